What follows belongs to an exercise in optimizing a design on an open flow for small area; a production flow would make more cautious choices.
In this exercise RTL edits were held to simulation tests only and were not proved equivalent to the original.
Runs are listed by start time; runs that overlapped did not see each other's results, and the first one shown may already differ from the original design.
Not every run is shown, and edits may drop behaviour that the tests do not exercise.
The clock port is modelled as an ideal driver; clocking choices that lean on that would not hold on a real chip.
Power is estimated from default activity; no workload was simulated.

[flow/run.sh]
#!/bin/bash
# synth_recipe.tcl (not shown) runs the flow's synth.tcl, then flattens the netlist and writes it again
# the make line also repeats each setting of config.mk as NAME=value (left out here)
make -C /OpenROAD-flow-scripts/flow DESIGN_CONFIG=/design/flow/config.mk WORK_HOME=/design/flow/orfs CLKGATE_MAP_FILE= SYNTH_SCRIPT=/design/flow/synth_recipe.tcl finish
[flow/config.mk]
export PLATFORM = sky130hd
export DESIGN_NAME = drsstc_sfp_transceiver_top
export DESIGN_NICKNAME = drsstc_sfp_transceiver_top
export VERILOG_FILES = /design/flow/design.v
export SDC_FILE = /design/flow/constraint.sdc
export NUM_CORES = 4
export LEC_CHECK = 0
export CAP_MARGIN = 20
export CORE_MARGIN = 2
export CORE_UTILIZATION = 40
export SLEW_MARGIN = 20
[flow/constraint.sdc]
create_clock -name core_clock -period 25.0 [get_ports {CLK_40M}]
set_input_delay 5.0000 -clock core_clock [delete_from_list [all_inputs] [get_ports {CLK_40M}]]
set_output_delay 5.0000 -clock core_clock [all_outputs]
set_load 0.01 [all_outputs]
[flow/design.v]
module reset_gen (
    input   wire    i_clk,
    input   wire    i_res_n,
    output  wire    o_res_n
);
    reg r_ff1;
    reg r_ff2;
    always @(posedge i_clk or negedge i_res_n) begin
        if (~i_res_n) begin
            r_ff1 <= 1'b0;
            r_ff2 <= 1'b0;
        end else begin
            r_ff1 <= 1'b1;
            r_ff2 <= r_ff1;
        end
    end
    assign o_res_n = r_ff2;
endmodule
module boot_seq (
    input   wire            i_clk,
    input   wire            i_res_n,
    input   wire    [1:0]   i_rx_led,
    input   wire    [1:0]   i_tx_led,
    output  wire    [1:0]   o_rx_led,
    output  wire    [1:0]   o_tx_led
);
    reg     [15:0]  r_cnt;
    reg     [ 1:0]  r_boot_st;
    wire            w_cnt_max = (r_cnt == 16'd39999);
    always @(posedge i_clk or negedge i_res_n) begin
        if (~i_res_n) begin
            r_cnt <= 16'd0;
            r_boot_st <= 2'd0;
        end else begin
            if (w_cnt_max) begin
                r_cnt <= 16'd0;
                if (r_boot_st != 2'b11) begin
                    r_boot_st <= r_boot_st + 2'd1;
                end
            end else begin
                r_cnt <= r_cnt + 16'd1;
            end
        end
    end
    assign o_rx_led = (r_boot_st == 2'd0) ? 2'b11 :
                      (r_boot_st == 2'd1) ? 2'b00 :
                      i_rx_led;
    assign o_tx_led = (r_boot_st == 2'd0) ? 2'b11 :
                      (r_boot_st == 2'd1) ? 2'b00 :
                      i_tx_led;
endmodule
module encode_8b10b (datain, dispin, dataout, dispout) ;
  input [8:0]   datain ;
  input 	dispin ;   
  output [9:0]	dataout ;
  output	dispout ;
  wire ai = datain[0] ;
  wire bi = datain[1] ;
  wire ci = datain[2] ;
  wire di = datain[3] ;
  wire ei = datain[4] ;
  wire fi = datain[5] ;
  wire gi = datain[6] ;
  wire hi = datain[7] ;
  wire ki = datain[8] ;
  wire aeqb = (ai & bi) | (!ai & !bi) ;
  wire ceqd = (ci & di) | (!ci & !di) ;
  wire l22 = (ai & bi & !ci & !di) |
	     (ci & di & !ai & !bi) |
	     ( !aeqb & !ceqd) ;
  wire l40 = ai & bi & ci & di ;
  wire l04 = !ai & !bi & !ci & !di ;
  wire l13 = ( !aeqb & !ci & !di) |
	     ( !ceqd & !ai & !bi) ;
  wire l31 = ( !aeqb & ci & di) |
	     ( !ceqd & ai & bi) ;
  wire ao = ai ;
  wire bo = (bi & !l40) | l04 ;
  wire co = l04 | ci | (ei & di & !ci & !bi & !ai) ;
  wire dout = di & ! (ai & bi & ci) ;
  wire eo = (ei | l13) & ! (ei & di & !ci & !bi & !ai) ;
  wire io = (l22 & !ei) |
	    (ei & !di & !ci & !(ai&bi)) |   
	    (ei & l40) |
	    (ki & ei & di & ci & !bi & !ai) |  
	    (ei & !di & ci & !bi & !ai) ;
  wire pd1s6 = (ei & di & !ci & !bi & !ai) | (!ei & !l22 & !l31) ;
  wire nd1s6 = ki | (ei & !l22 & !l13) | (!ei & !di & ci & bi & ai) ;
  wire ndos6 = pd1s6 ;
  wire pdos6 = ki | (ei & !l22 & !l13) ;
  wire alt7 = fi & gi & hi & (ki | 
			      (dispin ? (!ei & di & l31) : (ei & !di & l13))) ;
  wire fo = fi & ! alt7 ;
  wire go = gi | (!fi & !gi & !hi) ;
  wire ho = hi ;
  wire jo = (!hi & (gi ^ fi)) | alt7 ;
  wire nd1s4 = fi & gi ;
  wire pd1s4 = (!fi & !gi) | (ki & ((fi & !gi) | (!fi & gi))) ;
  wire ndos4 = (!fi & !gi) ;
  wire pdos4 = fi & gi & hi ;
  wire illegalk = ki & 
		  (ai | bi | !ci | !di | !ei) &  
		  (!fi | !gi | !hi | !ei | !l31) ;  
  wire compls6 = (pd1s6 & !dispin) | (nd1s6 & dispin) ;
  wire disp6 = dispin ^ (ndos6 | pdos6) ;
  wire compls4 = (pd1s4 & !disp6) | (nd1s4 & disp6) ;
  assign dispout = disp6 ^ (ndos4 | pdos4) ;
  assign dataout = {(ao ^ compls6), (bo ^ compls6),
		    (co ^ compls6), (dout ^ compls6),
		    (eo ^ compls6), (io ^ compls6),
		    (fo ^ compls4), (go ^ compls4),
		    (ho ^ compls4), (jo ^ compls4)};
endmodule
module serial_tx_master (
    input   wire            i_clk,       
    input   wire            i_res_n,
    input   wire            i_sfp_tx_flt,
    input   wire            i_IsPro,
    input   wire            i_IsMaster,
    input   wire            i_RawPls,
    input   wire    [2:0]   i_Option,
    output  wire            o_SerialData,
    output  wire            o_drv_en,
    output  wire            o_sfp_tx_dis_n,
    output  wire    [1:0]   o_tx_led
);
    reg             r_IsPro;
    reg             r_IsMaster;
    reg             r_RawPls;
    reg     [2:0]   r_Option;
    always @(posedge i_clk or negedge i_res_n) begin
        if (~i_res_n) begin
            r_IsPro <= 1'b0;
            r_IsMaster <= 1'b0;
            r_RawPls <= 1'b0;
            r_Option <= 3'd0;
        end else begin
            r_IsPro <= i_IsPro;
            r_IsMaster <= i_IsMaster;
            r_RawPls <= i_RawPls;
            r_Option <= i_Option;
        end
    end
    wire            w_p1 = r_IsPro ^ r_IsMaster ^ r_RawPls ^ 1'b1;
    wire            w_p2 = ^r_Option[2:0] ^ 1'b1;
    wire    [7:0]   w_mosi_8b = {r_IsPro, r_IsMaster, r_RawPls, w_p1, r_Option[2:0], w_p2};
    reg     [5:0]   r_sample_prsc_cnt;
    wire            w_sample_prsc_en = (r_sample_prsc_cnt == 6'd39); 
    always @(posedge i_clk or negedge i_res_n) begin
        if (~i_res_n) begin
            r_sample_prsc_cnt <= 6'd0;
        end else if (w_sample_prsc_en) begin
            r_sample_prsc_cnt <= 6'd0;
        end else begin
            r_sample_prsc_cnt <= r_sample_prsc_cnt + 6'd1;
        end
    end
    reg     [7:0]   r_mosi_8b;
    always @(posedge i_clk or negedge i_res_n) begin
        if (~i_res_n) begin
            r_mosi_8b <= 8'd0;
        end else if (w_sample_prsc_en) begin
            r_mosi_8b <= w_mosi_8b;
        end
    end
    reg     [7:0]   r_k28_5_cnt;
    wire            w_k28_5_en = (r_k28_5_cnt == 8'd0);
    always @(posedge i_clk or negedge i_res_n) begin
        if (~i_res_n) begin
            r_k28_5_cnt <= 8'd0;
        end else if (w_sample_prsc_en) begin
            r_k28_5_cnt <= r_k28_5_cnt + 8'd1;
        end
    end
    reg             r_dispin;
    wire            w_dispout;
    always @(posedge i_clk or negedge i_res_n) begin
        if (~i_res_n) begin
            r_dispin <= 1'b0;
        end else begin
            if (w_sample_prsc_en) begin
                r_dispin <= w_dispout;
            end
        end
    end
    wire    [9:0]   w_data_10b;
    encode_8b10b encode_8b10b_inst (
        .datain ( {w_k28_5_en, w_k28_5_en ? 8'hbc : r_mosi_8b[7:0]} ),
        .dispin ( r_dispin ),
        .dataout ( w_data_10b ),
        .dispout ( w_dispout )
    );
    reg     [1:0]   r_ser_prsc;
    wire            w_ser_en = (r_ser_prsc == 2'd0);
    always @(posedge i_clk or negedge i_res_n) begin
        if (~i_res_n) begin
            r_ser_prsc <= 2'd0;
        end else begin
            r_ser_prsc <= r_ser_prsc + 2'd1;
        end
    end
    reg             r_sample_prsc_en_ff;
    always @(posedge i_clk or negedge i_res_n) begin
        if (~i_res_n) begin
            r_sample_prsc_en_ff <= 1'b0;
        end else begin
            r_sample_prsc_en_ff <= w_sample_prsc_en;
        end
    end
    reg     [9:0]   r_tx_shiftreg;
    always @(posedge i_clk or negedge i_res_n) begin
        if (~i_res_n) begin
            r_tx_shiftreg <= 10'd0;
        end else if (w_ser_en) begin
            if (r_sample_prsc_en_ff) begin
                r_tx_shiftreg <= w_data_10b;
            end else begin
                r_tx_shiftreg <= {r_tx_shiftreg[8:0], 1'b0};
            end
        end
    end
    reg             r_serialData;
    always @(posedge i_clk or negedge i_res_n) begin
        if (~i_res_n) begin
            r_serialData <= 1'b0;
        end else begin
            r_serialData <= r_tx_shiftreg[9] & ~i_sfp_tx_flt;
        end
    end
    assign o_SerialData = r_serialData;
    assign o_tx_led[0] = i_sfp_tx_flt;   
    assign o_tx_led[1] = ~i_sfp_tx_flt;  
    assign o_drv_en = ~i_sfp_tx_flt;
    assign o_sfp_tx_dis_n = i_sfp_tx_flt;
endmodule
module cdr (
    input   wire            i_clk,
    input   wire            i_res_n,
    input   wire            i_SerialData,
    output  reg             o_RecoveryData,
    output  reg             o_DataEn
);
    reg     [2:0]   r_syncFF;
    always @(posedge i_clk or negedge i_res_n) begin
        if (~i_res_n) begin
            r_syncFF <= 3'd0;
        end else begin
            r_syncFF <= {r_syncFF[1:0], i_SerialData};
        end
    end
    wire            w_ts = r_syncFF[2] ^ r_syncFF[1];
    reg     [1:0]   r_rcvState;
    always @(posedge i_clk or negedge i_res_n) begin
        if (~i_res_n) begin
            r_rcvState <= 2'd0;
            o_RecoveryData <= 1'b0;
            o_DataEn <= 1'b0;
        end else begin
            if (w_ts) begin
                r_rcvState <= 2'd0;
            end else begin
                r_rcvState <= r_rcvState + 2'd1;
            end
            if (r_rcvState == 2'd1) begin    
                o_RecoveryData <= r_syncFF[2];
                o_DataEn <= 1'b1;
            end else begin
                o_DataEn <= 1'b0;
            end
        end
    end
endmodule
module decode_8b10b (datain, dispin, dataout, dispout, code_err, disp_err) ;
  input [9:0]   datain ;
  input		dispin ;
  output [8:0]	dataout ;
  output	dispout ;
  output	code_err ;
  output	disp_err ;
  wire ai = datain[9] ;
  wire bi = datain[8] ;
  wire ci = datain[7] ;
  wire di = datain[6] ;
  wire ei = datain[5] ;
  wire ii = datain[4] ;
  wire fi = datain[3] ;
  wire gi = datain[2] ;
  wire hi = datain[1] ;
  wire ji = datain[0] ;
  wire aeqb = (ai & bi) | (!ai & !bi) ;
  wire ceqd = (ci & di) | (!ci & !di) ;
  wire p22 = (ai & bi & !ci & !di) |
	     (ci & di & !ai & !bi) |
	     ( !aeqb & !ceqd) ;
  wire p13 = ( !aeqb & !ci & !di) |
	     ( !ceqd & !ai & !bi) ;
  wire p31 = ( !aeqb & ci & di) |
	     ( !ceqd & ai & bi) ;
  wire p40 = ai & bi & ci & di ;
  wire p04 = !ai & !bi & !ci & !di ;
  wire disp6a = p31 | (p22 & dispin) ;  
   wire disp6a2 = p31 & dispin ;   
   wire disp6a0 = p13 & ! dispin ;  
  wire disp6b = (((ei & ii & ! disp6a0) | (disp6a & (ei | ii)) | disp6a2 |
		  (ei & ii & di)) & (ei | ii | di)) ;
  wire p22bceeqi = p22 & bi & ci & (ei == ii) ;
  wire p22bncneeqi = p22 & !bi & !ci & (ei == ii) ;
  wire p13in = p13 & !ii ;
  wire p31i = p31 & ii ;
  wire p13dei = p13 & di & ei & ii ;
  wire p22aceeqi = p22 & ai & ci & (ei == ii) ;
  wire p22ancneeqi = p22 & !ai & !ci & (ei == ii) ;
  wire p13en = p13 & !ei ;
  wire anbnenin = !ai & !bi & !ei & !ii ;
  wire abei = ai & bi & ei & ii ;
  wire cdei = ci & di & ei & ii ;
  wire cndnenin = !ci & !di & !ei & !ii ;
  wire p22enin = p22 & !ei & !ii ;
  wire p22ei = p22 & ei & ii ;
  wire p31dnenin = p31 & !di & !ei & !ii ;
  wire p31e = p31 & ei ;
  wire compa = p22bncneeqi | p31i | p13dei | p22ancneeqi | 
		p13en | abei | cndnenin ;
  wire compb = p22bceeqi | p31i | p13dei | p22aceeqi | 
		p13en | abei | cndnenin ;
  wire compc = p22bceeqi | p31i | p13dei | p22ancneeqi | 
		p13en | anbnenin | cndnenin ;
  wire compd = p22bncneeqi | p31i | p13dei | p22aceeqi |
		p13en | abei | cndnenin ;
  wire compe = p22bncneeqi | p13in | p13dei | p22ancneeqi | 
		p13en | anbnenin | cndnenin ;
  wire ao = ai ^ compa ;
  wire bo = bi ^ compb ;
  wire co = ci ^ compc ;
  wire dout = di ^ compd ;
  wire eo = ei ^ compe ;
  wire feqg = (fi & gi) | (!fi & !gi) ;
  wire heqj = (hi & ji) | (!hi & !ji) ;
  wire fghj22 = (fi & gi & !hi & !ji) |
		(!fi & !gi & hi & ji) |
		( !feqg & !heqj) ;
  wire fghjp13 = ( !feqg & !hi & !ji) |
		 ( !heqj & !fi & !gi) ;
  wire fghjp31 = ( (!feqg) & hi & ji) |
		 ( !heqj & fi & gi) ;
  wire dispout = (fghjp31 | (disp6b & fghj22) | (hi & ji)) & (hi | ji) ;
  wire ko = ( (ci & di & ei & ii) | ( !ci & !di & !ei & !ii) |
		(p13 & !ei & ii & gi & hi & ji) |
		(p31 & ei & !ii & !gi & !hi & !ji)) ;
  wire alt7 =   (fi & !gi & !hi &  
		 ((dispin & ci & di & !ei & !ii) | ko |
		  (dispin & !ci & di & !ei & !ii))) |
		(!fi & gi & hi &  
		 (( !dispin & !ci & !di & ei & ii) | ko |
		  ( !dispin & ci & !di & ei & ii))) ;
  wire k28 = (ci & di & ei & ii) | ! (ci | di | ei | ii) ;
  wire k28p = ! (ci | di | ei | ii) ;
  wire fo = (ji & !fi & (hi | !gi | k28p)) |
	    (fi & !ji & (!hi | gi | !k28p)) |
	    (k28p & gi & hi) |
	    (!k28p & !gi & !hi) ;
  wire go = (ji & !fi & (hi | !gi | !k28p)) |
	    (fi & !ji & (!hi | gi |k28p)) |
	    (!k28p & gi & hi) |
	    (k28p & !gi & !hi) ;
  wire ho = ((ji ^ hi) & ! ((!fi & gi & !hi & ji & !k28p) | (!fi & gi & hi & !ji & k28p) | 
			    (fi & !gi & !hi & ji & !k28p) | (fi & !gi & hi & !ji & k28p))) |
	    (!fi & gi & hi & ji) | (fi & !gi & !hi & !ji) ;
  wire disp6p = (p31 & (ei | ii)) | (p22 & ei & ii) ;
  wire disp6n = (p13 & ! (ei & ii)) | (p22 & !ei & !ii) ;
  wire disp4p = fghjp31 ;
  wire disp4n = fghjp13 ;
  assign code_err = p40 | p04 | (fi & gi & hi & ji) | (!fi & !gi & !hi & !ji) |
		    (p13 & !ei & !ii) | (p31 & ei & ii) | 
		    (ei & ii & fi & gi & hi) | (!ei & !ii & !fi & !gi & !hi) | 
		    (ei & !ii & gi & hi & ji) | (!ei & ii & !gi & !hi & !ji) |
		    (!p31 & ei & !ii & !gi & !hi & !ji) |
		    (!p13 & !ei & ii & gi & hi & ji) |
		    (((ei & ii & !gi & !hi & !ji) | 
		      (!ei & !ii & gi & hi & ji)) &
		     ! ((ci & di & ei) | (!ci & !di & !ei))) |
		    (disp6p & disp4p) | (disp6n & disp4n) |
		    (ai & bi & ci & !ei & !ii & ((!fi & !gi) | fghjp13)) |
		    (!ai & !bi & !ci & ei & ii & ((fi & gi) | fghjp31)) |
		    (fi & gi & !hi & !ji & disp6p) |
		    (!fi & !gi & hi & ji & disp6n) |
		    (ci & di & ei & ii & !fi & !gi & !hi) |
		    (!ci & !di & !ei & !ii & fi & gi & hi) ;
  assign dataout = {ko, ho, go, fo, eo, dout, co, bo, ao} ;
   assign disp_err = ((dispin & disp6p) | (disp6n & !dispin) |
		      (dispin & !disp6n & fi & gi) |
		      (dispin & ai & bi & ci) |
		      (dispin & !disp6n & disp4p) |
		      (!dispin & !disp6p & !fi & !gi) |
		      (!dispin & !ai & !bi & !ci) |
		      (!dispin & !disp6p & disp4n) |
		      (disp6p & disp4p) | (disp6n & disp4n)) ;
endmodule
module serial_rx (
    input   wire            i_clk,       
    input   wire            i_res_n,
    input   wire            i_SerialData,
    output  wire            o_rcv_en_n,
    output  reg             o_IsPro,
    output  reg             o_IsMaster,
    output  reg             o_RawPls,
    output  reg     [2:0]   o_Option,
    output  wire    [1:0]   o_rx_led
);
    assign o_rcv_en_n = 1'b0;    
    wire            w_sync1bData;
    wire            w_sync1bEn;
    cdr cdr_inst (
        .i_clk ( i_clk ),
        .i_res_n ( i_res_n ),
        .i_SerialData ( i_SerialData ),
        .o_RecoveryData ( w_sync1bData ),
        .o_DataEn ( w_sync1bEn )
    );
    reg     [9:0]   r_10bShift;
    always @(posedge i_clk or negedge i_res_n) begin
        if (~i_res_n) begin
            r_10bShift <= 10'd0;
        end else if (w_sync1bEn) begin
            r_10bShift <= {r_10bShift[8:0], w_sync1bData};
        end
    end
    wire            w_k28_5_det = (r_10bShift == 10'b0011111010) | 
                                  (r_10bShift == 10'b1100000101);
    reg     [3:0]   r_sym_bitCnt;
    wire            r_sym_capture = (r_sym_bitCnt == 4'd9);
    reg     [9:0]   r_sym_data;
    always @(posedge i_clk or negedge i_res_n) begin
        if (~i_res_n) begin
            r_sym_bitCnt <= 4'd0;
            r_sym_data <= 10'd0;
        end else if (w_sync1bEn) begin
            if (w_k28_5_det || r_sym_capture) begin
                r_sym_bitCnt <= 4'd0;
            end else begin
                r_sym_bitCnt <= r_sym_bitCnt + 4'd1;
            end
            if (r_sym_capture) begin
                r_sym_data <= r_10bShift;
            end
        end
    end
    reg             r_sym_locked;
    reg     [15:0]  r_k28_5_cnt;
    always @(posedge i_clk or negedge i_res_n) begin
        if (~i_res_n) begin
            r_sym_locked <= 1'b0;
            r_k28_5_cnt <= 16'hFFFF;
        end else if (w_sync1bEn) begin
            if (w_k28_5_det) begin
                r_k28_5_cnt <= 16'd0;
                if (r_k28_5_cnt == 16'h9ff) begin
                    r_sym_locked <= 1'b1;
                end else begin
                    r_sym_locked <= 1'b0;
                end
            end else begin
                if (r_k28_5_cnt != 16'hFFFF) begin
                    r_k28_5_cnt <= r_k28_5_cnt + 16'd1;
                end
            end
            if (r_k28_5_cnt > 16'h9ff) begin
                r_sym_locked <= 1'b0;
            end
        end
    end
    wire            w_disp;
    reg             r_disp;
    wire            w_code_err;
    reg             r_code_err;
    wire            w_disp_err;
    reg             r_disp_err;
    always @(posedge i_clk or negedge i_res_n) begin
        if (~i_res_n) begin
            r_disp <= 1'b0;
            r_code_err <= 1'b1;
            r_disp_err <= 1'b1;
        end else begin
            if (r_sym_capture) begin
                r_disp <= w_disp;
                r_code_err <= w_code_err;
                r_disp_err <= w_disp_err;
            end
        end
    end
    wire    [7:0]   w_8b_data;
    decode_8b10b decode_8b10b (
        .datain ( r_sym_data[9:0] ),
        .dispin ( r_disp ),
        .dataout ( w_8b_data[7:0] ),
        .dispout ( w_disp ),
        .code_err ( w_code_err ),
        .disp_err ( w_disp_err )
    );
    reg             r_sym_capture_FF;
    reg             r_k28_5_det_FF;
    wire            w_out_trig = (~r_sym_capture & r_sym_capture_FF);
    always @(posedge i_clk or negedge i_res_n) begin
        if (~i_res_n) begin
            r_sym_capture_FF <= 1'b0;
            r_k28_5_det_FF <= 1'b0;
        end else begin
            r_sym_capture_FF <= r_sym_capture;
            r_k28_5_det_FF <= w_k28_5_det;
        end
    end
    wire            w_p1_ok = ^w_8b_data[7:4];
    wire            w_p2_ok = ^w_8b_data[3:0];
    always @(posedge i_clk or negedge i_res_n) begin
        if (~i_res_n) begin
            o_IsPro <= 1'b0;
            o_IsMaster <= 1'b0;
            o_RawPls <= 1'b0;
            o_Option <= 3'd0;
        end else if (w_out_trig) begin
            if (r_k28_5_det_FF) begin
            end else begin
                if (w_p1_ok & w_p2_ok & r_sym_locked) begin
                    o_IsPro <= w_8b_data[7];
                    o_IsMaster <= w_8b_data[6];
                    o_RawPls <= w_8b_data[5];
                    o_Option <= w_8b_data[3:1];
                end else begin
                    o_RawPls <= 1'b0;
                end
            end
        end
    end
    assign o_rx_led[0] = ~r_sym_locked;  
    assign o_rx_led[1] = o_RawPls;       
endmodule
module drsstc_sfp_transceiver_top (
    input           CLK_40M,
    input           RST_N,
    input   [7:0]   IN,
    output  [7:0]   OUT,
    input   [2:0]   LV_IN,
    output  [2:0]   LV_OUT,
    input   [7:0]   DIP_SW1,
    input   [7:0]   DIP_SW2,
    output  [1:0]   LED_TX,
    output  [1:0]   LED_RX,
    input           SFP_LOSS_SIG,    
    output          SFP_RATE_SEL,    
    output          SFP_TX_DIS_N,    
    input           SFP_TX_FLT,      
    input           LVDS_DAT_OUT,    
    output          LVDS_DAT_IN,     
    output          LVDS_DRV_EN,     
    output          LVDS_RCV_EN_N,   
    output          TP1,
    output          TP2
    );
    wire            w_IsMaster = ~DIP_SW1[0];
    wire    [2:0]   w_option = ~DIP_SW1[3:1];
    wire            w_clk = CLK_40M;
    wire    [1:0]   w_tx_led;
    wire    [1:0]   w_rx_led;
    wire            w_rst_n;
    reset_gen reset_gen_inst (
        .i_clk ( w_clk ),
        .i_res_n ( RST_N ),
        .o_res_n ( w_rst_n )
    );
    boot_seq boot_seq_inst (
        .i_clk ( w_clk ),
        .i_res_n ( w_rst_n ),
        .i_rx_led ( w_rx_led[1:0] ),
        .i_tx_led ( w_tx_led[1:0] ),
        .o_rx_led ( LED_RX[1:0] ),
        .o_tx_led ( LED_TX[1:0] )
    );
    serial_tx_master serial_tx_master_inst (
        .i_clk ( w_clk ),
        .i_res_n ( w_rst_n ),
        .i_sfp_tx_flt ( SFP_TX_FLT ),
        .i_IsPro ( 1'b0 ),
        .i_IsMaster ( w_IsMaster ),
        .i_RawPls ( IN[0] ),             
        .i_Option ( {2'd0, IN[1]} ),     
        .o_SerialData ( LVDS_DAT_IN ),
        .o_drv_en ( LVDS_DRV_EN ),
        .o_sfp_tx_dis_n ( SFP_TX_DIS_N ),
        .o_tx_led ( w_tx_led[1:0] )
    );
    wire    [2:0]   w_rx_option;
    serial_rx serial_rx_inst (
        .i_clk ( w_clk ),
        .i_res_n ( w_rst_n ),
        .i_SerialData ( LVDS_DAT_OUT ),
        .o_rcv_en_n ( LVDS_RCV_EN_N ),
        .o_IsPro (  ),
        .o_IsMaster (  ),
        .o_RawPls ( OUT[0] ),
        .o_Option ( w_rx_option[2:0] ),
        .o_rx_led ( w_rx_led[1:0] )
    );
    assign OUT[1] = w_rx_option[0];   
    assign OUT[7:2] = 6'd0;
    assign LV_OUT[2:0] = 3'd0;
    assign TP1 = 1'b0;
    assign TP2 = 1'b0;
    assign SFP_RATE_SEL = 1'b0;
endmodule
==> results.txt, run 1 <==
Status: finished clean
Pwr per Cell Area: 78.44 mW/mm2
Most frequent cells in the layout: dfrtp_1 (92), nor2_1 (57), nand2_1 (40), mux2_2 (32), nand3_1 (27)
DRT Pass-1 Iters: 6
Final std cells w/o fill: 774
Number of synthesis warnings: 6
Critical Path End Type: output port
Largest net degree at the start of global routing: 62
CTS Sinks: 109
CP Launch Type: primary input
Synth Flop Type: dfrtp_1
Maximum VDD drop: 38.23 uV
Die H: 125.6 um
Clk_skew: 0.007430 ns
Yosys reg bits: 109
Root Buffer: clkbuf_16
Gpl congestion: 0.7895
Resize count post-CTS: 0
Switching share of power: 0.3227
Crit share post-route: 0.4495
Internal power: 0.3396 mW
FP Rows: 44
Initial core utilization: 0.4084
Clock share of power: 0.261
Number of buffers added for setup after CTS: 0
Routed WL per cell: 13.33 um
Worst Path Required: 20.00 ns
Max Cap Violations: 0
Final TNS setup: 0 ns
CTS clk-pin slew, worst paths: 0.07 ns
Post-synthesis cell type count: 70
Post-cts hold buffer count: 0
Worst skew pair latency: 0.35 ns
# DRC: 0
DP HPWL: 7292 um
Leakage: 2.775 nW
Area delta synth->final: 8.083%
Flop pwr share: 0.480
H-tree Lvls: 3
Post-synth EDFFs: 0
Port Buffers: 15
Layout net count: 635
Critical path class: primary input to output port
Maximum clock frequency: 89.00 MHz
RSZ-0062 raised after global routing: false
Critical path peak fanout: 5
CP arrival: 6.24 ns
Vias in the first global route: 4000
Routed vias: 4120
Avg Cell Area, Syn: 10.07 um2
Hold WC Path Type: flop to asynchronous set/reset pin
N_diodes: 0
Design Area, Final: 0.006391 mm2
Normalized max-slew margin: 0.4363
Commonest non-fill, non-tap cell in the layout: dfrtp_1
DR vias/cell: 5.323
Post-route minimum period: 11.24 ns
CTS tree: done
Total GRT Usage: 0.1386
# setup viols final: 0
First-pass GRT wire length: 18250 um
Total die area: 0.01577 mm2
Max Transition Viols Final: 0
CTS Buf Count: 9
Initial antenna violation count: 0
Placed Area: 0.006120 mm2
Comb pwr share: 0.259
DRT iter0 DRCs: 238
Clock buffer depth: 2
Layout cells sized above 1: 0.1407
Antenna Nets Post-Route: 0
Switch Pwr: 0.1618 mW
Die Wd: 125.6 um
Synth Cell Area: 0.005913 mm2
Placed cells: 758
Fin. Hold Viols: 0
Core Box Area: 0.01448 mm2
Part of the Yosys area used for sequential elements: 0.4647
Worst Tran Pin Value: 0.8378 ns
I/O pin cnt: 54
Mapped Cells: 587
Final wirelength: 10320 um
Ys async rst share: 1.000
GR Overflow Total: 0
==> worst max-delay path: stages <==
cell and delay (ns):
clkdlybuf4s50_1 0.54, nand2_1 0.07, o21ai_0 0.07, clkdlybuf4s50_1 0.56
==> stage by stage <==
stage          hold slack (ns)  setup slack [ns]  utilization  power (mW)
6_report                0.3372             13.76       0.4414      0.5013
5_1_grt                 0.3530             13.66       0.4414      0.5379
4_1_cts                 0.3517             13.75       0.4414      0.5080
3_3_place_gp            0.3355             13.75       0.4227      0.3669
2_1_floorplan           0.3312             14.78            -      0.3482
3_5_place_dp            0.3355             13.75       0.4227      0.3738
==> area by class of cell <==
cell class / instances / area, um2
clock buffer: 12 / 246.5
clock inverter: 4 / 25.02
fill: 1356 / 8088
inverter: 22 / 82.58
multi-input combinational: 426 / 2890
sequential: 109 / 2751
tap: 184 / 230.2
timing repair buffer: 17 / 165.2
==> power groups by stage <==
stage | Clock, mW | Sequential [mW] | Combinational [mW]
2_1_floorplan | 0 | 0.226 | 0.122
4_1_cts | 0.137 | 0.241 | 0.130
3_3_place_gp | 0 | 0.242 | 0.125
5_1_grt | 0.144 | 0.246 | 0.147
6_report | 0.131 | 0.241 | 0.130
3_5_place_dp | 0 | 0.244 | 0.130
==> layer usage <==
metal	wire length, um	vias to the layer above	global-route usage
li1	-	2037	-
met5	0	-	0
met3	365	20	0.04065
met4	199	0	0.04706
met2	4900	60	0.2280
met1	4856	2003	0.1749
==> cell families after synthesis <==
kind of cell,synth area share
other,0.001270
xor gates and xnor gates,0.07088
DFF,0.4647
and+or+nand+nor,0.1892
muxes,0.07131
adders and majority gates,0.03809
buffers and inverters,0.05417
AOI/OAI and AO/OA,0.1105
==> cell usage after synthesis, types with 3 or more instances <==
cell,number,area (um2)
dfstp_2,16,420.4
clkbuf_1,16,60.06
o21ai_0,23,115.1
nand3_1,27,135.1
nor3_1,7,35.03
or3_1,4,25.02
buf_4,18,135.1
xor2_1,23,201.4
a21o_1,3,22.52
inv_1,22,82.58
a31oi_1,6,37.54
mux2_2,32,360.4
nor3b_1,3,22.52
buf_2,3,15.01
nand2b_1,4,25.02
dfrtp_1,93,2327
nand2_1,40,150.1
ha_1,18,225.2
nor2_1,57,214.0
and2_1,6,37.54
xnor2_1,23,201.4
and3_1,10,62.56
buf_1,3,11.26
a22o_1,4,35.03
or2_2,7,43.79
o31ai_1,3,22.52
nor4_1,6,37.54
o211ai_1,8,60.06
nor2b_1,8,50.05
and4_1,5,43.79
mux2i_1,5,50.05
a21oi_1,24,120.1
nand4_1,14,87.58
==> registers in the layout, indices dropped and copies added, names as in the netlist, 2 cells and up <==
signal / count
serial_tx_master_inst.r_ser_prsc: 2
serial_rx_inst.cdr_inst.r_rcvState: 2
serial_rx_inst.r_sym_data: 10
serial_tx_master_inst.r_mosi_8b: 5
serial_tx_master_inst.r_k28_5_cnt: 8
serial_rx_inst.cdr_inst.r_syncFF: 3
serial_tx_master_inst.r_sample_prsc_cnt: 6
serial_rx_inst.r_k28_5_cnt: 16
serial_rx_inst.r_sym_bitCnt: 4
boot_seq_inst.r_boot_st: 2
serial_tx_master_inst.r_tx_shiftreg: 10
serial_rx_inst.r_10bShift: 10
boot_seq_inst.r_cnt: 16
==> final timing paths <==
check                      slack (ns)                                             start                                                 end  depth (start not counted)
setup / recovery                13.76                                        SFP_TX_FLT                                           LED_TX[0]                          4
hold / removal                   0.34                    reset_gen_inst.r_ff2$_DFF_PN0_          serial_rx_inst.r_sym_bitCnt[2]$_DFFE_PN0P_                          0
setup reg to reg                21.15  serial_tx_master_inst.r_k28_5_cnt[4]$_DFFE_PN0P_  serial_tx_master_inst.r_tx_shiftreg[2]$_DFFE_PN0N_                         12
hold reg to reg                  0.34                    reset_gen_inst.r_ff2$_DFF_PN0_          serial_rx_inst.r_sym_bitCnt[2]$_DFFE_PN0P_                          0
max in group asynchronous       20.06                                             RST_N                      reset_gen_inst.r_ff2$_DFF_PN0_                          1
min in group core_clock          0.35                    reset_gen_inst.r_ff1$_DFF_PN0_                      reset_gen_inst.r_ff2$_DFF_PN0_                          0
==> run 2: changes to the inputs <==
==> flow/design.v (replaced) <==
module reset_gen (
    input   wire    i_clk,
    input   wire    i_res_n,
    output  wire    o_res_n
);
    reg r_ff1;
    reg r_ff2;
    always @(posedge i_clk or negedge i_res_n) begin
        if (~i_res_n) begin
            r_ff1 <= 1'b0;
            r_ff2 <= 1'b0;
        end else begin
            r_ff1 <= 1'b1;
            r_ff2 <= r_ff1;
        end
    end
    assign o_res_n = r_ff2;
endmodule
module encode_8b10b (datain, dispin, dataout, dispout) ;
  input [8:0]   datain ;
  input 	dispin ;   
  output [9:0]	dataout ;
  output	dispout ;
  wire ai = datain[0] ;
  wire bi = datain[1] ;
  wire ci = datain[2] ;
  wire di = datain[3] ;
  wire ei = datain[4] ;
  wire fi = datain[5] ;
  wire gi = datain[6] ;
  wire hi = datain[7] ;
  wire ki = datain[8] ;
  wire aeqb = (ai & bi) | (!ai & !bi) ;
  wire ceqd = (ci & di) | (!ci & !di) ;
  wire l22 = (ai & bi & !ci & !di) |
	     (ci & di & !ai & !bi) |
	     ( !aeqb & !ceqd) ;
  wire l40 = ai & bi & ci & di ;
  wire l04 = !ai & !bi & !ci & !di ;
  wire l13 = ( !aeqb & !ci & !di) |
	     ( !ceqd & !ai & !bi) ;
  wire l31 = ( !aeqb & ci & di) |
	     ( !ceqd & ai & bi) ;
  wire ao = ai ;
  wire bo = (bi & !l40) | l04 ;
  wire co = l04 | ci | (ei & di & !ci & !bi & !ai) ;
  wire dout = di & ! (ai & bi & ci) ;
  wire eo = (ei | l13) & ! (ei & di & !ci & !bi & !ai) ;
  wire io = (l22 & !ei) |
	    (ei & !di & !ci & !(ai&bi)) |   
	    (ei & l40) |
	    (ki & ei & di & ci & !bi & !ai) |  
	    (ei & !di & ci & !bi & !ai) ;
  wire pd1s6 = (ei & di & !ci & !bi & !ai) | (!ei & !l22 & !l31) ;
  wire nd1s6 = ki | (ei & !l22 & !l13) | (!ei & !di & ci & bi & ai) ;
  wire ndos6 = pd1s6 ;
  wire pdos6 = ki | (ei & !l22 & !l13) ;
  wire alt7 = fi & gi & hi & (ki | 
			      (dispin ? (!ei & di & l31) : (ei & !di & l13))) ;
  wire fo = fi & ! alt7 ;
  wire go = gi | (!fi & !gi & !hi) ;
  wire ho = hi ;
  wire jo = (!hi & (gi ^ fi)) | alt7 ;
  wire nd1s4 = fi & gi ;
  wire pd1s4 = (!fi & !gi) | (ki & ((fi & !gi) | (!fi & gi))) ;
  wire ndos4 = (!fi & !gi) ;
  wire pdos4 = fi & gi & hi ;
  wire illegalk = ki & 
		  (ai | bi | !ci | !di | !ei) &  
		  (!fi | !gi | !hi | !ei | !l31) ;  
  wire compls6 = (pd1s6 & !dispin) | (nd1s6 & dispin) ;
  wire disp6 = dispin ^ (ndos6 | pdos6) ;
  wire compls4 = (pd1s4 & !disp6) | (nd1s4 & disp6) ;
  assign dispout = disp6 ^ (ndos4 | pdos4) ;
  assign dataout = {(ao ^ compls6), (bo ^ compls6),
		    (co ^ compls6), (dout ^ compls6),
		    (eo ^ compls6), (io ^ compls6),
		    (fo ^ compls4), (go ^ compls4),
		    (ho ^ compls4), (jo ^ compls4)};
endmodule
module decode_8b10b (datain, dispin, dataout, dispout, code_err, disp_err) ;
  input [9:0]   datain ;
  input		dispin ;
  output [8:0]	dataout ;
  output	dispout ;
  output	code_err ;
  output	disp_err ;
  wire ai = datain[9] ;
  wire bi = datain[8] ;
  wire ci = datain[7] ;
  wire di = datain[6] ;
  wire ei = datain[5] ;
  wire ii = datain[4] ;
  wire fi = datain[3] ;
  wire gi = datain[2] ;
  wire hi = datain[1] ;
  wire ji = datain[0] ;
  wire aeqb = (ai & bi) | (!ai & !bi) ;
  wire ceqd = (ci & di) | (!ci & !di) ;
  wire p22 = (ai & bi & !ci & !di) |
	     (ci & di & !ai & !bi) |
	     ( !aeqb & !ceqd) ;
  wire p13 = ( !aeqb & !ci & !di) |
	     ( !ceqd & !ai & !bi) ;
  wire p31 = ( !aeqb & ci & di) |
	     ( !ceqd & ai & bi) ;
  wire p40 = ai & bi & ci & di ;
  wire p04 = !ai & !bi & !ci & !di ;
  wire disp6a = p31 | (p22 & dispin) ;  
   wire disp6a2 = p31 & dispin ;   
   wire disp6a0 = p13 & ! dispin ;  
  wire disp6b = (((ei & ii & ! disp6a0) | (disp6a & (ei | ii)) | disp6a2 |
		  (ei & ii & di)) & (ei | ii | di)) ;
  wire p22bceeqi = p22 & bi & ci & (ei == ii) ;
  wire p22bncneeqi = p22 & !bi & !ci & (ei == ii) ;
  wire p13in = p13 & !ii ;
  wire p31i = p31 & ii ;
  wire p13dei = p13 & di & ei & ii ;
  wire p22aceeqi = p22 & ai & ci & (ei == ii) ;
  wire p22ancneeqi = p22 & !ai & !ci & (ei == ii) ;
  wire p13en = p13 & !ei ;
  wire anbnenin = !ai & !bi & !ei & !ii ;
  wire abei = ai & bi & ei & ii ;
  wire cdei = ci & di & ei & ii ;
  wire cndnenin = !ci & !di & !ei & !ii ;
  wire p22enin = p22 & !ei & !ii ;
  wire p22ei = p22 & ei & ii ;
  wire p31dnenin = p31 & !di & !ei & !ii ;
  wire p31e = p31 & ei ;
  wire compa = p22bncneeqi | p31i | p13dei | p22ancneeqi | 
		p13en | abei | cndnenin ;
  wire compb = p22bceeqi | p31i | p13dei | p22aceeqi | 
		p13en | abei | cndnenin ;
  wire compc = p22bceeqi | p31i | p13dei | p22ancneeqi | 
		p13en | anbnenin | cndnenin ;
  wire compd = p22bncneeqi | p31i | p13dei | p22aceeqi |
		p13en | abei | cndnenin ;
  wire compe = p22bncneeqi | p13in | p13dei | p22ancneeqi | 
		p13en | anbnenin | cndnenin ;
  wire ao = ai ^ compa ;
  wire bo = bi ^ compb ;
  wire co = ci ^ compc ;
  wire dout = di ^ compd ;
  wire eo = ei ^ compe ;
  wire feqg = (fi & gi) | (!fi & !gi) ;
  wire heqj = (hi & ji) | (!hi & !ji) ;
  wire fghj22 = (fi & gi & !hi & !ji) |
		(!fi & !gi & hi & ji) |
		( !feqg & !heqj) ;
  wire fghjp13 = ( !feqg & !hi & !ji) |
		 ( !heqj & !fi & !gi) ;
  wire fghjp31 = ( (!feqg) & hi & ji) |
		 ( !heqj & fi & gi) ;
  wire dispout = (fghjp31 | (disp6b & fghj22) | (hi & ji)) & (hi | ji) ;
  wire ko = ( (ci & di & ei & ii) | ( !ci & !di & !ei & !ii) |
		(p13 & !ei & ii & gi & hi & ji) |
		(p31 & ei & !ii & !gi & !hi & !ji)) ;
  wire alt7 =   (fi & !gi & !hi &  
		 ((dispin & ci & di & !ei & !ii) | ko |
		  (dispin & !ci & di & !ei & !ii))) |
		(!fi & gi & hi &  
		 (( !dispin & !ci & !di & ei & ii) | ko |
		  ( !dispin & ci & !di & ei & ii))) ;
  wire k28 = (ci & di & ei & ii) | ! (ci | di | ei | ii) ;
  wire k28p = ! (ci | di | ei | ii) ;
  wire fo = (ji & !fi & (hi | !gi | k28p)) |
	    (fi & !ji & (!hi | gi | !k28p)) |
	    (k28p & gi & hi) |
	    (!k28p & !gi & !hi) ;
  wire go = (ji & !fi & (hi | !gi | !k28p)) |
	    (fi & !ji & (!hi | gi |k28p)) |
	    (!k28p & gi & hi) |
	    (k28p & !gi & !hi) ;
  wire ho = ((ji ^ hi) & ! ((!fi & gi & !hi & ji & !k28p) | (!fi & gi & hi & !ji & k28p) | 
			    (fi & !gi & !hi & ji & !k28p) | (fi & !gi & hi & !ji & k28p))) |
	    (!fi & gi & hi & ji) | (fi & !gi & !hi & !ji) ;
  wire disp6p = (p31 & (ei | ii)) | (p22 & ei & ii) ;
  wire disp6n = (p13 & ! (ei & ii)) | (p22 & !ei & !ii) ;
  wire disp4p = fghjp31 ;
  wire disp4n = fghjp13 ;
  assign code_err = p40 | p04 | (fi & gi & hi & ji) | (!fi & !gi & !hi & !ji) |
		    (p13 & !ei & !ii) | (p31 & ei & ii) | 
		    (ei & ii & fi & gi & hi) | (!ei & !ii & !fi & !gi & !hi) | 
		    (ei & !ii & gi & hi & ji) | (!ei & ii & !gi & !hi & !ji) |
		    (!p31 & ei & !ii & !gi & !hi & !ji) |
		    (!p13 & !ei & ii & gi & hi & ji) |
		    (((ei & ii & !gi & !hi & !ji) | 
		      (!ei & !ii & gi & hi & ji)) &
		     ! ((ci & di & ei) | (!ci & !di & !ei))) |
		    (disp6p & disp4p) | (disp6n & disp4n) |
		    (ai & bi & ci & !ei & !ii & ((!fi & !gi) | fghjp13)) |
		    (!ai & !bi & !ci & ei & ii & ((fi & gi) | fghjp31)) |
		    (fi & gi & !hi & !ji & disp6p) |
		    (!fi & !gi & hi & ji & disp6n) |
		    (ci & di & ei & ii & !fi & !gi & !hi) |
		    (!ci & !di & !ei & !ii & fi & gi & hi) ;
  assign dataout = {ko, ho, go, fo, eo, dout, co, bo, ao} ;
   assign disp_err = ((dispin & disp6p) | (disp6n & !dispin) |
		      (dispin & !disp6n & fi & gi) |
		      (dispin & ai & bi & ci) |
		      (dispin & !disp6n & disp4p) |
		      (!dispin & !disp6p & !fi & !gi) |
		      (!dispin & !ai & !bi & !ci) |
		      (!dispin & !disp6p & disp4n) |
		      (disp6p & disp4p) | (disp6n & disp4n)) ;
endmodule
module drsstc_sfp_transceiver_top (
    input           CLK_40M,
    input           RST_N,
    input   [7:0]   IN,
    output  [7:0]   OUT,
    input   [2:0]   LV_IN,
    output  [2:0]   LV_OUT,
    input   [7:0]   DIP_SW1,
    input   [7:0]   DIP_SW2,
    output  [1:0]   LED_TX,
    output  [1:0]   LED_RX,
    input           SFP_LOSS_SIG,
    output          SFP_RATE_SEL,
    output          SFP_TX_DIS_N,
    input           SFP_TX_FLT,
    input           LVDS_DAT_OUT,
    output          LVDS_DAT_IN,
    output          LVDS_DRV_EN,
    output          LVDS_RCV_EN_N,
    output          TP1,
    output          TP2
    );
    wire            w_clk = CLK_40M;
    wire            w_rst_n;
    reset_gen reset_gen_inst (
        .i_clk ( w_clk ),
        .i_res_n ( RST_N ),
        .o_res_n ( w_rst_n )
    );
    reg     [1:0]   r_ser;
    reg     [3:0]   r_bit;
    reg     [7:0]   r_frm;
    reg     [2:0]   r_hi;
    reg             r_boot1;     
    reg             r_boot2;     
    wire            w_bit9  = (r_bit == 4'd9);
    wire            w_smp   = w_bit9 & (r_ser == 2'd1);    
    wire            w_frm   = w_bit9 & (r_ser == 2'd2);    
    wire            w_last  = (r_bit == 4'd8) & (r_ser == 2'd3);
    wire            w_k28   = (r_frm == 8'd0);
    wire            w_first = w_k28 & (r_hi == 3'd0) & ~r_boot1;
    always @(posedge w_clk or negedge w_rst_n) begin
        if (~w_rst_n) begin
            r_ser <= 2'd3;
            r_bit <= 4'd9;
            r_frm <= 8'd0;
            r_hi <= 3'd0;
            r_boot1 <= 1'b0;
            r_boot2 <= 1'b0;
        end else begin
            r_ser <= r_ser + 2'd1;
            if (r_ser == 2'd3) begin
                r_bit <= w_bit9 ? 4'd0 : r_bit + 4'd1;
            end
            if (w_frm) begin
                r_frm <= r_frm + 8'd1;
                if (r_frm == 8'hff) begin
                    r_hi <= r_hi + 3'd1;
                end
                if (r_hi == 3'd3 && r_frm == 8'd231) begin
                    r_boot1 <= 1'b1;
                end
                if (r_hi == 3'd7 && r_frm == 8'd207) begin
                    r_boot2 <= 1'b1;
                end
            end
        end
    end
    reg             r_M, r_R, r_O;
    always @(posedge w_clk) begin
        if (w_smp) begin
            r_M <= ~DIP_SW1[0];
            r_R <= IN[0];
            r_O <= IN[1];
        end
    end
    wire            w_p1 = ~(r_M ^ r_R);
    wire            w_p2 = ~r_O;
    wire    [7:0]   w_mosi_8b = {1'b0, r_M, r_R, w_p1, 2'b00, r_O, w_p2};
    reg             r_disp;
    wire    [9:0]   w_sym;
    wire            w_dispout;
    encode_8b10b encode_8b10b_inst (
        .datain ( {w_k28, w_k28 ? 8'hbc : w_mosi_8b} ),
        .dispin ( r_disp ),
        .dataout ( w_sym ),
        .dispout ( w_dispout )
    );
    reg             r_lastbit;
    always @(posedge w_clk) begin
        if (w_last) begin
            r_lastbit <= w_sym[0] & ~w_first;
        end
    end
    always @(posedge w_clk or negedge w_rst_n) begin
        if (~w_rst_n) begin
            r_disp <= 1'b0;
        end else if (w_last) begin
            r_disp <= w_dispout;
        end
    end
    wire            w_txbit = ~w_first & (w_bit9 ? r_lastbit : w_sym[4'd9 - r_bit]);
    reg             r_serialData;
    always @(posedge w_clk or negedge w_rst_n) begin
        if (~w_rst_n) begin
            r_serialData <= 1'b0;
        end else begin
            r_serialData <= w_txbit & ~SFP_TX_FLT;
        end
    end
    reg     [2:0]   r_syncFF;
    reg     [1:0]   r_rcvState;
    reg             r_DataEn;
    wire            w_ts = r_syncFF[2] ^ r_syncFF[1];
    always @(posedge w_clk or negedge w_rst_n) begin
        if (~w_rst_n) begin
            r_syncFF <= 3'd0;
            r_rcvState <= 2'd0;
            r_DataEn <= 1'b0;
        end else begin
            r_syncFF <= {r_syncFF[1:0], LVDS_DAT_OUT};
            r_rcvState <= w_ts ? 2'd0 : r_rcvState + 2'd1;
            r_DataEn <= (r_rcvState == 2'd1);
        end
    end
    wire            w_rxbit = r_syncFF[2] ^ ~r_rcvState[1];
    reg     [9:0]   r_shift;
    reg             r_shift10;
    always @(posedge w_clk or negedge w_rst_n) begin
        if (~w_rst_n) begin
            r_shift <= 10'd0;
        end else if (r_DataEn) begin
            r_shift <= {r_shift[8:0], w_rxbit};
        end
    end
    always @(posedge w_clk) begin
        if (r_DataEn) begin
            r_shift10 <= r_shift[9];
        end
    end
    wire            w_k28_det = (r_shift == 10'b0011111010) |
                                (r_shift == 10'b1100000101);
    reg     [3:0]   r_bitCnt;
    wire            w_capture = (r_bitCnt == 4'd9);
    reg     [7:0]   r_gap;       
    reg             r_sat;       
    reg             r_locked;
    wire            w_gap_end = (r_gap == 8'hff) & w_capture;
    always @(posedge w_clk or negedge w_rst_n) begin
        if (~w_rst_n) begin
            r_bitCnt <= 4'd0;
            r_sat <= 1'b1;
            r_locked <= 1'b0;
        end else if (r_DataEn) begin
            if (w_k28_det || w_capture) begin
                r_bitCnt <= 4'd0;
            end else begin
                r_bitCnt <= r_bitCnt + 4'd1;
            end
            if (w_k28_det) begin
                r_sat <= 1'b0;
            end else if (w_gap_end) begin
                r_sat <= 1'b1;
            end
            if (r_sat) begin
                r_locked <= 1'b0;
            end else if (w_k28_det) begin
                r_locked <= w_gap_end;
            end
        end
    end
    always @(posedge w_clk) begin
        if (r_DataEn) begin
            if (w_k28_det) begin
                r_gap <= 8'd0;
            end else if (w_capture) begin
                r_gap <= r_gap + 8'd1;
            end
        end
    end
    reg             r_capture_FF;
    reg             r_k28_5_det_FF;
    always @(posedge w_clk) begin
        r_capture_FF <= w_capture;
        r_k28_5_det_FF <= w_k28_det;
    end
    wire            w_out_trig = r_capture_FF & ~w_capture & ~r_k28_5_det_FF;
    wire    [8:0]   w_8b_data;
    decode_8b10b decode_8b10b_inst (
        .datain ( {r_shift10, r_shift[9:1]} ),
        .dispin ( 1'b0 ),
        .dataout ( w_8b_data ),
        .dispout ( ),
        .code_err ( ),
        .disp_err ( )
    );
    wire            w_ok = (^w_8b_data[7:4]) & (^w_8b_data[3:0]) & r_locked;
    reg             r_RawPls;
    reg             r_Option;
    always @(posedge w_clk or negedge w_rst_n) begin
        if (~w_rst_n) begin
            r_RawPls <= 1'b0;
            r_Option <= 1'b0;
        end else if (w_out_trig) begin
            r_RawPls <= w_ok & w_8b_data[5];
            if (w_ok) begin
                r_Option <= w_8b_data[1];
            end
        end
    end
    wire    [1:0]   w_rx_led = {r_RawPls, ~r_locked};
    wire    [1:0]   w_tx_led = {~SFP_TX_FLT, SFP_TX_FLT};
    assign LED_RX = ~r_boot1 ? 2'b11 : ~r_boot2 ? 2'b00 : w_rx_led;
    assign LED_TX = ~r_boot1 ? 2'b11 : ~r_boot2 ? 2'b00 : w_tx_led;
    assign OUT[0] = r_RawPls;
    assign OUT[1] = r_Option;
    assign OUT[7:2] = 6'd0;
    assign LV_OUT[2:0] = 3'd0;
    assign TP1 = 1'b0;
    assign TP2 = 1'b0;
    assign SFP_RATE_SEL = 1'b0;
    assign SFP_TX_DIS_N = SFP_TX_FLT;
    assign LVDS_DRV_EN = ~SFP_TX_FLT;
    assign LVDS_RCV_EN_N = 1'b0;
    assign LVDS_DAT_IN = r_serialData;
endmodule
==> run 2 against run 1 <==
  * Critical path type unchanged
  * Sequential cell count down 47
  * Largest cell class unchanged
  * Register-to-register slack better by 0.43 ns
  * Clock skew up 0.0087 ns
  * Maximum frequency down 1.2%
  * Still clean
==> results.txt, run 2 <==
# setup viols final: 0
Resize count post-CTS: 0
Part of the Yosys area used for sequential elements: 0.4050
R2R Path Start: r_shift[8]$_DFFE_PN0P_
Routed vias: 2966
Critical path class: primary input to output port
Vias in the first global route: 2761
Die H: 103.8 um
Post-synthesis cell type count: 65
Number of buffers added for setup after CTS: 0
Synth Flop Type: dfrtp_1
Maximum clock frequency: 87.97 MHz
DRT Pass-1 Iters: 4
Port Buffers: 15
Post-route minimum period: 11.37 ns
Initial antenna violation count: 0
Normalized max-slew margin: 0.5035
CP arrival: 6.37 ns
Area delta synth->final: 9.080%
Core Box Area: 0.009729 mm2
Layout net count: 486
Status: finished clean
Placed cells: 551
Ys async rst share: 0.7581
FP Rows: 36
CP Launch Type: primary input
Top cell type's share of synthesized area: 0.2639
Max Transition Viols Final: 0
Hold WC Path Type: flop to asynchronous set/reset pin
Commonest non-fill, non-tap cell in the layout: dfrtp_1
Crit share post-route: 0.4547
Most frequent cells in the layout: dfrtp_1 (41), inv_1 (32), nor2_1 (29), nand2_1 (29), o21ai_0 (28)
Final std cells w/o fill: 567
Mapped Cells: 421
R2R Setup Slk: 21.58 ns
RSZ-0062 raised after global routing: false
Yosys reg bits: 62
Most common cell in the netlist: dfrtp_1
I/O pin cnt: 54
Max Cap Violations: 0
Final TNS setup: 0 ns
Commonest cells post-synth: dfrtp_1 (42), inv_1 (32), nand2_1 (29), nor2_1 (29), o21ai_0 (28)
Worst skew pair latency: 0.35 ns
DR vias/cell: 5.231
DRT iter0 DRCs: 98
CTS Buf Count: 9
Synth Cell Area: 0.003983 mm2
Antenna Nets Post-Route: 0
H-tree Lvls: 3
Pwr per Cell Area: 87.36 mW/mm2
CTS Sinks: 62
Most flops, register: r_shift
Total GRT Usage: 0.1449
DP Worst Slack: 13.61 ns
N_diodes: 0
Die Wd: 103.8 um
Clk_skew: 0.01614 ns
Leakage: 1.805 nW
First-pass GRT wire length: 12910 um
Critical path peak fanout: 3
R2r endpoint: r_Option$_DFFE_PN0P_
Root Buffer: clkbuf_8
CTS clk-pin slew, worst paths: 0.08 ns
Total die area: 0.01077 mm2
Max FFs per register: 10
CTS tree: done
Clock buffer depth: 2
R2r worst-path depth: 10
Gpl congestion: 0.8661
DP HPWL: 5386 um
Post-cts hold buffer count: 0
Routed WL per cell: 13.38 um
GR Overflow Total: 0
Final wirelength: 7585 um
Maximum VDD drop: 40.81 uV
Avg Cell Area, Syn: 9.460 um2
Largest regs: r_shift (10), r_frm (8), r_gap (8)
Post-route setup slack: 13.63 ns
Worst Path Required: 20.00 ns
Synth area leaders: dfrtp_1 (26%), edfxtp_1 (9.8%), ha_1 (7.9%), xnor2_1 (4.2%), o21ai_0 (3.5%)
Initial core utilization: 0.4093
Number of synthesis warnings: 2
Post-synth EDFFs: 13
Critical Path End Type: output port
# DRC: 0
Layout cells sized above 1: 0.09677
Yosys top cell by area: dfrtp_1
Largest net degree at the start of global routing: 46
Worst Tran Pin Value: 0.7432 ns
Fin. Hold Viols: 0
Worst hold slack: 0.3371 ns
run 2: cell count changes in the layout (fill, tap and decap cells not counted), sizes merged, moves of 11 or more:
cell,previous run,this run
nor2,57,29
edfxtp,0,13
dfrtp,93,42
mux2,33,8
dfstp,16,5
run 2: area by class of cell:
cell class                      count  area (um2)
Timing Repair Buffer               17       165.2
Fill cell                         976        5385
Clock buffer                       12       135.1
Inverter                           32       120.1
Tap cell                          133       166.4
Sequential cell                    62        1617
Multi-Input combinational cell    307        2093
Clock inverter                      4       47.55
run 2: power breakdown:
group / internal [mW] / switching, mW
Combinational: 0.0664 / 0.0747
Sequential: 0.119 / 0.0348
Clock: 0.0458 / 0.0390
run 2: how the worst max path moves through the flow:
stage                     from   endpoint  slack, ns
floorplan           SFP_TX_FLT  LED_TX[0]      14.64
global placement    SFP_TX_FLT  LED_TX[0]      13.61
detailed placement  SFP_TX_FLT  LED_TX[0]      13.61
CTS                 SFP_TX_FLT  LED_TX[0]      13.61
global route        SFP_TX_FLT  LED_TX[0]      13.57
finish              SFP_TX_FLT  LED_TX[0]      13.63
run 2: metal layers:
layer | GRT usage | wire [um]
met1 | 0.1856 | 3639
met2 | 0.2431 | 3518
met3 | 0.03839 | 285
met4 | 0.03861 | 143
met5 | 0 | 0
run 2: worst max-delay path: stages:
cell,delay (ns)
clkdlybuf4s50_1,0.56
inv_1,0.09
o21ai_0,0.16
clkdlybuf4s50_1,0.55
run 2: cells by family (layout without fill, tap and decap cells):
logic type	after synthesis	count (layout)	share of synthesized area
fa+ha+maj	25	25	0.07854
simple gates	139	139	0.1888
other cells	2	14	0.001886
buf+inv	64	65	0.08074
flops	62	62	0.4050
xor+xnor	32	32	0.07037
mux	12	12	0.03267
compound gates	85	85	0.1420
run 2: stage by stage:
stage	area (um2)	utilization	power, mW
after CTS	4342	0.4462	0.3812
after global placement	4159	0.4275	0.2912
after floorplan	4028	-	0.2719
after global routing	4344	0.4465	0.4052
after detailed placement	4159	0.4275	0.2953
final	4344	0.4465	0.3795
==> run 3: changes to the inputs <==
--- a/flow/design.v
+++ b/flow/design.v
@@ -256,18 +256,11 @@
         end else begin
             r_ser <= r_ser + 2'd1;
-            if (r_ser == 2'd3) begin
-                r_bit <= w_bit9 ? 4'd0 : r_bit + 4'd1;
+            r_bit <= (w_bit9 & (r_ser == 2'd3)) ? 4'd0 : r_bit + {3'd0, (r_ser == 2'd3)};
+            {r_hi, r_frm} <= {r_hi, r_frm} + {10'd0, w_frm};
+            if (w_frm && r_hi == 3'd3 && r_frm == 8'd231) begin
+                r_boot1 <= 1'b1;
             end
-            if (w_frm) begin
-                r_frm <= r_frm + 8'd1;
-                if (r_frm == 8'hff) begin
-                    r_hi <= r_hi + 3'd1;
-                end
-                if (r_hi == 3'd3 && r_frm == 8'd231) begin
-                    r_boot1 <= 1'b1;
-                end
-                if (r_hi == 3'd7 && r_frm == 8'd207) begin
-                    r_boot2 <= 1'b1;
-                end
+            if (w_frm && r_hi == 3'd7 && r_frm == 8'd207) begin
+                r_boot2 <= 1'b1;
             end
         end
@@ -356,12 +349,13 @@
         if (~w_rst_n) begin
             r_bitCnt <= 4'd0;
+        end else begin
+            r_bitCnt <= (r_DataEn & (w_k28_det | w_capture)) ? 4'd0 : r_bitCnt + {3'd0, r_DataEn};
+        end
+    end
+    always @(posedge w_clk or negedge w_rst_n) begin
+        if (~w_rst_n) begin
             r_sat <= 1'b1;
             r_locked <= 1'b0;
         end else if (r_DataEn) begin
-            if (w_k28_det || w_capture) begin
-                r_bitCnt <= 4'd0;
-            end else begin
-                r_bitCnt <= r_bitCnt + 4'd1;
-            end
             if (w_k28_det) begin
                 r_sat <= 1'b0;
@@ -377,11 +371,5 @@
     end
     always @(posedge w_clk) begin
-        if (r_DataEn) begin
-            if (w_k28_det) begin
-                r_gap <= 8'd0;
-            end else if (w_capture) begin
-                r_gap <= r_gap + 8'd1;
-            end
-        end
+        r_gap <= (r_DataEn & w_k28_det) ? 8'd0 : r_gap + {7'd0, r_DataEn & w_capture};
     end
     reg             r_capture_FF;
==> run 3 against run 2 <==
  * Non-clock buffer count decreased by 2
  * Largest power group unchanged
  * Sequential cell count unchanged
  * Final area shrank 8.1%
  * Sequential power decreased by 4%
  * Critical path type unchanged
  * Routed wire length fell by 13%
  * Clock power about the same
  * Via count shrank 12%
  * Still clean on timing, DRC and antenna
  * Register-to-register slack got worse by 0.22 ns
  * Global-route usage barely moved
  * Utilization shrank 0.61 points
==> results.txt, run 3 <==
CTS tree: done
Largest net degree at the start of global routing: 46
Die H: 99.95 um
Part of the Yosys area used for sequential elements: 0.4162
Most frequent cells in the layout: dfrtp_1 (41), nor2_1 (29), nand2_1 (27), inv_1 (21), o21ai_0 (21)
Commonest cells post-synth: dfrtp_1 (42), nor2_1 (29), nand2_1 (27)
Final wirelength: 6577 um
R2r worst-path depth: 10
Maximum VDD drop: 36.61 uV
Port Buffers: 15
H-tree Lvls: 3
Largest regs: r_shift (10), r_frm (8), r_gap (8)
Top cell type's share of synthesized area: 0.2854
Critical Path End Type: output port
Final TNS setup: 0 ns
I/O pin cnt: 54
Normalized max-slew margin: 0.5734
RSZ-0062 raised after global routing: false
Core Box Area: 0.009065 mm2
WP depth: 4
DRT iter0 DRCs: 91
Critical path class: primary input to output port
Fin. Hold Viols: 0
Total die area: 0.009989 mm2
Routed vias: 2618
Pwr per Cell Area: 92.08 mW/mm2
Yosys top cell by area: dfrtp_1
Critical path peak fanout: 4
Total GRT Usage: 0.1444
Synth Cell Area: 0.003682 mm2
Number of synthesis warnings: 2
Gpl congestion: 0.8309
Critical path's top delay family: buffers and inverters
Synth Flop Type: dfrtp_1
DRT Pass-1 Iters: 6
Post-route setup slack: 13.61 ns
GR Overflow Total: 0
Number of buffers added for setup after CTS: 0
Post-synth EDFFs: 5
Layout cells sized above 1: 0.1005
Initial antenna violation count: 0
# DRC: 0
CP arrival: 6.39 ns
Worst Path Required: 20.00 ns
Hold WC Path Type: flop to asynchronous set/reset pin
# setup viols final: 0
Maximum clock frequency: 87.77 MHz
DR vias/cell: 5.246
Avg Cell Area, Syn: 9.741 um2
Leakage: 1.682 nW
Most common cell in the netlist: dfrtp_1
Worst Tran Pin Value: 0.6340 ns
Post-synthesis cell type count: 66
Root Buffer: clkbuf_8
Max Cap Violations: 0
Crit share post-route: 0.4557
Vias in the first global route: 2424
CP Launch Type: primary input
First-pass GRT wire length: 11700 um
Worst skew pair latency: 0.34 ns
Bufs and invs on worst path: 3
Ys async rst share: 0.7581
Commonest non-fill, non-tap cell in the layout: dfrtp_1
N_diodes: 0
Post-route minimum period: 11.39 ns
Resize count post-CTS: 0
Most used cell, CP: clkdlybuf4s50_1
DP HPWL: 4690 um
Clk_skew: 0.007129 ns
Status: finished clean
CP peak stage delay: 0.59 ns
Initial core utilization: 0.4062
CP cell instances: clkdlybuf4s50_1 > inv_1 > o21ai_0 > clkdlybuf4s50_1
Synth area leaders: dfrtp_1 (29%), ha_1 (6.8%), dfxtp_1 (5.4%), xnor2_1 (4.5%), edfxtp_1 (4.1%)
Antenna Nets Post-Route: 0
Yosys reg bits: 62
Routed WL per cell: 13.18 um
Most flops, register: r_shift
Max FFs per register: 10
CTS Sinks: 62
Die Wd: 99.95 um
Clock buffer depth: 2
Max Transition Viols Final: 0
Mapped Cells: 378
FP Rows: 35
Crit-path slowest cell: clkdlybuf4s50_1
CTS Buf Count: 9
Post-cts hold buffer count: 0
Layout net count: 435
CTS clk-pin slew, worst paths: 0.07 ns
Area delta synth->final: 8.427%
DP Worst Slack: 13.58 ns
run 3: cell types whose count changed in the layout (fill, tap and decap cells not counted), moves of 4 or more:
cell	delta
edfxtp_1	-8
ha_1	-5
o21ai_0	-7
dfxtp_1	+8
inv_1	-11
nand3_1	-5
nor4_1	+6
or3b_2	-4
run 3: final timing paths:
check / start / endpoint / slack [ns]
max: SFP_TX_FLT / LED_TX[0] / 13.61
min: reset_gen_inst.r_ff2$_DFF_PN0_ / r_syncFF[0]$_DFF_PN0_ / 0.34
max reg2reg: r_shift[8]$_DFFE_PN0P_ / r_Option$_DFFE_PN0P_ / 21.36
min reg2reg: reset_gen_inst.r_ff2$_DFF_PN0_ / r_syncFF[0]$_DFF_PN0_ / 0.34
max in group asynchronous: RST_N / reset_gen_inst.r_ff2$_DFF_PN0_ / 20.05
min in group core_clock: r_syncFF[0]$_DFF_PN0_ / r_syncFF[1]$_DFF_PN0_ / 0.35
run 3: metrics by stage:
stage | power [mW] | cell area [um2] | cells | hold slack (ns) | util
2_1_floorplan | 0.2661 | 3727 | 390 | 0.3312 | -
3_3_place_gp | 0.2807 | 3801 | 483 | 0.3355 | 0.4193
3_5_place_dp | 0.2836 | 3801 | 483 | 0.3389 | 0.4193
4_1_cts | 0.3701 | 3990 | 499 | 0.3555 | 0.4402
5_1_grt | 0.3970 | 3993 | 499 | 0.3618 | 0.4404
6_report | 0.3676 | 3993 | 499 | 0.3369 | 0.4404
run 3: cell type report:
| cell class | count | area, um2 |
|---|---|---|
| clock buffers | 10 | 127.6 |
| clock inverters | 6 | 61.31 |
| flip-flops and latches | 62 | 1536 |
| multi-input cells | 274 | 1899 |
| inverters | 21 | 78.83 |
| repair buffers | 15 | 150.1 |
| well taps | 111 | 138.9 |
| fillers | 879 | 5072 |
run 3: layer usage:
metal  routed length [um]  GRT usage
met5                    0          0
met4                   89    0.04742
met3                  190    0.02994
met2                 2836     0.2110
met1                 3461     0.2141
run 3: worst register-to-register path, cell delays in order, from the launching register on:
cell and delay, ns:
dfrtp_1 0.60, inv_1 0.24, ha_1 0.36, and2_2 0.23, o311a_1 0.42, a2111oi_4 0.49
mux2i_1 0.23, o211ai_1 0.14, o211ai_1 0.23, nor3b_1 0.23, mux2_1 0.34
run 3: power by group:
group	leakage, nW	internal (mW)	total (mW)	switching [mW]
sequential	0.709	0.116	0.148	0.0316
combinational	0.881	0.0674	0.135	0.0679
clock	0.0926	0.0457	0.0848	0.0390
run 3: cell families after synthesis:
family	after synthesis	share of synthesized area
AND/OR/NAND/NOR	127	0.1859
XOR/XNOR	33	0.07849
adder cells (fa/ha/maj)	20	0.06796
other	2	0.002039
AO/OA/AOI/OAI	71	0.1424
buffers and inverters	54	0.08019
multiplexers	9	0.02684
flip-flops	62	0.4162
==> run 4: changes to the inputs <==
==> flow/design.v (replaced) <==
module reset_gen (
    input   wire    i_clk,
    input   wire    i_res_n,
    output  wire    o_res_n
);
    reg r_ff1;
    reg r_ff2;
    always @(posedge i_clk or negedge i_res_n) begin
        if (~i_res_n) begin
            r_ff1 <= 1'b0;
            r_ff2 <= 1'b0;
        end else begin
            r_ff1 <= 1'b1;
            r_ff2 <= r_ff1;
        end
    end
    assign o_res_n = r_ff2;
endmodule
module rx_decode(s, fo, bo, ok);
  input [9:0] s;
  wire [9:0] s;
  output fo;
  wire fo;
  output bo;
  wire bo;
  output ok;
  wire ok;
  wire _000_;
  wire _001_;
  wire _002_;
  wire _003_;
  wire _004_;
  wire _005_;
  wire _006_;
  wire _007_;
  wire _008_;
  wire _009_;
  wire _010_;
  wire _011_;
  wire _012_;
  wire _013_;
  wire _014_;
  wire _015_;
  wire _016_;
  wire _017_;
  wire _018_;
  wire _019_;
  wire _020_;
  wire _021_;
  wire _022_;
  wire _023_;
  wire _024_;
  wire _025_;
  wire _026_;
  wire _027_;
  wire _028_;
  wire _029_;
  wire _030_;
  wire _031_;
  wire _032_;
  wire _033_;
  wire _034_;
  wire _035_;
  wire _036_;
  wire _037_;
  wire _038_;
  wire _039_;
  wire _040_;
  wire _041_;
  wire _042_;
  wire _043_;
  wire _044_;
  wire _045_;
  wire _046_;
  wire _047_;
  wire _048_;
  wire _049_;
  wire _050_;
  wire _051_;
  wire _052_;
  wire _053_;
  wire _054_;
  wire _055_;
  wire _056_;
  wire _057_;
  wire _058_;
  wire _059_;
  wire _060_;
  wire _061_;
  wire _062_;
  wire _063_;
  wire _064_;
  wire _065_;
  wire _066_;
  wire _067_;
  wire _068_;
  wire _069_;
  wire _070_;
  wire _071_;
  wire _072_;
  wire _073_;
  wire _074_;
  wire _075_;
  wire _076_;
  wire _077_;
  wire _078_;
  wire _079_;
  wire _080_;
  wire _081_;
  wire _082_;
  wire _083_;
  wire _084_;
  wire _085_;
  wire _086_;
  wire _087_;
  wire _088_;
  wire _089_;
  wire _090_;
  wire _091_;
  wire _092_;
  wire _093_;
  wire _094_;
  wire _095_;
  wire _096_;
  wire _097_;
  wire _098_;
  wire _099_;
  wire _100_;
  wire _101_;
  wire _102_;
  wire _103_;
  wire _104_;
  wire _105_;
  wire _106_;
  wire _107_;
  wire _108_;
  wire _109_;
  wire _110_;
  wire _111_;
  assign _041_ = 4'h4 >> { _026_, s[8] };
  assign _042_ = 4'h1 >> { _041_, _027_ };
  assign _043_ = 4'h1 >> { _042_, s[4] };
  assign _044_ = 4'h1 >> { s[6], s[7] };
  assign _045_ = 4'h8 >> { s[6], s[7] };
  assign _046_ = 4'h1 >> { _045_, _044_ };
  assign _047_ = 4'h1 >> { _046_, _034_ };
  assign _048_ = 4'h8 >> { _047_, _033_ };
  assign _049_ = 4'h1 >> { _048_, _043_ };
  assign _050_ = 4'h4 >> { _049_, _040_ };
  assign _051_ = 4'h4 >> { _050_, _032_ };
  assign _052_ = 4'h4 >> { _049_, _032_ };
  assign _053_ = 4'h1 >> { _048_, _032_ };
  assign _054_ = 4'h4 >> { _053_, _043_ };
  assign _055_ = 4'h4 >> { _016_, _040_ };
  assign _056_ = 4'h1 >> { s[4], s[7] };
  assign _057_ = 4'h8 >> { _056_, _026_ };
  assign _058_ = 4'h1 >> s[5:4];
  assign _059_ = 4'h8 >> { _058_, _044_ };
  assign _060_ = 4'h8 >> { _018_, s[1] };
  assign _061_ = 4'h8 >> { _060_, s[2] };
  assign _062_ = 4'h1 >> { _018_, s[1] };
  assign _063_ = 4'h4 >> { _062_, s[2] };
  assign _064_ = 4'h1 >> { _063_, _061_ };
  assign _065_ = 4'h1 >> { _062_, s[2] };
  assign _066_ = 4'h2 >> { _060_, s[2] };
  assign _067_ = 4'h1 >> { _066_, _065_ };
  assign _068_ = 4'h4 >> { s[3], s[0] };
  assign _069_ = 4'h4 >> { _068_, _060_ };
  assign _070_ = 4'h2 >> { s[3], s[0] };
  assign _071_ = 4'h4 >> { _070_, _062_ };
  assign _072_ = 4'h1 >> { _071_, _069_ };
  assign _073_ = 4'h4 >> { _072_, _019_ };
  assign _074_ = 4'h8 >> s[9:8];
  assign _075_ = 4'h1 >> s[9:8];
  assign _076_ = 4'h2 >> { _075_, s[6] };
  assign _077_ = 4'h1 >> { _076_, _074_ };
  assign _078_ = 4'h1 >> { _074_, s[6] };
  assign _079_ = 4'h1 >> { _078_, _075_ };
  assign _080_ = 4'h4 >> { _020_, s[5] };
  assign _081_ = 4'h4 >> { s[4], s[6] };
  assign _082_ = 4'h2 >> { _081_, s[5] };
  assign _083_ = 4'h4 >> { _082_, _020_ };
  assign _084_ = 4'h1 >> { _083_, _080_ };
  assign _085_ = 4'h8 >> { _020_, s[5] };
  assign _086_ = 4'h1 >> { _082_, _020_ };
  assign _087_ = 4'h1 >> { _086_, _085_ };
  assign _088_ = 4'h8 >> { _073_, s[0] };
  assign _089_ = 4'h2 >> { _073_, s[1] };
  assign _090_ = 4'h1 >> { _089_, _088_ };
  assign _091_ = 4'h1 >> { _073_, s[1] };
  assign _092_ = 4'h4 >> { _073_, s[0] };
  assign _093_ = 4'h1 >> { _092_, _091_ };
  assign _094_ = 4'h1 >> { _022_, s[2] };
  assign _095_ = 4'h8 >> { _022_, s[2] };
  assign _096_ = 4'h1 >> { _095_, _094_ };
  assign _097_ = 4'h1 >> { _096_, _021_ };
  assign _098_ = 4'h1 >> { _075_, _074_ };
  assign _099_ = 4'h4 >> { _098_, _046_ };
  assign _100_ = 4'h1 >> { _098_, _047_ };
  assign _101_ = 4'h4 >> { _045_, s[5] };
  assign _102_ = 4'h8 >> { _101_, _036_ };
  assign _103_ = 4'h8 >> { _058_, _045_ };
  assign _104_ = 4'h4 >> { _103_, s[9] };
  assign _105_ = 4'h4 >> { _045_, s[9] };
  assign _106_ = 4'h8 >> { _105_, _058_ };
  assign _107_ = 4'h1 >> { _023_, _100_ };
  assign _108_ = 4'h4 >> { _107_, _099_ };
  assign _109_ = 4'h1 >> { _023_, _099_ };
  assign _110_ = 4'h4 >> { _109_, _100_ };
  assign _111_ = 4'h8 >> { _096_, _021_ };
  assign _000_ = 4'h1 >> { _111_, _024_ };
  assign _001_ = 4'h4 >> { _000_, _097_ };
  assign _002_ = 4'h2 >> { _021_, s[2] };
  assign _003_ = 4'h4 >> { _021_, s[2] };
  assign _004_ = 4'h1 >> { _003_, _002_ };
  assign _005_ = 4'h8 >> { _021_, s[2] };
  assign _006_ = 4'h1 >> { _021_, s[2] };
  assign _007_ = 4'h1 >> { _006_, _005_ };
  assign _008_ = 4'h4 >> { _025_, _022_ };
  assign _009_ = 4'h2 >> { _025_, _022_ };
  assign _010_ = 4'h1 >> { _009_, _008_ };
  assign _011_ = 4'h1 >> { _010_, _024_ };
  assign _012_ = 4'h1 >> { _025_, _022_ };
  assign _013_ = 4'h8 >> { _025_, _022_ };
  assign _014_ = 4'h1 >> { _013_, _024_ };
  assign _015_ = 4'h4 >> { _014_, _012_ };
  assign _016_ = 4'he >> { _052_, _054_ };
  assign _017_ = 4'he >> { _051_, _055_ };
  assign _018_ = 4'he >> { _057_, _059_ };
  assign _019_ = 4'hb >> { _064_, _067_ };
  assign _020_ = 4'hb >> { _077_, _079_ };
  assign _021_ = 4'hb >> { _084_, _087_ };
  assign _022_ = 4'hb >> { _090_, _093_ };
  assign _023_ = 8'hfe >> { _102_, _104_, _106_ };
  assign _024_ = 4'he >> { _108_, _110_ };
  assign _025_ = 4'hb >> { _004_, _007_ };
  assign ok = 8'hfe >> { _001_, _011_, _015_ };
  assign bo = 2'h1 >> _017_;
  assign fo = 2'h1 >> _073_;
  assign _026_ = 4'h1 >> { s[5], s[6] };
  assign _027_ = 4'h2 >> { _026_, s[8] };
  assign _028_ = 4'h4 >> s[5:4];
  assign _029_ = 4'h2 >> { _028_, s[6] };
  assign _030_ = 4'h1 >> { _029_, _027_ };
  assign _031_ = 4'h1 >> { s[9], s[7] };
  assign _032_ = 4'h4 >> { _031_, _030_ };
  assign _033_ = 4'h8 >> { s[4], s[9] };
  assign _034_ = 4'h8 >> { _033_, s[5] };
  assign _035_ = 4'h4 >> { _034_, s[8] };
  assign _036_ = 4'h1 >> { s[4], s[9] };
  assign _037_ = 4'h2 >> { _033_, _026_ };
  assign _038_ = 4'h4 >> { _037_, _036_ };
  assign _039_ = 4'h1 >> { _038_, _035_ };
  assign _040_ = 4'h2 >> { _039_, s[7] };
endmodule
module drsstc_sfp_transceiver_top (
    input           CLK_40M,
    input           RST_N,
    input   [7:0]   IN,
    output  [7:0]   OUT,
    input   [2:0]   LV_IN,
    output  [2:0]   LV_OUT,
    input   [7:0]   DIP_SW1,
    input   [7:0]   DIP_SW2,
    output  [1:0]   LED_TX,
    output  [1:0]   LED_RX,
    input           SFP_LOSS_SIG,
    output          SFP_RATE_SEL,
    output          SFP_TX_DIS_N,
    input           SFP_TX_FLT,
    input           LVDS_DAT_OUT,
    output          LVDS_DAT_IN,
    output          LVDS_DRV_EN,
    output          LVDS_RCV_EN_N,
    output          TP1,
    output          TP2
    );
    wire            w_clk = CLK_40M;
    wire            w_rst_n;
    reset_gen reset_gen_inst (
        .i_clk ( w_clk ),
        .i_res_n ( RST_N ),
        .o_res_n ( w_rst_n )
    );
    reg     [1:0]   r_ser;
    reg     [3:0]   r_bit;
    reg     [10:0]  r_frm;
    reg             r_boot2;     
    wire            w_boot1 = r_boot2 | r_frm[10] |
                              ((&r_frm[9:5]) & (r_frm[4] | r_frm[3]));   
    wire            w_bit0  = (r_bit == 4'd0);
    wire            w_smp   = w_bit0 & (r_ser == 2'd2);    
    wire            w_frm   = w_bit0 & (r_ser == 2'd3);    
    wire            w_bit9  = r_bit[3] & r_bit[0];           
    wire            w_last  = w_bit9 & (r_ser == 2'd0);
    wire            w_k28   = (r_frm[7:0] == 8'd0);
    wire            w_first = (r_frm == 11'd0) & ~r_boot2;
    always @(posedge w_clk or negedge w_rst_n) begin
        if (~w_rst_n) begin
            r_ser <= 2'd0;
            r_bit <= 4'd0;
            r_frm <= 11'd0;
            r_boot2 <= 1'b0;
        end else begin
            r_ser <= r_ser + 2'd1;
            r_bit <= w_last ? 4'd0 : r_bit + {3'd0, (r_ser == 2'd0)};
            r_frm <= r_frm + {10'd0, w_frm};
            if (w_frm && (&r_frm[10:6]) && (&r_frm[3:0])) begin
                r_boot2 <= 1'b1;
            end
        end
    end
    reg             r_X, r_P, r_Q;
    always @(posedge w_clk) begin
        if (w_smp) begin
            r_X <= ~DIP_SW1[0] ^ IN[0];
            r_P <= ~DIP_SW1[0] ^ IN[0] ^ IN[1];
            r_Q <= ~DIP_SW1[0];
        end
    end
    reg             r_disp;      
    reg             r_lastbit;   
    wire            w_K = w_k28;
    wire            w_a = ~w_K & ~r_P;
    wire            w_b = ~w_K & r_P;
    wire            w_c = w_K | r_X;                 
    wire            w_e = w_K | ~r_X;
    wire            w_f = w_K | ~(r_X & r_Q);
    wire            w_g = ~w_K & r_Q;
    wire            w_h = w_K | ~(r_X | r_Q);
    wire            w_j = ~w_K & (r_X | ~r_Q);
    wire            w_m6 = r_disp & (w_K | r_X);
    wire            w_m4 = r_disp & (w_K | ~r_X);
    wire            w_dispout = ~r_disp ^ (~r_X & r_Q & ~w_K);
    always @(posedge w_clk) begin
        if (w_last) begin
            r_lastbit <= (w_j ^ w_m4) & ~w_first;
        end
    end
    always @(posedge w_clk or negedge w_rst_n) begin
        if (~w_rst_n) begin
            r_disp <= 1'b0;
        end else if (w_last) begin
            r_disp <= w_dispout;
        end
    end
    reg             w_symbit;
    always @(*) begin
        case (r_bit)
            4'd1: w_symbit = w_a ^ w_m6;
            4'd2: w_symbit = w_b ^ w_m6;
            4'd3: w_symbit = w_c ^ w_m6;
            4'd4: w_symbit = w_c ^ w_m6;
            4'd5: w_symbit = w_e ^ w_m6;
            4'd6: w_symbit = ~w_m6;
            4'd7: w_symbit = w_f ^ w_m4;
            4'd8: w_symbit = w_g ^ w_m4;
            4'd9: w_symbit = w_h ^ w_m4;
            default: w_symbit = r_lastbit;
        endcase
    end
    wire            w_txbit = ~w_first & w_symbit;
    reg             r_serialData;
    always @(posedge w_clk or negedge w_rst_n) begin
        if (~w_rst_n) begin
            r_serialData <= 1'b0;
        end else begin
            r_serialData <= w_txbit & ~SFP_TX_FLT;
        end
    end
    reg     [2:0]   r_syncFF;
    reg     [1:0]   r_rcvState;
    reg             r_DataEn;
    wire            w_ts = r_syncFF[2] ^ r_syncFF[1];
    always @(posedge w_clk or negedge w_rst_n) begin
        if (~w_rst_n) begin
            r_syncFF <= 3'd0;
            r_rcvState <= 2'd0;
            r_DataEn <= 1'b0;
        end else begin
            r_syncFF <= {r_syncFF[1:0], LVDS_DAT_OUT};
            r_rcvState <= w_ts ? 2'd0 : r_rcvState + 2'd1;
            r_DataEn <= (r_rcvState == 2'd1);
        end
    end
    wire            w_rxbit = r_syncFF[2] ^ ~r_rcvState[1];
    reg     [9:0]   r_shift;
    reg             r_shift10;
    always @(posedge w_clk or negedge w_rst_n) begin
        if (~w_rst_n) begin
            r_shift[0] <= 1'b0;
            r_shift[1] <= 1'b0;
            r_shift[3] <= 1'b0;
            r_shift[5] <= 1'b0;
        end else if (r_DataEn) begin
            r_shift[0] <= w_rxbit;
            r_shift[1] <= r_shift[0];
            r_shift[3] <= r_shift[2];
            r_shift[5] <= r_shift[4];
        end
    end
    always @(posedge w_clk) begin
        if (r_DataEn) begin
            r_shift[2] <= r_shift[1];
            r_shift[4] <= r_shift[3];
            r_shift[9:6] <= r_shift[8:5];
            r_shift10 <= r_shift[9];
        end
    end
    wire            w_k28_det = (r_shift == 10'b0011111010) |
                                (r_shift == 10'b1100000101);
    reg     [3:0]   r_bitCnt;
    wire            w_capture = r_bitCnt[3] & r_bitCnt[0];    
    reg     [7:0]   r_gap;       
    reg             r_gapok;     
    reg             r_locked;
    wire            w_gap_end = (r_gap == 8'hff) & w_capture;
    always @(posedge w_clk or negedge w_rst_n) begin
        if (~w_rst_n) begin
            r_bitCnt <= 4'd0;
        end else begin
            r_bitCnt <= (r_DataEn & (w_k28_det | w_capture)) ? 4'd0 : r_bitCnt + {3'd0, r_DataEn};
        end
    end
    always @(posedge w_clk or negedge w_rst_n) begin
        if (~w_rst_n) begin
            r_gapok <= 1'b0;
            r_locked <= 1'b0;
        end else if (r_DataEn) begin
            if (w_k28_det) begin
                r_gapok <= 1'b1;
            end else if (w_gap_end) begin
                r_gapok <= 1'b0;
            end
            if (~r_gapok) begin
                r_locked <= 1'b0;
            end else if (w_k28_det) begin
                r_locked <= w_gap_end;
            end
        end
    end
    always @(posedge w_clk) begin
        r_gap <= (r_DataEn & w_k28_det) ? 8'd0 : r_gap + {7'd0, r_DataEn & w_capture};
    end
    reg             r_capture_FF;
    reg             r_k28_5_det_FF;
    always @(posedge w_clk) begin
        r_capture_FF <= w_capture;
        r_k28_5_det_FF <= w_k28_det;
    end
    wire            w_out_trig = r_capture_FF & ~w_capture & ~r_k28_5_det_FF;
    wire            w_dec_f, w_dec_b, w_dec_ok;
    rx_decode rx_decode_inst (
        .s ( {r_shift10, r_shift[9:1]} ),
        .fo ( w_dec_f ),
        .bo ( w_dec_b ),
        .ok ( w_dec_ok )
    );
    wire            w_ok = w_dec_ok & r_locked;
    reg             r_RawPls;
    reg             r_Option;
    always @(posedge w_clk or negedge w_rst_n) begin
        if (~w_rst_n) begin
            r_RawPls <= 1'b0;
            r_Option <= 1'b0;
        end else if (w_out_trig) begin
            r_RawPls <= w_ok & w_dec_f;
            if (w_ok) begin
                r_Option <= w_dec_b;
            end
        end
    end
    wire    [1:0]   w_rx_led = {r_RawPls, ~r_locked};
    wire    [1:0]   w_tx_led = {~SFP_TX_FLT, SFP_TX_FLT};
    assign LED_RX = ~w_boot1 ? 2'b11 : ~r_boot2 ? 2'b00 : w_rx_led;
    assign LED_TX = ~w_boot1 ? 2'b11 : ~r_boot2 ? 2'b00 : w_tx_led;
    assign OUT[0] = r_RawPls;
    assign OUT[1] = r_Option;
    assign OUT[7:2] = 6'd0;
    assign LV_OUT[2:0] = 3'd0;
    assign TP1 = 1'b0;
    assign TP2 = 1'b0;
    assign SFP_RATE_SEL = 1'b0;
    assign SFP_TX_DIS_N = SFP_TX_FLT;
    assign LVDS_DRV_EN = ~SFP_TX_FLT;
    assign LVDS_RCV_EN_N = 1'b0;
    assign LVDS_DAT_IN = r_serialData;
endmodule
==> flow/flow/run.sh (new file) <==
#!/bin/bash
set -euo pipefail
bash standard.sh \
  "CTS_ARGS=-sink_clustering_enable -repair_clock_nets -sink_clustering_size 30 -sink_clustering_max_diameter 1000 -dont_use_dummy_load -buf_list sky130_fd_sc_hd__clkbuf_4 -root_buf sky130_fd_sc_hd__clkbuf_4" \
  "BUFFER_PORTS_ARGS=-buffer_cell sky130_fd_sc_hd__buf_1" \
  SKIP_REPAIR_TIE_FANOUT=1 \
  finish > flow_make.log 2>&1
==> flow/standard.sh (new file) <==
#!/bin/bash
# synth_recipe.tcl (not shown) runs the flow's synth.tcl, then flattens the netlist and writes it again
# the make line also repeats each setting of config.mk as NAME=value (left out here)
make -C /OpenROAD-flow-scripts/flow DESIGN_CONFIG=/design/flow/config.mk WORK_HOME=/design/flow/orfs CLKGATE_MAP_FILE= SYNTH_SCRIPT=/design/flow/synth_recipe.tcl "${@:-finish}"
removed: flow/run.sh
==> run 4 against run 3 <==
  * Highest routed layer unchanged
  * Clock power down 45%
  * Routed wire length down 22%
  * Count of clock-buffer cells in the layout down 1
  * Synthesized cell count down 15%
  * Die area down 12%
  * Synthesized area down 12%
  * Global-route usage down 1.7 points
  * Sequential share of layout area up 7.6 points
  * Final area down 17%
==> results.txt, run 4 <==
Worst Tran Pin Value: 0.5476 ns
Maximum VDD drop: 29.87 uV
Critical path class: primary input to output port
Hold WC Path Type: flop to asynchronous set/reset pin
# DRC: 0
Post-synth EDFFs: 11
Crit share post-route: 0.4196
Commonest non-fill, non-tap cell in the layout: dfrtp_1
Routed vias: 2153
Critical Path End Type: output port
Layout net count: 371
Max Transition Viols Final: 0
Total GRT Usage: 0.1276
Initial antenna violation count: 0
Maximum clock frequency: 95.32 MHz
DRT Pass-1 Iters: 4
Routed WL per cell: 12.15 um
CP peak stage delay: 0.17 ns
DRT iter0 DRCs: 81
Fin. Hold Viols: 0
Clock buffer depth: 2
Worst skew pair latency: 0.40 ns
Most frequent cells in the layout: dfrtp_1 (40), nor2_1 (31), nand2_1 (24), ha_1 (18)
DP HPWL: 3674 um
Clk_skew: 0.03623 ns
# setup viols final: 0
FP Rows: 32
CTS tree: done
Gpl congestion: 0.7813
Largest regs: r_frm (11), r_shift (10), r_gap (8)
Placed cells: 412
Synth area leaders: dfrtp_1 (31%), edfxtp_1 (10%), ha_1 (7.0%), dfxtp_1 (6.2%), xnor2_1 (4.3%)
Yosys top cell by area: dfrtp_1
Leakage: 1.395 nW
CP Launch Type: primary input
Max Cap Violations: 0
Post-route minimum period: 10.49 ns
Most flops, register: r_frm
R2r worst-path depth: 12
Top cell type's share of synthesized area: 0.3098
Setup crit end: LED_TX[0]
Post-cts hold buffer count: 0
Commonest cells post-synth: dfrtp_1 (40), nor2_1 (31), nand2_1 (24)
Status: finished clean
Antenna Nets Post-Route: 0
Most common cell in the netlist: dfrtp_1
N_diodes: 0
DR vias/cell: 5.114
Max FFs per register: 11
R2r endpoint: r_Option$_DFFE_PN0P_
CTS Sinks: 61
Layout cells sized above 1: 0.07210
Die Wd: 93.87 um
Normalized max-slew margin: 0.6342
R2R Path Start: r_shift[9]$_DFFE_PP_
Synth Flop Type: dfrtp_1
Most used cell, CP: buf_1
Largest net degree at the start of global routing: 39
Ys async rst share: 0.6557
RSZ-0062 raised after global routing: false
Avg Cell Area, Syn: 10.03 um2
Area delta synth->final: 2.788%
I/O pin cnt: 54
Yosys reg bits: 61
Worst Path Required: 20.00 ns
Synth Cell Area: 0.003231 mm2
Final std cells w/o fill: 421
Core Box Area: 0.007767 mm2
Number of synthesis warnings: 2
Die H: 93.87 um
Filler instances: 774
Part of the Yosys area used for sequential elements: 0.4741
CP arrival: 5.49 ns
Pwr per Cell Area: 68.39 mW/mm2
CP cell instances: buf_1 > inv_1 > o21ai_0 > buf_1
Root Buffer: clkbuf_4
Vias in the first global route: 1950
Final TNS setup: 0 ns
Initial core utilization: 0.4159
Critical path peak fanout: 3
GR Overflow Total: 0
Number of buffers added for setup after CTS: 0
Final wirelength: 5114 um
Mapped Cells: 322
H-tree Lvls: 3
First-pass GRT wire length: 8728 um
CTS Buf Count: 9
R2R Setup Slk: 22.12 ns
Setup crit start: SFP_TX_FLT
Port Buffers: 15
Resize count post-CTS: 0
CTS clk-pin slew, worst paths: 0.12 ns
Crit-path slowest cell: buf_1
Total die area: 0.008812 mm2
Post-synthesis cell type count: 50
run 4: worst max-delay path, delay by kind of cell:
| kind | cells | cell delay [ns] |
|---|---|---|
| compound gates | 1 | 0.15 |
| buf+inv | 3 | 0.34 |
run 4: per-stage QoR:
stage | hold WS, ns | utilization | worst slack [ns] | power, mW | instance area, um2
2_1_floorplan | 0.3312 | - | 14.65 | 0.1751 | 3231
3_3_place_gp | 0.3046 | 0.4188 | 14.52 | 0.1809 | 3253
6_report | 0.2613 | 0.4275 | 14.51 | 0.2271 | 3321
5_1_grt | 0.3302 | 0.4275 | 14.47 | 0.2424 | 3321
3_5_place_dp | 0.3136 | 0.4188 | 14.50 | 0.1836 | 3253
4_1_cts | 0.2865 | 0.4275 | 14.50 | 0.2306 | 3321
run 4: metal layers:
layer	track usage	vias up	share of wire
li1	-	1087	-
met3	0.04334	8	0.030
met2	0.1881	33	0.45
met5	0	-	0
met1	0.1710	1025	0.50
met4	0.05435	0	0.015
run 4: worst min path at each step:
stage                                         startpoint                    end  slack [ns]  depth (start not counted)
after floorplan                    r_syncFF[0]$_DFF_PN0_  r_syncFF[1]$_DFF_PN0_        0.33                          0
after global placement    reset_gen_inst.r_ff2$_DFF_PN0_  r_syncFF[0]$_DFF_PN0_        0.30                          1
after detailed placement  reset_gen_inst.r_ff2$_DFF_PN0_  r_syncFF[1]$_DFF_PN0_        0.31                          1
after CTS                 reset_gen_inst.r_ff2$_DFF_PN0_    r_boot2$_DFFE_PN0P_        0.29                          1
after global routing      reset_gen_inst.r_ff2$_DFF_PN0_    r_boot2$_DFFE_PN0P_        0.33                          1
final                     reset_gen_inst.r_ff2$_DFF_PN0_     r_frm[8]$_DFF_PN0_        0.26                          1
run 4: area by class of cell:
cell class / count / area [um2] / share of cell area
clock buffers: 9 / 67.56 / 0.02035
multi-input cells: 220 / 1481 / 0.4461
repair buffers: 16 / 63.81 / 0.01922
well taps: 102 / 127.6 / 0.03843
flip-flops and latches: 61 / 1531 / 0.4612
inverters: 13 / 48.80 / 0.01469
run 4: cell families (layout without fill, tap and decap cells):
group	count (synthesis)	count (layout)	share of synthesized area
AND/OR/NAND/NOR	122	122	0.1909
flip-flops	61	61	0.4741
AO/OA/AOI/OAI	42	42	0.08870
buffers and inverters	41	38	0.06739
XOR/XNOR	26	26	0.07049
adder cells (fa/ha/maj)	18	18	0.06971
multiplexers	10	10	0.03641
other	2	2	0.002325
run 4: report_power, final:
| group | internal, mW | switching [mW] |
|---|---|---|
| sequential | 0.115 | 0.0170 |
| combinational | 0.0268 | 0.0217 |
| clock | 0.0167 | 0.0296 |
| total | 0.159 | 0.0683 |
==> run 5: changes to the inputs <==
--- a/flow/design.v
+++ b/flow/design.v
@@ -17,4 +17,125 @@
     assign o_res_n = r_ff2;
 endmodule
+module tx_bit(v, K, X, A, B, d, J, first, txbit);
+  input [3:0] v;
+  wire [3:0] v;
+  input K;
+  wire K;
+  input X;
+  wire X;
+  input A;
+  wire A;
+  input B;
+  wire B;
+  input d;
+  wire d;
+  input J;
+  wire J;
+  input first;
+  wire first;
+  output txbit;
+  wire txbit;
+  wire _000_;
+  wire _001_;
+  wire _002_;
+  wire _003_;
+  wire _004_;
+  wire _005_;
+  wire _006_;
+  wire _007_;
+  wire _008_;
+  wire _009_;
+  wire _010_;
+  wire _011_;
+  wire _012_;
+  wire _013_;
+  wire _014_;
+  wire _015_;
+  wire _016_;
+  wire _017_;
+  wire _018_;
+  wire _019_;
+  wire _020_;
+  wire _021_;
+  wire _022_;
+  wire _023_;
+  wire _024_;
+  wire _025_;
+  wire _026_;
+  wire _027_;
+  wire _028_;
+  wire _029_;
+  wire _030_;
+  wire _031_;
+  wire _032_;
+  wire _033_;
+  wire _034_;
+  wire _035_;
+  wire _036_;
+  wire _037_;
+  wire _038_;
+  wire _039_;
+  wire _040_;
+  wire _041_;
+  wire _042_;
+  wire _043_;
+  wire _044_;
+  wire _045_;
+  wire _046_;
+  wire _047_;
+  wire _048_;
+  wire _049_;
+  assign _000_ = 4'h1 >> { A, v[3] };
+  assign _001_ = 4'h2 >> { B, v[3] };
+  assign _002_ = 4'h1 >> { _001_, _000_ };
+  assign _003_ = 4'h1 >> { _002_, v[2] };
+  assign _004_ = 4'h2 >> { d, X };
+  assign _005_ = 4'h2 >> { X, v[1] };
+  assign _006_ = 4'h2 >> { _005_, v[2] };
+  assign _007_ = 4'h4 >> { _006_, _004_ };
+  assign _008_ = 4'h1 >> { _007_, _003_ };
+  assign _009_ = 4'h1 >> { v[3], v[1] };
+  assign _010_ = 4'h4 >> { _009_, _008_ };
+  assign _011_ = 4'h1 >> { _006_, _004_ };
+  assign _012_ = 4'h8 >> { B, v[2] };
+  assign _013_ = 4'h2 >> { _012_, v[1] };
+  assign _014_ = 4'h4 >> { _013_, _011_ };
+  assign _015_ = 4'h2 >> { d, v[2] };
+  assign _016_ = 4'h1 >> { _015_, _001_ };
+  assign _017_ = 4'h1 >> { _016_, X };
+  assign _018_ = 4'h2 >> { _017_, v[0] };
+  assign _019_ = 4'h4 >> { _018_, _014_ };
+  assign _020_ = 4'h4 >> { _019_, _010_ };
+  assign _021_ = 4'h1 >> { _008_, v[0] };
+  assign _022_ = 4'h1 >> { _021_, K };
+  assign _023_ = 4'h4 >> { _022_, _020_ };
+  assign _024_ = 4'h1 >> v[2:1];
+  assign _025_ = 4'h1 >> { v[3], v[0] };
+  assign _026_ = 4'h2 >> { _025_, _024_ };
+  assign _027_ = 4'h1 >> { _024_, v[3] };
+  assign _028_ = 4'h1 >> { _027_, _026_ };
+  assign _029_ = 4'h2 >> { _024_, v[3] };
+  assign _030_ = 4'h1 >> { v[2], v[0] };
+  assign _031_ = 4'h8 >> { _030_, _009_ };
+  assign _032_ = 4'h1 >> { _031_, _029_ };
+  assign _033_ = 4'h2 >> { _009_, v[0] };
+  assign _034_ = 4'h1 >> { _033_, v[2] };
+  assign _035_ = 4'h4 >> { _009_, v[2] };
+  assign _036_ = 4'h1 >> { _035_, _030_ };
+  assign _037_ = 4'h1 >> { _048_, d };
+  assign _038_ = 4'h8 >> { _048_, d };
+  assign _039_ = 4'h2 >> { _038_, K };
+  assign _040_ = 4'h4 >> { _039_, _037_ };
+  assign _041_ = 4'h2 >> { _037_, K };
+  assign _042_ = 4'h4 >> { _041_, _038_ };
+  assign _043_ = 4'h2 >> { _049_, _047_ };
+  assign _044_ = 4'h4 >> { _043_, _023_ };
+  assign _045_ = 4'h1 >> { _047_, J };
+  assign _046_ = 4'h1 >> { _045_, first };
+  assign txbit = 4'h4 >> { _046_, _044_ };
+  assign _047_ = 4'hb >> { _028_, _032_ };
+  assign _048_ = 4'hb >> { _034_, _036_ };
+  assign _049_ = 4'he >> { _040_, _042_ };
+endmodule
 module rx_decode(s, fo, bo, ok);
   input [9:0] s;
@@ -311,29 +432,22 @@
         end
     end
-    reg             r_X, r_P, r_Q;
+    reg             r_disp;      
+    reg             r_lastbit;   
+    reg             r_X, r_A, r_B;
+    wire            w_Xin = ~DIP_SW1[0] ^ IN[0];
     always @(posedge w_clk) begin
         if (w_smp) begin
-            r_X <= ~DIP_SW1[0] ^ IN[0];
-            r_P <= ~DIP_SW1[0] ^ IN[0] ^ IN[1];
-            r_Q <= ~DIP_SW1[0];
+            r_X <= w_Xin;
+            r_A <= w_Xin ^ IN[1] ^ (r_disp & w_Xin);
+            r_B <= ~DIP_SW1[0] ^ (r_disp & ~w_Xin);
         end
     end
-    reg             r_disp;      
-    reg             r_lastbit;   
     wire            w_K = w_k28;
-    wire            w_a = ~w_K & ~r_P;
-    wire            w_b = ~w_K & r_P;
-    wire            w_c = w_K | r_X;                 
-    wire            w_e = w_K | ~r_X;
-    wire            w_f = w_K | ~(r_X & r_Q);
-    wire            w_g = ~w_K & r_Q;
-    wire            w_h = w_K | ~(r_X | r_Q);
-    wire            w_j = ~w_K & (r_X | ~r_Q);
-    wire            w_m6 = r_disp & (w_K | r_X);
-    wire            w_m4 = r_disp & (w_K | ~r_X);
-    wire            w_dispout = ~r_disp ^ (~r_X & r_Q & ~w_K);
+    wire            w_nd = ~r_disp;
+    wire            w_dispout = w_nd ^ (~r_X & (r_B ^ r_disp) & ~w_K);
+    wire            w_j = w_K ? r_disp : (r_X | ~r_B);
     always @(posedge w_clk) begin
         if (w_last) begin
-            r_lastbit <= (w_j ^ w_m4) & ~w_first;
+            r_lastbit <= w_j & ~w_first;
         end
     end
@@ -345,20 +459,16 @@
         end
     end
-    reg             w_symbit;
-    always @(*) begin
-        case (r_bit)
-            4'd1: w_symbit = w_a ^ w_m6;
-            4'd2: w_symbit = w_b ^ w_m6;
-            4'd3: w_symbit = w_c ^ w_m6;
-            4'd4: w_symbit = w_c ^ w_m6;
-            4'd5: w_symbit = w_e ^ w_m6;
-            4'd6: w_symbit = ~w_m6;
-            4'd7: w_symbit = w_f ^ w_m4;
-            4'd8: w_symbit = w_g ^ w_m4;
-            4'd9: w_symbit = w_h ^ w_m4;
-            default: w_symbit = r_lastbit;
-        endcase
-    end
-    wire            w_txbit = ~w_first & w_symbit;
+    wire            w_txbit;
+    tx_bit tx_bit_inst (
+        .v ( r_bit ),
+        .K ( w_K ),
+        .X ( r_X ),
+        .A ( r_A ),
+        .B ( r_B ),
+        .d ( r_disp ),
+        .J ( r_lastbit ),
+        .first ( w_first ),
+        .txbit ( w_txbit )
+    );
     reg             r_serialData;
     always @(posedge w_clk or negedge w_rst_n) begin
@@ -377,11 +487,12 @@
             r_syncFF <= 3'd0;
             r_rcvState <= 2'd0;
-            r_DataEn <= 1'b0;
         end else begin
             r_syncFF <= {r_syncFF[1:0], LVDS_DAT_OUT};
             r_rcvState <= w_ts ? 2'd0 : r_rcvState + 2'd1;
-            r_DataEn <= (r_rcvState == 2'd1);
         end
     end
+    always @(posedge w_clk) begin
+        r_DataEn <= (r_rcvState == 2'd1);
+    end
     wire            w_rxbit = r_syncFF[2] ^ ~r_rcvState[1];
     reg     [9:0]   r_shift;
==> flow/flow/run.sh (replaced) <==
#!/bin/bash
set -euo pipefail
bash standard.sh \
  "PRE_CTS_TCL=$PWD/flow/clock_tree.tcl" \
  "CTS_ARGS=-repair_clock_nets -dont_use_dummy_load" \
  "BUFFER_PORTS_ARGS=-buffer_cell sky130_fd_sc_hd__buf_1" \
  SKIP_REPAIR_TIE_FANOUT=1 \
  finish > flow_make.log 2>&1
==> flow/flow/clock_tree.tcl (new file) <==
# Pre-CTS hook: drive the flip-flop clock pins from a few clock buffers fed
# straight from the clock port, one buffer per group of nearby flip-flops
# (k-means on the placed positions, buffer at the group's centre). All
# clock pins then see the same two-stage path: port -> buffer -> pin.
set ngroups [expr {[info exists ::env(CLK_GROUPS)] ? $::env(CLK_GROUPS) : 4}]
set bufcell [expr {[info exists ::env(CLK_BUF)] ? $::env(CLK_BUF) : "sky130_fd_sc_hd__clkbuf_8"}]
set clk_net [get_nets CLK_40M]
set pins {}
set xs {}
set ys {}
foreach pin [get_pins -of_objects $clk_net] {
  if {[get_property $pin direction] ne "input"} { continue }
  set inst [[sta::sta_to_db_pin $pin] getInst]
  set bb [$inst getBBox]
  lappend pins $pin
  lappend xs [expr {([$bb xMin] + [$bb xMax]) / 2.0}]
  lappend ys [expr {([$bb yMin] + [$bb yMax]) / 2.0}]
}
set n [llength $pins]
# initial centres: spread along x
set idx [lsort -real -indices $xs]
set cx {}
set cy {}
for {set g 0} {$g < $ngroups} {incr g} {
  set k [lindex $idx [expr {int(($g + 0.5) * $n / $ngroups)}]]
  lappend cx [lindex $xs $k]
  lappend cy [lindex $ys $k]
}
for {set it 0} {$it < 50} {incr it} {
  set asg {}
  for {set i 0} {$i < $n} {incr i} {
    set best 0
    set bd 1e30
    for {set g 0} {$g < $ngroups} {incr g} {
      set d [expr {abs([lindex $xs $i] - [lindex $cx $g]) + abs([lindex $ys $i] - [lindex $cy $g])}]
      if {$d < $bd} { set bd $d; set best $g }
    }
    lappend asg $best
  }
  for {set g 0} {$g < $ngroups} {incr g} {
    set sx 0.0; set sy 0.0; set c 0
    for {set i 0} {$i < $n} {incr i} {
      if {[lindex $asg $i] == $g} { set sx [expr {$sx + [lindex $xs $i]}]; set sy [expr {$sy + [lindex $ys $i]}]; incr c }
    }
    if {$c > 0} { lset cx $g [expr {$sx / $c}]; lset cy $g [expr {$sy / $c}] }
  }
}
set dbu [[ord::get_db_block] getDbUnitsPerMicron]
for {set g 0} {$g < $ngroups} {incr g} {
  set grp {}
  for {set i 0} {$i < $n} {incr i} {
    if {[lindex $asg $i] == $g} { lappend grp [lindex $pins $i] }
  }
  if {[llength $grp] == 0} { continue }
  puts "clock group $g: [llength $grp] pins at [expr {[lindex $cx $g] / $dbu}] [expr {[lindex $cy $g] / $dbu}]"
  insert_buffer -buffer_cell $bufcell -net $clk_net -load_pins $grp \
    -location [list [expr {[lindex $cx $g] / $dbu}] [expr {[lindex $cy $g] / $dbu}]] \
    -buffer_name clkbuf_leaf_$g -net_name clknet_leaf_$g
}
--- a/flow/config.mk
+++ b/flow/config.mk
@@ -8,4 +8,4 @@
 export CAP_MARGIN = 20
 export CORE_MARGIN = 2
-export CORE_UTILIZATION = 40
+export CORE_UTILIZATION = 65
 export SLEW_MARGIN = 20
==> run 5 against run 4 <==
  * Total power down 3.6%
  * Maximum frequency about the same
  * Still clean
  * Combinational power about the same
==> results.txt, run 5 <==
Crit share post-route: 0.4196
Max Cap Violations: 0
N_diodes: 0
Fin. Hold Viols: 0
Number of synthesis warnings: 2
Worst skew pair latency: 0.16 ns
Gpl congestion: 0.8043
Most used cell, CP: buf_1
Avg Cell Area, Syn: 10.56 um2
R2R Setup Slk: 22.15 ns
Antenna Nets Post-Route: 0
Core Box Area: 0.004692 mm2
Ys async rst share: 0.6393
Clk_skew: 0.01855 ns
Maximum clock frequency: 95.34 MHz
Status: finished clean
CTS clk-pin slew, worst paths: 0.09 ns
Critical path class: primary input to output port
First-pass GRT wire length: 7797 um
Routed vias: 1904
Port Buffers: 15
Post-synth EDFFs: 11
Synth Flop Type: dfrtp_1
CP Launch Type: primary input
Initial core utilization: 0.6707
Worst Path Required: 20.00 ns
Leakage: 1.342 nW
DP HPWL: 3332 um
CP cell instances: buf_1 > inv_1 > o21ai_0 > buf_1
Die H: 73.58 um
FP Rows: 25
# setup viols final: 0
RSZ-0062 raised after global routing: false
Largest net degree at the start of global routing: 33
Vias in the first global route: 1750
Post-route minimum period: 10.49 ns
Total power: 0.2188 mW
Post-synthesis cell type count: 53
Total die area: 0.005414 mm2
Max FFs per register: 11
DRT iter0 DRCs: 63
Resize count post-CTS: 0
Critical path peak fanout: 4
DR vias/cell: 5.487
CP peak stage delay: 0.17 ns
Yosys reg bits: 61
CP arrival: 5.49 ns
Yosys top cell by area: dfrtp_1
Most frequent cells in the layout: dfrtp_1 (39), nor2_1 (25), ha_1 (18), nand2_1 (17), buf_1 (15)
I/O pin cnt: 54
Routed WL per cell: 13.01 um
Maximum VDD drop: 51.15 uV
Largest regs: r_frm (11), r_shift (10), r_gap (8)
Commonest non-fill, non-tap cell in the layout: dfrtp_1
Worst Tran Pin Value: 0.5707 ns
Normalized max-slew margin: 0.6190
Initial antenna violation count: 0
Area delta synth->final: 0.3976%
Mapped Cells: 298
GR Overflow Total: 0
Final TNS setup: 0 ns
Hold WC Path Type: flop to asynchronous set/reset pin
Crit-path slowest cell: buf_1
# DRC: 0
Synth Cell Area: 0.003147 mm2
Synth area leaders: dfrtp_1 (31%), edfxtp_1 (10%), ha_1 (7.2%), dfxtp_1 (7.0%), buf_4 (4.1%)
Number of buffers added for setup after CTS: 0
Max Transition Viols Final: 0
Critical Path End Type: output port
Final wirelength: 4513 um
Die Wd: 73.58 um
Total GRT Usage: 0.1742
Most common cell in the netlist: dfrtp_1
DRT Pass-1 Iters: 4
Layout cells sized above 1: 0.07850
Commonest cells post-synth: dfrtp_1 (39), nor2_1 (25), ha_1 (18)
Layout net count: 345
Post-cts hold buffer count: 0
Part of the Yosys area used for sequential elements: 0.4851
Pwr per Cell Area: 69.26 mW/mm2
Top cell type's share of synthesized area: 0.3101
Most flops, register: r_frm
-- run 5: cell types whose count changed after synthesis, sizes merged, moves of 3 or more --
cell and change:
and2 +3, nor4 -3, clkbuf -4, nand2 -7
nor2 -4, nand3 -6, o21ai -4
-- run 5: per-stage QoR --
| step | area [um2] | hold slack [ns] | worst slack (ns) | std cells | util |
|---|---|---|---|---|---|
| final | 3159 | 0.09464 | 14.51 | 347 | 0.6733 |
| after global routing | 3159 | 0.1226 | 14.43 | 347 | 0.6733 |
| after CTS | 3159 | 0.09251 | 14.50 | 347 | 0.6733 |
| after detailed placement | 3104 | 0.08985 | 14.50 | 343 | 0.6616 |
| after global placement | 3104 | 0.09104 | 14.50 | 343 | 0.6616 |
| after floorplan | 3147 | 0.3312 | 14.66 | 298 | - |
-- run 5: final cells by class, clock buffers not listed --
cell class                 count  area [um2]
fill                         395        1533
sequential                    61        1526
multi-input combinational    199        1398
tap                           54       67.56
timing repair buffer          16       63.81
inverter                      13       48.80
-- run 5: final timing paths --
path,start,to,cells past startpoint
setup / recovery,SFP_TX_FLT,LED_TX[0],4
hold / removal,reset_gen_inst.r_ff2$_DFF_PN0_,r_ser[1]$_DFF_PN0_,0
setup reg to reg,r_shift[7]$_DFFE_PP_,r_Option$_DFFE_PN0P_,11
hold reg to reg,reset_gen_inst.r_ff2$_DFF_PN0_,r_ser[1]$_DFF_PN0_,0
max in group asynchronous,RST_N,reset_gen_inst.r_ff1$_DFF_PN0_,1
min in group core_clock,r_syncFF[0]$_DFF_PN0_,r_syncFF[1]$_DFF_PN0_,0
-- run 5: worst max-delay path: cells and delay by family --
family | cells | cell delay (ns)
AO/OA/AOI/OAI | 1 | 0.13
buffers and inverters | 3 | 0.36
-- run 5: layer usage --
layer | vias to the layer above | track usage | routed length [um]
met4 | 0 | 0.02424 | 76
met2 | 30 | 0.2738 | 1935
met5 | - | 0 | 0
met3 | 9 | 0.01646 | 173
met1 | 867 | 0.2707 | 2327
li1 | 998 | - | -
-- run 5: logic make-up after synthesis --
| family | count (synthesis) | synth area share |
|---|---|---|
| AO/OA/AOI/OAI | 41 | 0.09304 |
| buffers and inverters | 38 | 0.07077 |
| XOR/XNOR | 24 | 0.06680 |
| multiplexers | 11 | 0.04095 |
| other | 2 | 0.002387 |
| adder cells (fa/ha/maj) | 18 | 0.07157 |
| AND/OR/NAND/NOR | 103 | 0.1694 |
| flip-flops | 61 | 0.4851 |
-- run 5: where the power goes --
group / leakage, nW / internal (mW) / switching (mW)
combinational: 0.618 / 0.0272 / 0.0215
sequential: 0.695 / 0.115 / 0.0175
clock: 0.0288 / 0.0148 / 0.0226
==> run 6: changes to the inputs <==
--- a/flow/flow/run.sh
+++ b/flow/flow/run.sh
@@ -2,4 +2,5 @@
 set -euo pipefail
 bash standard.sh \
+  "POST_FLOORPLAN_TCL=$PWD/flow/downsize.tcl" \
   "PRE_CTS_TCL=$PWD/flow/clock_tree.tcl" \
   "CTS_ARGS=-repair_clock_nets -dont_use_dummy_load" \
==> flow/flow/downsize.tcl (new file) <==
# Post-floorplan hook: synthesis sizes some gates up for drive strength;
# put every combinational gate back to the smallest-area cell of its kind
# (same function and pins, only the _N drive suffix differs). The standard
# repair_design after placement then sizes up only what slew or
# capacitance limits need.
set dont_use {}
if {[info exists ::env(DONT_USE_CELLS)]} { set dont_use $::env(DONT_USE_CELLS) }
set db [ord::get_db]
set masters {}
foreach lib [$db getLibs] {
  foreach m [$lib getMasters] { lappend masters $m }
}
set nswap 0
foreach inst [[ord::get_db_block] getInsts] {
  set m [$inst getMaster]
  if {[$m getType] ne "CORE"} { continue }
  set name [$m getName]
  if {![regexp {^(sky130_fd_sc_hd__[a-z0-9]+)_([0-9]+)$} $name -> base drive]} { continue }
  if {[regexp {__(df|edf|sdf|dl|conb|tap|fill|decap|diode|clk)} $name]} { continue }
  set best $name
  set barea [expr {[$m getWidth] * [$m getHeight]}]
  foreach m2 $masters {
    set n2 [$m2 getName]
    if {![regexp "^${base}_\[0-9\]+\$" $n2]} { continue }
    if {[lsearch -exact $dont_use $n2] >= 0} { continue }
    if {[llength [get_lib_cells -quiet */$n2]] == 0} { continue }
    set a2 [expr {[$m2 getWidth] * [$m2 getHeight]}]
    if {$a2 < $barea} { set best $n2; set barea $a2 }
  }
  if {$best ne $name} {
    replace_cell [$inst getName] $best
    incr nswap
  }
}
puts "downsize: $nswap gates set to their smallest size"
==> run 6 against run 5 <==
  * Combinational power decreased by 13%
  * Die area unchanged
  * Maximum frequency decreased by 0.11%
  * Final cell count stayed put
  * Critical path depth is the same
  * Utilization is 0.88 points lower
  * Critical endpoint unchanged
  * Largest power group unchanged
  * Via count grew 1.4%
  * Hold slack worse by 0.033 ns
  * Routed wire length decreased by 0.91%
==> results.txt, run 6 <==
Status: finished clean
Critical Path End Type: output port
Worst skew pair latency: 0.16 ns
Initial core utilization: 0.6707
Switching share of power: 0.2741
Total GRT Usage: 0.1730
DRT Pass-1 Iters: 5
CTS clk-pin slew, worst paths: 0.11 ns
Yosys reg bits: 61
Final TNS setup: 0 ns
Hold WC Path Type: flop to asynchronous set/reset pin
Total die area: 0.005414 mm2
Resize count post-CTS: 0
Flop pwr share: 0.623
Switch Pwr: 0.05780 mW
Post-route minimum period: 10.50 ns
R2r worst-path depth: 11
Layout cells sized above 1: 0.05119
Area delta synth->final: -0.9145%
Comb pwr share: 0.202
Worst Path Required: 20.00 ns
Internal power: 0.1531 mW
N_diodes: 0
Routed vias: 1930
R2R Setup Slk: 21.95 ns
Final wirelength: 4472 um
Synth Flop Type: dfrtp_1
Most common cell in the netlist: dfrtp_1
Placed cells: 343
Die Wd: 73.58 um
Die H: 73.58 um
Fin. Hold Viols: 0
DR vias/cell: 5.562
Commonest non-fill, non-tap cell in the layout: dfrtp_1
Clock share of power: 0.175
Routed WL per cell: 12.89 um
Crit share post-route: 0.4200
CP Launch Type: primary input
Maximum clock frequency: 95.24 MHz
Post-cts hold buffer count: 0
Post-synthesis cell type count: 53
DP Worst Slack: 14.50 ns
Max Cap Violations: 0
Max Transition Viols Final: 0
DRT iter0 DRCs: 113
Most flops, register: r_frm
DP HPWL: 3386 um
Commonest cells post-synth: dfrtp_1 (39), nor2_1 (25), ha_1 (18)
Mapped Cells: 298
Fin util: 0.6645
Gpl congestion: 0.7999
Clk_skew: 0.02807 ns
Yosys top cell by area: dfrtp_1
Port Buffers: 15
Layout net count: 345
Pwr per Cell Area: 67.63 mW/mm2
Ys async rst share: 0.6393
Top cell type's share of synthesized area: 0.3101
Final std cells w/o fill: 347
CP arrival: 5.50 ns
I/O pin cnt: 54
FP Rows: 25
Leakage: 1.318 nW
Worst Tran Pin Value: 0.7082 ns
Avg Cell Area, Syn: 10.56 um2
Post-route setup slack: 14.50 ns
RSZ-0062 raised after global routing: false
Critical path peak fanout: 4
R2r endpoint: r_Option$_DFFE_PN0P_
Vias in the first global route: 1750
Normalized max-slew margin: 0.5217
Largest net degree at the start of global routing: 35
Initial antenna violation count: 0
# DRC: 0
GR Overflow Total: 0
Maximum VDD drop: 64.48 uV
R2R Path Start: r_shift[7]$_DFFE_PP_
Post-synth EDFFs: 11
Critical path class: primary input to output port
Total power: 0.2109 mW
# setup viols final: 0
Max FFs per register: 11
Most frequent cells in the layout: dfrtp_1 (39), nor2_1 (27), ha_1 (18), nand2_1 (17), buf_1 (15)
Synth area leaders: dfrtp_1 (31%), edfxtp_1 (10%), ha_1 (7.2%), dfxtp_1 (7.0%), buf_4 (4.1%)
Part of the Yosys area used for sequential elements: 0.4851
Core Box Area: 0.004692 mm2
Largest regs: r_frm (11), r_shift (10), r_gap (8)
Number of synthesis warnings: 2
Antenna Nets Post-Route: 0
First-pass GRT wire length: 7707 um
Number of buffers added for setup after CTS: 0
Synth Cell Area: 0.003147 mm2
[run 6: cell counts after synthesis]
Identical to the previous run, type by type.
[run 6: power groups by stage]
stage | Combinational (mW) | Clock, mW | Sequential (mW)
global placement | 0.0418 | 0 | 0.133
CTS | 0.0437 | 0.0293 | 0.134
global route | 0.0501 | 0.0416 | 0.134
detailed placement | 0.0433 | 0 | 0.134
floorplan | 0.0522 | 0 | 0.126
finish | 0.0426 | 0.0369 | 0.131
[run 6: final cells by class, clock buffers not listed]
cell class,count,area (um2)
fillers,381,1574
inverters,13,48.80
multi-input cells,199,1356
flip-flops and latches,61,1526
well taps,54,67.56
repair buffers,16,63.81
[run 6: stage by stage]
step / cell area [um2] / hold WS [ns]
final: 3118 / 0.06204
after global routing: 3118 / 0.09179
after CTS: 3118 / 0.05953
after detailed placement: 3063 / 0.05510
after global placement: 3063 / 0.05151
after floorplan: 3147 / 0.3312
[run 6: layer usage]
layer | vias to the layer above | wire length (um) | track usage
li1 | 1004 | - | -
met1 | 898 | 2175 | 0.2543
met2 | 23 | 2067 | 0.2927
met3 | 5 | 169 | 0.01235
met4 | 0 | 59 | 0.01818
met5 | - | 0 | 0
[run 6: worst max-delay path, cell delays in order]
cell and delay (ns):
buf_1 0.13, inv_1 0.06, o21ai_0 0.14, buf_1 0.17
[run 6: logic make-up (layout without fill, tap and decap cells)]
kind of cell / count (synthesis) / after routing / synth area share
buffers and inverters: 38 / 33 / 0.07077
XOR/XNOR: 24 / 24 / 0.06680
AND/OR/NAND/NOR: 103 / 103 / 0.1694
multiplexers: 11 / 11 / 0.04095
flip-flops: 61 / 61 / 0.4851
AO/OA/AOI/OAI: 41 / 41 / 0.09304
adder cells (fa/ha/maj): 18 / 18 / 0.07157
other: 2 / 2 / 0.002387
[run 6: how the worst max path moves through the flow]
| stage | from | endpoint | cells after the start |
|---|---|---|---|
| after floorplan | SFP_TX_FLT | LED_TX[0] | 2 |
| after global placement | SFP_TX_FLT | LED_TX[0] | 4 |
| after detailed placement | SFP_TX_FLT | LED_TX[0] | 4 |
| after CTS | SFP_TX_FLT | LED_TX[0] | 4 |
| after global routing | SFP_TX_FLT | LED_TX[0] | 4 |
| final | SFP_TX_FLT | LED_TX[0] | 4 |
==> run 7: changes to the inputs <==
--- a/flow/design.v
+++ b/flow/design.v
@@ -459,5 +459,5 @@
         end
     end
-    wire            w_txbit;
+    wire            w_symbit;
     tx_bit tx_bit_inst (
         .v ( r_bit ),
@@ -469,6 +469,7 @@
         .J ( r_lastbit ),
         .first ( w_first ),
-        .txbit ( w_txbit )
+        .txbit ( w_symbit )
     );
+    wire            w_txbit = ~w_first & w_symbit;
     reg             r_serialData;
     always @(posedge w_clk or negedge w_rst_n) begin
==> run 7 against run 6 <==
  * Critical endpoint unchanged
  * Hold slack gained 0.013 ns
  * Final cell count grew 1.4%
  * Total power grew 0.65%
==> results.txt, run 7 <==
Status: finished clean
DR vias/cell: 5.506
Fin. Hold Viols: 0
Filler instances: 401
Multi-input gate area: 0.001359 mm2
Ys async rst share: 0.6393
Hold WC Path Type: flop to asynchronous set/reset pin
Clk_skew: 0.01572 ns
Top cell type's share of synthesized area: 0.3099
Final TNS setup: 0 ns
Layout net count: 350
Routed vias: 1938
Post-synth EDFFs: 11
Maximum VDD drop: 48.11 uV
Largest regs: r_frm (11), r_shift (10), r_gap (8)
# DRC: 0
Leakage: 1.312 nW
CP Launch Type: primary input
Layout cells sized above 1: 0.05369
RSZ-0062 raised after global routing: false
Normalized max-slew margin: 0.5716
Critical Path End Type: output port
Worst skew pair latency: 0.15 ns
Die H: 73.61 um
Most flops, register: r_frm
Mapped Cells: 302
Post-Synth Adder-Cell Area: 0.07151
Post-synthesis cell type count: 53
Synth Area in Simple Gates: 0.1732
Core Box Area: 0.004692 mm2
Port Buffers: 15
Total GRT Usage: 0.1856
Max Cap Violations: 0
Synth Flop Type: dfrtp_1
Max FFs per register: 11
Critical path class: primary input to output port
Final wirelength: 4603 um
I/O pin cnt: 54
Worst Tran Pin Value: 0.6343 ns
Synth Area in Compound Gates: 0.08979
Vias in the first global route: 1902
Crit share post-route: 0.4202
Number of buffers added for setup after CTS: 0
Yosys reg bits: 61
Synth Cell Area: 0.003149 mm2
Pwr per Cell Area: 67.93 mW/mm2
DRT Pass-1 Iters: 4
Part of the Yosys area used for sequential elements: 0.4847
GR Overflow Total: 0
# setup viols final: 0
Critical path peak fanout: 4
Routed WL per cell: 13.08 um
Initial core utilization: 0.6712
Maximum clock frequency: 95.20 MHz
FP Rows: 25
Commonest cells post-synth: dfrtp_1 (39), nor2_1 (29), nand2_1 (21)
Max Transition Viols Final: 0
Total power: 0.2122 mW
Synth area leaders: dfrtp_1 (31%), edfxtp_1 (10%), ha_1 (7.2%), dfxtp_1 (7.0%), buf_4 (4.3%)
Yosys top cell by area: dfrtp_1
Mux share of post-synthesis cell area: 0.04211
Largest family of logic cells by synthesized area: simple AND/OR/NAND/NOR gates
Initial antenna violation count: 0
Post-cts hold buffer count: 0
First-pass GRT wire length: 8286 um
Avg Cell Area, Syn: 10.43 um2
N_diodes: 0
Gpl congestion: 0.7737
FF+latch area: 0.001526 mm2
Largest net degree at the start of global routing: 34
Area delta synth->final: -0.7945%
Number of synthesis warnings: 2
Commonest non-fill, non-tap cell in the layout: dfrtp_1
DRT iter0 DRCs: 64
Xor/xnor share of the synthesized area: 0.06675
Placed cells: 348
Final std cells w/o fill: 352
Die Wd: 73.61 um
Antenna Nets Post-Route: 0
CP arrival: 5.50 ns
Total die area: 0.005418 mm2
Post-route minimum period: 10.50 ns
Resize count post-CTS: 0
CTS clk-pin slew, worst paths: 0.09 ns
Most common cell in the netlist: dfrtp_1
DP HPWL: 3376 um
Most frequent cells in the layout: dfrtp_1 (39), nor2_1 (31), nand2_1 (21), ha_1 (18)
Worst Path Required: 20.00 ns
run 7: logic make-up (layout without fill, tap and decap cells):
logic type               count (synthesis)  after routing
AO/OA/AOI/OAI                           41             41
XOR/XNOR                                24             24
adder cells (fa/ha/maj)                 18             18
buffers and inverters                   38             34
flip-flops                              61             61
multiplexers                            11             11
other                                    2              2
AND/OR/NAND/NOR                        107            107
run 7: cell type report, clock buffers not listed:
cell class | instances | share of cell area
inverters | 14 | 0.01682
multi-input cells | 203 | 0.4349
flip-flops and latches | 61 | 0.4886
well taps | 54 | 0.02163
repair buffers | 16 | 0.02042
run 7: path summary, 6_finish.rpt:
kind / from / end / slack, ns / cells past startpoint
max: SFP_TX_FLT / LED_TX[0] / 14.50 / 4
min: reset_gen_inst.r_ff2$_DFF_PN0_ / r_disp$_DFFE_PN0P_ / 0.07 / 0
max reg2reg: r_shift[7]$_DFFE_PP_ / r_Option$_DFFE_PN0P_ / 22.05 / 11
min reg2reg: reset_gen_inst.r_ff2$_DFF_PN0_ / r_disp$_DFFE_PN0P_ / 0.07 / 0
max in group asynchronous: RST_N / reset_gen_inst.r_ff1$_DFF_PN0_ / 20.25 / 1
min in group core_clock: reset_gen_inst.r_ff1$_DFF_PN0_ / reset_gen_inst.r_ff2$_DFF_PN0_ / 0.35 / 0
run 7: worst max-delay path, cell delays in order:
cell     delay [ns]
buf_1          0.13
inv_1          0.07
o21ai_0        0.14
buf_1          0.17
run 7: through the flow:
stage / cell area (um2) / hold WS (ns) / setup WS, ns / util
floorplan: 3149 / 0.3312 / 14.66 / -
global placement: 3069 / 0.06863 / 14.51 / 0.6541
detailed placement: 3069 / 0.07308 / 14.50 / 0.6541
CTS: 3124 / 0.06989 / 14.50 / 0.6659
global route: 3124 / 0.09838 / 14.42 / 0.6659
finish: 3124 / 0.07493 / 14.50 / 0.6659
run 7: power by group:
group | switching, mW | internal (mW) | total [mW]
clock | 0.0226 | 0.0148 | 0.0374
sequential | 0.0173 | 0.115 | 0.133
combinational | 0.0195 | 0.0229 | 0.0424
total | 0.0593 | 0.153 | 0.212
run 7: layer usage:
metal	global-route usage	wire, um	vias up	part of all wire
met2	0.3224	2150	13	0.47
li1	-	-	1008	-
met5	0	0	-	0
met1	0.2652	2260	912	0.49
met4	0.01616	53	0	0.012
met3	0.01646	138	5	0.030
==> run 8: changes to the inputs <==
--- a/flow/design.v
+++ b/flow/design.v
@@ -138,13 +138,15 @@
   assign _049_ = 4'he >> { _040_, _042_ };
 endmodule
-module rx_decode(s, fo, bo, ok);
+module rx_decode(s, lk, rp, oe, bo);
   input [9:0] s;
   wire [9:0] s;
-  output fo;
-  wire fo;
+  input lk;
+  wire lk;
+  output rp;
+  wire rp;
+  output oe;
+  wire oe;
   output bo;
   wire bo;
-  output ok;
-  wire ok;
   wire _000_;
   wire _001_;
@@ -202,176 +204,62 @@
   wire _053_;
   wire _054_;
-  wire _055_;
-  wire _056_;
-  wire _057_;
-  wire _058_;
-  wire _059_;
-  wire _060_;
-  wire _061_;
-  wire _062_;
-  wire _063_;
-  wire _064_;
-  wire _065_;
-  wire _066_;
-  wire _067_;
-  wire _068_;
-  wire _069_;
-  wire _070_;
-  wire _071_;
-  wire _072_;
-  wire _073_;
-  wire _074_;
-  wire _075_;
-  wire _076_;
-  wire _077_;
-  wire _078_;
-  wire _079_;
-  wire _080_;
-  wire _081_;
-  wire _082_;
-  wire _083_;
-  wire _084_;
-  wire _085_;
-  wire _086_;
-  wire _087_;
-  wire _088_;
-  wire _089_;
-  wire _090_;
-  wire _091_;
-  wire _092_;
-  wire _093_;
-  wire _094_;
-  wire _095_;
-  wire _096_;
-  wire _097_;
-  wire _098_;
-  wire _099_;
-  wire _100_;
-  wire _101_;
-  wire _102_;
-  wire _103_;
-  wire _104_;
-  wire _105_;
-  wire _106_;
-  wire _107_;
-  wire _108_;
-  wire _109_;
-  wire _110_;
-  wire _111_;
-  assign _041_ = 4'h4 >> { _026_, s[8] };
-  assign _042_ = 4'h1 >> { _041_, _027_ };
-  assign _043_ = 4'h1 >> { _042_, s[4] };
-  assign _044_ = 4'h1 >> { s[6], s[7] };
-  assign _045_ = 4'h8 >> { s[6], s[7] };
-  assign _046_ = 4'h1 >> { _045_, _044_ };
-  assign _047_ = 4'h1 >> { _046_, _034_ };
-  assign _048_ = 4'h8 >> { _047_, _033_ };
-  assign _049_ = 4'h1 >> { _048_, _043_ };
-  assign _050_ = 4'h4 >> { _049_, _040_ };
-  assign _051_ = 4'h4 >> { _050_, _032_ };
-  assign _052_ = 4'h4 >> { _049_, _032_ };
-  assign _053_ = 4'h1 >> { _048_, _032_ };
-  assign _054_ = 4'h4 >> { _053_, _043_ };
-  assign _055_ = 4'h4 >> { _016_, _040_ };
-  assign _056_ = 4'h1 >> { s[4], s[7] };
-  assign _057_ = 4'h8 >> { _056_, _026_ };
-  assign _058_ = 4'h1 >> s[5:4];
-  assign _059_ = 4'h8 >> { _058_, _044_ };
-  assign _060_ = 4'h8 >> { _018_, s[1] };
-  assign _061_ = 4'h8 >> { _060_, s[2] };
-  assign _062_ = 4'h1 >> { _018_, s[1] };
-  assign _063_ = 4'h4 >> { _062_, s[2] };
-  assign _064_ = 4'h1 >> { _063_, _061_ };
-  assign _065_ = 4'h1 >> { _062_, s[2] };
-  assign _066_ = 4'h2 >> { _060_, s[2] };
-  assign _067_ = 4'h1 >> { _066_, _065_ };
-  assign _068_ = 4'h4 >> { s[3], s[0] };
-  assign _069_ = 4'h4 >> { _068_, _060_ };
-  assign _070_ = 4'h2 >> { s[3], s[0] };
-  assign _071_ = 4'h4 >> { _070_, _062_ };
-  assign _072_ = 4'h1 >> { _071_, _069_ };
-  assign _073_ = 4'h4 >> { _072_, _019_ };
-  assign _074_ = 4'h8 >> s[9:8];
-  assign _075_ = 4'h1 >> s[9:8];
-  assign _076_ = 4'h2 >> { _075_, s[6] };
-  assign _077_ = 4'h1 >> { _076_, _074_ };
-  assign _078_ = 4'h1 >> { _074_, s[6] };
-  assign _079_ = 4'h1 >> { _078_, _075_ };
-  assign _080_ = 4'h4 >> { _020_, s[5] };
-  assign _081_ = 4'h4 >> { s[4], s[6] };
-  assign _082_ = 4'h2 >> { _081_, s[5] };
-  assign _083_ = 4'h4 >> { _082_, _020_ };
-  assign _084_ = 4'h1 >> { _083_, _080_ };
-  assign _085_ = 4'h8 >> { _020_, s[5] };
-  assign _086_ = 4'h1 >> { _082_, _020_ };
-  assign _087_ = 4'h1 >> { _086_, _085_ };
-  assign _088_ = 4'h8 >> { _073_, s[0] };
-  assign _089_ = 4'h2 >> { _073_, s[1] };
-  assign _090_ = 4'h1 >> { _089_, _088_ };
-  assign _091_ = 4'h1 >> { _073_, s[1] };
-  assign _092_ = 4'h4 >> { _073_, s[0] };
-  assign _093_ = 4'h1 >> { _092_, _091_ };
-  assign _094_ = 4'h1 >> { _022_, s[2] };
-  assign _095_ = 4'h8 >> { _022_, s[2] };
-  assign _096_ = 4'h1 >> { _095_, _094_ };
-  assign _097_ = 4'h1 >> { _096_, _021_ };
-  assign _098_ = 4'h1 >> { _075_, _074_ };
-  assign _099_ = 4'h4 >> { _098_, _046_ };
-  assign _100_ = 4'h1 >> { _098_, _047_ };
-  assign _101_ = 4'h4 >> { _045_, s[5] };
-  assign _102_ = 4'h8 >> { _101_, _036_ };
-  assign _103_ = 4'h8 >> { _058_, _045_ };
-  assign _104_ = 4'h4 >> { _103_, s[9] };
-  assign _105_ = 4'h4 >> { _045_, s[9] };
-  assign _106_ = 4'h8 >> { _105_, _058_ };
-  assign _107_ = 4'h1 >> { _023_, _100_ };
-  assign _108_ = 4'h4 >> { _107_, _099_ };
-  assign _109_ = 4'h1 >> { _023_, _099_ };
-  assign _110_ = 4'h4 >> { _109_, _100_ };
-  assign _111_ = 4'h8 >> { _096_, _021_ };
-  assign _000_ = 4'h1 >> { _111_, _024_ };
-  assign _001_ = 4'h4 >> { _000_, _097_ };
-  assign _002_ = 4'h2 >> { _021_, s[2] };
-  assign _003_ = 4'h4 >> { _021_, s[2] };
-  assign _004_ = 4'h1 >> { _003_, _002_ };
-  assign _005_ = 4'h8 >> { _021_, s[2] };
-  assign _006_ = 4'h1 >> { _021_, s[2] };
-  assign _007_ = 4'h1 >> { _006_, _005_ };
-  assign _008_ = 4'h4 >> { _025_, _022_ };
-  assign _009_ = 4'h2 >> { _025_, _022_ };
-  assign _010_ = 4'h1 >> { _009_, _008_ };
-  assign _011_ = 4'h1 >> { _010_, _024_ };
-  assign _012_ = 4'h1 >> { _025_, _022_ };
-  assign _013_ = 4'h8 >> { _025_, _022_ };
-  assign _014_ = 4'h1 >> { _013_, _024_ };
-  assign _015_ = 4'h4 >> { _014_, _012_ };
-  assign _016_ = 4'he >> { _052_, _054_ };
-  assign _017_ = 4'he >> { _051_, _055_ };
-  assign _018_ = 4'he >> { _057_, _059_ };
-  assign _019_ = 4'hb >> { _064_, _067_ };
-  assign _020_ = 4'hb >> { _077_, _079_ };
-  assign _021_ = 4'hb >> { _084_, _087_ };
-  assign _022_ = 4'hb >> { _090_, _093_ };
-  assign _023_ = 8'hfe >> { _102_, _104_, _106_ };
-  assign _024_ = 4'he >> { _108_, _110_ };
-  assign _025_ = 4'hb >> { _004_, _007_ };
-  assign ok = 8'hfe >> { _001_, _011_, _015_ };
-  assign bo = 2'h1 >> _017_;
-  assign fo = 2'h1 >> _073_;
-  assign _026_ = 4'h1 >> { s[5], s[6] };
-  assign _027_ = 4'h2 >> { _026_, s[8] };
-  assign _028_ = 4'h4 >> s[5:4];
-  assign _029_ = 4'h2 >> { _028_, s[6] };
-  assign _030_ = 4'h1 >> { _029_, _027_ };
-  assign _031_ = 4'h1 >> { s[9], s[7] };
-  assign _032_ = 4'h4 >> { _031_, _030_ };
-  assign _033_ = 4'h8 >> { s[4], s[9] };
-  assign _034_ = 4'h8 >> { _033_, s[5] };
-  assign _035_ = 4'h4 >> { _034_, s[8] };
-  assign _036_ = 4'h1 >> { s[4], s[9] };
-  assign _037_ = 4'h2 >> { _033_, _026_ };
-  assign _038_ = 4'h4 >> { _037_, _036_ };
-  assign _039_ = 4'h1 >> { _038_, _035_ };
-  assign _040_ = 4'h2 >> { _039_, s[7] };
+  assign _008_ = s[9] & s[7];
+  assign _009_ = ~(_008_ | _000_);
+  assign _010_ = _009_ | _007_;
+  assign _011_ = _008_ | ~(_006_);
+  assign _012_ = ~(_011_ & s[4]);
+  assign _013_ = _010_ & ~(_012_);
+  assign _014_ = s[4] | ~(_006_);
+  assign _015_ = s[8] & ~(_014_);
+  assign _016_ = _008_ | ~(s[8]);
+  assign _017_ = _006_ | s[4];
+  assign _018_ = _016_ & ~(_017_);
+  assign _019_ = _018_ | _015_;
+  assign _020_ = _019_ | _013_;
+  assign bo = _020_ | _005_;
+  assign _021_ = ~s[5];
+  assign _022_ = s[6] & s[8];
+  assign _023_ = ~(s[6] | s[8]);
+  assign _024_ = s[9] & ~(_023_);
+  assign _025_ = _024_ | _022_;
+  assign _026_ = _021_ & ~(_025_);
+  assign _027_ = _014_ | ~(_026_);
+  assign _028_ = ~(s[4] & s[9]);
+  assign _029_ = _001_ & ~(_028_);
+  assign _030_ = ~(_023_ | _022_);
+  assign _031_ = _030_ ^ _009_;
+  assign _032_ = _031_ | _029_;
+  assign _033_ = _027_ & ~(_032_);
+  assign _034_ = lk & ~(_033_);
+  assign _035_ = s[4] & ~(s[6]);
+  assign _036_ = ~(_035_ | _025_);
+  assign _037_ = _021_ ? _025_ : _036_;
+  assign _038_ = ~(s[1] & s[0]);
+  assign _039_ = _038_ & ~(s[3]);
+  assign _040_ = ~(_039_ ^ s[2]);
+  assign _041_ = ~(_017_ | s[7]);
+  assign _042_ = _041_ ? s[0] : s[1];
+  assign _043_ = ~(_042_ & _040_);
+  assign _044_ = s[1] | s[0];
+  assign _045_ = s[2] & ~(_044_);
+  assign _046_ = _043_ & ~(_045_);
+  assign _047_ = _046_ ^ _037_;
+  assign oe = _034_ & ~(_047_);
+  assign _048_ = _026_ | s[1];
+  assign _049_ = _048_ | s[2];
+  assign _050_ = s[3] | ~(s[0]);
+  assign _051_ = _048_ & ~(_050_);
+  assign _052_ = s[3] & ~(s[0]);
+  assign _053_ = _052_ | _051_;
+  assign _054_ = _049_ & ~(_053_);
+  assign rp = oe & ~(_054_);
+  assign _000_ = ~(s[9] | s[7]);
+  assign _001_ = s[5] & s[8];
+  assign _002_ = s[5] & ~(s[4]);
+  assign _003_ = _002_ | ~(s[6]);
+  assign _004_ = _003_ & ~(_001_);
+  assign _005_ = _000_ & ~(_004_);
+  assign _006_ = s[5] | s[6];
+  assign _007_ = _006_ & ~(_001_);
 endmodule
 module drsstc_sfp_transceiver_top (
@@ -562,12 +450,12 @@
     end
     wire            w_out_trig = r_capture_FF & ~w_capture & ~r_k28_5_det_FF;
-    wire            w_dec_f, w_dec_b, w_dec_ok;
+    wire            w_dec_rp, w_dec_oe, w_dec_b;
     rx_decode rx_decode_inst (
         .s ( {r_shift10, r_shift[9:1]} ),
-        .fo ( w_dec_f ),
-        .bo ( w_dec_b ),
-        .ok ( w_dec_ok )
+        .lk ( r_locked ),
+        .rp ( w_dec_rp ),    
+        .oe ( w_dec_oe ),    
+        .bo ( w_dec_b )
     );
-    wire            w_ok = w_dec_ok & r_locked;
     reg             r_RawPls;
     reg             r_Option;
@@ -577,6 +465,6 @@
             r_Option <= 1'b0;
         end else if (w_out_trig) begin
-            r_RawPls <= w_ok & w_dec_f;
-            if (w_ok) begin
+            r_RawPls <= w_dec_rp;
+            if (w_dec_oe) begin
                 r_Option <= w_dec_b;
             end
==> run 8 against run 7 <==
  * Still clean
  * Utilization down 0.53 points
  * Routed wire length up 0.59%
  * Combinational power down 13%
  * Total power down 3.1%
  * First-iteration DRC count up 33%
  * Die area down 2.3%
  * Sequential share of layout area up 1.1 points
  * Maximum frequency up 0.15%
  * Global-route usage down 0.68 points
  * Largest cell class unchanged
==> results.txt, run 8 <==
Initial antenna violation count: 0
DRT iter0 DRCs: 85
Most flops, register: r_frm
DP Worst Slack: 14.51 ns
Largest family of logic cells by synthesized area: simple AND/OR/NAND/NOR gates
Gpl congestion: 0.8697
Normalized max-slew margin: 0.5672
CTS clk-pin slew, worst paths: 0.10 ns
Vias in the first global route: 1741
DR vias/cell: 5.621
Synth Flop Type: dfrtp_1
Total GRT Usage: 0.1788
RSZ-0062 raised after global routing: false
Die H: 72.77 um
Clk_skew: 0.03588 ns
Mapped Cells: 293
GR Overflow Total: 0
Critical Path End Type: output port
Max Cap Violations: 0
Met2 Use GR: 0.2838
Routed vias: 1928
Post-route minimum period: 10.49 ns
Total die area: 0.005295 mm2
Most common cell in the netlist: dfrtp_1
# DRC: 0
Xor/xnor share of the synthesized area: 0.06838
Routed WL per cell: 13.50 um
First-pass GRT wire length: 7941 um
Avg Cell Area, Syn: 10.49 um2
Final std cells w/o fill: 343
Area delta synth->final: -0.5292%
Synth Cell Area: 0.003074 mm2
Resize count post-CTS: 0
Busiest grt layer: met2
Synth Area in Simple Gates: 0.1701
Max FFs per register: 11
FP Rows: 25
Synth Area in Compound Gates: 0.09687
Yosys top cell by area: dfrtp_1
Post-Synth Adder-Cell Area: 0.06512
Synth area leaders: dfrtp_1 (32%), edfxtp_1 (11%), dfxtp_1 (7.2%), ha_1 (6.5%), xnor2_1 (4.6%)
Global-route met1 utilization: 0.2814
Fin. Hold Viols: 0
Part of the Yosys area used for sequential elements: 0.4965
Ys async rst share: 0.6393
Core Box Area: 0.004629 mm2
Final TNS setup: 0 ns
Post-route setup slack: 14.51 ns
Antenna Nets Post-Route: 0
Crit share post-route: 0.4196
Layout net count: 339
Number of synthesis warnings: 2
I/O pin cnt: 54
Fin util: 0.6605
Mux share of post-synthesis cell area: 0.02768
DRT Pass-1 Iters: 4
Worst Tran Pin Value: 0.6483 ns
Initial core utilization: 0.6641
Port Buffers: 15
Placed cells: 339
Post-cts hold buffer count: 0
Status: finished clean
Worst skew pair latency: 0.16 ns
Maximum VDD drop: 40.96 uV
Worst Path Required: 20.00 ns
Hold WC Path Type: flop to asynchronous set/reset pin
Worst hold slack: 0.1025 ns
Critical path class: primary input to output port
Leakage: 1.303 nW
CP Launch Type: primary input
N_diodes: 0
DP HPWL: 3368 um
Commonest non-fill, non-tap cell in the layout: dfrtp_1
Commonest cells post-synth: dfrtp_1 (39), nor2_1 (27), nand2_1 (20)
Largest net degree at the start of global routing: 33
Met3 Use GR: 0.01105
# setup viols final: 0
Final wirelength: 4630 um
Largest regs: r_frm (11), r_shift (10), r_gap (8)
Post-synth EDFFs: 11
Pwr per Cell Area: 67.27 mW/mm2
Maximum clock frequency: 95.34 MHz
Layout cells sized above 1: 0.03806
Max Transition Viols Final: 0
Post-synthesis cell type count: 58
Number of buffers added for setup after CTS: 0
CP arrival: 5.49 ns
Critical path peak fanout: 3
Most frequent cells in the layout: dfrtp_1 (39), nor2_1 (27), nand2_1 (20), xnor2_1 (16), ha_1 (16)
Top cell type's share of synthesized area: 0.3175
Die Wd: 72.77 um
Yosys reg bits: 61
[run 8: final timing paths]
kind | startpoint | to | slack (ns) | cells past startpoint
setup / recovery | SFP_TX_FLT | LED_TX[0] | 14.51 | 4
hold / removal | reset_gen_inst.r_ff2$_DFF_PN0_ | r_shift[5]$_DFFE_PN0P_ | 0.10 | 0
setup reg to reg | r_bit[1]$_DFF_PN0_ | r_frm[10]$_DFF_PN0_ | 22.64 | 8
hold reg to reg | reset_gen_inst.r_ff2$_DFF_PN0_ | r_shift[5]$_DFFE_PN0P_ | 0.10 | 0
max in group asynchronous | RST_N | reset_gen_inst.r_ff2$_DFF_PN0_ | 20.28 | 1
min in group core_clock | reset_gen_inst.r_ff1$_DFF_PN0_ | reset_gen_inst.r_ff2$_DFF_PN0_ | 0.36 | 0
[run 8: critical path: stages]
cell and delay [ns]:
buf_1 0.11, inv_1 0.08, o21ai_0 0.13, buf_1 0.17
[run 8: per-layer routing]
layer  part of all wire  vias to the layer above
met5                  0                        -
met2               0.45                       31
li1                   -                      991
met1               0.51                      899
met3              0.024                        7
met4              0.012                        0
[run 8: cell type report, clock buffers not listed]
cell class,instances,area (um2)
fill,368,1572
sequential,61,1526
multi-input combinational,193,1289
tap,54,67.56
timing repair buffer,16,63.81
inverter,15,56.30
[run 8: cell families (layout without fill, tap and decap cells)]
logic type,after synthesis,after routing
XOR/XNOR,24,24
AO/OA/AOI/OAI,44,44
multiplexers,8,8
buffers and inverters,39,35
adder cells (fa/ha/maj),16,16
flip-flops,61,61
AND/OR/NAND/NOR,99,99
other,2,2
[run 8: per-stage QoR]
stage	power, mW	instance area (um2)
after floorplan	0.1648	3074
after global placement	0.1679	3003
after detailed placement	0.1699	3003
after CTS	0.1996	3058
after global routing	0.2188	3058
final	0.2057	3058
[run 8: power by group]
group	internal [mW]	total [mW]	switching, mW
registers	0.115	0.131	0.0157
logic	0.0189	0.0369	0.0180
clock network	0.0148	0.0380	0.0232
==> run 9: changes to the inputs <==
--- a/flow/design.v
+++ b/flow/design.v
@@ -138,15 +138,19 @@
   assign _049_ = 4'he >> { _040_, _042_ };
 endmodule
-module rx_decode(s, lk, rp, oe, bo);
+module rx_decode(s, lk, tr, rpo, opo, rpn, opn);
   input [9:0] s;
   wire [9:0] s;
   input lk;
   wire lk;
-  output rp;
-  wire rp;
-  output oe;
-  wire oe;
-  output bo;
-  wire bo;
+  input tr;
+  wire tr;
+  input rpo;
+  wire rpo;
+  input opo;
+  wire opo;
+  output rpn;
+  wire rpn;
+  output opn;
+  wire opn;
   wire _000_;
   wire _001_;
@@ -204,62 +208,71 @@
   wire _053_;
   wire _054_;
-  assign _008_ = s[9] & s[7];
-  assign _009_ = ~(_008_ | _000_);
-  assign _010_ = _009_ | _007_;
-  assign _011_ = _008_ | ~(_006_);
-  assign _012_ = ~(_011_ & s[4]);
-  assign _013_ = _010_ & ~(_012_);
-  assign _014_ = s[4] | ~(_006_);
-  assign _015_ = s[8] & ~(_014_);
-  assign _016_ = _008_ | ~(s[8]);
-  assign _017_ = _006_ | s[4];
-  assign _018_ = _016_ & ~(_017_);
-  assign _019_ = _018_ | _015_;
-  assign _020_ = _019_ | _013_;
-  assign bo = _020_ | _005_;
-  assign _021_ = ~s[5];
-  assign _022_ = s[6] & s[8];
-  assign _023_ = ~(s[6] | s[8]);
-  assign _024_ = s[9] & ~(_023_);
-  assign _025_ = _024_ | _022_;
-  assign _026_ = _021_ & ~(_025_);
-  assign _027_ = _014_ | ~(_026_);
-  assign _028_ = ~(s[4] & s[9]);
-  assign _029_ = _001_ & ~(_028_);
-  assign _030_ = ~(_023_ | _022_);
-  assign _031_ = _030_ ^ _009_;
-  assign _032_ = _031_ | _029_;
-  assign _033_ = _027_ & ~(_032_);
-  assign _034_ = lk & ~(_033_);
-  assign _035_ = s[4] & ~(s[6]);
-  assign _036_ = ~(_035_ | _025_);
-  assign _037_ = _021_ ? _025_ : _036_;
-  assign _038_ = ~(s[1] & s[0]);
-  assign _039_ = _038_ & ~(s[3]);
-  assign _040_ = ~(_039_ ^ s[2]);
-  assign _041_ = ~(_017_ | s[7]);
-  assign _042_ = _041_ ? s[0] : s[1];
-  assign _043_ = ~(_042_ & _040_);
-  assign _044_ = s[1] | s[0];
-  assign _045_ = s[2] & ~(_044_);
-  assign _046_ = _043_ & ~(_045_);
-  assign _047_ = _046_ ^ _037_;
-  assign oe = _034_ & ~(_047_);
-  assign _048_ = _026_ | s[1];
-  assign _049_ = _048_ | s[2];
-  assign _050_ = s[3] | ~(s[0]);
-  assign _051_ = _048_ & ~(_050_);
-  assign _052_ = s[3] & ~(s[0]);
-  assign _053_ = _052_ | _051_;
-  assign _054_ = _049_ & ~(_053_);
-  assign rp = oe & ~(_054_);
-  assign _000_ = ~(s[9] | s[7]);
-  assign _001_ = s[5] & s[8];
-  assign _002_ = s[5] & ~(s[4]);
-  assign _003_ = _002_ | ~(s[6]);
-  assign _004_ = _003_ & ~(_001_);
-  assign _005_ = _000_ & ~(_004_);
-  assign _006_ = s[5] | s[6];
-  assign _007_ = _006_ & ~(_001_);
+  wire _055_;
+  wire _056_;
+  wire _057_;
+  wire _058_;
+  wire _059_;
+  assign _000_ = ~s[5];
+  assign _001_ = s[7] & s[6];
+  assign _002_ = _000_ & ~(_001_);
+  assign _003_ = s[4] & s[6];
+  assign _004_ = _003_ | s[8];
+  assign _005_ = _004_ | _002_;
+  assign _006_ = _005_ | s[5];
+  assign _007_ = ~(s[8] & s[4]);
+  assign _008_ = s[5] & ~(_007_);
+  assign _009_ = s[8] | s[9];
+  assign _010_ = s[8] & s[9];
+  assign _011_ = _009_ & ~(_010_);
+  assign _012_ = ~(s[7] | s[6]);
+  assign _013_ = _001_ | _012_;
+  assign _014_ = _011_ | ~(_013_);
+  assign _015_ = _014_ | _008_;
+  assign _016_ = _015_ | ~(_006_);
+  assign _017_ = _011_ & ~(_013_);
+  assign _018_ = ~(lk & tr);
+  assign _019_ = _018_ | _017_;
+  assign _020_ = _016_ & ~(_019_);
+  assign _021_ = ~s[0];
+  assign _022_ = s[4] | s[5];
+  assign _023_ = _012_ & ~(_022_);
+  assign _024_ = s[3] & ~(_023_);
+  assign _025_ = _021_ & ~(_024_);
+  assign _026_ = ~s[1];
+  assign _027_ = _022_ | ~(_012_);
+  assign _028_ = s[3] & ~(_027_);
+  assign _029_ = _026_ & ~(_028_);
+  assign _030_ = _029_ | s[2];
+  assign _031_ = _030_ | _025_;
+  assign _032_ = ~s[3];
+  assign _033_ = _032_ & ~(_027_);
+  assign _034_ = _033_ | _021_;
+  assign _035_ = _032_ & ~(_023_);
+  assign _036_ = _035_ | _026_;
+  assign _037_ = ~(_036_ & s[2]);
+  assign _038_ = _034_ & ~(_037_);
+  assign _039_ = _038_ | ~(_031_);
+  assign _040_ = ~s[7];
+  assign _041_ = _040_ & ~(_010_);
+  assign _042_ = _009_ & ~(_041_);
+  assign _043_ = _042_ | s[5];
+  assign _044_ = _042_ | s[4];
+  assign _045_ = _040_ & ~(_009_);
+  assign _046_ = _045_ | _000_;
+  assign _047_ = _044_ & ~(_046_);
+  assign _048_ = _047_ | ~(_043_);
+  assign _049_ = _048_ ^ _039_;
+  assign _050_ = _020_ & ~(_049_);
+  assign _051_ = _043_ | ~(s[8]);
+  assign _052_ = _007_ | _041_;
+  assign _053_ = ~(_052_ & _005_);
+  assign _054_ = _051_ & ~(_053_);
+  assign opn = _050_ ? _054_ : opo;
+  assign _055_ = rpo & ~(tr);
+  assign _056_ = _026_ & ~(_048_);
+  assign _057_ = ~(s[3] ^ s[0]);
+  assign _058_ = _056_ ? s[2] : _057_;
+  assign _059_ = _050_ & ~(_058_);
+  assign rpn = _059_ | _055_;
 endmodule
 module drsstc_sfp_transceiver_top (
@@ -450,23 +463,23 @@
     end
     wire            w_out_trig = r_capture_FF & ~w_capture & ~r_k28_5_det_FF;
-    wire            w_dec_rp, w_dec_oe, w_dec_b;
+    reg             r_RawPls;
+    reg             r_Option;
+    wire            w_RawPls_next, w_Option_next;
     rx_decode rx_decode_inst (
         .s ( {r_shift10, r_shift[9:1]} ),
         .lk ( r_locked ),
-        .rp ( w_dec_rp ),    
-        .oe ( w_dec_oe ),    
-        .bo ( w_dec_b )
+        .tr ( w_out_trig ),
+        .rpo ( r_RawPls ),
+        .opo ( r_Option ),
+        .rpn ( w_RawPls_next ),
+        .opn ( w_Option_next )
     );
-    reg             r_RawPls;
-    reg             r_Option;
     always @(posedge w_clk or negedge w_rst_n) begin
         if (~w_rst_n) begin
             r_RawPls <= 1'b0;
             r_Option <= 1'b0;
-        end else if (w_out_trig) begin
-            r_RawPls <= w_dec_rp;
-            if (w_dec_oe) begin
-                r_Option <= w_dec_b;
-            end
+        end else begin
+            r_RawPls <= w_RawPls_next;
+            r_Option <= w_Option_next;
         end
     end
==> run 9 against run 8 <==
  * Combinational power is 11% lower
  * Critical path depth stayed put
  * Final cell count is 2.0% lower
  * Routed wire length is 6.3% lower
  * Sequential share of layout area is 0.64 points higher
  * Clock skew is 0.033 ns lower
  * Die area is 1.2% lower
  * Critical path type unchanged
  * First-iteration DRC count is 19% higher
  * Sequential cell count stayed put
  * Total power is 2.3% lower
  * Global-route usage is 0.49 points lower
  * Worst setup slack better by 0.018 ns
==> results.txt, run 9 <==
Core Box Area: 0.004414 mm2
Clk_skew: 0.003173 ns
Max FFs per register: 11
Port Buffers: 15
Layout cells sized above 1: 0.04225
Layout net count: 334
Avg Cell Area, Syn: 10.57 um2
Normalized max-slew margin: 0.6216
CP Launch Type: primary input
Maximum VDD drop: 48.83 uV
DR vias/cell: 5.500
Worst skew pair latency: 0.15 ns
Crit share post-route: 0.4188
Most flops, register: r_frm
Final TNS setup: 0 ns
Top cell type's share of synthesized area: 0.3216
FP Rows: 24
Largest net degree at the start of global routing: 34
Gpl congestion: 0.7633
Status: finished clean
Critical path class: primary input to output port
Number of buffers added for setup after CTS: 0
Initial antenna violation count: 0
CP cell instances: buf_1 > inv_1 > o21ai_0 > buf_1
Maximum clock frequency: 95.51 MHz
Number of synthesis warnings: 2
Yosys top cell by area: dfrtp_1
Synth area leaders: dfrtp_1 (32%), edfxtp_1 (11%), dfxtp_1 (7.3%), ha_1 (6.6%), xnor2_1 (4.3%)
Largest regs: r_frm (11), r_shift (10), r_gap (8)
CP peak stage delay: 0.17 ns
Total die area: 0.005230 mm2
Vias in the first global route: 1739
Worst Tran Pin Value: 0.5533 ns
# setup viols final: 0
Ys async rst share: 0.6393
Mapped Cells: 287
CP arrival: 5.47 ns
Most common cell in the netlist: dfrtp_1
Die Wd: 72.32 um
Filler instances: 381
Leakage: 1.295 nW
Die H: 72.32 um
Crit-path slowest cell: buf_1
First-pass GRT wire length: 7596 um
Hold WC Path Type: flop to asynchronous set/reset pin
Max Transition Viols Final: 0
Commonest cells post-synth: dfrtp_1 (39), nor2_1 (32), buf_4 (17), nand2_1 (17), ha_1 (16)
Yosys reg bits: 61
I/O pin cnt: 54
R2r worst-path depth: 8
Routed vias: 1848
Fin. Hold Viols: 0
GR Overflow Total: 0
Most used cell, CP: buf_1
Area delta synth->final: -0.4947%
Max Cap Violations: 0
Total GRT Usage: 0.1739
Critical Path End Type: output port
Commonest non-fill, non-tap cell in the layout: dfrtp_1
Routed WL per cell: 12.90 um
CTS clk-pin slew, worst paths: 0.09 ns
Resize count post-CTS: 0
Critical path peak fanout: 3
# DRC: 0
Fin util: 0.6840
Pwr per Cell Area: 66.55 mW/mm2
Post-route setup slack: 14.53 ns
Post-synth EDFFs: 11
Most frequent cells in the layout: dfrtp_1 (39), nor2_1 (33), nand2_1 (17), ha_1 (16)
Synth Cell Area: 0.003034 mm2
Post-route minimum period: 10.47 ns
DP Worst Slack: 14.52 ns
Part of the Yosys area used for sequential elements: 0.5031
Post-synthesis cell type count: 51
Worst Path Required: 20.00 ns
Post-cts hold buffer count: 0
RSZ-0062 raised after global routing: false
N_diodes: 0
DP HPWL: 3191 um
Antenna Nets Post-Route: 0
DRT iter0 DRCs: 101
Synth Flop Type: dfrtp_1
DRT Pass-1 Iters: 4
Final wirelength: 4336 um
Initial core utilization: 0.6874
## run 9: cell types whose count changed after synthesis, moves of 3 or more
cell     delta
nor2_1      +5
nand2_1     -3
a21oi_1     -3
nor3_1      +3
## run 9: final timing paths
check,from,end,slack [ns]
min reg2reg,reset_gen_inst.r_ff2$_DFF_PN0_,r_bit[0]$_DFF_PN0_,0.08
max in group asynchronous,RST_N,reset_gen_inst.r_ff1$_DFF_PN0_,20.26
max,SFP_TX_FLT,LED_TX[0],14.53
max reg2reg,r_shift[8]$_DFFE_PP_,r_Option$_DFFE_PN0P_,22.37
min,reset_gen_inst.r_ff2$_DFF_PN0_,r_bit[0]$_DFF_PN0_,0.08
min in group core_clock,r_syncFF[0]$_DFF_PN0_,r_syncFF[1]$_DFF_PN0_,0.36
## run 9: cell type report, clock buffers not listed
cell class                      instances  area [um2]  share of cell area
Sequential cell                        61        1526              0.5056
Multi-Input combinational cell        190        1260              0.4173
Tap cell                               52       65.06             0.02155
Timing Repair Buffer                   16       63.81             0.02114
Inverter                               13       48.80             0.01616
## run 9: per-layer routing
layer,wire [um],GRT usage
met3,177,0.02500
met4,43,0.02096
met1,2211,0.2532
met5,0,0
met2,1903,0.2875
## run 9: logic make-up after synthesis
kind of cell               after synthesis  share of synthesized area
AOI/OAI and AO/OA                       40                    0.09155
xor gates and xnor gates                23                    0.06639
adders and majority gates               16                    0.06598
buffers and inverters                   36                    0.06804
DFF                                     61                     0.5031
muxes                                    8                    0.03010
other                                    2                   0.002475
and+or+nand+nor                        101                     0.1724
## run 9: worst max-delay path, delay by kind of cell
family	cells	cell delay [ns]
buf+inv	3	0.34
compound gates	1	0.13
## run 9: power by group
group | switching [mW] | internal, mW | total, mW
Sequential | 0.0154 | 0.115 | 0.131
Combinational | 0.0152 | 0.0176 | 0.0328
Clock | 0.0226 | 0.0148 | 0.0374
Total | 0.0532 | 0.148 | 0.201
## run 9: through the flow
stage                     cells  power (mW)  area [um2]  hold WS, ns
final                       336      0.2009        3019      0.07641
after global routing        336      0.2140        3019       0.1082
after CTS                   336      0.1957        3019      0.07478
after detailed placement    332      0.1662        2964      0.07596
after global placement      332      0.1643        2964      0.07469
after floorplan             287      0.1645        3034       0.3312
==> run 10: changes to the inputs <==
--- a/flow/design.v
+++ b/flow/design.v
@@ -456,11 +456,9 @@
         r_gap <= (r_DataEn & w_k28_det) ? 8'd0 : r_gap + {7'd0, r_DataEn & w_capture};
     end
-    reg             r_capture_FF;
-    reg             r_k28_5_det_FF;
+    reg             r_out_trig;
     always @(posedge w_clk) begin
-        r_capture_FF <= w_capture;
-        r_k28_5_det_FF <= w_k28_det;
+        r_out_trig <= r_DataEn & w_capture & ~w_k28_det;
     end
-    wire            w_out_trig = r_capture_FF & ~w_capture & ~r_k28_5_det_FF;
+    wire            w_out_trig = r_out_trig;
     reg             r_RawPls;
     reg             r_Option;
==> run 10 against run 9 <==
  * Highest routed layer unchanged
  * Synthesized area fell by 1.2%
  * Final cell count unchanged
  * Critical path depth unchanged
  * Largest power group unchanged
  * Combinational power fell by 4%
  * Maximum frequency decreased by 0.23%
  * Sequential power is essentially flat
  * Final area is 0.58% lower
  * Synthesized cell count is 0.35% higher
  * Total power shrank 1.4%
  * Worst setup slack got worse by 0.024 ns
  * Still clean
==> results.txt, run 10 <==
Status: finished clean
DRT Pass-1 Iters: 4
Critical Path End Type: output port
Placed cells: 332
Ys async rst share: 0.6500
DP HPWL: 3204 um
Total die area: 0.005173 mm2
Pwr per Cell Area: 65.98 mW/mm2
Maximum clock frequency: 95.29 MHz
Crit share post-route: 0.4198
Total power: 0.1981 mW
GR Overflow Total: 0
Most used cell, CP: buf_1
Area delta synth->final: 0.08349%
Yosys top cell by area: dfrtp_1
Hold WC Path Type: flop to asynchronous set/reset pin
Max FFs per register: 11
Routed vias: 1889
Commonest cells post-synth: dfrtp_1 (39), nor2_1 (32), buf_4 (18), nand2_1 (18), ha_1 (16)
CP Launch Type: primary input
Most frequent cells in the layout: dfrtp_1 (39), nor2_1 (33), nand2_1 (18), ha_1 (16)
R2r worst-path depth: 8
Largest regs: r_frm (11), r_shift (10), r_gap (8)
Gpl congestion: 0.7590
Design Area, Final: 0.003002 mm2
Layout net count: 334
Mapped Cells: 288
Initial antenna violation count: 0
Port Buffers: 15
Synth Flop Type: dfrtp_1
Initial core utilization: 0.6794
Global-route met1 utilization: 0.2669
Synth area leaders: dfrtp_1 (33%), edfxtp_1 (11%), dfxtp_1 (6.7%), ha_1 (6.7%), buf_4 (4.5%)
Yosys reg bits: 60
Worst skew pair latency: 0.17 ns
Crit-path slowest cell: buf_1
Final std cells w/o fill: 336
Number of buffers added for setup after CTS: 0
Worst hold slack: 0.01850 ns
Core Box Area: 0.004414 mm2
Final TNS setup: 0 ns
Most flops, register: r_frm
# DRC: 0
Met2 Use GR: 0.3210
CP peak stage delay: 0.17 ns
Avg Cell Area, Syn: 10.41 um2
Top cell type's share of synthesized area: 0.3254
Filler instances: 359
R2R Path Start: r_shift[8]$_DFFE_PP_
Most common cell in the netlist: dfrtp_1
Leakage: 1.284 nW
Total GRT Usage: 0.1856
R2R Setup Slk: 22.60 ns
Max Transition Viols Final: 0
Critical path class: primary input to output port
CP cell instances: buf_1 > inv_1 > o21ai_0 > buf_1
Post-cts hold buffer count: 0
WP depth: 4
Largest net degree at the start of global routing: 37
Worst Path Required: 20.00 ns
I/O pin cnt: 54
Max Cap Violations: 0
Critical path's top delay family: buffers and inverters
Commonest non-fill, non-tap cell in the layout: dfrtp_1
CTS clk-pin slew, worst paths: 0.09 ns
Busiest grt layer: met2
FP Rows: 24
Bufs and invs on worst path: 3
Maximum VDD drop: 53.69 uV
Placed Area: 0.002947 mm2
DR vias/cell: 5.622
Clk_skew: 0.05439 ns
Die Wd: 71.93 um
Resize count post-CTS: 0
Post-synth EDFFs: 11
Vias in the first global route: 1812
RSZ-0062 raised after global routing: false
Normalized max-slew margin: 0.5855
Post-synthesis cell type count: 50
Final wirelength: 4450 um
Antenna Nets Post-Route: 0
Die H: 71.93 um
Routed WL per cell: 13.24 um
Post-route minimum period: 10.49 ns
Met3 Use GR: 0.01806
# setup viols final: 0
Layout cells sized above 1: 0.04225
Critical path peak fanout: 3
Fin. Hold Viols: 0
Worst Tran Pin Value: 0.6209 ns
Number of synthesis warnings: 2
DRT iter0 DRCs: 88
N_diodes: 0
CP arrival: 5.49 ns
First-pass GRT wire length: 7997 um
R2r endpoint: r_Option$_DFFE_PN0P_
Part of the Yosys area used for sequential elements: 0.5023
Synth Cell Area: 0.002999 mm2
run 10: changes by cell type in the layout (fill, tap and decap cells not counted), sizes merged, moves of 2 or more:
cell     before  now
mux2i         2    4
nand3        10   13
and3          6    3
a2111oi       2    0
a21oi         4    6
o21ai        17   15
run 10: kinds of logic after synthesis:
family          Yosys count  share of synthesized area
buf+inv                  37                    0.07259
simple gates            102                     0.1731
mux                      10                    0.03588
compound gates           38                    0.07968
other cells               2                   0.002504
fa+ha+maj                16                    0.06675
flops                    60                     0.5023
xor+xnor                 23                    0.06717
run 10: worst max-delay path by stage:
stage,start,to,slack [ns]
after floorplan,SFP_TX_FLT,LED_TX[0],14.65
after global placement,SFP_TX_FLT,LED_TX[0],14.52
after detailed placement,SFP_TX_FLT,LED_TX[0],14.51
after CTS,SFP_TX_FLT,LED_TX[0],14.50
after global routing,SFP_TX_FLT,LED_TX[0],14.40
final,SFP_TX_FLT,LED_TX[0],14.51
run 10: area by class of cell, clock buffers not listed:
type                    instances  area [um2]  area share
inverters                      13       48.80     0.01626
repair buffers                 16       63.81     0.02126
well taps                      52       65.06     0.02168
multi-input cells             191        1262      0.4206
flip-flops and latches         60        1506      0.5019
run 10: report_power, final:
part	internal [mW]	switching [mW]
registers	0.113	0.0161
clock network	0.0147	0.0223
logic	0.0171	0.0145
total	0.145	0.0529
run 10: routing by layer:
metal / vias to the layer above / routed length, um
met5: - / 0
met4: 0 / 60
met3: 6 / 156
met2: 17 / 1971
met1: 900 / 2261
li1: 966 / -
run 10: stage by stage:
step | util | setup WS, ns
after floorplan | - | 14.65
after global placement | 0.6675 | 14.52
after detailed placement | 0.6675 | 14.51
after CTS | 0.6800 | 14.50
after global routing | 0.6800 | 14.40
final | 0.6800 | 14.51
==> run 11: changes to the inputs <==
--- a/flow/config.mk
+++ b/flow/config.mk
@@ -9,3 +9,4 @@
 export CORE_MARGIN = 2
 export CORE_UTILIZATION = 65
+export HOLD_SLACK_MARGIN = 0.1
 export SLEW_MARGIN = 20
==> run 11 against run 10 <==
  * Still clean
  * Critical path depth is the same
  * Sequential cell count unchanged
  * Die area stayed put
  * Final area rose by 0.33%
  * Clock power hardly changed
  * Critical endpoint unchanged
  * Highest routed layer unchanged
==> results.txt, run 11 <==
GR Overflow Total: 0
Max Cap Violations: 0
FP Rows: 24
R2r worst-path depth: 8
Antenna Nets Post-Route: 0
Max FFs per register: 11
Number of synthesis warnings: 2
Leakage: 1.288 nW
Area delta synth->final: 0.4173%
Most flops, register: r_frm
Maximum VDD drop: 54.78 uV
Hold WC Path Type: flop to asynchronous set/reset pin
Total die area: 0.005173 mm2
Internal power: 0.1453 mW
First-pass GRT wire length: 8038 um
Filler instances: 358
Final wirelength: 4468 um
Routed vias: 1889
R2r endpoint: r_Option$_DFFE_PN0P_
RSZ-0062 raised after global routing: false
Final TNS setup: 0 ns
Maximum clock frequency: 95.29 MHz
Largest net degree at the start of global routing: 37
Layout cells sized above 1: 0.04211
Design Area, Final: 0.003012 mm2
Avg Cell Area, Syn: 10.41 um2
Worst Path Required: 20.00 ns
Die H: 71.93 um
Part of the Yosys area used for sequential elements: 0.5023
Crit share post-route: 0.4198
Initial core utilization: 0.6794
Routed WL per cell: 13.26 um
Die Wd: 71.93 um
Initial antenna violation count: 0
Worst skew pair latency: 0.17 ns
Post-synth EDFFs: 11
Top cell type's share of synthesized area: 0.3254
Status: finished clean
Ys async rst share: 0.6500
DRT Pass-1 Iters: 4
Commonest non-fill, non-tap cell in the layout: dfrtp_1
Critical path peak fanout: 3
Fin. Hold Viols: 0
DP HPWL: 3204 um
CTS clk-pin slew, worst paths: 0.12 ns
Pwr per Cell Area: 65.85 mW/mm2
Yosys top cell by area: dfrtp_1
Layout net count: 335
Gpl congestion: 0.7590
Synth area leaders: dfrtp_1 (33%), edfxtp_1 (11%), dfxtp_1 (6.7%), ha_1 (6.7%), buf_4 (4.5%)
Mapped Cells: 288
# DRC: 0
Critical Path End Type: output port
Vias in the first global route: 1824
Most common cell in the netlist: dfrtp_1
Max Transition Viols Final: 0
Number of buffers added for setup after CTS: 0
CP Launch Type: primary input
Post-synthesis cell type count: 50
DRT iter0 DRCs: 103
Core Box Area: 0.004414 mm2
DR vias/cell: 5.605
Largest regs: r_frm (11), r_shift (10), r_gap (8)
Flop pwr share: 0.653
Normalized max-slew margin: 0.5854
Comb pwr share: 0.160
Critical path class: primary input to output port
Synth Flop Type: dfrtp_1
Switching share of power: 0.2675
N_diodes: 0
I/O pin cnt: 54
Clk_skew: 0.05435 ns
Port Buffers: 15
# setup viols final: 0
Switch Pwr: 0.05304 mW
Placed Area: 0.002947 mm2
Clock share of power: 0.187
Yosys reg bits: 60
Total GRT Usage: 0.1865
Commonest cells post-synth: dfrtp_1 (39), nor2_1 (32), buf_4 (18), nand2_1 (18), ha_1 (16)
Synth Cell Area: 0.002999 mm2
Most frequent cells in the layout: dfrtp_1 (39), nor2_1 (33), nand2_1 (18), ha_1 (16)
CP arrival: 5.49 ns
R2R Path Start: r_shift[8]$_DFFE_PP_
Post-route minimum period: 10.49 ns
R2R Setup Slk: 22.60 ns
Worst Tran Pin Value: 0.6210 ns
run 11: worst max-delay path, stage by stage:
cell and delay [ns]:
buf_1 0.10, inv_1 0.07, o21ai_0 0.15, buf_1 0.17
run 11: worst max-delay path by stage:
stage               start   endpoint  slack, ns  cells past startpoint
3_5_place_dp   SFP_TX_FLT  LED_TX[0]      14.51                      4
3_3_place_gp   SFP_TX_FLT  LED_TX[0]      14.52                      4
5_1_grt        SFP_TX_FLT  LED_TX[0]      14.40                      4
2_1_floorplan  SFP_TX_FLT  LED_TX[0]      14.65                      2
4_1_cts        SFP_TX_FLT  LED_TX[0]      14.50                      4
6_report       SFP_TX_FLT  LED_TX[0]      14.51                      4
run 11: repair_timing:
action,4_1_cts,5_1_grt
resized for setup,0,0
hold buffers,1,0
endpoints found under the hold margin,1,0
run 11: final cells by class, clock buffers not listed:
| type | count | area (um2) | share of cell area |
|---|---|---|---|
| well taps | 52 | 65.06 | 0.02160 |
| repair buffers | 17 | 73.82 | 0.02451 |
| flip-flops and latches | 60 | 1506 | 0.5002 |
| multi-input cells | 191 | 1262 | 0.4192 |
| inverters | 13 | 48.80 | 0.01620 |
run 11: stage by stage:
stage	instances	total power [mW]	utilization	setup slack [ns]	hold WS, ns
3_3_place_gp	332	0.1614	0.6675	14.52	0.008556
2_1_floorplan	288	0.1589	-	14.65	0.3312
6_report	337	0.1983	0.6823	14.51	0.2913
3_5_place_dp	332	0.1627	0.6675	14.51	0.01082
4_1_cts	337	0.1926	0.6823	14.50	0.3209
5_1_grt	337	0.2110	0.6823	14.40	0.3566
run 11: power groups by stage:
stage / registers (mW) / clock network (mW) / logic [mW]
2_1_floorplan: 0.125 / 0 / 0.0338
3_3_place_gp: 0.131 / 0 / 0.0308
3_5_place_dp: 0.131 / 0 / 0.0316
4_1_cts: 0.132 / 0.0290 / 0.0321
5_1_grt: 0.132 / 0.0414 / 0.0378
6_report: 0.129 / 0.0371 / 0.0317
run 11: layer usage:
| metal | GRT usage | part of all wire | vias to the layer above |
|---|---|---|---|
| met3 | 0.01806 | 0.034 | 6 |
| met4 | 0.01887 | 0.013 | 0 |
| met1 | 0.2678 | 0.51 | 902 |
| met2 | 0.3230 | 0.44 | 15 |
| li1 | - | - | 966 |
| met5 | 0 | 0 | - |
run 11: kinds of logic (layout without fill, tap and decap cells):
kind of cell | after synthesis | after routing | share of synthesized area
xor+xnor | 23 | 23 | 0.06717
fa+ha+maj | 16 | 16 | 0.06675
simple gates | 102 | 102 | 0.1731
flops | 60 | 60 | 0.5023
other cells | 2 | 2 | 0.002504
compound gates | 38 | 38 | 0.07968
mux | 10 | 10 | 0.03588
buf+inv | 37 | 34 | 0.07259
==> run 12: changes to the inputs <==
--- a/flow/flow/clock_tree.tcl
+++ b/flow/flow/clock_tree.tcl
@@ -1,6 +1,7 @@
 # Pre-CTS hook: drive the flip-flop clock pins from a few clock buffers fed
 # straight from the clock port, one buffer per group of nearby flip-flops
-# (k-means on the placed positions, buffer at the group's centre). All
-# clock pins then see the same two-stage path: port -> buffer -> pin.
+# (k-means on the placed positions with groups of at most ceil(n/k) pins,
+# buffer at the group's centre). Every clock pin then sees the same
+# two-stage path: port -> buffer -> pin.
 set ngroups [expr {[info exists ::env(CLK_GROUPS)] ? $::env(CLK_GROUPS) : 4}]
 set bufcell [expr {[info exists ::env(CLK_BUF)] ? $::env(CLK_BUF) : "sky130_fd_sc_hd__clkbuf_8"}]
@@ -18,4 +19,5 @@
 }
 set n [llength $pins]
+set cap [expr {($n + $ngroups - 1) / $ngroups}]
 # initial centres: spread along x
 set idx [lsort -real -indices $xs]
@@ -28,13 +30,19 @@
 }
 for {set it 0} {$it < 50} {incr it} {
-  set asg {}
+  # capacity-limited assignment: closest (pin, group) pairs first
+  set pairs {}
   for {set i 0} {$i < $n} {incr i} {
-    set best 0
-    set bd 1e30
     for {set g 0} {$g < $ngroups} {incr g} {
-      set d [expr {abs([lindex $xs $i] - [lindex $cx $g]) + abs([lindex $ys $i] - [lindex $cy $g])}]
-      if {$d < $bd} { set bd $d; set best $g }
+      lappend pairs [list [expr {abs([lindex $xs $i] - [lindex $cx $g]) + abs([lindex $ys $i] - [lindex $cy $g])}] $i $g]
     }
-    lappend asg $best
+  }
+  set pairs [lsort -real -index 0 $pairs]
+  set asg [lrepeat $n -1]
+  set cnt [lrepeat $ngroups 0]
+  foreach p $pairs {
+    lassign $p d i g
+    if {[lindex $asg $i] >= 0 || [lindex $cnt $g] >= $cap} { continue }
+    lset asg $i $g
+    lset cnt $g [expr {[lindex $cnt $g] + 1}]
   }
   for {set g 0} {$g < $ngroups} {incr g} {
==> run 12 against run 11 <==
  * Final area is the same
  * Combinational power is essentially flat
  * Worst setup slack lost 0.00090 ns
  * Critical path depth is the same
  * Final cell count is the same
  * Clock skew shrank 0.040 ns
  * Critical path type unchanged
  * Utilization is the same
  * Synthesized area is the same
  * Register-to-register slack lost 0.02 ns
  * Largest power group unchanged
==> results.txt, run 12 <==
Status: finished clean
Number of synthesis warnings: 2
Layout cells sized above 1: 0.04211
Ys async rst share: 0.6500
Leakage: 1.288 nW
Critical path peak fanout: 3
Initial core utilization: 0.6794
Worst skew pair latency: 0.16 ns
CP cell instances: buf_1 > inv_1 > o21ai_0 > buf_1
Initial antenna violation count: 0
Fin. Hold Viols: 0
Normalized max-slew margin: 0.5967
CTS clk-pin slew, worst paths: 0.10 ns
Critical path class: primary input to output port
Resize count post-CTS: 0
DRT Pass-1 Iters: 4
Crit share post-route: 0.4198
Post-route minimum period: 10.50 ns
CP Launch Type: primary input
Max Transition Viols Final: 0
Crit-path slowest cell: buf_1
Routed WL per cell: 13.29 um
Synth Flop Type: dfrtp_1
Hold WC Path Type: flop to asynchronous set/reset pin
N_diodes: 0
Commonest cells post-synth: dfrtp_1 (39), nor2_1 (32), buf_4 (18), nand2_1 (18), ha_1 (16)
I/O pin cnt: 54
Worst Path Required: 20.00 ns
Antenna Nets Post-Route: 0
Synth Cell Area: 0.002999 mm2
Design Area, Final: 0.003012 mm2
Pwr per Cell Area: 66.12 mW/mm2
Maximum VDD drop: 67.77 uV
Total GRT Usage: 0.1868
RSZ-0062 raised after global routing: false
Max Cap Violations: 0
CP peak stage delay: 0.17 ns
Placed Area: 0.002947 mm2
Largest net degree at the start of global routing: 37
Vias in the first global route: 1827
Die Wd: 71.93 um
First-pass GRT wire length: 8017 um
Synth area leaders: dfrtp_1 (33%), edfxtp_1 (11%), dfxtp_1 (6.7%), ha_1 (6.7%), buf_4 (4.5%)
Max FFs per register: 11
Most common cell in the netlist: dfrtp_1
Layout net count: 335
Largest regs: r_frm (11), r_shift (10), r_gap (8)
Commonest non-fill, non-tap cell in the layout: dfrtp_1
Mapped Cells: 288
# setup viols final: 0
Worst Tran Pin Value: 0.6041 ns
DP HPWL: 3204 um
Final TNS setup: 0 ns
Die H: 71.93 um
Clk_skew: 0.01464 ns
GR Overflow Total: 0
Post-synthesis cell type count: 50
Bufs and invs on worst path: 3
CP arrival: 5.50 ns
Top cell type's share of synthesized area: 0.3254
Maximum clock frequency: 95.28 MHz
Most frequent cells in the layout: dfrtp_1 (39), nor2_1 (33), nand2_1 (18), ha_1 (16)
Avg Cell Area, Syn: 10.41 um2
FP Rows: 24
Most used cell, CP: buf_1
DR vias/cell: 5.564
Yosys reg bits: 60
Port Buffers: 15
Most flops, register: r_frm
Critical Path End Type: output port
DRT iter0 DRCs: 81
# DRC: 0
Routed vias: 1875
Yosys top cell by area: dfrtp_1
Total die area: 0.005173 mm2
Core Box Area: 0.004414 mm2
Final wirelength: 4479 um
Gpl congestion: 0.7590
Post-synth EDFFs: 11
Critical path's top delay family: buffers and inverters
Area delta synth->final: 0.4173%
Worst hold slack: 0.2875 ns
Part of the Yosys area used for sequential elements: 0.5023
==> run 12: cell counts in the layout (fill, tap and decap cells not counted) <==
No cell type changed its count.
==> run 12: routing by layer <==
| metal | part of all wire | GRT usage | wire length, um | vias up |
|---|---|---|---|---|
| met5 | 0 | 0 | 0 | - |
| met4 | 0.015 | 0.02725 | 67 | 0 |
| met3 | 0.032 | 0.01111 | 144 | 6 |
| met2 | 0.45 | 0.3272 | 2002 | 22 |
| met1 | 0.51 | 0.2659 | 2264 | 884 |
| li1 | - | - | - | 963 |
==> run 12: stage by stage <==
step,setup WS [ns],std cells,total power [mW],util
2_1_floorplan,14.65,288,0.1589,-
3_3_place_gp,14.52,332,0.1614,0.6675
3_5_place_dp,14.51,332,0.1627,0.6675
4_1_cts,14.50,337,0.1923,0.6823
5_1_grt,14.40,337,0.2119,0.6823
6_report,14.50,337,0.1991,0.6823
==> run 12: cell families (layout without fill, tap and decap cells) <==
family                   after synthesis  in the layout  share of synthesized area
AND/OR/NAND/NOR                      102            102                     0.1731
multiplexers                          10             10                    0.03588
XOR/XNOR                              23             23                    0.06717
other                                  2              2                   0.002504
AO/OA/AOI/OAI                         38             38                    0.07968
buffers and inverters                 37             34                    0.07259
adder cells (fa/ha/maj)               16             16                    0.06675
flip-flops                            60             60                     0.5023
==> run 12: power by group <==
group / switching, mW / total, mW / internal [mW]
Clock: 0.0235 / 0.0383 / 0.0148
Sequential: 0.0159 / 0.129 / 0.113
Combinational: 0.0145 / 0.0317 / 0.0172
==> run 12: worst register-to-register path: cells and delay by family, from the launching register on <==
kind / cells / cell delay [ns]
XOR/XNOR: 1 / 0.16
AND/OR/NAND/NOR: 5 / 1.33
flip-flops: 1 / 0.47
adder cells (fa/ha/maj): 2 / 0.37
==> run 12: final cells by class, clock buffers not listed <==
class | instances | area (um2)
sequential | 60 | 1506
fill | 361 | 1403
multi-input combinational | 191 | 1262
timing repair buffer | 17 | 73.82
tap | 52 | 65.06
inverter | 13 | 48.80
==> run 12: worst paths after layout <==
| path | slack (ns) | depth (start not counted) | endpoint | start |
|---|---|---|---|---|
| max | 14.50 | 4 | LED_TX[0] | SFP_TX_FLT |
| max in group asynchronous | 20.26 | 1 | reset_gen_inst.r_ff1$_DFF_PN0_ | RST_N |
| min in group core_clock | 0.35 | 0 | r_syncFF[1]$_DFF_PN0_ | r_syncFF[0]$_DFF_PN0_ |
| min reg2reg | 0.29 | 1 | r_syncFF[2]$_DFF_PN0_ | reset_gen_inst.r_ff2$_DFF_PN0_ |
| min | 0.29 | 1 | r_syncFF[2]$_DFF_PN0_ | reset_gen_inst.r_ff2$_DFF_PN0_ |
| max reg2reg | 22.58 | 8 | r_frm[10]$_DFF_PN0_ | r_bit[1]$_DFF_PN0_ |
==> run 12: repair_timing <==
action,4_1_cts,5_1_grt
hold buffers,1,0
hold endpoints to repair,1,0
buffers inserted,0,0
==> run 13: changes to the inputs <==
--- a/flow/flow/clock_tree.tcl
+++ b/flow/flow/clock_tree.tcl
@@ -1,9 +1,11 @@
-# Pre-CTS hook: drive the flip-flop clock pins from a few clock buffers fed
-# straight from the clock port, one buffer per group of nearby flip-flops
-# (k-means on the placed positions with groups of at most ceil(n/k) pins,
-# buffer at the group's centre). Every clock pin then sees the same
-# two-stage path: port -> buffer -> pin.
-set ngroups [expr {[info exists ::env(CLK_GROUPS)] ? $::env(CLK_GROUPS) : 4}]
-set bufcell [expr {[info exists ::env(CLK_BUF)] ? $::env(CLK_BUF) : "sky130_fd_sc_hd__clkbuf_8"}]
+# Pre-CTS hook: build the clock tree by hand. The flip-flops are split into
+# six groups of nearby flip-flops (k-means on the placed positions, groups
+# of at most ceil(n/6) pins); each group gets a clkbuf_4 at its centre,
+# and one clkbuf_2 fed by the clock port drives the six group buffers, so
+# every clock pin sees the same path: port -> clkbuf_2 -> clkbuf_4 -> pin.
+# TritonCTS then finds nothing left to buffer.
+set ngroups 6
+set bufcell sky130_fd_sc_hd__clkbuf_4
+set rootcell sky130_fd_sc_hd__clkbuf_2
 set clk_net [get_nets CLK_40M]
 set pins {}
@@ -66,2 +68,13 @@
     -buffer_name clkbuf_leaf_$g -net_name clknet_leaf_$g
 }
+# root buffer between the port and the group buffers
+set leaves {}
+foreach pin [get_pins -of_objects $clk_net] {
+  if {[get_property $pin direction] eq "input"} { lappend leaves $pin }
+}
+set sx 0.0; set sy 0.0
+for {set g 0} {$g < $ngroups} {incr g} { set sx [expr {$sx + [lindex $cx $g]}]; set sy [expr {$sy + [lindex $cy $g]}] }
+insert_buffer -buffer_cell $rootcell -net $clk_net -load_pins $leaves \
+  -location [list [expr {$sx / $ngroups / $dbu}] [expr {$sy / $ngroups / $dbu}]] \
+  -buffer_name clkbuf_root -net_name clknet_root
+puts "clock root buffer drives [llength $leaves] group buffers"
==> run 13 against run 12 <==
  * Still clean
  * Total power grew 0.21%
  * Routed wire length shrank 0.71%
  * Sequential cell count is the same
  * Worst setup slack lost 0.0033 ns
  * Sequential power is essentially flat
  * Utilization shrank 0.11 points
  * Maximum frequency is essentially flat
  * Via count grew 0.16%
  * Synthesized area is the same
  * Final cell count grew 0.89%
  * Largest cell class unchanged
  * Highest routed layer unchanged
==> results.txt, run 13 <==
Fin util: 0.6811
Most flops, register: r_frm
Gpl congestion: 0.7590
Layout net count: 338
First-pass GRT wire length: 7990 um
Total die area: 0.005173 mm2
Antenna Nets Post-Route: 0
Final TNS setup: 0 ns
FF+latch area: 0.001506 mm2
Flop pwr share: 0.647
Maximum clock frequency: 95.25 MHz
DRT iter0 DRCs: 79
Comb pwr share: 0.159
Routed WL per cell: 13.08 um
Post-route minimum period: 10.50 ns
Largest net degree at the start of global routing: 37
Pwr per Cell Area: 66.37 mW/mm2
Worst hold slack: 0.3007 ns
Max Transition Viols Final: 0
Hold WC Path Type: flop to asynchronous set/reset pin
Worst skew pair latency: 0.42 ns
Clk_skew: 0.005564 ns
DRT Pass-1 Iters: 4
Core Box Area: 0.004414 mm2
Critical path peak fanout: 3
Filler instances: 360
RSZ-0062 raised after global routing: false
Max Cap Violations: 0
Leakage: 1.291 nW
Clock share of power: 0.194
Die Wd: 71.93 um
Switch Pwr: 0.05697 mW
Internal power: 0.1426 mW
Critical path class: primary input to output port
Ys async rst share: 0.6500
Synth Cell Area: 0.002999 mm2
Avg Cell Area, Syn: 10.41 um2
# DRC: 0
CP Launch Type: primary input
Routed vias: 1878
Top cell type's share of synthesized area: 0.3254
Most common cell in the netlist: dfrtp_1
Crit share post-route: 0.4199
Fin. Hold Viols: 0
CP arrival: 5.50 ns
Design Area, Final: 0.003007 mm2
GR Overflow Total: 0
Max FFs per register: 11
Commonest cells post-synth: dfrtp_1 (39), nor2_1 (32), buf_4 (18), nand2_1 (18), ha_1 (16)
Post-synth EDFFs: 11
Placed Area: 0.002947 mm2
Part of the Yosys area used for sequential elements: 0.5023
CTS clk-pin slew, worst paths: 0.10 ns
Normalized max-slew margin: 0.5964
Mapped Cells: 288
Multi-input gate area: 0.001262 mm2
Initial antenna violation count: 0
Vias in the first global route: 1831
Area delta synth->final: 0.2502%
N_diodes: 0
Total power: 0.1995 mW
Worst Tran Pin Value: 0.6046 ns
FP Rows: 24
Worst Path Required: 20.00 ns
Initial core utilization: 0.6794
R2R Setup Slk: 22.59 ns
Post-synthesis cell type count: 50
Commonest non-fill, non-tap cell in the layout: dfrtp_1
Largest regs: r_frm (11), r_shift (10), r_gap (8)
Most frequent cells in the layout: dfrtp_1 (39), nor2_1 (33), nand2_1 (18), ha_1 (16)
Port Buffers: 15
Synth area leaders: dfrtp_1 (33%), edfxtp_1 (11%), dfxtp_1 (6.7%), ha_1 (6.7%), buf_4 (4.5%)
DR vias/cell: 5.524
Critical Path End Type: output port
Total GRT Usage: 0.1862
DP HPWL: 3204 um
Number of synthesis warnings: 2
Synth Flop Type: dfrtp_1
# setup viols final: 0
Layout cells sized above 1: 0.05208
Maximum VDD drop: 58.17 uV
I/O pin cnt: 54
Yosys top cell by area: dfrtp_1
Yosys reg bits: 60
Final wirelength: 4447 um
Switching share of power: 0.2855
Status: finished clean
Die H: 71.93 um
-- run 13: cell counts after synthesis --
No cell type changed its count.
-- run 13: kinds of logic (layout without fill, tap and decap cells) --
kind of cell / Yosys count / count (layout) / synth area share
AO/OA/AOI/OAI: 38 / 38 / 0.07968
XOR/XNOR: 23 / 23 / 0.06717
adder cells (fa/ha/maj): 16 / 16 / 0.06675
buffers and inverters: 37 / 37 / 0.07259
flip-flops: 60 / 60 / 0.5023
multiplexers: 10 / 10 / 0.03588
other: 2 / 2 / 0.002504
AND/OR/NAND/NOR: 102 / 102 / 0.1731
-- run 13: area by class of cell, clock buffers not listed --
| cell class | instances | share of cell area |
|---|---|---|
| inverter | 13 | 0.01623 |
| multi-input combinational | 191 | 0.4199 |
| sequential | 60 | 0.5010 |
| tap | 52 | 0.02164 |
| timing repair buffer | 17 | 0.02455 |
-- run 13: power groups by stage --
stage | clock network, mW | logic, mW | registers, mW
floorplan | 0 | 0.0338 | 0.125
global placement | 0 | 0.0308 | 0.131
detailed placement | 0 | 0.0316 | 0.131
CTS | 0.0288 | 0.0319 | 0.131
global route | 0.0448 | 0.0377 | 0.132
finish | 0.0387 | 0.0316 | 0.129
-- run 13: critical path: stages --
cell     delay (ns)
buf_1          0.10
inv_1          0.08
o21ai_0        0.15
buf_1          0.17
-- run 13: through the flow --
step,setup WS [ns],cells
after floorplan,14.65,288
after global placement,14.52,332
after detailed placement,14.51,332
after CTS,14.50,340
after global routing,14.40,340
final,14.50,340
-- run 13: path summary, 6_finish.rpt --
| kind | start | endpoint | cells past startpoint |
|---|---|---|---|
| worst max-delay path | SFP_TX_FLT | LED_TX[0] | 4 |
| worst min-delay path | reset_gen_inst.r_ff2$_DFF_PN0_ | r_syncFF[2]$_DFF_PN0_ | 1 |
| min in group core_clock | r_syncFF[0]$_DFF_PN0_ | r_syncFF[1]$_DFF_PN0_ | 0 |
| worst min register to register | reset_gen_inst.r_ff2$_DFF_PN0_ | r_syncFF[2]$_DFF_PN0_ | 1 |
| worst max register to register | r_shift[8]$_DFFE_PP_ | r_Option$_DFFE_PN0P_ | 8 |
| max in group asynchronous | RST_N | reset_gen_inst.r_ff2$_DFF_PN0_ | 1 |
-- run 13: routing by layer --
metal	share of wire	up-vias	GRT usage
li1	-	973	-
met1	0.51	880	0.2631
met2	0.45	23	0.3210
met3	0.042	2	0.02361
met4	0.0065	0	0.02306
met5	0	-	0
-- run 13: what timing repair did --
item                      4_1_cts  5_1_grt
hold buffers                    1        0
setup buffers                   0        0
resized for setup               0        0
hold endpoints to repair        1        0

[re-timing with driven ports]
The flow's constraints put no driver on any port. The routed layouts listed below were extracted and timed again, unchanged, in two steps.
Step 1 sets driving cells, clkbuf_16 on the clock port and buf_2 on the other inputs (assumed; they add their load-dependent delay and slew).
Step 2 adds t to the input delays and takes it off the output delays; t is the mean of the earliest and latest rising clock arrival at the registers after step 1. Input paths then give back, and output paths get back, about the clock's delay inside the block.
Three values: no drivers, after step 1, after step 2; two values: the first two.
run | shift t [ns] | setup slack, ns | hold slack, ns | latest minus earliest clock arrival (ns) | worst slew at a driven data input, ns
run 1 | 0.382 | 13.763 / 13.738 / 13.738 | 0.337 / 0.337 / 0.337 | 0.008 / 0.008 | 0.04
run 2 | 0.366 | 13.632 / 13.608 / 13.608 | 0.337 / 0.337 / 0.337 | 0.017 / 0.016 | 0.03
run 3 | 0.358 | 13.607 / 13.583 / 13.583 | 0.337 / 0.337 / 0.337 | 0.010 / 0.010 | 0.03
run 4 | 0.408 | 14.509 / 14.486 / 14.486 | 0.261 / 0.261 / 0.261 | 0.037 / 0.036 | 0.03
run 5 | 0.202 | 14.511 / 14.486 / 14.486 | 0.095 / 0.095 / 0.095 | 0.020 / 0.019 | 0.03
run 6 | 0.202 | 14.500 / 14.477 / 14.477 | 0.062 / 0.062 / 0.062 | 0.028 / 0.028 | 0.03
run 7 | 0.206 | 14.495 / 14.474 / 14.474 | 0.075 / 0.075 / 0.075 | 0.016 / 0.016 | 0.03
run 8 | 0.200 | 14.511 / 14.489 / 14.489 | 0.103 / 0.103 / 0.103 | 0.036 / 0.037 | 0.03
run 9 | 0.203 | 14.529 / 14.507 / 14.507 | 0.076 / 0.076 / 0.076 | 0.003 / 0.004 | 0.03
run 10 | 0.202 | 14.505 / 14.478 / 14.478 | 0.019 / 0.018 / 0.018 | 0.054 / 0.054 | 0.03
run 11 | 0.202 | 14.505 / 14.478 / 14.478 | 0.291 / 0.291 / 0.291 | 0.054 / 0.054 | 0.03
run 12 | 0.208 | 14.505 / 14.477 / 14.477 | 0.287 / 0.288 / 0.288 | 0.016 / 0.015 | 0.03
run 13 | 0.438 | 14.501 / 14.473 / 14.473 | 0.301 / 0.301 / 0.301 | 0.006 / 0.005 | 0.03
After both steps setup and hold are still met in every run listed.
